This design comes from an exercise in tuning for small area on the open sky130 flow, not from production work.
In this exercise RTL edits were held to simulation tests only and were not proved equivalent to the original.
Runs are listed by start time; runs that overlapped did not see each other's results, and the first one shown may already differ from the original design.
Some runs may be left out. An edit can pass the tests and still lose a function that they never use.
Power is estimated from default activity; no workload was simulated.

==> flow/design.v <==
`timescale 1ns / 1ps
module registro_param #(parameter N = 8)(
    input logic clk, reset, load,
    input logic [N-1 :0] D,
    output logic [N-1 :0] Q
    );
    always_ff@(posedge clk)
        if (reset)
            begin
                Q <= 'b0;
            end
        else if (load)
            Q <= D;   
        else 
            Q <= Q;   
endmodule
`timescale 1ns / 1ps
module S4_actividad3 #(parameter M = 8)(
	input logic [M-1:0] A,
	input logic [M-1:0] B,
	input logic [1:0] OpCode,
	output logic [M-1:0] Result,
	output logic [4:0] Flags
);
	logic N, Z, C, V, P;
	always_comb begin
		case(OpCode)
			2'b00: begin
			    {C, Result} = A - B;
				V = (Result[M-1] & ~A[M-1] & B[M-1]) | (~Result[M-1] & A[M-1] & ~B[M-1]);
			end
			2'b01: begin
			    {C, Result} = A + B;
				V = (Result[M-1] & ~A[M-1] & ~B[M-1]) | (~Result[M-1] & A[M-1] & B[M-1]);		
			end
			2'b10: begin
				Result = (A | B);
				C = 1'b0;
				V = 1'b0;
			end
			2'b11: begin
				Result = (A & B);
				C = 1'b0;
				V = 1'b0;
			end
		endcase
		N = Result[M-1];
		Z = (Result == '0);
		P = ^Result;
		Flags = {N, Z, C, V, P};
	end
endmodule
`timescale 1ns / 1ps
module alu_in_out_reg #(parameter N = 16)(
    input logic [N-1 : 0] data_in,
    input logic load_A, load_B, load_Op, clk, reset, updateRes,
    output logic [N-1 : 0] Result,
    output logic [4:0] Flags
    );
    logic [1:0] V_op;
    logic [N-1 : 0] V_a, V_b;
    logic [1:0] data_in_op;
    logic [N-1:0] Result_alu;
    logic [4:0] Flags_alu;
    assign  data_in_op = data_in[1:0];
    registro_param #(.N(N)) registro_a (.clk(clk), .reset(reset) , .load(load_A), .D(data_in),.Q(V_a));
    registro_param #(.N(N)) registro_b (.clk(clk), .reset(reset) , .load(load_B), .D(data_in),.Q(V_b));
    registro_param #(.N(2)) registro_op (.clk(clk), .reset(reset) , .load(load_Op), .D(data_in_op),.Q(V_op));
    S4_actividad3 #(.M(N)) alu (.A(V_a), .B(V_b), .OpCode(V_op), .Result(Result_alu), .Flags(Flags_alu));
    registro_param #(.N(N)) result_alu (.clk(clk), .reset(reset), .load(updateRes), .D(Result_alu),.Q(Result));  
    registro_param #(.N(5)) result_flags (.clk(clk), .reset(reset), .load(updateRes), .D(Flags_alu),.Q(Flags));
endmodule
`timescale 1ns / 1ps
module Debouncer_FSM #(
    parameter DELAY=15                  
    )
(
	input 	logic clk,                  
	input 	logic rst,                  
	input 	logic PB,                   
	output 	logic PB_pressed_status,    
	output  logic PB_pressed_pulse,     
	output  logic PB_released_pulse     
 );
	logic    PB_sync_aux, PB_sync;
 always_ff @(posedge clk) begin
     if (rst) begin
         PB_sync_aux <= 1'b0;
         PB_sync     <= 1'b0;
     end
     else begin
         PB_sync_aux <= PB;
         PB_sync     <= PB_sync_aux;
     end
 end
	localparam DELAY_WIDTH = $clog2(DELAY);
	logic [DELAY_WIDTH-1:0]    delay_timer; 
    enum logic[5:0] {PB_IDLE, PB_COUNT, PB_PRESSED, PB_STABLE, PB_RELEASED} state, next_state;
  always_ff @(posedge clk) begin
	if (rst) delay_timer <= 0;
	else if (state != next_state) delay_timer <= 0;  
	else delay_timer <= delay_timer + 1;
  end
    always_comb begin
        next_state          = PB_IDLE;
        PB_pressed_status   = 1'b0;
        PB_pressed_pulse    = 1'b0;
        PB_released_pulse   = 1'b0;
        case (state)
            PB_IDLE:        begin
                                if(PB_sync) begin    
                                    next_state= PB_COUNT;
                                end
                            end
            PB_COUNT:       begin
                                if ((PB_sync && (delay_timer >= DELAY-1))) begin
                                    next_state = PB_PRESSED;
                                end 
                                else if (PB_sync)
                                    next_state = PB_COUNT;
                            end
             PB_PRESSED:    begin
                                PB_pressed_pulse = 1'b1;
                                if (PB_sync)
                                    next_state = PB_STABLE;
                            end
             PB_STABLE:     begin
                                PB_pressed_status=1'b1;
                                next_state = PB_STABLE;
                                if (~PB_sync)
                                    next_state = PB_RELEASED;
                            end
              PB_RELEASED:  begin
                                PB_released_pulse = 1'b1;
                                next_state = PB_IDLE;
                            end    
         endcase
    end    
    always@(posedge clk) begin
        if(rst) 
            state <= PB_IDLE;
        else 
            state <= next_state;
    end
endmodule
`timescale 1ns / 1ps
module ReversePolishFSM(
    input logic Enter_pulse,reset,clock,Undo_pulse,
    output logic [2:0] Status,
    output logic LoadOpA,LoadOpB,LoadOpCode,
    output logic updateRes, ToDisplaySel
    );
    enum logic [7:0] {Entering_OpA, Load_OpA, Entering_OpB, Load_OpB, 
    Entering_OpCode, Load_OpCode, Show_Result } state, next_state;
    always_comb begin 
    next_state = Entering_OpA;
    Status = 3'b000;
    LoadOpA = 1'b0;
    LoadOpB = 1'b0;
    LoadOpCode = 1'b0;
    updateRes = 1'b0;
    ToDisplaySel = 1'b0;
        case (state)
            Entering_OpA:   begin
                                if (Enter_pulse) begin
                                    next_state = Load_OpA;
                                    end
                                else
                                    next_state = Entering_OpA;
                                Status = 3'd0;
                                LoadOpA = 1'b0;
                                LoadOpB = 1'b0;
                                LoadOpCode = 1'b0;
                                updateRes = 1'b0;
                                ToDisplaySel = 1'b0;
                            end
            Load_OpA:   begin
                            next_state = Entering_OpB;
                            Status = 3'd1;
                            LoadOpA = 1'b1;
                            LoadOpB = 1'b0;
                            LoadOpCode = 1'b0;
                            updateRes = 1'b0;
                            ToDisplaySel = 1'b0;
                        end
            Entering_OpB:   begin
                                if (Enter_pulse)
                                    next_state = Load_OpB;
                                else if (Undo_pulse)
                                    next_state = Entering_OpA;
                                else
                                    next_state = Entering_OpB;
                            Status = 3'd2;
                            LoadOpA = 1'b0;
                            LoadOpB = 1'b0;
                            LoadOpCode = 1'b0;
                            updateRes = 1'b0;
                            ToDisplaySel = 1'b0;
                        end
            Load_OpB:   begin
                            next_state = Entering_OpCode;
                            Status = 3'd3;
                            LoadOpA = 1'b0;
                            LoadOpB = 1'b1;
                            LoadOpCode = 1'b0;
                            updateRes = 1'b0;
                            ToDisplaySel = 1'b0;
                        end
            Entering_OpCode:   begin
                                if (Enter_pulse)
                                    next_state = Load_OpCode;
                                else if (Undo_pulse)
                                    next_state = Entering_OpB;
                                else
                                    next_state = Entering_OpCode;
                            Status = 3'd4;
                            LoadOpA = 1'b0;
                            LoadOpB = 1'b0;
                            LoadOpCode = 1'b0;
                            updateRes = 1'b0;
                            ToDisplaySel = 1'b0;
                        end
            Load_OpCode:   begin
                            next_state = Show_Result;
                            Status = 3'd5;
                            LoadOpA = 1'b0;
                            LoadOpB = 1'b0;
                            LoadOpCode = 1'b1;
                            updateRes = 1'b0;
                            ToDisplaySel = 1'b0;
                        end
            Show_Result:   begin
                                if (Enter_pulse)
                                    next_state = Entering_OpA;
                                else if (Undo_pulse)
                                    next_state = Entering_OpCode;
                                else
                                    next_state = Show_Result;
                            Status = 3'd6;
                            LoadOpA = 1'b0;
                            LoadOpB = 1'b0;
                            LoadOpCode = 1'b0;
                            updateRes = 1'b1;
                            ToDisplaySel = 1'b1;
                        end                        
        endcase
        end
    always_ff @(posedge clock) begin
        if(reset) 
            state <= Entering_OpA;
        else 
            state <= next_state;
    end
endmodule
`timescale 1ns / 1ps
module Display_selector(
    input logic [15:0] DataIn, Alu_result,
    input logic ToDisplaySel,
    output logic [15:0] ToDisplay
    );
    always_comb begin
        case(ToDisplaySel)
         1'b0:  ToDisplay = DataIn;
         1'b1:  ToDisplay = Alu_result;
         default ToDisplay = DataIn;      
        endcase
        end
endmodule
module unsigned_to_bcd
(
	input  logic 		clk, 	  
				reset,    
	input  logic 		trigger,  
	input  logic [31:0] 	in,       
	output logic  		idle,     
	output logic [31:0] 	bcd 	  
);
	localparam COUNTER_MAX = 32;
	enum logic [2:0] {S_IDLE, S_SHIFT, S_ADD3} state, state_next;
	logic [31:0] shift, shift_next;
	logic [31:0] bcd_next;
	logic [5:0] counter, counter_next;  
	always_comb begin
		{state_next, shift_next, bcd_next, counter_next} = {state, shift, bcd, counter};
		idle = 1'b0;  
		case (state)
		S_IDLE: begin
			counter_next = 'd1;
			shift_next = 'd0;
			idle = 1'b1;
			if (trigger) begin
				state_next = S_SHIFT;
			end
		end
		S_ADD3: begin
			if (shift[31:28] >= 5)
				shift_next[31:28] = shift[31:28] + 4'd3;
			if (shift[27:24] >= 5)
				shift_next[27:24] = shift[27:24] + 4'd3;
			if (shift[23:20] >= 5)
				shift_next[23:20] = shift[23:20] + 4'd3;
			if (shift[19:16] >= 5)
				shift_next[19:16] = shift[19:16] + 4'd3;
			if (shift[15:12] >= 5)
				shift_next[15:12] = shift[15:12] + 4'd3;
			if (shift[11:8] >= 5)
				shift_next[11:8] = shift[11:8] + 4'd3;
			if (shift[7:4] >= 5)
				shift_next[7:4] = shift[7:4] + 4'd3;
			if (shift[3:0] >= 5)
				shift_next[3:0] = shift[3:0] + 4'd3;
			state_next = S_SHIFT;
		end
		S_SHIFT: begin
			shift_next = {shift[30:0], in[COUNTER_MAX - counter_next]};
			if (counter == COUNTER_MAX) begin
				bcd_next = shift_next;
				state_next = S_IDLE;
			end else
				state_next = S_ADD3;
			counter_next = counter + 'd1;
		end
		default: begin
			state_next = S_IDLE;
		end
		endcase
	end
	always @(posedge clk) begin
		if(reset) begin
			{shift, bcd, counter} <= 'd0;
			state <= S_IDLE;
		end
		else
			{state, shift, bcd, counter} <= {state_next, shift_next, bcd_next, counter_next};
	end
endmodule
`timescale 1ns / 1ps
module contador_parameter #(parameter N = 3)(
    input logic clk,reset,
    output logic [N-1:0] count
    );
    always_ff @(posedge clk) 
    begin
        if(reset)
            count <= 'b0;
        else 
            count <= count + 1'b1;
    end
endmodule
`timescale 1ns / 1ps
module bcd_4bit(
    input logic [31:0] HEX,
    input logic [2:0] r_counter,
    output logic [3:0] digito_elegido
    );
    always_comb 
        begin
            case (r_counter)
                3'b000: digito_elegido = HEX[3:0];
                3'b001: digito_elegido = HEX[7:4];
                3'b010: digito_elegido = HEX[11:8];
                3'b011: digito_elegido = HEX[15:12];
                3'b100: digito_elegido = HEX[19:16];
                3'b101: digito_elegido = HEX[23:20];
                3'b110: digito_elegido = HEX[27:24];
                3'b111: digito_elegido = HEX[31:28];
                default: digito_elegido = 'b0;
            endcase
        end
endmodule
`timescale 1ns / 1ps
module BCD_to_sevenseg(
    input logic [3:0] BCD_in, 
    output logic [6:0] sevenSeg
    );
    always_comb begin
        case (BCD_in)
            4'd0:   sevenSeg = 7'b0000_001;  
            4'd1:   sevenSeg = 7'b1001_111;
            4'd2:   sevenSeg = 7'b0010_010;
            4'd3:   sevenSeg = 7'b0000_110;
            4'd4:   sevenSeg = 7'b1001_100;
            4'd5:   sevenSeg = 7'b0100_100;
            4'd6:   sevenSeg = 7'b0100_000;
            4'd7:   sevenSeg = 7'b0001_111;
            4'd8:   sevenSeg = 7'b0000_000;
            4'd9:   sevenSeg = 7'b0001_100;
            4'd10:  sevenSeg = 7'b0001_000;
            4'd11:  sevenSeg = 7'b1100_000;
            4'd12:  sevenSeg = 7'b0110_001;
            4'd13:  sevenSeg = 7'b1000_010;
            4'd14:  sevenSeg = 7'b0110_000;
            4'd15:  sevenSeg = 7'b0111_000;
            default sevenSeg = 'b0;
        endcase
    end 
endmodule 
`timescale 1ns / 1ps
module display_control(
    input logic [2:0] r_counter,
    output logic [7:0] Anodo
    );
    always_comb 
        begin
            case (r_counter)
                3'b000: Anodo = 8'b1111_1110;
                3'b001: Anodo = 8'b1111_1101;
                3'b010: Anodo = 8'b1111_1011;
                3'b011: Anodo = 8'b1111_0111;
                3'b100: Anodo = 8'b1110_1111;
                3'b101: Anodo = 8'b1101_1111;
                3'b110: Anodo = 8'b1011_1111;
                3'b111: Anodo = 8'b0111_1111;
                default: Anodo = 'b0;
            endcase
        end
endmodule
`timescale 1ns / 1ps
module S4_actividad1(
    input  logic        clock,
    input  logic        reset,
    input  logic [31:0] HEX_in,
    output logic [6:0]  segments,
    output logic [7:0]  anodes
    );
    logic [2:0]refresh_counter;
    logic [3:0] elegido;
    contador_parameter #(.N(3)) R_counter (.clk(clock), .reset(reset) , .count(refresh_counter));
    bcd_4bit bcd_selector (.HEX(HEX_in), .r_counter(refresh_counter), .digito_elegido(elegido));    
    BCD_to_sevenseg bcd_seg(.BCD_in(elegido), .sevenSeg(segments));
    display_control control_anodo (.r_counter(refresh_counter), .Anodo (anodes));
endmodule
`timescale 1ns / 1ps
module S8_actividad2 #(parameter N_DEBOUNCER = 10)(
    input logic clk,
    input logic resetN,
    input logic Enter,Undo, DisplayFormat,                
    input logic [15:0] DataIn,
    output logic [6:0] Segments,
    output logic [4:0] Flags,
    output logic [2:0] Status,
    output logic [7:0] Anodes 
    );
    logic reset;
    assign reset = ~resetN;
    logic EnterPulse;
    logic UndoPulse;
    logic LoadOpA,LoadOpB,LoadOpCode;
    logic updateRes, ToDisplaySel;
    logic [15:0] Alu_Result;
    logic [15:0] ToDisplay;
    Debouncer_FSM #(.DELAY(N_DEBOUNCER))debouncer_enterpulse (
        .clk(clk),
        .rst (reset),
        .PB(Enter),
        .PB_pressed_status(),
        .PB_pressed_pulse(EnterPulse),
        .PB_released_pulse()
        );
    Debouncer_FSM #(.DELAY(N_DEBOUNCER)) debouncer_undopulse (
        .clk(clk),
        .rst (reset),
        .PB(Undo),
        .PB_pressed_status(),
        .PB_pressed_pulse(UndoPulse),
        .PB_released_pulse()
        );
    ReversePolishFSM Maquina_estados (
        .Enter_pulse(EnterPulse),
	    .Undo_pulse (UndoPulse),
        .reset(reset),
        .clock(clk),
        .Status(Status),
        .LoadOpA(LoadOpA),
        .LoadOpB(LoadOpB),
        .LoadOpCode(LoadOpCode),
        .updateRes(updateRes),
        .ToDisplaySel(ToDisplaySel)
        );
    alu_in_out_reg #(.N(16)) Alu (
        .data_in(DataIn),
        .load_A(LoadOpA),
        .load_B(LoadOpB),
        .load_Op(LoadOpCode),
        .clk(clk),
        .reset(reset),
        .updateRes(updateRes),
        .Result(Alu_Result),
        .Flags(Flags)
        );
    Display_selector valor_a_display(
        .DataIn(DataIn),
        .Alu_result(Alu_Result),
        .ToDisplaySel(ToDisplaySel),
        .ToDisplay({ToDisplay})
        );     
    logic idle;
    logic [31:0] in_double_dabble;
    logic [31:0] bcd_out;
    assign in_double_dabble = {16'b0,ToDisplay};
    unsigned_to_bcd double_dabble (
        .clk(clk),
    	.reset(reset),
		.trigger(1'b1),
		.in(in_double_dabble),
		.idle(idle),
		.bcd(bcd_out)
	);
    logic [31:0] in_sevenSeg;
    always_comb begin 
        case (DisplayFormat)
            1'b0: in_sevenSeg = {16'b0,ToDisplay};
            1'b1: in_sevenSeg = {bcd_out};
        endcase
        end
    S4_actividad1 Hex_to_sevenSeg (
        .clock(clk),
        .reset(reset),
        .HEX_in(in_sevenSeg),
        .segments(Segments),
        .anodes(Anodes)
        );
endmodule
==> flow/run.sh <==
#!/bin/bash
# synth_recipe.tcl (not shown) runs the flow's synth.tcl, then flattens the netlist and writes it again
# the make line also repeats each setting of config.mk as NAME=value (left out here)
make -C /OpenROAD-flow-scripts/flow DESIGN_CONFIG=/design/flow/config.mk WORK_HOME=/design/flow/orfs CLKGATE_MAP_FILE= SYNTH_SCRIPT=/design/flow/synth_recipe.tcl finish
==> flow/config.mk <==
export PLATFORM = sky130hd
export DESIGN_NAME = S8_actividad2
export DESIGN_NICKNAME = S8_actividad2
export VERILOG_FILES = /design/flow/design.v
export SDC_FILE = /design/flow/constraint.sdc
export NUM_CORES = 4
export LEC_CHECK = 0
export CAP_MARGIN = 20
export CORE_MARGIN = 2
export CORE_UTILIZATION = 40
export PLACE_DENSITY = 0.6
export SLEW_MARGIN = 20
==> flow/constraint.sdc <==
create_clock -name core_clock -period 10.0 [get_ports {clk}]
set_input_delay 2.0000 -clock core_clock [delete_from_list [all_inputs] [get_ports {clk}]]
set_output_delay 2.0000 -clock core_clock [all_outputs]
set_load 0.01 [all_outputs]
==> impl_results.md, run 1 <==
* Status: finished clean
* Top cell types by occurrence after synthesis: sky130_fd_sc_hd__nand2_1 (200), sky130_fd_sc_hd__dfxtp_1 (158), sky130_fd_sc_hd__a21oi_1 (145), sky130_fd_sc_hd__inv_1 (100), sky130_fd_sc_hd__ha_1 (99)
* Maximum buffer depth of the clock tree at 2
* Timing-limited maximum frequency at 0.1320 GHz
* Leakage Power at 4.108 nW
* Cell at the slowest stage of the critical path: sky130_fd_sc_hd__clkdlybuf4s50_1
* Ranking of synthesized cells by area: sky130_fd_sc_hd__dfxtp_1 (30%), sky130_fd_sc_hd__ha_1 (12%), sky130_fd_sc_hd__nand2_1 (7.2%), sky130_fd_sc_hd__a21oi_1 (7.0%), sky130_fd_sc_hd__inv_1 (3.6%)
* Non-filler instance count after layout at around 1.7k
* Die outline area at 27,260 µm²
* Global-route wire length before repair at 44,580 µm
* Number of register bits inferred by synthesis at 158
* Count of antenna-violating nets left after detailed routing at 0
* Clock network fraction of total power at 0.428
* Critical path endpoint category: output pin
* TritonCTS clock tree: built
* Cell area after synthesis at about 10,000 µm²
* Count of max-cap constraint violations at 0
* Biggest cell delay along the critical path at 1.06 ns
* Clock Root Buffer: sky130_fd_sc_hd__clkbuf_16
* Largest net degree at the start of global routing at 64
* Dpl cell area at roughly 11,000 µm²
* Clk sinks at 158
* Antenna violations before repair at 0
* Worst EP required at 8.00 ns
* All-Layer GR Usage at 0.2067
* Net Sw Frac at 0.2759
* Final wirelength at 27,710 µm
* Maximum ir drop on the vdd rail at ~0.12 mV
* Pins Over Slew Limit at 0
* Share of synthesized cell area in full adder, half adder and majority cells at 0.1231
* Mux share of post-synthesis cell area at 0.05471
* Cell chain of the critical path: clkdlybuf4s50_1 > nand2_1 > o21ai_0 > a22o_1 > nor3_1 > a21oi_1 > inv_1 > ha_1 > or3b_1 > nand3_1 > clkdlybuf4s50_1
* Dominant synthesized flop cell: sky130_fd_sc_hd__dfxtp_1
* Biggest fanout along the worst timing path at 28
* Number of hold buffers added after cts at 0
* Setup TNS at 0 ns
* Gr ovfl total at 0
* Setup Crit Path Kind: primary input to output pin
* Internal power at 1.103 mW
* Final Hold Fails at 0
* Fraction of layout instances using a drive strength above 1 at 0.04930
* Area added between synthesis and finish at 11.58%
* Distinct cell type count of the synthesized netlist at between 70 and 80
* Wirelength per Cell at 16.41 µm
* Setup WS post-layout at 2.424 ns
* Fraction of synthesis flops using an asynchronous set or reset pin at 0
* Final min period at 7.576 ns
* Critical Path AT at about 5.6 ns
* Crit Reg-Reg Startpoint: Alu.registro_b.Q[1]
* Final HPWL DP at 19,960 µm
* Post-cts sizing count at 0
* Count of antenna diodes in the layout at 0
* Sequential share of the synthesized area at 0.3046
* Number of synthesized flops with an enable pin at 0
* Nets at about 1.5k
* Number of vias after detailed routing at ~9.3k
* Vias per inst at about 5.5
* Vert. Die Dim at around 170 µm
* Worst Max-Slew Pin Slew at roughly 0.93 ns
* Reported net switching power at 0.4203 mW
* Ratio of final minimum period to clock period at 0.7576
* Most used cell along the critical path: sky130_fd_sc_hd__clkdlybuf4s50_1
* Xor-xnor portion of the synthesized cell area at 0.03374
* Initial standard-cell utilization of the core at 0.4100
* RSZ-0062 raised after global routing: false
* Count of final setup violators at 0
* H-tree level count at 4
* Detailed router's first-iteration violation count at 628
* Tightest Hold Check Type: flip-flop to flip-flop
* Boundary pin count at 44
* Placed instance count at about 1.7k
* Hold_sp: debouncer_enterpulse.PB_sync_aux
* Num CTS Buffers at 17
* Buffers inserted during post-CTS setup optimization at 0
* Number of warning messages in the yosys log at 13
* Synthesized-area fraction occupied by and/or/nand/nor cells at 0.2059
* Cells after synthesis at 1,352
* Top cell type by total area after synthesis: sky130_fd_sc_hd__dfxtp_1
* Most common cell in the synthesized netlist: sky130_fd_sc_hd__nand2_1
* Post-synth top area share at 0.3046
* Filler cell count in the final layout at approximately 2.5k
* Placement-stage worst setup slack at ~2.5 ns
* Combinational family with the most area after synthesis: compound AO/OA/AOI/OAI gates
* Post-Syn Nets at 1,474
* CP Launch Type: primary input
* Count of cells along the worst register-to-register path at 14
* Die W at 165.1 µm
* Critical path launch point: DisplayFormat
* Core area at 25,330 µm²
* Logic pwr share at 0.144
* Worst hold path stage count at 1
* Final GP Congestion at roughly 0.86
* Vias in the first global route at 8,624
* Area fraction in compound gates after synthesis at 0.2088
* Final Instance Area at 11,590 µm²
* Number of rows in the core area at 58
* Count of buffers inserted at the top-level ports at 43
* Total power at 1.524 mW
* Clock-pin slew reported for the worst setup and hold paths after clock tree synthesis at about 0.06 ns
* Rel. slew slack at 0.3761
* Router iterations before antenna repair at 6
* Mean Syn Cell Area at a little under 8 µm²
* Clock latency at the later pin of the worst-skew pair at 0.43 ns
* Cell Pwr Density at 131.5 nW/µm²
* Total DRC errors in the routed layout at 0
* Final worst clock skew at 0.009326 ns
* Sequential share of power at 0.427
[flip-flops by register name, indices dropped and copies added, names as in the netlist, 2 cells and up]
| name | cells |
|---|---|
| Maquina_estados.state | 3 |
| double_dabble.counter | 6 |
| debouncer_undopulse.state | 3 |
| Alu.result_flags.Q | 5 |
| Alu.registro_a.Q | 16 |
| Alu.result_alu.Q | 15 |
| debouncer_enterpulse.state | 3 |
| Alu.registro_op.Q | 2 |
| double_dabble.bcd | 32 |
| debouncer_undopulse.delay_timer | 4 |
| debouncer_enterpulse.delay_timer | 4 |
| Anodes | 8 |
| Alu.registro_b.Q | 16 |
| double_dabble.shift | 32 |
| double_dabble.state | 2 |
| Hex_to_sevenSeg.R_counter.count | 3 |
[placed cells by master, fill, tap and decap left out, drive strengths merged, types with 32 or more instances in the layout]
| cell type | synthesis | routed |
|---|---|---|
| a21oi | 145 | 145 |
| clkdlybuf4s50 | 0 | 43 |
| dfxtp | 158 | 158 |
| ha | 99 | 99 |
| inv | 104 | 109 |
| mux2i | 32 | 32 |
| nand2 | 200 | 200 |
| nand2b | 32 | 32 |
| nand3 | 55 | 55 |
| nor2 | 85 | 85 |
| o21ai | 69 | 69 |
[stage by stage]
step / utilization / hold slack (ns)
4_1_cts: 0.4572 / 0.4487
3_3_place_gp: 0.4334 / 0.4200
5_1_grt: 0.4575 / 0.4678
3_5_place_dp: 0.4340 / 0.4223
2_1_floorplan: - / 0.4096
6_report: 0.4575 / 0.4493
[per-layer routing]
layer | part of all wire | vias up | track usage
met5 | 0 | - | 0
met4 | 0.031 | 0 | 0.08142
met3 | 0.047 | 48 | 0.02872
met2 | 0.46 | 229 | 0.3438
met1 | 0.46 | 4384 | 0.2709
li1 | - | 4683 | -
[worst paths after layout]
| kind | to | slack (ns) |
|---|---|---|
| worst min-delay path | debouncer_enterpulse.PB_sync | 0.45 |
| worst max register to register | Alu.result_flags.Q[0] | 5.63 |
| worst max-delay path | Segments[3] | 2.42 |
| worst min register to register | debouncer_enterpulse.PB_sync | 0.45 |
[critical path, delay by kind of cell]
| family | cells | cell delay (ns) |
|---|---|---|
| AND/OR/NAND/NOR | 4 | 0.61 |
| AO/OA/AOI/OAI | 3 | 0.77 |
| adder cells (fa/ha/maj) | 1 | 0.40 |
| buffers and inverters | 3 | 1.79 |
[power by group through the flow]
stage	combinational, mW	clock (mW)	sequential [mW]
finish	0.220	0.652	0.651
global route	0.241	0.696	0.653
CTS	0.219	0.664	0.651
detailed placement	0.218	0	0.665
global placement	0.216	0	0.665
floorplan	0.143	0	0.661
[cell families after synthesis]
group	count (synthesis)
multiplexers	46
buffers and inverters	183
AND/OR/NAND/NOR	467
flip-flops	158
adder cells (fa/ha/maj)	101
XOR/XNOR	40
AO/OA/AOI/OAI	357
[final cells by class]
class	count	area (µm²)	area share
clock buffers	18	429.2	0.03704
clock inverters	14	157.7	0.01361
inverters	105	395.4	0.03413
multi-input cells	1011	6515	0.5623
flip-flops and latches	158	3163	0.2730
well taps	330	412.9	0.03564
repair buffers	53	513.0	0.04428
==> run 2: changes to the inputs <==
==> flow/design.v (replaced) <==
module Debouncer_FSM (
    input  logic clk,
    input  logic rst,
    input  logic PB,
    output logic PB_pressed_pulse
);
    logic PB_sync_aux, PB_sync;
    logic [3:0] st;
    always_ff @(posedge clk) begin
        PB_sync_aux <= PB;
        PB_sync     <= PB_sync_aux;
    end
    always_ff @(posedge clk) begin
        if (rst)
            st <= 4'd14;
        else if (st[3:1] == 3'b111)
            st <= st + 4'd1;
        else if (st == 4'd13)
            st <= 4'd0;
        else if (st == 4'd12)
            st <= PB_sync ? 4'd12 : 4'd13;
        else
            st <= PB_sync ? st + 4'd1 : 4'd0;
    end
    assign PB_pressed_pulse = (st == 4'd11);
endmodule
module S8_actividad2 #(parameter N_DEBOUNCER = 10)(
    input  logic        clk,
    input  logic        resetN,
    input  logic        Enter, Undo, DisplayFormat,
    input  logic [15:0] DataIn,
    output logic [6:0]  Segments,
    output logic [4:0]  Flags,
    output logic [2:0]  Status,
    output logic [7:0]  Anodes
);
    logic reset;
    assign reset = ~resetN;
    logic EnterPulse, UndoPulse;
    Debouncer_FSM debouncer_enterpulse (.clk(clk), .rst(reset), .PB(Enter), .PB_pressed_pulse(EnterPulse));
    Debouncer_FSM debouncer_undopulse  (.clk(clk), .rst(reset), .PB(Undo),  .PB_pressed_pulse(UndoPulse));
    logic [2:0] state;
    always_ff @(posedge clk) begin
        if (reset)
            state <= 3'd0;
        else case (state)
            3'd0: if (EnterPulse) state <= 3'd1;
            3'd1: state <= 3'd2;
            3'd2: if (EnterPulse) state <= 3'd3; else if (UndoPulse) state <= 3'd0;
            3'd3: state <= 3'd4;
            3'd4: if (EnterPulse) state <= 3'd5; else if (UndoPulse) state <= 3'd2;
            3'd5: state <= 3'd6;
            3'd6: if (EnterPulse) state <= 3'd0; else if (UndoPulse) state <= 3'd4;
            default: state <= 3'd0;
        endcase
    end
    assign Status = state;
    logic show;
    assign show = (state == 3'd6);
    logic [15:0] opA, opB;
    logic [1:0]  opc;
    always_ff @(posedge clk) begin
        if (state == 3'd1) opA <= DataIn;
        if (state == 3'd3) opB <= DataIn;
        if (state == 3'd5) opc <= DataIn[1:0];
    end
    logic        sub, lg;
    logic [15:0] bx, sum, cout, alu;
    logic [16:0] cin;
    assign sub = (opc == 2'd0);
    assign lg  = opc[1];
    assign bx  = opB ^ {16{sub}};
    assign cin[0] = sub;
    always_comb begin
        for (int i = 0; i < 16; i++) begin
            logic ci;
            ci = lg ? ~opc[0] : cin[i];
            sum[i]   = opA[i] ^ bx[i] ^ ci;
            cout[i]  = (opA[i] & bx[i]) | (ci & (opA[i] | bx[i]));
            cin[i+1] = cout[i];
        end
    end
    assign alu = lg ? cout : sum;
    logic c15, c16;
    assign c15 = cin[15];
    assign c16 = cin[16];
    logic [15:0] res;
    logic        fC, fV, valid;
    always_ff @(posedge clk) begin
        if (show) res <= alu;
        if (reset) begin
            fC <= 1'b0;
            fV <= 1'b0;
            valid <= 1'b0;
        end else if (show) begin
            fC <= ~opc[1] & (c16 ^ sub);
            fV <= ~opc[1] & (c16 ^ c15);
            valid <= 1'b1;
        end
    end
    assign Flags = {valid & res[15], valid & ~(|res), fC, fV, valid & (^res)};
    logic [15:0] ToDisplay;
    assign ToDisplay = show ? (valid ? res : 16'd0) : DataIn;
    logic [5:0] ph;
    always_ff @(posedge clk) begin
        if (reset) ph <= 6'd0;
        else       ph <= ph + 6'd1;
    end
    logic [17:0] sh, sh_add;
    logic        bit_in;
    logic [18:0] bcd;
    logic        bvalid;
    assign bit_in = ph[5] & ToDisplay[~ph[4:1]];
    always_comb begin
        sh_add = sh;
        for (int d = 0; d < 4; d++)
            if (sh[4*d +: 4] >= 4'd5) sh_add[4*d +: 4] = sh[4*d +: 4] + 4'd3;
    end
    always_ff @(posedge clk) begin
        if (~ph[5] | ph[0]) sh <= {sh[16:0], bit_in};
        else                sh <= sh_add;
        if (ph == 6'd63) bcd <= {sh, bit_in};
        if (reset)           bvalid <= 1'b0;
        else if (ph == 6'd63) bvalid <= 1'b1;
    end
    logic [2:0] k;
    logic [3:0] hexd, decd, digit;
    assign k = ph[2:0];
    always_comb begin
        case (k[1:0])
            2'd0: hexd = ToDisplay[3:0];
            2'd1: hexd = ToDisplay[7:4];
            2'd2: hexd = ToDisplay[11:8];
            default: hexd = ToDisplay[15:12];
        endcase
        if (k[2]) hexd = 4'd0;
        case (k)
            3'd0: decd = bcd[3:0];
            3'd1: decd = bcd[7:4];
            3'd2: decd = bcd[11:8];
            3'd3: decd = bcd[15:12];
            3'd4: decd = {1'b0, bcd[18:16]};
            default: decd = 4'd0;
        endcase
        if (!bvalid) decd = 4'd0;
        digit = DisplayFormat ? decd : hexd;
        case (digit)
            4'd0:  Segments = 7'b0000001;
            4'd1:  Segments = 7'b1001111;
            4'd2:  Segments = 7'b0010010;
            4'd3:  Segments = 7'b0000110;
            4'd4:  Segments = 7'b1001100;
            4'd5:  Segments = 7'b0100100;
            4'd6:  Segments = 7'b0100000;
            4'd7:  Segments = 7'b0001111;
            4'd8:  Segments = 7'b0000000;
            4'd9:  Segments = 7'b0001100;
            4'd10: Segments = 7'b0001000;
            4'd11: Segments = 7'b1100000;
            4'd12: Segments = 7'b0110001;
            4'd13: Segments = 7'b1000010;
            4'd14: Segments = 7'b0110000;
            default: Segments = 7'b0111000;
        endcase
        Anodes = ~(8'd1 << k);
    end
endmodule
==> run 2 against run 1 <==
  * Highest routed layer unchanged
  * Fmax shrank 21%
  * First-iteration DRC count shrank 51%
  * Via count shrank 51%
  * Sequential cell count shrank 46
  * Largest power group is now registers
  * Die area shrank 35%
  * Hold slack lost 0.11 ns
  * Critical endpoint is now fV
  * Count of clock-buffer cells in the layout shrank 9
  * Clock power shrank 44%
  * Cell area shrank 34%
  * Critical path depth grew 39
  * Combinational power shrank about 10%
==> impl_results.md, run 2 <==
* Boundary pin count at 44 (unchanged)
* Mean Syn Cell Area at 10.76 µm² (+40%)
* Number of vias after detailed routing at 4,534 (-51%)
* Count of antenna diodes in the layout at 0 (unchanged)
* Pins Over Slew Limit at 0 (unchanged)
* Number of warning messages in the yosys log at 2 (-11)
* Post-Syn Nets at 686 (-53%)
* Dominant synthesized flop cell: sky130_fd_sc_hd__edfxtp_1
* Min-Delay Endpoint: debouncer_undopulse.PB_sync
* Clock Root Buffer: sky130_fd_sc_hd__clkbuf_16
* Xor-xnor portion of the synthesized cell area at 0.04367 (+0.009928)
* TritonCTS clock tree: built
* Core area at 16,350 µm² (-35%)
* Antenna violations before repair at 0 (unchanged)
* Maximum buffer depth of the clock tree at 2 (unchanged)
* Cell area after synthesis at 6619 µm² (-36%)
* Final HPWL DP at 10,040 µm (-50%)
* Synthesized-area fraction occupied by and/or/nand/nor cells at 0.1060 (-0.09988)
* Clock-pin slew reported for the worst setup and hold paths after clock tree synthesis at 0.07 ns (about the same)
* Num CTS Buffers at 9 (-8)
* All-Layer GR Usage at 0.1637 (-0.04302)
* Tightest Hold Check Type: flip-flop to flip-flop
* Final worst clock skew at 0.005563 ns (-0.003763 ns)
* Fraction of layout instances using a drive strength above 1 at 0.1214 (+0.07205)
* Wirelength per Cell at 16.24 µm (-0.99%)
* Worst Hold Margin at 0.3347 ns (-0.1146 ns)
* Setup Crit Path Kind: flip-flop to flip-flop
* Vert. Die Dim at 132.6 µm (-20%)
* Largest net degree at the start of global routing at 37 (-42%)
* Rel. slew slack at 0.3174 (-0.05872)
* Post-synth top area share at 0.3947 (+0.09009)
* Ranking of synthesized cells by area: sky130_fd_sc_hd__edfxtp_1 (39%), sky130_fd_sc_hd__dfxtp_1 (7.6%), sky130_fd_sc_hd__ha_1 (6.4%), sky130_fd_sc_hd__fa_1 (4.8%), sky130_fd_sc_hd__inv_1 (4.4%)
* Internal power at 0.8054 mW (-27%)
* Number of hold buffers added after cts at 0 (unchanged)
* Final GP Congestion at 0.8446 (-2.2%)
* Share of synthesized cell area in full adder, half adder and majority cells at 0.1127 (-0.01048)
* Number of register bits inferred by synthesis at 112 (-29%)
* Detailed router's first-iteration violation count at 306 (-51%)
* Top cell types by occurrence after synthesis: sky130_fd_sc_hd__edfxtp_1 (87), sky130_fd_sc_hd__inv_1 (78), sky130_fd_sc_hd__nand2_1 (52), sky130_fd_sc_hd__o21ai_0 (39), sky130_fd_sc_hd__ha_1 (34)
* Maximum ir drop on the vdd rail at 0.09178 mV (-21%)
* Status: finished clean
* Count of max-cap constraint violations at 0 (unchanged)
* Hold_sp: debouncer_undopulse.PB_sync_aux
* Global-route wire length before repair at 22,890 µm (-49%)
* CP Launch Type: flip-flop
* Most used cell along the critical path: sky130_fd_sc_hd__fa_2
* Fraction of synthesis flops using an asynchronous set or reset pin at 0 (unchanged)
* Count of final setup violators at 0 (unchanged)
* Worst hold path stage count at 0 (-1)
* Commonest non-fill, non-tap cell in the layout: sky130_fd_sc_hd__edfxtp_1
* Leakage Power at 2.944 nW (-28%)
* Reported net switching power at 0.3040 mW (-28%)
* Vias per inst at 5.206 (-5.9%)
* Count of antenna-violating nets left after detailed routing at 0 (unchanged)
* Worst EP required at 10.29 ns (+2.29 ns)
* Ratio of final minimum period to clock period at 0.9539 (+0.1963)
* Distinct cell type count of the synthesized netlist at 65 (-12%)
* Final wirelength at 14,150 µm (-49%)
* Vias in the first global route at 4,501 (-48%)
* Area fraction in compound gates after synthesis at 0.1357 (-0.07309)
* Timing-limited maximum frequency at 0.1048 GHz (-21%)
* Critical Path AT at 9.83 ns (+4.25 ns)
* Worst reg2reg path endpoint: fV
* Count of buffers inserted at the top-level ports at 43 (unchanged)
* Biggest fanout along the worst timing path at 3 (-89%)
* Net Sw Frac at 0.2740 (-0.001845)
* H-tree level count at 3 (-1)
* Combinational family with the most area after synthesis: compound AO/OA/AOI/OAI gates
* Final min period at 9.539 ns (+1.963 ns)
* Die outline area at 17,590 µm² (-35%)
* Clock network fraction of total power at 0.327 (-0.101)
* Logic pwr share at 0.178 (+0.034)
* Mux share of post-synthesis cell area at 0.06144 (+0.006731)
* Cell Pwr Density at 145.1 nW/µm² (+10%)
* Sequential share of the synthesized area at 0.4703 (+0.1657)
* Critical path endpoint category: flip-flop
* Commonest cells after routing, fill and taps aside: sky130_fd_sc_hd__edfxtp_1 (87), sky130_fd_sc_hd__inv_1 (72), sky130_fd_sc_hd__nand2_1 (52)
* Router iterations before antenna repair at 5 (-1)
* Max FFs per register at 19
* Total DRC errors in the routed layout at 0 (unchanged)
* Gr ovfl total at 0 (unchanged)
* Clk sinks at 112 (-29%)
* Die W at 132.6 µm (-20%)
* Register ranked first by flip-flop count: bcd
* Top cell type by total area after synthesis: sky130_fd_sc_hd__edfxtp_1
* R2r setup slk at 0.46 ns (-5.17 ns)
* Worst Max-Slew Pin Slew at 1.023 ns (+0.08801 ns)
* Number of rows in the core area at 47 (-19%)
* Area added between synthesis and finish at 15.50%
* Crit Reg-Reg Startpoint: opc[0]
* Cell at the slowest stage of the critical path: sky130_fd_sc_hd__edfxtp_1
* Cells after synthesis at 615 (-55%)
* Final Hold Fails at 0 (unchanged)
* Utilization after layout at 0.4676 (+0.01016)
* Count of cells along the worst register-to-register path at 50 (+36)
* Biggest cell delay along the critical path at 0.43 ns (-0.63 ns)
* Initial standard-cell utilization of the core at 0.4049 (-0.005122)
* Clock latency at the later pin of the worst-skew pair at 0.36 ns (-0.07 ns)
* Number of synthesized flops with an enable pin at 87 (+87)
* Most common cell in the synthesized netlist: sky130_fd_sc_hd__edfxtp_1
* Nets at 717 (-51%)
* Sequential share of power at 0.495 (+0.068)
-- run 2: cell count changes after synthesis, sizes merged, moves of 17 or more --
| cell | previous run | this run |
|---|---|---|
| a211oi | 25 | 3 |
| a21oi | 145 | 12 |
| clkbuf | 62 | 18 |
| dfxtp | 158 | 25 |
| edfxtp | 0 | 87 |
| ha | 99 | 34 |
| inv | 104 | 79 |
| nand2 | 200 | 52 |
| nand2b | 32 | 4 |
| nand3 | 55 | 19 |
| nor2 | 85 | 29 |
| nor3 | 29 | 12 |
| o21ai | 69 | 39 |
| o22ai | 25 | 2 |
-- run 2: timing repair --
item                       CTS  global route
setup endpoints to repair    0             4
gates resized for setup      0            49
setup buffers                0             4
-- run 2: through the flow --
stage	power (mW)	TNS [ns]	std cells	instance area [µm²]	worst slack (ns)
detailed placement	0.7540	0	851	7226	0.07036
global route	1.160	-0.03725	871	7645	-0.03725
finish	1.109	0	871	7645	0.4605
CTS	1.117	0	867	7522	0.07417
global placement	0.7405	0	851	7226	0.3805
floorplan	0.6905	0	615	6619	0.2283
-- run 2: final cells by class --
| class | count | area [µm²] |
|---|---|---|
| flip-flops and latches | 112 | 3113 |
| clock buffers | 9 | 225.2 |
| inverters | 80 | 301.5 |
| fillers | 1507 | 8703 |
| repair buffers | 54 | 513.0 |
| multi-input cells | 389 | 3146 |
| clock inverters | 7 | 71.32 |
| well taps | 220 | 275.3 |
-- run 2: cells by family (layout without fill, tap and decap cells) --
| kind of cell | after synthesis | after routing |
|---|---|---|
| and+or+nand+nor | 147 | 147 |
| AOI/OAI and AO/OA | 123 | 123 |
| buffers and inverters | 114 | 150 |
| DFF | 112 | 112 |
| adders and majority gates | 50 | 50 |
| muxes | 36 | 36 |
| xor gates and xnor gates | 33 | 33 |
-- run 2: critical path, delay by kind of cell (launching register included) --
family	cells	cell delay (ns)
buf+inv	13	0.81
mux	1	0.19
fa+ha+maj	16	6.27
flops	1	0.43
simple gates	3	0.48
xor+xnor	2	0.25
compound gates	15	1.05
-- run 2: per-layer routing --
metal / wire length, µm / part of all wire / GRT usage
met1: 6397 / 0.45 / 0.2084
met2: 7112 / 0.50 / 0.2855
met3: 480 / 0.034 / 0.03103
met4: 158 / 0.011 / 0.04421
met5: 0 / 0 / 0
-- run 2: worst max-delay path by stage --
stage,depth (start not counted),end,from
2_1_floorplan,51,fV,opc[1]
3_3_place_gp,50,fV,opc[1]
3_5_place_dp,50,fV,opc[1]
4_1_cts,50,fV,opc[1]
5_1_grt,50,fV,opc[0]
6_report,50,fV,opc[0]
-- run 2: power by group through the flow --
stage	registers [mW]	clock network (mW)	logic, mW
floorplan	0.544	0	0.146
global placement	0.556	0	0.184
detailed placement	0.559	0	0.195
CTS	0.549	0.372	0.196
global route	0.553	0.387	0.220
finish	0.549	0.363	0.197
==> run 3: changes to the inputs <==
==> flow/design.v (replaced) <==
module alu_in_out_reg (
    input  logic        clk, reset,
    input  logic [2:0]  state,
    input  logic [15:0] DataIn,
    output logic [4:0]  Flags,
    output logic [15:0] ToDisplay
);
    logic show;
    assign show = (state == 3'd6);
    logic [15:0] opA, opB;
    logic [1:0]  opc;
    always_ff @(posedge clk) begin
        if (state == 3'd1) opA <= DataIn;
        if (state == 3'd3) opB <= DataIn;
        if (state == 3'd5) opc <= DataIn[1:0];
    end
    logic        sub, lg;
    logic [15:0] bx, sum, lgc, alu;
    logic [16:0] c;
    assign sub = ~opc[1] & ~opc[0];
    assign lg  = opc[1];
    assign bx  = opB ^ {16{sub}};
    assign c[0] = sub;
    always_comb begin
        for (int i = 0; i < 16; i++) begin
            sum[i]   = opA[i] ^ bx[i] ^ c[i];
            c[i+1]   = (opA[i] & bx[i]) | (c[i] & (opA[i] | bx[i]));
            lgc[i]   = (opA[i] & opB[i]) | (~opc[0] & (opA[i] | opB[i]));
        end
    end
    assign alu = lg ? lgc : sum;
    logic c15, c16;
    assign c15 = c[15];
    assign c16 = c[16];
    logic [15:0] res;
    logic        fC, fV, valid;
    always_ff @(posedge clk) begin
        if (show) res <= alu;
        if (reset) begin
            fC <= 1'b0;
            fV <= 1'b0;
            valid <= 1'b0;
        end else if (show) begin
            fC <= ~opc[1] & (c16 ^ sub);
            fV <= ~opc[1] & (c16 ^ c15);
            valid <= 1'b1;
        end
    end
    assign Flags = {valid & res[15], valid & ~(|res), fC, fV, valid & (^res)};
    assign ToDisplay = show ? (valid ? res : 16'd0) : DataIn;
endmodule
module Debouncer_FSM (
    input  logic clk,
    input  logic rst,
    input  logic PB,
    output logic PB_pressed_pulse
);
    logic PB_sync_aux, PB_sync;
    logic [3:0] st, nx, adv;
    always_ff @(posedge clk) begin
        PB_sync_aux <= PB;
        PB_sync     <= PB_sync_aux;
    end
    localparam logic [3:0] R0 = 4'd1, R1 = 4'd2, I = 4'd4, P = 4'd12, S = 4'd8, RL = 4'd0;
    assign adv = {st[2:0], st[3] ^ st[2]};
    always_comb begin
        if (st == RL)                  nx = I;
        else if (st == R0 || st == R1) nx = adv;
        else if (st == S)              nx = PB_sync ? S : RL;
        else                           nx = PB_sync ? adv : I;
    end
    always_ff @(posedge clk) st <= rst ? R0 : nx;
    assign PB_pressed_pulse = (st == P);
endmodule
module ReversePolishFSM (
    input  logic clk, reset, Enter_pulse, Undo_pulse,
    output logic [2:0] state
);
    always_ff @(posedge clk) begin
        if (reset)
            state <= 3'd0;
        else case (state)
            3'd0: if (Enter_pulse) state <= 3'd1;
            3'd1: state <= 3'd2;
            3'd2: if (Enter_pulse) state <= 3'd3; else if (Undo_pulse) state <= 3'd0;
            3'd3: state <= 3'd4;
            3'd4: if (Enter_pulse) state <= 3'd5; else if (Undo_pulse) state <= 3'd2;
            3'd5: state <= 3'd6;
            3'd6: if (Enter_pulse) state <= 3'd0; else if (Undo_pulse) state <= 3'd4;
            default: state <= 3'd0;
        endcase
    end
endmodule
module unsigned_to_bcd (
    input  logic        clk, reset,
    input  logic [15:0] ToDisplay,
    output logic [5:0]  ph,
    output logic [18:0] bcd,
    output logic        bvalid
);
    always_ff @(posedge clk) begin
        if (reset) ph <= 6'd0;
        else       ph <= ph + 6'd1;
    end
    function automatic logic [3:0] add3(input logic [3:0] d);
        case (d)
            4'd5: add3 = 4'd8;
            4'd6: add3 = 4'd9;
            4'd7: add3 = 4'd10;
            4'd8: add3 = 4'd11;
            4'd9: add3 = 4'd12;
            default: add3 = d;
        endcase
    endfunction
    logic [17:0] sh, sh_add;
    logic        bit_in;
    assign bit_in = ph[5] & ToDisplay[~ph[4:1]];
    always_comb begin
        sh_add[17:16] = sh[17:16];
        for (int d = 0; d < 4; d++) sh_add[4*d +: 4] = add3(sh[4*d +: 4]);
    end
    always_ff @(posedge clk) begin
        if (~ph[5] | ph[0]) sh <= {sh[16:0], bit_in};
        else                sh <= sh_add;
        if (ph == 6'd63) bcd <= {sh, bit_in};
        if (reset)            bvalid <= 1'b0;
        else if (ph == 6'd63) bvalid <= 1'b1;
    end
endmodule
module S4_actividad1 (
    input  logic [2:0]  k,
    input  logic [15:0] ToDisplay,
    input  logic [18:0] bcd,
    input  logic        bvalid,
    input  logic        DisplayFormat,
    output logic [6:0]  Segments,
    output logic [7:0]  Anodes
);
    logic [3:0] hexd, decd, digit;
    always_comb begin
        case (k[1:0])
            2'd0: hexd = ToDisplay[3:0];
            2'd1: hexd = ToDisplay[7:4];
            2'd2: hexd = ToDisplay[11:8];
            default: hexd = ToDisplay[15:12];
        endcase
        if (k[2]) hexd = 4'd0;
        case (k)
            3'd0: decd = bcd[3:0];
            3'd1: decd = bcd[7:4];
            3'd2: decd = bcd[11:8];
            3'd3: decd = bcd[15:12];
            3'd4: decd = {1'b0, bcd[18:16]};
            default: decd = 4'd0;
        endcase
        if (!bvalid) decd = 4'd0;
        digit = DisplayFormat ? decd : hexd;
        case (digit)
            4'd0:  Segments = 7'b0000001;
            4'd1:  Segments = 7'b1001111;
            4'd2:  Segments = 7'b0010010;
            4'd3:  Segments = 7'b0000110;
            4'd4:  Segments = 7'b1001100;
            4'd5:  Segments = 7'b0100100;
            4'd6:  Segments = 7'b0100000;
            4'd7:  Segments = 7'b0001111;
            4'd8:  Segments = 7'b0000000;
            4'd9:  Segments = 7'b0001100;
            4'd10: Segments = 7'b0001000;
            4'd11: Segments = 7'b1100000;
            4'd12: Segments = 7'b0110001;
            4'd13: Segments = 7'b1000010;
            4'd14: Segments = 7'b0110000;
            default: Segments = 7'b0111000;
        endcase
        Anodes = ~(8'd1 << k);
    end
endmodule
module S8_actividad2 #(parameter N_DEBOUNCER = 10)(
    input  logic        clk,
    input  logic        resetN,
    input  logic        Enter, Undo, DisplayFormat,
    input  logic [15:0] DataIn,
    output logic [6:0]  Segments,
    output logic [4:0]  Flags,
    output logic [2:0]  Status,
    output logic [7:0]  Anodes
);
    logic reset;
    assign reset = ~resetN;
    logic EnterPulse, UndoPulse;
    Debouncer_FSM debouncer_enterpulse (.clk(clk), .rst(reset), .PB(Enter), .PB_pressed_pulse(EnterPulse));
    Debouncer_FSM debouncer_undopulse  (.clk(clk), .rst(reset), .PB(Undo),  .PB_pressed_pulse(UndoPulse));
    logic [2:0] state;
    ReversePolishFSM fsm (.clk(clk), .reset(reset), .Enter_pulse(EnterPulse), .Undo_pulse(UndoPulse), .state(state));
    assign Status = state;
    logic [15:0] ToDisplay;
    alu_in_out_reg alu (.clk(clk), .reset(reset), .state(state), .DataIn(DataIn), .Flags(Flags), .ToDisplay(ToDisplay));
    logic [5:0] ph;
    logic [18:0] bcd;
    logic bvalid;
    unsigned_to_bcd dd (.clk(clk), .reset(reset), .ToDisplay(ToDisplay), .ph(ph), .bcd(bcd), .bvalid(bvalid));
    S4_actividad1 disp (.k(ph[2:0]), .ToDisplay(ToDisplay), .bcd(bcd), .bvalid(bvalid), .DisplayFormat(DisplayFormat),
                        .Segments(Segments), .Anodes(Anodes));
endmodule
==> flow/flow/run.sh (new file) <==
#!/bin/bash
# Own layout flow: the standard ORFS flow (standard.sh) with
#  - an area-oriented ABC script and full-adder-only extraction in synthesis
#    (registers are mapped exactly as in the standard synthesis),
#  - minimum-size port buffers,
#  - a clock tree of small buffers without dummy loads.
# Each tool's output is kept in logs under this folder (orfs/logs) and in flow_make.log.
set -euo pipefail
W=$(pwd)
rm -rf "$W/scripts_mod"
cp -r "$FLOW_HOME/scripts" "$W/scripts_mod"
cp "$W/flow/abc_area.script" "$W/scripts_mod/abc_area.script"
sed -i 's/^  extract_fa {\*}\[dont_use_extract_fa_args\]$/  extract_fa -fa/' "$W/scripts_mod/synth.tcl"
grep -q '^  extract_fa -fa$' "$W/scripts_mod/synth.tcl"
. "$W/flow/knobs.sh"
bash "$W/standard.sh" SCRIPTS_DIR="$W/scripts_mod" ABC_AREA=1 \
  "BUFFER_PORTS_ARGS=$BUFFER_PORTS_ARGS" \
  "CTS_ARGS=$CTS_ARGS" \
  finish > "$W/flow_make.log" 2>&1
==> flow/flow/abc_area.script (new file) <==
strash
dch -f
map -a
strash
dch -f
map -a
strash
dch -f
amap
topo
==> flow/flow/knobs.sh (new file) <==
BUFFER_PORTS_ARGS="-buffer_cell sky130_fd_sc_hd__buf_1"
CTS_ARGS="-sink_clustering_enable -repair_clock_nets -dont_use_dummy_load -buf_list sky130_fd_sc_hd__clkbuf_8"
==> flow/standard.sh (new file) <==
#!/bin/bash
# synth_recipe.tcl (not shown) runs the flow's synth.tcl, then flattens the netlist and writes it again
# the make line also repeats each setting of config.mk as NAME=value (left out here)
make -C /OpenROAD-flow-scripts/flow DESIGN_CONFIG=/design/flow/config.mk WORK_HOME=/design/flow/orfs CLKGATE_MAP_FILE= SYNTH_SCRIPT=/design/flow/synth_recipe.tcl "${@:-finish}"
--- a/flow/config.mk
+++ b/flow/config.mk
@@ -7,6 +7,6 @@
 export LEC_CHECK = 0
 export CAP_MARGIN = 20
 export CORE_MARGIN = 2
-export CORE_UTILIZATION = 40
-export PLACE_DENSITY = 0.6
+export CORE_UTILIZATION = 65
+export PLACE_DENSITY = 0.75
 export SLEW_MARGIN = 20
removed: flow/run.sh
==> run 3 against run 2 <==
  * Still clean on timing, DRC and antenna
  * Utilization increased by 26 points
  * Combinational power shrank 68%
  * Area after synthesis decreased by 16%
  * Sequential power is 7.7% lower
  * Synthesized cell count is 8.0% lower
  * Routed wire length shrank 15%
  * Die area decreased by 47%
  * Sequential share of layout area is 11 points higher
  * First-iteration DRC count decreased by 7.2%
  * Critical endpoint is now alu.fV
  * Highest routed layer unchanged
==> impl_results.md, run 3 <==
* Final HPWL DP at 8763 µm (-13%)
* Count of buffers inserted at the top-level ports at 43 (unchanged)
* Detailed router's first-iteration violation count at 284 (-7.2%)
* Commonest cells after routing, fill and taps aside: sky130_fd_sc_hd__nor2_1 (100), sky130_fd_sc_hd__edfxtp_1 (87), sky130_fd_sc_hd__clkinv_1 (83)
* Leakage Power at 1.979 nW (-33%)
* Top cell types by occurrence after synthesis: sky130_fd_sc_hd__nor2_1 (100), sky130_fd_sc_hd__edfxtp_1 (87), sky130_fd_sc_hd__clkinv_1 (83), sky130_fd_sc_hd__nand2_1 (60), sky130_fd_sc_hd__a21oi_1 (53)
* Filler cell count in the final layout at 615 (-59%)
* Top cell type by total area after synthesis: sky130_fd_sc_hd__edfxtp_1
* Boundary pin count at 44 (unchanged)
* Router iterations before antenna repair at 5 (unchanged)
* CP Launch Type: flip-flop
* R2r setup slk at 1.10 ns (+0.64 ns)
* Cell Pwr Density at 130.5 nW/µm² (-10%)
* Gr ovfl total at 0 (unchanged)
* Setup Crit Path Kind: flip-flop to flip-flop
* Final GP Congestion at 0.8649 (+2.4%)
* Worst Hold Margin at 0.3391 ns (+0.004391 ns)
* Min-Delay Endpoint: debouncer_undopulse.PB_sync
* Final Hold Fails at 0 (unchanged)
* Status: finished clean
* Number of register bits inferred by synthesis at 112 (unchanged)
* Die outline area at 9284 µm² (-47%)
* Cell area after synthesis at 5544 µm² (-16%)
* Number of synthesized flops with an enable pin at 87 (unchanged)
* Critical Path AT at 9.20 ns (-0.63 ns)
* Critical path endpoint category: flip-flop
* Buffers inserted during post-CTS setup optimization at 0 (unchanged)
* Final wirelength at 12,060 µm (-15%)
* Tightest Hold Check Type: flip-flop to flip-flop
* Count of antenna diodes in the layout at 0 (unchanged)
* Number of warning messages in the yosys log at 5 (+3)
* Dominant synthesized flop cell: sky130_fd_sc_hd__edfxtp_1
* Vias in the first global route at 4,192 (-6.9%)
* Count of cells along the worst register-to-register path at 27 (-46%)
* Worst EP required at 10.29 ns (about the same)
* Post-cts sizing count at 0 (unchanged)
* Crit Reg-Reg Startpoint: alu.opc[1]
* Worst reg2reg path endpoint: alu.fV
* Ranking of synthesized cells by area: sky130_fd_sc_hd__edfxtp_1 (47%), sky130_fd_sc_hd__dfxtp_1 (9.0%), sky130_fd_sc_hd__nor2_1 (6.8%), sky130_fd_sc_hd__clkinv_1 (5.6%), sky130_fd_sc_hd__fa_1 (5.4%)
* Commonest non-fill, non-tap cell in the layout: sky130_fd_sc_hd__nor2_1
* Post-synth top area share at 0.4712 (+0.07652)
* Vias per inst at 6.153 (+18%)
* Setup TNS at 0 ns (unchanged)
* Number of hold buffers added after cts at 0 (unchanged)
* Area added between synthesis and finish at 7.989%
* Timing-limited maximum frequency at 0.1123 GHz (+7.2%)
* Number of rows in the core area at 33 (-30%)
* Num CTS Buffers at 9 (unchanged)
* Worst hold path stage count at 0 (unchanged)
* Nets at 658 (-8.2%)
* Global-route wire length before repair at 19,040 µm (-17%)
* Largest net degree at the start of global routing at 29 (-22%)
* Register ranked first by flip-flop count: dd.bcd
* Initial standard-cell utilization of the core at 0.6714 (+0.2665)
* Biggest cell delay along the critical path at 0.69 ns (+0.26 ns)
* Clock Root Buffer: sky130_fd_sc_hd__clkbuf_8
* Core area at 8258 µm² (-49%)
* Wirelength per Cell at 16.64 µm (+2.4%)
* Mean Syn Cell Area at 9.795 µm² (-9.0%)
* Maximum ir drop on the vdd rail at 0.09189 mV (+0.12%)
* Worst Max-Slew Pin Slew at 0.9699 ns (-0.05284 ns)
* Count of max-cap constraint violations at 0 (unchanged)
* Cells after synthesis at 566 (-8.0%)
* Pins Over Slew Limit at 0 (unchanged)
* Count of final setup violators at 0 (unchanged)
* Sequential share of the synthesized area at 0.5615 (+0.09118)
* Number of vias after detailed routing at 4,461 (-1.6%)
* Max FFs per register at 19 (unchanged)
* RSZ-0062 raised after global routing: false
* Rel. slew slack at 0.3513 (+0.03386)
* Count of antenna-violating nets left after detailed routing at 0 (unchanged)
* Most used cell along the critical path: sky130_fd_sc_hd__fa_1
* Final worst clock skew at 0.02617 ns (+0.02061 ns)
* Clock latency at the later pin of the worst-skew pair at 0.36 ns (about the same)
* H-tree level count at 3 (unchanged)
* TritonCTS clock tree: built
* Clock-pin slew reported for the worst setup and hold paths after clock tree synthesis at 0.11 ns (+0.04 ns)
* Fraction of synthesis flops using an asynchronous set or reset pin at 0 (unchanged)
* Ratio of final minimum period to clock period at 0.8901 (-0.06383)
* Final min period at 8.901 ns (-0.6383 ns)
* Antenna violations before repair at 0 (unchanged)
* Distinct cell type count of the synthesized netlist at 33 (-49%)
* All-Layer GR Usage at 0.2685 (+0.1049)
* Fraction of layout instances using a drive strength above 1 at 0.02258 (-0.09877)
* Maximum buffer depth of the clock tree at 2 (unchanged)
* Vert. Die Dim at 96.36 µm (-27%)
* Hold_sp: debouncer_undopulse.PB_sync_aux
* Biggest fanout along the worst timing path at 28 (+25)
* Most common cell in the synthesized netlist: sky130_fd_sc_hd__nor2_1
* Utilization after layout at 0.7250 (+0.2574)
* Post-Syn Nets at 602 (-12%)
* Total DRC errors in the routed layout at 0 (unchanged)
* Die W at 96.36 µm (-27%)
* Cell at the slowest stage of the critical path: sky130_fd_sc_hd__clkinv_1
* Clk sinks at 112 (unchanged)
run 3: cell type report:
type,count,area [µm²],area share
multi-input combinational,369,2116,0.3534
inverter,83,311.5,0.05204
clock buffer,9,123.9,0.02069
sequential,112,3113,0.5200
tap,105,131.4,0.02194
timing repair buffer,47,191.4,0.03197
run 3: critical path, delay by kind of cell, from the launching register on:
kind | cells | cell delay, ns
fa+ha+maj | 15 | 6.08
buf+inv | 6 | 1.24
compound gates | 3 | 0.46
flops | 1 | 0.37
simple gates | 3 | 0.68
run 3: worst max-delay path by stage:
stage	startpoint	to	slack, ns	cells after the start
floorplan	alu.opc[1]	alu.fV	1.82	26
global placement	alu.opc[1]	alu.fV	1.33	27
detailed placement	alu.opc[1]	alu.fV	1.04	27
CTS	alu.opc[1]	alu.fV	0.99	27
global route	alu.opc[1]	alu.fV	0.55	27
finish	alu.opc[1]	alu.fV	1.10	27
run 3: power breakdown:
part           leakage (nW)  internal (mW)  switching (mW)
clock network        0.0647         0.0813           0.130
logic                 0.860         0.0212          0.0410
registers              1.05          0.501         0.00598
run 3: logic make-up (layout without fill, tap and decap cells):
| logic type | Yosys count | in the layout | share of synthesized area |
|---|---|---|---|
| and+or+nand+nor | 192 | 192 | 0.1406 |
| AOI/OAI and AO/OA | 161 | 161 | 0.1833 |
| DFF | 112 | 112 | 0.5615 |
| buffers and inverters | 85 | 139 | 0.05890 |
| adders and majority gates | 15 | 15 | 0.05416 |
| xor gates and xnor gates | 1 | 1 | 0.001580 |
run 3: routing by layer:
metal | routed length, µm | GRT usage | vias to the layer above | part of all wire
met5 | 0 | 0 | - | 0
met4 | 163 | 0.08333 | 0 | 0.014
met3 | 678 | 0.04307 | 15 | 0.056
met2 | 6160 | 0.4809 | 158 | 0.51
met1 | 5060 | 0.3335 | 2150 | 0.42
li1 | - | - | 2138 | -
run 3: stage by stage:
step                      power [mW]  worst slack (ns)  instances  cell area, µm²
after floorplan               0.5577             1.818        566            5544
after global placement        0.5766             1.333        716            5863
after detailed placement      0.5788             1.042        716            5863
after CTS                     0.7823            0.9932        725            5987
after global routing          0.8072            0.5541        725            5987
final                         0.7810             1.099        725            5987
==> run 4: changes to the inputs <==
--- a/flow/config.mk
+++ b/flow/config.mk
@@ -7,6 +7,6 @@
 export LEC_CHECK = 0
 export CAP_MARGIN = 20
 export CORE_MARGIN = 2
-export CORE_UTILIZATION = 65
-export PLACE_DENSITY = 0.75
+export CORE_UTILIZATION = 40
+export PLACE_DENSITY = 0.6
 export SLEW_MARGIN = 20
==> run 4 against run 3 <==
  * Area after synthesis unchanged
  * Final cell count increased by 10%
  * Total power increased by 0.46%
  * Sequential share of layout area decreased by 0.81 points
  * Cell area increased by 1.6%
  * Still clean
  * Combinational power about the same
  * Sequential cell count unchanged
==> impl_results.md, run 4 <==
* Count of antenna diodes in the layout at 0 (unchanged)
* Vias in the first global route at 4,234 (+1.0%)
* Number of register bits inferred by synthesis at 112 (unchanged)
* Nets at 659 (+0.15%)
* Fraction of synthesis flops using an asynchronous set or reset pin at 0 (unchanged)
* Max FFs per register at 19 (unchanged)
* Cell Pwr Density at 129.0 nW/µm² (-1.1%)
* Min-Delay Endpoint: debouncer_undopulse.PB_sync
* Boundary pin count at 44 (unchanged)
* Count of buffers inserted at the top-level ports at 43 (unchanged)
* Die outline area at 14,820 µm² (+60%)
* Largest net degree at the start of global routing at 24 (-17%)
* Worst Max-Slew Pin Slew at 0.9344 ns (-0.03560 ns)
* Initial standard-cell utilization of the core at 0.4041 (-0.2673)
* Top cell type by total area after synthesis: sky130_fd_sc_hd__edfxtp_1
* Clock Root Buffer: sky130_fd_sc_hd__clkbuf_8
* Area added between synthesis and finish at 9.704%
* Placed instance count at 792 (+11%)
* Number of synthesized flops with an enable pin at 87 (unchanged)
* Global-route wire length before repair at 20,570 µm (+8.0%)
* Number of vias after detailed routing at 4,359 (-2.3%)
* Worst hold path stage count at 0 (unchanged)
* Cells after synthesis at 566 (unchanged)
* Biggest fanout along the worst timing path at 17 (-39%)
* Leakage Power at 1.984 nW (+0.25%)
* Total DRC errors in the routed layout at 0 (unchanged)
* Critical Path AT at 8.81 ns (-0.39 ns)
* Wirelength per Cell at 15.75 µm (-5.4%)
* Final wirelength at 12,610 µm (+4.5%)
* Rel. slew slack at 0.3692 (+0.01792)
* Final HPWL DP at 9109 µm (+4.0%)
* Final GP Congestion at 0.8578 (-0.82%)
* Router iterations before antenna repair at 5 (unchanged)
* Number of warning messages in the yosys log at 5 (unchanged)
* Critical path endpoint category: flip-flop
* Clock latency at the later pin of the worst-skew pair at 0.39 ns (+0.03 ns)
* Count of max-cap constraint violations at 0 (unchanged)
* Worst EP required at 10.30 ns (about the same)
* Clk sinks at 112 (unchanged)
* H-tree level count at 3 (unchanged)
* Buffers inserted during post-CTS setup optimization at 0 (unchanged)
* Register ranked first by flip-flop count: dd.bcd
* Clock-pin slew reported for the worst setup and hold paths after clock tree synthesis at 0.10 ns (about the same)
* Worst reg2reg path endpoint: alu.fV
* Maximum buffer depth of the clock tree at 2 (unchanged)
* Commonest cells after routing, fill and taps aside: sky130_fd_sc_hd__nor2_1 (100), sky130_fd_sc_hd__edfxtp_1 (87), sky130_fd_sc_hd__clkinv_1 (83)
* Pins Over Slew Limit at 0 (unchanged)
* Ratio of final minimum period to clock period at 0.8510 (-0.03915)
* Final Hold Fails at 0 (unchanged)
* RSZ-0062 raised after global routing: false
* Count of cells along the worst register-to-register path at 26 (-3.7%)
* Setup TNS at 0 ns (unchanged)
* Final min period at 8.510 ns (-0.3915 ns)
* Sequential share of the synthesized area at 0.5615 (unchanged)
* Fraction of layout instances using a drive strength above 1 at 0.02415 (+0.001574)
* Ranking of synthesized cells by area: sky130_fd_sc_hd__edfxtp_1 (47%), sky130_fd_sc_hd__dfxtp_1 (9.0%), sky130_fd_sc_hd__nor2_1 (6.8%), sky130_fd_sc_hd__clkinv_1 (5.6%), sky130_fd_sc_hd__fa_1 (5.4%)
* Vert. Die Dim at 121.7 µm (+26%)
* Most common cell in the synthesized netlist: sky130_fd_sc_hd__nor2_1
* CP Launch Type: flip-flop
* Top cell types by occurrence after synthesis: sky130_fd_sc_hd__nor2_1 (100), sky130_fd_sc_hd__edfxtp_1 (87), sky130_fd_sc_hd__clkinv_1 (83), sky130_fd_sc_hd__nand2_1 (60), sky130_fd_sc_hd__a21oi_1 (53)
* Number of rows in the core area at 43 (+30%)
* Distinct cell type count of the synthesized netlist at 33 (unchanged)
* Post-Syn Nets at 602 (unchanged)
* Core area at 13,720 µm² (+66%)
* Maximum ir drop on the vdd rail at 0.09395 mV (+2.2%)
* Setup Crit Path Kind: flip-flop to flip-flop
* Mean Syn Cell Area at 9.795 µm² (unchanged)
* Count of final setup violators at 0 (unchanged)
* Dominant synthesized flop cell: sky130_fd_sc_hd__edfxtp_1
* Hold_sp: debouncer_undopulse.PB_sync_aux
* Antenna violations before repair at 0 (unchanged)
* Die W at 121.7 µm (+26%)
* Tightest Hold Check Type: flip-flop to flip-flop
* Commonest non-fill, non-tap cell in the layout: sky130_fd_sc_hd__nor2_1
* Number of hold buffers added after cts at 0 (unchanged)
* R2r setup slk at 1.49 ns (+0.39 ns)
* Non-filler instance count after layout at 801 (+10%)
* Timing-limited maximum frequency at 0.1175 GHz (+4.6%)
* Count of antenna-violating nets left after detailed routing at 0 (unchanged)
* Vias per inst at 5.442 (-12%)
* Detailed router's first-iteration violation count at 356 (+25%)
* Num CTS Buffers at 9 (unchanged)
* Final worst clock skew at 0.04154 ns (+0.01537 ns)
* Crit Reg-Reg Startpoint: alu.opc[1]
* TritonCTS clock tree: built
* Post-synth top area share at 0.4712 (unchanged)
* Post-cts sizing count at 0 (unchanged)
* All-Layer GR Usage at 0.1797 (-0.08888)
* Status: finished clean
* Gr ovfl total at 0 (unchanged)
* Cell area after synthesis at 5544 µm² (unchanged)
-- run 4: logic make-up (layout without fill, tap and decap cells) --
| family | after synthesis | count (layout) | synth area share |
|---|---|---|---|
| AOI/OAI and AO/OA | 161 | 161 | 0.1833 |
| adders and majority gates | 15 | 15 | 0.05416 |
| and+or+nand+nor | 192 | 192 | 0.1406 |
| xor gates and xnor gates | 1 | 1 | 0.001580 |
| DFF | 112 | 112 | 0.5615 |
| buffers and inverters | 85 | 140 | 0.05890 |
-- run 4: critical path, stage by stage (launching register included) --
cell and delay, ns:
sky130_fd_sc_hd__edfxtp_1 0.69, sky130_fd_sc_hd__nor2_1 0.43, sky130_fd_sc_hd__clkinv_1 0.24, sky130_fd_sc_hd__nor2_1 0.13, sky130_fd_sc_hd__a21oi_1 0.07, sky130_fd_sc_hd__fa_1 0.46
sky130_fd_sc_hd__fa_1 0.41, sky130_fd_sc_hd__clkinv_1 0.07, sky130_fd_sc_hd__fa_1 0.18, sky130_fd_sc_hd__clkinv_1 0.09, sky130_fd_sc_hd__fa_1 0.44, sky130_fd_sc_hd__fa_1 0.44
sky130_fd_sc_hd__fa_1 0.43, sky130_fd_sc_hd__fa_1 0.44, sky130_fd_sc_hd__fa_1 0.44, sky130_fd_sc_hd__fa_1 0.42, sky130_fd_sc_hd__fa_1 0.42, sky130_fd_sc_hd__fa_1 0.42
sky130_fd_sc_hd__fa_1 0.43, sky130_fd_sc_hd__fa_1 0.40, sky130_fd_sc_hd__clkinv_1 0.07, sky130_fd_sc_hd__fa_1 0.19, sky130_fd_sc_hd__clkinv_1 0.11, sky130_fd_sc_hd__fa_1 0.45
sky130_fd_sc_hd__a221oi_1 0.35, sky130_fd_sc_hd__a21oi_1 0.09, sky130_fd_sc_hd__nor2_1 0.10
-- run 4: how the worst max path moves through the flow --
stage | from | to | slack [ns] | cells after the start
after floorplan | alu.opc[1] | alu.fV | 1.82 | 26
after global placement | alu.opc[1] | alu.fV | 1.64 | 26
after detailed placement | alu.opc[1] | alu.fV | 1.49 | 26
after CTS | alu.opc[1] | alu.fV | 1.41 | 26
after global routing | alu.opc[1] | alu.fV | 1.02 | 26
final | alu.opc[1] | alu.fV | 1.49 | 26
-- run 4: cell type report --
| type | count | area (µm²) |
|---|---|---|
| clock buffers | 9 | 123.9 |
| repair buffers | 48 | 198.9 |
| fillers | 1328 | 7637 |
| multi-input cells | 369 | 2110 |
| inverters | 83 | 311.5 |
| flip-flops and latches | 112 | 3113 |
| well taps | 180 | 225.2 |
-- run 4: report_power, final --
| group | switching [mW] | total, mW | internal [mW] |
|---|---|---|---|
| Combinational | 0.0413 | 0.0626 | 0.0212 |
| Clock | 0.134 | 0.215 | 0.0812 |
| Sequential | 0.00577 | 0.507 | 0.501 |
| Total | 0.181 | 0.785 | 0.604 |
-- run 4: metal layers --
layer | wire [µm] | track usage | vias up
met1 | 5581 | 0.2299 | 2062
li1 | - | - | 2150
met4 | 105 | 0.04885 | 0
met2 | 6206 | 0.3044 | 139
met5 | 0 | 0 | -
met3 | 719 | 0.04541 | 8
-- run 4: through the flow --
stage / hold slack [ns] / power (mW) / setup slack, ns / utilization / instance area (µm²)
after floorplan: 0.3096 / 0.5577 / 1.818 / - / 5544
after CTS: 0.3332 / 0.7950 / 1.415 / 0.4433 / 6082
after detailed placement: 0.3121 / 0.5795 / 1.489 / 0.4343 / 5958
after global routing: 0.3392 / 0.8193 / 1.021 / 0.4433 / 6082
after global placement: 0.3109 / 0.5774 / 1.642 / 0.4343 / 5958
final: 0.3321 / 0.7846 / 1.490 / 0.4433 / 6082
==> run 5: changes to the inputs <==
==> flow/flow/run.sh (replaced) <==
#!/bin/bash
# Own layout flow: the standard ORFS flow (standard.sh) with
#  - area-oriented ABC scripts and full-adder-only extraction in synthesis;
#    a few synthesis variants are tried and the smallest netlist is laid out
#    (registers are mapped exactly as in the standard synthesis, only the
#    combinational mapping differs between variants),
#  - minimum-size port buffers,
#  - a clock tree of clkbuf_8 buffers without dummy loads.
# Tool output: flow_*.log in this folder and orfs*/logs.
set -euo pipefail
W=$(pwd)
. "$W/flow/knobs.sh"

mkvariant() { # name noabc abc-script-file
  local d="$W/sd_$1"
  rm -rf "$d"; cp -r "$FLOW_HOME/scripts" "$d"
  cp "$W/flow/$3" "$d/abc_area.script"
  sed -i 's/^  extract_fa {\*}\[dont_use_extract_fa_args\]$/  extract_fa -fa/' "$d/synth.tcl"
  grep -q '^  extract_fa -fa$' "$d/synth.tcl"
  if [ "$2" = 1 ]; then
    sed -i 's/^  synth -top \$::env(DESIGN_NAME) -run fine: {\*}\$synth_full_args$/  synth -top $::env(DESIGN_NAME) -run fine: -noabc {*}$synth_full_args/' "$d/synth.tcl"
    grep -q -- '-run fine: -noabc' "$d/synth.tcl"
  fi
}

VARIANTS="a7:0:abc_a7.script a7n:1:abc_a7.script a4:0:abc_a4.script a4n:1:abc_a4.script a10:0:abc_a10.script a10n:1:abc_a10.script"
best=""; bestarea=""
for v in $VARIANTS; do
  IFS=: read -r name na scr <<< "$v"
  mkvariant "$name" "$na" "$scr"
done
pids=()
for v in $VARIANTS; do
  IFS=: read -r name na scr <<< "$v"
  bash "$W/standard.sh" WORK_HOME="$W/syn_$name" SCRIPTS_DIR="$W/sd_$name" ABC_AREA=1 synth > "$W/flow_synth_$name.log" 2>&1 &
  pids+=($!)
  while [ "$(jobs -rp | wc -l)" -ge 3 ]; do sleep 1; done
done
wait
for v in $VARIANTS; do
  IFS=: read -r name na scr <<< "$v"
  f="$W/syn_$name/reports/$FLOW_PLATFORM/S8_actividad2/base/synth_stat.txt"
  [ -f "$f" ] || continue
  a=$(grep "Chip area" "$f" | tail -1 | awk '{print $NF}')
  echo "variant $name area $a" | tee -a "$W/flow_variants.log"
  if [ -z "$bestarea" ] || awk "BEGIN{exit !($a < $bestarea)}"; then best=$name; bestarea=$a; fi
done
echo "chosen $best $bestarea" | tee -a "$W/flow_variants.log"
bash "$W/standard.sh" SCRIPTS_DIR="$W/sd_$best" ABC_AREA=1 \
  "BUFFER_PORTS_ARGS=$BUFFER_PORTS_ARGS" \
  "CTS_ARGS=$CTS_ARGS" \
  finish > "$W/flow_make.log" 2>&1
==> flow/flow/abc_a10.script (new file) <==
strash
dch -f
amap
topo
==> flow/flow/abc_a4.script (new file) <==
strash
dch -f
map -a
strash
dch -f
map -a
strash
dch -f
amap
strash
dch -f
map -a
strash
dch -f
amap
topo
==> flow/flow/abc_a7.script (new file) <==
strash
dch -f
map -a
strash
dch -f
map -a
strash
dch -f
amap
topo
--- a/flow/config.mk
+++ b/flow/config.mk
@@ -7,6 +7,6 @@
 export LEC_CHECK = 0
 export CAP_MARGIN = 20
 export CORE_MARGIN = 2
-export CORE_UTILIZATION = 40
-export PLACE_DENSITY = 0.6
+export CORE_UTILIZATION = 65
+export PLACE_DENSITY = 0.75
 export SLEW_MARGIN = 20
removed: flow/flow/abc_area.script
==> run 5 against run 4 <==
  * Total power down 0.12%
  * Hold slack better by 0.0061 ns
  * Setup slack worse by 0.70 ns
  * Highest routed layer unchanged
  * Clock skew down 0.011 ns
  * Critical endpoint is now alu.fV
  * Routed wire length down 2.0%
==> impl_results.md, run 5 <==
* Wirelength per Cell at 17.28 µm (+9.8%)
* Die W at 96.16 µm (-21%)
* Fraction of synthesis flops using an asynchronous set or reset pin at 0 (unchanged)
* Maximum ir drop on the vdd rail at 0.08649 mV (-7.9%)
* Maximum buffer depth of the clock tree at 2 (unchanged)
* Count of max-cap constraint violations at 0 (unchanged)
* Critical path endpoint category: flip-flop
* Logic pwr share at 0.078 (-0.002)
* H-tree level count at 3 (unchanged)
* Status: finished clean
* Critical Path AT at 9.48 ns (+0.67 ns)
* CP Launch Type: flip-flop
* Count of final setup violators at 0 (unchanged)
* Critical path launch point: alu.opc[1]
* Initial standard-cell utilization of the core at 0.6718 (+0.2677)
* Vias in the first global route at 4,196 (-0.90%)
* Worst hold path stage count at 0 (unchanged)
* Net Sw Frac at 0.2307 (+0.0002935)
* Max FFs per register at 19 (unchanged)
* Post-synth top area share at 0.4733 (+0.002029)
* Num CTS Buffers at 9 (unchanged)
* Register ranked first by flip-flop count: dd.bcd
* Router iterations before antenna repair at 6 (+1)
* Post-Syn Nets at 591 (-1.8%)
* Post-cts sizing count at 0 (unchanged)
* Global-route wire length before repair at 19,490 µm (-5.3%)
* Commonest non-fill, non-tap cell in the layout: sky130_fd_sc_hd__nor2_1
* Largest net degree at the start of global routing at 23 (-4.2%)
* Count of buffers inserted at the top-level ports at 43 (unchanged)
* Sequential share of the synthesized area at 0.5639 (+0.002418)
* Number of vias after detailed routing at 4,433 (+1.7%)
* Ratio of final minimum period to clock period at 0.9206 (+0.06958)
* Cell area after synthesis at 5520 µm² (-0.43%)
* Dominant synthesized flop cell: sky130_fd_sc_hd__edfxtp_1
* Setup Crit Path Kind: flip-flop to flip-flop
* Clock latency at the later pin of the worst-skew pair at 0.37 ns (-0.02 ns)
* Antenna violations before repair at 0 (unchanged)
* Distinct cell type count of the synthesized netlist at 40 (+21%)
* Filler cell count in the final layout at 631 (-52%)
* Utilization after layout at 0.7279 (+0.2846)
* Timing-limited maximum frequency at 0.1086 GHz (-7.6%)
* Worst Max-Slew Pin Slew at 0.9481 ns (+0.01374 ns)
* Mean Syn Cell Area at 9.964 µm² (+1.7%)
* Number of synthesized flops with an enable pin at 87 (unchanged)
* Final HPWL DP at 9058 µm (-0.56%)
* Biggest fanout along the worst timing path at 21 (+4)
* Ranking of synthesized cells by area: sky130_fd_sc_hd__edfxtp_1 (47%), sky130_fd_sc_hd__dfxtp_1 (9.1%), sky130_fd_sc_hd__a21oi_1 (7.2%), sky130_fd_sc_hd__nor2_1 (6.9%), sky130_fd_sc_hd__fa_1 (5.8%)
* Commonest cells after routing, fill and taps aside: sky130_fd_sc_hd__nor2_1 (101), sky130_fd_sc_hd__edfxtp_1 (87), sky130_fd_sc_hd__a21oi_1 (79)
* Final wirelength at 12,360 µm (-2.0%)
* Die outline area at 9246 µm² (-38%)
* Hold_sp: debouncer_enterpulse.PB_sync_aux
* Reported net switching power at 0.1808 mW (about the same)
* Total DRC errors in the routed layout at 0 (unchanged)
* TritonCTS clock tree: built
* Internal power at 0.6029 mW (-0.16%)
* Pins Over Slew Limit at 0 (unchanged)
* Rel. slew slack at 0.3599 (-0.009273)
* Count of antenna diodes in the layout at 0 (unchanged)
* Clk sinks at 112 (unchanged)
* Final min period at 9.206 ns (+0.6958 ns)
* Most common cell in the synthesized netlist: sky130_fd_sc_hd__nor2_1
* CP endpoint: alu.fV
* Tightest Hold Check Type: flip-flop to flip-flop
* Setup WS post-layout at 0.7945 ns (-0.6958 ns)
* Top cell type by total area after synthesis: sky130_fd_sc_hd__edfxtp_1
* Fraction of layout instances using a drive strength above 1 at 0.02787 (+0.003714)
* Final GP Congestion at 0.8966 (+4.5%)
* Leakage Power at 1.971 nW (-0.64%)
* Setup TNS at 0 ns (unchanged)
* Cell Pwr Density at 131.0 nW/µm² (+1.6%)
* Sequential share of power at 0.647 (about the same)
* Clock Root Buffer: sky130_fd_sc_hd__clkbuf_8
* Cells after synthesis at 554 (-2.1%)
* Detailed router's first-iteration violation count at 236 (-34%)
* Core area at 8217 µm² (-40%)
* Vias per inst at 6.200 (+14%)
* Buffers inserted during post-CTS setup optimization at 0 (unchanged)
* Crit Reg-Reg Startpoint: alu.opc[1]
* Area added between synthesis and finish at 8.341%
* Nets at 649 (-1.5%)
* Gr ovfl total at 0 (unchanged)
* Number of warning messages in the yosys log at 5 (unchanged)
* All-Layer GR Usage at 0.2805 (+0.1008)
* RSZ-0062 raised after global routing: false
* Worst EP required at 10.27 ns (-0.03 ns)
* Top cell types by occurrence after synthesis: sky130_fd_sc_hd__nor2_1 (102), sky130_fd_sc_hd__edfxtp_1 (87), sky130_fd_sc_hd__a21oi_1 (79), sky130_fd_sc_hd__clkinv_1 (59), sky130_fd_sc_hd__o21ai_0 (50)
* Count of antenna-violating nets left after detailed routing at 0 (unchanged)
* Number of rows in the core area at 33 (-23%)
* Number of register bits inferred by synthesis at 112 (unchanged)
* Boundary pin count at 44 (unchanged)
* Clock network fraction of total power at 0.275 (about the same)
* Clock-pin slew reported for the worst setup and hold paths after clock tree synthesis at 0.11 ns (about the same)
* Placement-stage worst setup slack at 0.7878 ns (-0.7009 ns)
* Worst reg2reg path endpoint: alu.fV
* Count of cells along the worst register-to-register path at 21 (-19%)
* Final worst clock skew at 0.03050 ns (-0.01104 ns)
* Vert. Die Dim at 96.16 µm (-21%)
* R2r setup slk at 0.79 ns (-0.70 ns)
* Final Hold Fails at 0 (unchanged)
* Number of hold buffers added after cts at 0 (unchanged)
-- run 5: changes by cell type in the layout (fill, tap and decap cells not counted), sizes merged, moves of 4 or more --
cell,previous run,this run
or3,0,4
nand3,5,9
o21ai,35,50
o22ai,15,9
a22oi,7,2
nor3,16,11
nand2,60,39
a211oi,6,11
a32oi,13,3
a21oi,53,79
clkinv,83,59
-- run 5: cells by family (layout without fill, tap and decap cells) --
| kind of cell | after synthesis | count (layout) | synth area share |
|---|---|---|---|
| and+or+nand+nor | 174 | 174 | 0.1299 |
| buffers and inverters | 61 | 117 | 0.04284 |
| AOI/OAI and AO/OA | 191 | 191 | 0.2054 |
| adders and majority gates | 16 | 16 | 0.05802 |
| DFF | 112 | 112 | 0.5639 |
-- run 5: layout make-up --
class	instances	area, µm²	share of cell area
clock buffers	9	123.9	0.02071
repair buffers	49	206.4	0.03452
well taps	105	131.4	0.02197
flip-flops and latches	112	3113	0.5205
multi-input cells	381	2185	0.3653
inverters	59	221.5	0.03703
-- run 5: worst min path at each step --
stage                                        end  slack (ns)
floorplan           debouncer_enterpulse.PB_sync        0.31
global placement    debouncer_enterpulse.PB_sync        0.31
detailed placement  debouncer_enterpulse.PB_sync        0.31
CTS                 debouncer_enterpulse.PB_sync        0.34
global route        debouncer_enterpulse.PB_sync        0.35
finish              debouncer_enterpulse.PB_sync        0.34
-- run 5: worst max-delay path: stages, from the launching register on --
cell	delay (ns)
sky130_fd_sc_hd__edfxtp_1	0.80
sky130_fd_sc_hd__nor2_2	0.14
sky130_fd_sc_hd__buf_4	0.24
sky130_fd_sc_hd__fa_1	0.43
sky130_fd_sc_hd__fa_1	0.47
sky130_fd_sc_hd__fa_1	0.47
sky130_fd_sc_hd__fa_1	0.46
sky130_fd_sc_hd__fa_1	0.48
sky130_fd_sc_hd__fa_1	0.47
sky130_fd_sc_hd__fa_1	0.47
sky130_fd_sc_hd__fa_1	0.46
sky130_fd_sc_hd__fa_1	0.48
sky130_fd_sc_hd__fa_1	0.47
sky130_fd_sc_hd__fa_1	0.47
sky130_fd_sc_hd__fa_1	0.46
sky130_fd_sc_hd__fa_1	0.46
sky130_fd_sc_hd__fa_1	0.46
sky130_fd_sc_hd__fa_1	0.50
sky130_fd_sc_hd__fa_1	0.50
sky130_fd_sc_hd__a211oi_1	0.27
sky130_fd_sc_hd__a21oi_1	0.07
sky130_fd_sc_hd__nor2_1	0.09
-- run 5: power groups by stage --
stage | sequential [mW] | clock [mW] | combinational, mW
after floorplan | 0.516 | 0 | 0.0402
after global placement | 0.517 | 0 | 0.0584
after detailed placement | 0.517 | 0 | 0.0602
after CTS | 0.507 | 0.217 | 0.0605
after global routing | 0.508 | 0.232 | 0.0684
final | 0.507 | 0.215 | 0.0615
-- run 5: stage by stage --
| step | power, mW | hold WS [ns] | instance area (µm²) | cells |
|---|---|---|---|---|
| 5_1_grt | 0.8087 | 0.3454 | 5981 | 715 |
| 2_1_floorplan | 0.5562 | 0.3096 | 5520 | 554 |
| 3_5_place_dp | 0.5776 | 0.3138 | 5857 | 706 |
| 6_report | 0.7837 | 0.3381 | 5981 | 715 |
| 4_1_cts | 0.7844 | 0.3411 | 5981 | 715 |
| 3_3_place_gp | 0.5755 | 0.3109 | 5857 | 706 |
-- run 5: layer usage --
metal	up-vias	routed length [µm]	track usage	part of all wire
met2	175	6352	0.5110	0.51
met3	22	883	0.04855	0.071
li1	2143	-	-	-
met5	-	0	0	0
met4	0	216	0.08690	0.017
met1	2093	4905	0.3374	0.40
==> run 6: changes to the inputs <==
--- a/flow/config.mk
+++ b/flow/config.mk
@@ -8,5 +8,6 @@
 export CAP_MARGIN = 20
 export CORE_MARGIN = 2
 export CORE_UTILIZATION = 65
+export GPL_TIMING_DRIVEN = 0
 export PLACE_DENSITY = 0.75
 export SLEW_MARGIN = 20
==> run 6 against run 5 <==
  * Clock skew increased by 0.0015 ns
  * Largest cell class unchanged
  * Critical path depth is 1 higher
  * Sequential share of layout area fell by 0.34 points
  * Total power is 0.55% lower
  * First-iteration DRC count grew 31%
  * Largest power group unchanged
  * Sequential cell count unchanged
  * Hold slack worse by 0.0019 ns
  * Count of clock-buffer cells in the layout unchanged
  * Critical path type unchanged
==> impl_results.md, run 6 <==
* Number of warning messages in the yosys log at 5 (unchanged)
* Largest net degree at the start of global routing at 36 (+57%)
* Biggest fanout along the worst timing path at 19 (-9.5%)
* Total DRC errors in the routed layout at 0 (unchanged)
* Num CTS Buffers at 9 (unchanged)
* Most used cell along the critical path: sky130_fd_sc_hd__fa_1
* Count of final setup violators at 0 (unchanged)
* CP Launch Type: flip-flop
* Commonest non-fill, non-tap cell in the layout: sky130_fd_sc_hd__nor2_1
* Boundary pin count at 44 (unchanged)
* Number of synthesized flops with an enable pin at 87 (unchanged)
* Utilization after layout at 0.7326 (+0.004720)
* Final GP Congestion at 0.8842 (-1.4%)
* Die outline area at 9246 µm² (unchanged)
* Clk sinks at 112 (unchanged)
* Dpl cell area at 5882 µm² (+0.43%)
* Count of buffer and inverter cells on the critical path at 1 (unchanged)
* Cell chain of the critical path: nor2_4 > buf_4 > fa_1 > fa_1 > fa_1 > fa_1 > fa_1 > fa_1 > fa_1 > fa_1 > fa_1 > fa_1 > fa_1 > fa_1 > fa_1 > fa_1 > fa_1 > fa_1 > nor2_1 > a211oi_1 > a21oi_1 > nor2_1
* Die W at 96.16 µm (unchanged)
* Area added between synthesis and finish at 9.043%
* Maximum buffer depth of the clock tree at 2 (unchanged)
* Tightest Hold Check Type: flip-flop to flip-flop
* Count of buffers inserted at the top-level ports at 43 (unchanged)
* H-tree level count at 3 (unchanged)
* Worst EP required at 10.26 ns (about the same)
* Top metal layer carrying routed signals: met4
* Number of rows in the core area at 33 (unchanged)
* Detailed router's first-iteration violation count at 309 (+31%)
* Clock latency at the later pin of the worst-skew pair at 0.37 ns (about the same)
* Count of antenna-violating nets left after detailed routing at 0 (unchanged)
* Critical Path AT at 9.64 ns (+0.16 ns)
* Antenna violations before repair at 0 (unchanged)
* RSZ-0062 raised after global routing: false
* Maximum ir drop on the vdd rail at 0.09848 mV (+14%)
* Sequential share of the synthesized area at 0.5639 (unchanged)
* Leakage Power at 1.986 nW (+0.78%)
* Fraction of layout instances using a drive strength above 1 at 0.03752 (+0.009652)
* Setup WS post-layout at 0.6232 ns (-0.1713 ns)
* Met3 routed WL at 745 µm (-16%)
* Core area at 8217 µm² (unchanged)
* Commonest cells after routing, fill and taps aside: sky130_fd_sc_hd__nor2_1 (98), sky130_fd_sc_hd__edfxtp_1 (87), sky130_fd_sc_hd__a21oi_1 (79)
* TritonCTS clock tree: built
* Biggest cell delay along the critical path at 0.87 ns (+0.07 ns)
* Count of max-cap constraint violations at 0 (unchanged)
* Final Hold Fails at 0 (unchanged)
* Critical path endpoint category: flip-flop
* Top cell type by total area after synthesis: sky130_fd_sc_hd__edfxtp_1
* Vias in the first global route at 4,119 (-1.8%)
* Cell at the slowest stage of the critical path: sky130_fd_sc_hd__edfxtp_1
* Timing-limited maximum frequency at 0.1066 GHz (-1.8%)
* Cell Pwr Density at 129.5 nW/µm² (-1.2%)
* Global-route wire length before repair at 19,090 µm (-2.0%)
* Fraction of synthesis flops using an asynchronous set or reset pin at 0 (unchanged)
* Number of vias after detailed routing at 4,410 (-0.52%)
* Final HPWL DP at 9056 µm (about the same)
* Final wirelength at 12,350 µm (about the same)
* Vias per inst at 6.142 (-0.93%)
* Top cell types by occurrence after synthesis: sky130_fd_sc_hd__nor2_1 (102), sky130_fd_sc_hd__edfxtp_1 (87), sky130_fd_sc_hd__a21oi_1 (79), sky130_fd_sc_hd__clkinv_1 (59), sky130_fd_sc_hd__o21ai_0 (50)
* DR WL met2 at 6373 µm (+0.33%)
* Count of antenna diodes in the layout at 0 (unchanged)
* Distinct cell type count of the synthesized netlist at 40 (unchanged)
* Sum of routed wire segments on met1 at 4993 µm (+1.8%)
* Post-Syn Nets at 591 (unchanged)
* Final Instance Area at 6020 µm² (+0.65%)
* Setup Crit Path Kind: flip-flop to flip-flop
* Placement-stage worst setup slack at 0.04124 ns (-0.7466 ns)
* Most common cell in the synthesized netlist: sky130_fd_sc_hd__nor2_1
* Cells after synthesis at 554 (unchanged)
* Family with the most delay on the worst path: adder cells
* Cell area after synthesis at 5520 µm² (unchanged)
* Vert. Die Dim at 96.16 µm (unchanged)
* Status: finished clean
* Ranking of synthesized cells by area: sky130_fd_sc_hd__edfxtp_1 (47%), sky130_fd_sc_hd__dfxtp_1 (9.1%), sky130_fd_sc_hd__a21oi_1 (7.2%), sky130_fd_sc_hd__nor2_1 (6.9%), sky130_fd_sc_hd__fa_1 (5.8%)
* Wirelength per Cell at 17.20 µm (-0.45%)
* Total power at 0.7794 mW (-0.55%)
* Gr ovfl total at 0 (unchanged)
* Ratio of final minimum period to clock period at 0.9377 (+0.01713)
* Clock Root Buffer: sky130_fd_sc_hd__clkbuf_8
* Setup TNS at 0 ns (unchanged)
* Mean Syn Cell Area at 9.964 µm² (unchanged)
* Worst Max-Slew Pin Slew at 0.9486 ns (+0.0004890 ns)
* Rel. slew slack at 0.3596 (about the same)
* Max FFs per register at 19 (unchanged)
* Clock-pin slew reported for the worst setup and hold paths after clock tree synthesis at 0.11 ns (about the same)
* Final worst clock skew at 0.03205 ns (+0.001549 ns)
* Pins Over Slew Limit at 0 (unchanged)
* Final min period at 9.377 ns (+0.1713 ns)
* Router iterations before antenna repair at 6 (unchanged)
* Register ranked first by flip-flop count: dd.bcd
* Nets at 652 (+0.46%)
* Number of register bits inferred by synthesis at 112 (unchanged)
* Dominant synthesized flop cell: sky130_fd_sc_hd__edfxtp_1
* Post-synth top area share at 0.4733 (unchanged)
* Initial standard-cell utilization of the core at 0.6718 (unchanged)
* All-Layer GR Usage at 0.2720 (-0.008488)
## run 6: cell count changes in the layout (fill, tap and decap cells not counted), sizes merged
cell  previous run  this run
nor2           102       103
buf             49        51
## run 6: per-stage QoR
stage / hold WS, ns / instances
final: 0.3362 / 718
after global routing: 0.3523 / 718
after CTS: 0.3384 / 716
after detailed placement: 0.3143 / 707
after global placement: 0.3114 / 702
after floorplan: 0.3096 / 554
## run 6: repair_timing
item | CTS | global route
gates resized for setup | 0 | 0
pin swaps | 1 | 1
cloned | 0 | 1
hold buffers | 0 | 0
setup endpoints to repair | 1 | 3
buffers inserted | 0 | 1
## run 6: cells by family after synthesis
| family | Yosys count | share of synthesized area |
|---|---|---|
| compound gates | 191 | 0.2054 |
| simple gates | 174 | 0.1299 |
| flops | 112 | 0.5639 |
| buf+inv | 61 | 0.04284 |
| fa+ha+maj | 16 | 0.05802 |
## run 6: final timing paths
check / from / endpoint / slack (ns) / cells past startpoint
max: alu.opc[1] / alu.fC / 0.62 / 22
min: debouncer_undopulse.PB_sync_aux / debouncer_undopulse.PB_sync / 0.34 / 0
max reg2reg: alu.opc[1] / alu.fC / 0.62 / 22
min reg2reg: debouncer_undopulse.PB_sync_aux / debouncer_undopulse.PB_sync / 0.34 / 0
## run 6: power by group
group | internal (mW) | switching [mW]
Sequential | 0.501 | 0.00576
Combinational | 0.0204 | 0.0419
Clock | 0.0813 | 0.129
## run 6: layer usage
layer | track usage | up-vias
li1 | - | 2160
met1 | 0.3367 | 2057
met2 | 0.4809 | 173
met3 | 0.03681 | 20
met4 | 0.1083 | 0
met5 | 0 | -
## run 6: layout make-up
cell class | count | area, µm²
multi-input combinational | 382 | 2197
inverter | 59 | 221.5
buffer | 2 | 15.01
tap | 105 | 131.4
clock buffer | 9 | 123.9
sequential | 112 | 3113
fill | 616 | 2197
timing repair buffer | 49 | 217.7
## run 6: worst reg2reg max path: cells and delay by family (launching register included)
| kind | cells | cell delay, ns |
|---|---|---|
| AND/OR/NAND/NOR | 3 | 0.28 |
| buffers and inverters | 1 | 0.23 |
| flip-flops | 1 | 0.87 |
| AO/OA/AOI/OAI | 2 | 0.21 |
| adder cells (fa/ha/maj) | 16 | 7.66 |
==> run 7: changes to the inputs <==
--- a/flow/config.mk
+++ b/flow/config.mk
@@ -5,9 +5,9 @@
 export SDC_FILE = /design/flow/constraint.sdc
 export NUM_CORES = 4
 export LEC_CHECK = 0
-export CAP_MARGIN = 20
+export CAP_MARGIN = 0
 export CORE_MARGIN = 2
 export CORE_UTILIZATION = 65
 export GPL_TIMING_DRIVEN = 0
 export PLACE_DENSITY = 0.75
-export SLEW_MARGIN = 20
+export SLEW_MARGIN = 0
==> run 7 against run 6 <==
  * Area after synthesis did not move
  * Critical path depth did not move
  * First-iteration DRC count fell by 6.8%
  * Setup slack got worse by 0.034 ns
  * Still clean
  * Global-route usage rose by 0.45 points
  * Cell area rose by 0.15%
  * Sequential cell count did not move
  * Fmax fell by 0.36%
  * Hold slack improved by 0.00092 ns
==> impl_results.md, run 7 <==
* Clock-pin slew reported for the worst setup and hold paths after clock tree synthesis at 0.11 ns (about the same)
* Detailed router's first-iteration violation count at 288 (-6.8%)
* Core area at 8217 µm² (unchanged)
* Vert. Die Dim at 96.16 µm (unchanged)
* Filler cell count in the final layout at 609 (-1.1%)
* Antenna violations before repair at 0 (unchanged)
* Fraction of layout instances using a drive strength above 1 at 0.03752 (unchanged)
* RSZ-0062 raised after global routing: false
* Timing-limited maximum frequency at 0.1063 GHz (-0.36%)
* Xor-xnor portion of the synthesized cell area at 0 (unchanged)
* Post-synth top area share at 0.4733 (unchanged)
* Register ranked first by flip-flop count: dd.bcd
* Number of rows in the core area at 33 (unchanged)
* Die outline area at 9246 µm² (unchanged)
* Top cell type by total area after synthesis: sky130_fd_sc_hd__edfxtp_1
* Area occupied by multi-input gates at 2191 µm² (-0.28%)
* Commonest non-fill, non-tap cell in the layout: sky130_fd_sc_hd__nor2_1
* Cells after synthesis at 554 (unchanged)
* Mean Syn Cell Area at 9.964 µm² (unchanged)
* Final Instance Area at 6028 µm² (+0.15%)
* Area added between synthesis and finish at 9.202%
* Max FFs per register at 19 (unchanged)
* Count of antenna diodes in the layout at 0 (unchanged)
* Synthesized-area fraction occupied by and/or/nand/nor cells at 0.1299 (unchanged)
* Count of antenna-violating nets left after detailed routing at 0 (unchanged)
* Non-filler instance count after layout at 718 (unchanged)
* Largest net degree at the start of global routing at 23 (-36%)
* Clk sinks at 112 (unchanged)
* Reported net switching power at 0.1800 mW (+1.9%)
* Distinct cell type count of the synthesized netlist at 40 (unchanged)
* Final GP Congestion at 0.8842 (unchanged)
* Placed instance count at 705 (-0.28%)
* Clock Root Buffer: sky130_fd_sc_hd__clkbuf_8
* Final worst clock skew at 0.03105 ns (-0.0009986 ns)
* TritonCTS clock tree: built
* Boundary pin count at 44 (unchanged)
* Clock network fraction of total power at 0.273 (+0.003)
* Leakage Power at 1.991 nW (+0.24%)
* Rel. slew slack at 0.3601 (+0.0004650)
* Number of vias after detailed routing at 4,394 (-0.36%)
* Net Sw Frac at 0.2299 (+0.003394)
* Sequential share of the synthesized area at 0.5639 (unchanged)
* All-Layer GR Usage at 0.2765 (+0.004544)
* Post-Syn Nets at 591 (unchanged)
* Global-route wire length before repair at 19,160 µm (+0.36%)
* Wirelength per Cell at 17.25 µm (+0.27%)
* Setup Crit Path Kind: flip-flop to flip-flop
* Nets at 652 (unchanged)
* Dpl cell area at 5869 µm² (-0.21%)
* Final wirelength at 12,390 µm (+0.27%)
* CP Launch Type: flip-flop
* Pins Over Slew Limit at 0 (unchanged)
* Count of max-cap constraint violations at 0 (unchanged)
* Cell area after synthesis at 5520 µm² (unchanged)
* Gr ovfl total at 0 (unchanged)
* Fraction of synthesis flops using an asynchronous set or reset pin at 0 (unchanged)
* Number of warning messages in the yosys log at 5 (unchanged)
* Vias in the first global route at 4,140 (+0.51%)
* Maximum ir drop on the vdd rail at 0.1289 mV (+31%)
* Worst Max-Slew Pin Slew at 0.9479 ns (-0.0006887 ns)
* Number of synthesized flops with an enable pin at 87 (unchanged)
* Sequential cell area in the final layout at 3113 µm² (unchanged)
* Sequential share of power at 0.647 (-0.003)
* Mux share of post-synthesis cell area at 0 (unchanged)
* Logic pwr share at 0.080 (about the same)
* Tightest Hold Check Type: flip-flop to flip-flop
* Most common cell in the synthesized netlist: sky130_fd_sc_hd__nor2_1
* Combinational family with the most area after synthesis: compound AO/OA/AOI/OAI gates
* Initial standard-cell utilization of the core at 0.6718 (unchanged)
* Cell Pwr Density at 129.9 nW/µm² (+0.30%)
* Critical Path AT at 9.68 ns (+0.04 ns)
* Commonest cells after routing, fill and taps aside: sky130_fd_sc_hd__nor2_1 (98), sky130_fd_sc_hd__edfxtp_1 (87), sky130_fd_sc_hd__a21oi_1 (79)
* Final min period at 9.411 ns (+0.03427 ns)
* Area fraction in compound gates after synthesis at 0.2053 (unchanged)
* Critical path endpoint category: flip-flop
* Total DRC errors in the routed layout at 0 (unchanged)
* Count of buffers inserted at the top-level ports at 43 (unchanged)
* Final HPWL DP at 9051 µm (about the same)
* Setup WS post-layout at 0.5889 ns (-0.03427 ns)
* Num CTS Buffers at 9 (unchanged)
* Status: finished clean
* Dominant synthesized flop cell: sky130_fd_sc_hd__edfxtp_1
* Final Hold Fails at 0 (unchanged)
* Count of final setup violators at 0 (unchanged)
* Internal power at 0.6028 mW (about the same)
* Router iterations before antenna repair at 5 (-1)
* Total power at 0.7828 mW (+0.44%)
* Clock latency at the later pin of the worst-skew pair at 0.37 ns (about the same)
* Worst EP required at 10.27 ns (about the same)
* Die W at 96.16 µm (unchanged)
* Maximum buffer depth of the clock tree at 2 (unchanged)
* Placement-stage worst setup slack at 0.1037 ns (+0.06242 ns)
* H-tree level count at 3 (unchanged)
* Number of register bits inferred by synthesis at 112 (unchanged)
* Vias per inst at 6.120 (-0.36%)
* Ratio of final minimum period to clock period at 0.9411 (+0.003427)
* Top cell types by occurrence after synthesis: sky130_fd_sc_hd__nor2_1 (102), sky130_fd_sc_hd__edfxtp_1 (87), sky130_fd_sc_hd__a21oi_1 (79), sky130_fd_sc_hd__clkinv_1 (59), sky130_fd_sc_hd__o21ai_0 (50)
* Biggest fanout along the worst timing path at 18 (-1)
* Ranking of synthesized cells by area: sky130_fd_sc_hd__edfxtp_1 (47%), sky130_fd_sc_hd__dfxtp_1 (9.1%), sky130_fd_sc_hd__a21oi_1 (7.2%), sky130_fd_sc_hd__nor2_1 (6.9%), sky130_fd_sc_hd__fa_1 (5.8%)
* Share of synthesized cell area in full adder, half adder and majority cells at 0.05802 (unchanged)
==> run 7: changes by cell type in the layout (fill, tap and decap cells not counted), sizes merged <==
cell	delta
buf	+1
nor2	-1
==> run 7: cells by family (layout without fill, tap and decap cells) <==
kind of cell	Yosys count	count (layout)
compound gates	191	191
fa+ha+maj	16	16
buf+inv	61	120
flops	112	112
simple gates	174	174
==> run 7: stage by stage <==
| stage | TNS [ns] | hold slack, ns | utilization |
|---|---|---|---|
| after floorplan | 0 | 0.3096 | - |
| after global placement | -3.090 | 0.3114 | 0.7075 |
| after detailed placement | 0 | 0.3143 | 0.7143 |
| after CTS | 0 | 0.3394 | 0.7294 |
| after global routing | 0 | 0.3526 | 0.7337 |
| final | 0 | 0.3371 | 0.7337 |
==> run 7: path summary, 6_finish.rpt <==
| check | depth (start not counted) | startpoint | slack, ns | endpoint |
|---|---|---|---|---|
| worst min register to register | 0 | debouncer_undopulse.PB_sync_aux | 0.34 | debouncer_undopulse.PB_sync |
| worst max register to register | 22 | alu.opc[1] | 0.59 | alu.fC |
| worst max-delay path | 22 | alu.opc[1] | 0.59 | alu.fC |
| worst min-delay path | 0 | debouncer_undopulse.PB_sync_aux | 0.34 | debouncer_undopulse.PB_sync |
==> run 7: metal layers <==
layer	vias to the layer above	GRT usage	wire [µm]
li1	2152	-	-
met5	-	0	0
met1	2071	0.3340	5040
met4	0	0.1012	231
met2	148	0.4925	6452
met3	23	0.05090	661
==> run 7: layout make-up <==
class	count	share of cell area
Buffer	2	0.002491
Inverter	59	0.03674
Sequential cell	112	0.5164
Multi-Input combinational cell	381	0.3634
Timing Repair Buffer	50	0.03861
Clock buffer	9	0.02055
Tap cell	105	0.02179
==> run 7: repair_timing <==
action / CTS / global route
buffers inserted: 0 / 4
setup endpoints to repair: 0 / 3
gates resized for setup: 0 / 1
hold buffers: 0 / 0
==> run 7: critical path, cell delays in order, from the launching register on <==
cell	delay [ns]
sky130_fd_sc_hd__edfxtp_1	0.87
sky130_fd_sc_hd__nor2_4	0.11
sky130_fd_sc_hd__nor2_1	0.14
sky130_fd_sc_hd__a21oi_1	0.07
sky130_fd_sc_hd__fa_1	0.46
sky130_fd_sc_hd__fa_1	0.49
sky130_fd_sc_hd__fa_1	0.50
sky130_fd_sc_hd__fa_1	0.46
sky130_fd_sc_hd__fa_1	0.49
sky130_fd_sc_hd__fa_1	0.48
sky130_fd_sc_hd__fa_1	0.47
sky130_fd_sc_hd__fa_1	0.47
sky130_fd_sc_hd__fa_1	0.47
sky130_fd_sc_hd__fa_1	0.47
sky130_fd_sc_hd__fa_1	0.46
sky130_fd_sc_hd__fa_1	0.46
sky130_fd_sc_hd__fa_1	0.48
sky130_fd_sc_hd__fa_1	0.48
sky130_fd_sc_hd__fa_1	0.53
sky130_fd_sc_hd__fa_1	0.51
sky130_fd_sc_hd__a211oi_1	0.26
sky130_fd_sc_hd__a21oi_1	0.07
sky130_fd_sc_hd__nor2_1	0.12
==> run 7: power groups by stage <==
stage | Clock (mW) | Combinational [mW] | Sequential [mW]
2_1_floorplan | 0 | 0.0402 | 0.516
3_3_place_gp | 0 | 0.0575 | 0.517
3_5_place_dp | 0 | 0.0604 | 0.517
4_1_cts | 0.213 | 0.0608 | 0.507
5_1_grt | 0.234 | 0.0690 | 0.508
6_report | 0.214 | 0.0623 | 0.507
==> run 8: changes to the inputs <==
--- a/flow/flow/run.sh
+++ b/flow/flow/run.sh
@@ -23,7 +23,7 @@
   fi
 }
 
-VARIANTS="a7:0:abc_a7.script a7n:1:abc_a7.script a4:0:abc_a4.script a4n:1:abc_a4.script a10:0:abc_a10.script a10n:1:abc_a10.script"
+VARIANTS="a7:0:abc_a7.script a4n:1:abc_a4.script a10:0:abc_a10.script d30:0:abc_d30.script d30n:1:abc_d30.script"
 best=""; bestarea=""
 for v in $VARIANTS; do
   IFS=: read -r name na scr <<< "$v"
==> flow/flow/abc_d30.script (new file) <==
strash
&get -n
&deepsyn -T 30
&put
dch -f
amap
strash
dch -f
map -a
strash
dch -f
amap
topo
--- a/flow/config.mk
+++ b/flow/config.mk
@@ -5,9 +5,8 @@
 export SDC_FILE = /design/flow/constraint.sdc
 export NUM_CORES = 4
 export LEC_CHECK = 0
-export CAP_MARGIN = 0
+export CAP_MARGIN = 20
 export CORE_MARGIN = 2
 export CORE_UTILIZATION = 65
-export GPL_TIMING_DRIVEN = 0
 export PLACE_DENSITY = 0.75
-export SLEW_MARGIN = 0
+export SLEW_MARGIN = 20
==> run 8 against run 7 <==
  * Still clean
  * Global-route usage shrank 0.063 points
  * Final cell count down 3.2%
  * Register-to-register slack gained 0.31 ns
  * Critical path type unchanged
  * Largest cell class unchanged
==> impl_results.md, run 8 <==
* Biggest cell delay along the critical path at 0.51 ns (-0.36 ns)
* Nets at 629 (-3.5%)
* Final GP Congestion at 0.9351 (+5.8%)
* Mux share of post-synthesis cell area at 0 (unchanged)
* Count of cells along the worst register-to-register path at 21 (-4.5%)
* Leakage Power at 1.939 nW (-2.6%)
* Maximum ir drop on the vdd rail at 0.1032 mV (-20%)
* RSZ-0062 raised after global routing: false
* Count of antenna-violating nets left after detailed routing at 0 (unchanged)
* Rel. slew slack at 0.4122 (+0.05216)
* Global-route wire length before repair at 18,890 µm (-1.4%)
* Count of buffers inserted at the top-level ports at 43 (unchanged)
* Fraction of layout instances using a drive strength above 1 at 0.02881 (-0.008707)
* Hold_sp: debouncer_enterpulse.PB_sync_aux
* Vias in the first global route at 3,896 (-5.9%)
* Fraction of synthesis flops using an asynchronous set or reset pin at 0 (unchanged)
* Total DRC errors in the routed layout at 0 (unchanged)
* Worst Hold Margin at 0.3462 ns (+0.009056 ns)
* Crit Reg-Reg Startpoint: alu.opc[1]
* Die W at 95.26 µm (-0.94%)
* H-tree level count at 3 (unchanged)
* Final wirelength at 11,690 µm (-5.6%)
* Wirelength per Cell at 16.83 µm (-2.5%)
* Combinational family with the most area after synthesis: compound AO/OA/AOI/OAI gates
* Mean Syn Cell Area at 10.12 µm² (+1.5%)
* Cell at the slowest stage of the critical path: sky130_fd_sc_hd__fa_1
* Synthesized-area fraction occupied by and/or/nand/nor cells at 0.1463 (+0.01645)
* Critical path launch point: alu.opc[1]
* CP Launch Type: flip-flop
* Register ranked first by flip-flop count: dd.bcd
* Ranking of synthesized cells by area: sky130_fd_sc_hd__edfxtp_1 (48%), sky130_fd_sc_hd__dfxtp_1 (9.2%), sky130_fd_sc_hd__nor2_1 (6.7%), sky130_fd_sc_hd__a21oi_1 (6.0%), sky130_fd_sc_hd__fa_1 (5.9%)
* Post-synth top area share at 0.4827 (+0.009408)
* Max FFs per register at 19 (unchanged)
* Pins Over Slew Limit at 0 (unchanged)
* Distinct cell type count of the synthesized netlist at 37 (-7.5%)
* All-Layer GR Usage at 0.2759 (-0.0006306)
* Clock latency at the later pin of the worst-skew pair at 0.38 ns (about the same)
* Boundary pin count at 44 (unchanged)
* Status: finished clean
* Post-Syn Nets at 572 (-3.2%)
* Count of max-cap constraint violations at 0 (unchanged)
* Number of warning messages in the yosys log at 5 (unchanged)
* Final worst clock skew at 0.03592 ns (+0.004871 ns)
* Timing-limited maximum frequency at 0.1099 GHz (+3.4%)
* Number of hold buffers added after cts at 0 (unchanged)
* Detailed router's first-iteration violation count at 257 (-11%)
* Buffers inserted during post-CTS setup optimization at 0 (unchanged)
* Area fraction in compound gates after synthesis at 0.1768 (-0.02851)
* Setup Crit Path Kind: flip-flop to flip-flop
* Gr ovfl total at 0 (unchanged)
* Ratio of final minimum period to clock period at 0.9102 (-0.03092)
* Sequential share of the synthesized area at 0.5751 (+0.01121)
* Setup TNS at 0 ns (unchanged)
* Number of synthesized flops with an enable pin at 87 (unchanged)
* Most common cell in the synthesized netlist: sky130_fd_sc_hd__nor2_1
* Critical path endpoint category: flip-flop
* Die outline area at 9074 µm² (-1.9%)
* Number of register bits inferred by synthesis at 112 (unchanged)
* Worst Max-Slew Pin Slew at 0.8788 ns (-0.06906 ns)
* TritonCTS clock tree: built
* Core area at 8134 µm² (-1.0%)
* Final Hold Fails at 0 (unchanged)
* Cell Pwr Density at 133.0 nW/µm² (+2.4%)
* Commonest non-fill, non-tap cell in the layout: sky130_fd_sc_hd__nor2_1
* Cell area after synthesis at 5413 µm² (-1.9%)
* Number of rows in the core area at 33 (unchanged)
* Count of antenna diodes in the layout at 0 (unchanged)
* Xor-xnor portion of the synthesized cell area at 0.001618 (+0.001618)
* Worst reg2reg path endpoint: alu.fV
* Top cell type by total area after synthesis: sky130_fd_sc_hd__edfxtp_1
* Share of synthesized cell area in full adder, half adder and majority cells at 0.05918 (+0.001153)
* Final min period at 9.102 ns (-0.3092 ns)
* CP endpoint: alu.fV
* Biggest fanout along the worst timing path at 18 (unchanged)
* Vert. Die Dim at 95.26 µm (-0.94%)
* Number of vias after detailed routing at 4,212 (-4.1%)
* Count of final setup violators at 0 (unchanged)
* R2r setup slk at 0.90 ns (+0.31 ns)
* Area added between synthesis and finish at 8.460%
* Most used cell along the critical path: sky130_fd_sc_hd__fa_1
* Vias per inst at 6.060 (-0.97%)
* Cell chain of the critical path: buf_4 > nor2_2 > a21oi_1 > fa_1 > fa_1 > fa_1 > fa_1 > fa_1 > fa_1 > fa_1 > fa_1 > fa_1 > fa_1 > fa_1 > fa_1 > fa_1 > fa_1 > fa_1 > fa_1 > o21ai_0 > o22ai_1
* Num CTS Buffers at 9 (unchanged)
* Maximum buffer depth of the clock tree at 2 (unchanged)
* Antenna violations before repair at 0 (unchanged)
* Tightest Hold Check Type: flip-flop to flip-flop
* Largest net degree at the start of global routing at 35 (+52%)
* Router iterations before antenna repair at 6 (+1)
* Cells after synthesis at 535 (-3.4%)
* Clock Root Buffer: sky130_fd_sc_hd__clkbuf_8
* Worst EP required at 10.25 ns (-0.02 ns)
* Post-cts sizing count at 0 (unchanged)
* Clock-pin slew reported for the worst setup and hold paths after clock tree synthesis at 0.11 ns (about the same)
* Commonest cells after routing, fill and taps aside: sky130_fd_sc_hd__nor2_1 (95), sky130_fd_sc_hd__edfxtp_1 (87), sky130_fd_sc_hd__a21oi_1 (65)
* Final HPWL DP at 8366 µm (-7.6%)
* Initial standard-cell utilization of the core at 0.6654 (-0.006408)
* Top cell types by occurrence after synthesis: sky130_fd_sc_hd__nor2_1 (96), sky130_fd_sc_hd__edfxtp_1 (87), sky130_fd_sc_hd__a21oi_1 (65), sky130_fd_sc_hd__clkinv_1 (55), sky130_fd_sc_hd__o21ai_0 (41)
* Critical Path AT at 9.35 ns (-0.33 ns)
* Clk sinks at 112 (unchanged)
* Dominant synthesized flop cell: sky130_fd_sc_hd__edfxtp_1
## run 8: changes by cell type after synthesis, sizes merged, moves of 4 or more
cell | before | now
a21oi | 79 | 65
o221ai | 4 | 0
nor2 | 102 | 96
or2 | 1 | 5
o21ai | 50 | 41
a222oi | 4 | 0
nor3 | 11 | 29
o22ai | 9 | 14
clkinv | 59 | 55
## run 8: logic make-up (layout without fill, tap and decap cells)
group,after synthesis,after routing
buffers and inverters,57,112
AO/OA/AOI/OAI,162,162
AND/OR/NAND/NOR,187,187
adder cells (fa/ha/maj),16,16
XOR/XNOR,1,1
flip-flops,112,112
## run 8: where the power goes
group | switching, mW | leakage [nW] | internal [mW]
clock network | 0.131 | 0.0647 | 0.0812
registers | 0.00593 | 1.05 | 0.501
logic | 0.0408 | 0.822 | 0.0211
## run 8: stage by stage
step                instances  utilization  instance area [µm²]  setup slack (ns)  power [mW]
floorplan                 535            -                 5413            0.3116      0.5567
CTS                       695       0.7217                 5871            0.8420      0.7858
global route              695       0.7217                 5871            0.5395      0.8063
finish                    695       0.7217                 5871            0.8981      0.7809
detailed placement        686       0.7065                 5747            0.9173      0.5781
global placement          686       0.7065                 5747             1.088      0.5760
## run 8: worst min-delay path by stage
| stage | to | slack [ns] | depth (start not counted) |
|---|---|---|---|
| global placement | debouncer_enterpulse.PB_sync | 0.31 | 0 |
| CTS | debouncer_enterpulse.PB_sync | 0.35 | 0 |
| finish | debouncer_enterpulse.PB_sync | 0.35 | 0 |
| detailed placement | debouncer_undopulse.PB_sync | 0.31 | 0 |
| global route | debouncer_undopulse.PB_sync | 0.36 | 0 |
| floorplan | debouncer_enterpulse.PB_sync | 0.31 | 0 |
## run 8: cell type report
| cell class | instances | area (µm²) |
|---|---|---|
| sequential | 112 | 3113 |
| fill | 610 | 2263 |
| multi-input combinational | 366 | 2097 |
| inverter | 55 | 206.4 |
| timing repair buffer | 48 | 198.9 |
| tap | 105 | 131.4 |
| clock buffer | 9 | 123.9 |
## run 8: metal layers
metal | vias to the layer above | track usage | part of all wire
met3 | 15 | 0.05692 | 0.067
met2 | 146 | 0.4689 | 0.51
met4 | 0 | 0.08333 | 0.014
met5 | - | 0 | 0
met1 | 1990 | 0.3591 | 0.41
li1 | 2061 | - | -
## run 8: critical path: cells and delay by family (launching register included)
| kind | cells | cell delay, ns |
|---|---|---|
| fa+ha+maj | 16 | 7.63 |
| simple gates | 1 | 0.30 |
| buf+inv | 1 | 0.21 |
| compound gates | 3 | 0.47 |
| flops | 1 | 0.36 |
==> run 9: changes to the inputs <==
--- a/flow/design.v
+++ b/flow/design.v
@@ -6,13 +6,13 @@
     output logic [15:0] ToDisplay
 );
     logic show;
-    assign show = (state == 3'd6);
+    assign show = state[2] & state[1];    
     logic [15:0] opA, opB;
     logic [1:0]  opc;
     always_ff @(posedge clk) begin
         if (state == 3'd1) opA <= DataIn;
         if (state == 3'd3) opB <= DataIn;
-        if (state == 3'd5) opc <= DataIn[1:0];
+        if (state[2] & state[0]) opc <= DataIn[1:0];    
     end
     logic        sub, lg;
     logic [15:0] bx, sum, lgc, alu;
@@ -103,14 +103,12 @@
         else       ph <= ph + 6'd1;
     end
     function automatic logic [3:0] add3(input logic [3:0] d);
-        case (d)
-            4'd5: add3 = 4'd8;
-            4'd6: add3 = 4'd9;
-            4'd7: add3 = 4'd10;
-            4'd8: add3 = 4'd11;
-            4'd9: add3 = 4'd12;
-            default: add3 = d;
-        endcase
+        logic g;
+        g = d[3] | (d[2] & (d[1] | d[0]));
+        add3[3] = g;
+        add3[2] = (d[2] & ~d[1] & ~d[0]) | (d[3] & d[0]);
+        add3[1] = (~g & d[1]) | (d[2] & d[1] & d[0]) | (d[3] & ~d[0]);
+        add3[0] = d[0] ^ g;
     endfunction
     logic [17:0] sh, sh_add;
     logic        bit_in;
==> run 9 against run 8 <==
  * Total power shrank 1.3%
  * Count of clock-buffer cells in the layout stayed put
  * Setup slack lost 0.41 ns
  * Die area down 1.5%
  * Sequential share of layout area decreased by 1.9 points
  * Hold slack worse by 0.0075 ns
  * Clock skew shrank 0.012 ns
  * Synthesized cell count grew 5.0%
  * Register-to-register slack worse by 0.41 ns
  * Cell area is 1.6% lower
  * Via count is 2.5% higher
  * Largest cell class unchanged
==> impl_results.md, run 9 <==
* Leakage Power at 1.945 nW (+0.28%)
* Family with the most delay on the worst path: adder cells
* Final GP Congestion at 0.9088 (-2.8%)
* Final wirelength at 11,870 µm (+1.5%)
* Met1 usage at 0.3541 (-0.005002)
* Worst EP required at 10.27 ns (+0.02 ns)
* Mean Syn Cell Area at 9.480 µm² (-6.3%)
* Clock latency at the later pin of the worst-skew pair at 0.37 ns (about the same)
* Boundary pin count at 44 (unchanged)
* Clock Root Buffer: sky130_fd_sc_hd__clkbuf_8
* Clock-pin slew reported for the worst setup and hold paths after clock tree synthesis at 0.10 ns (about the same)
* Final HPWL DP at 8725 µm (+4.3%)
* Num CTS Buffers at 9 (unchanged)
* Gr ovfl total at 0 (unchanged)
* Most used cell along the critical path: sky130_fd_sc_hd__fa_1
* Cell chain of the critical path: nor2_2 > a21oi_1 > fa_1 > fa_1 > fa_1 > fa_1 > fa_1 > fa_1 > fa_1 > fa_1 > fa_1 > fa_1 > fa_1 > fa_1 > fa_1 > fa_1 > fa_1 > fa_1 > clkinv_1 > nor2_1 > o32ai_1
* Largest net degree at the start of global routing at 23 (-34%)
* Count of buffers inserted at the top-level ports at 43 (unchanged)
* Biggest cell delay along the critical path at 0.70 ns (+0.19 ns)
* Pins Over Slew Limit at 0 (unchanged)
* Critical path endpoint category: flip-flop
* RSZ-0062 raised after global routing: false
* Die W at 94.54 µm (-0.76%)
* Post-cts sizing count at 0 (unchanged)
* H-tree level count at 3 (unchanged)
* Clk sinks at 112 (unchanged)
* Ratio of final minimum period to clock period at 0.9510 (+0.04081)
* Tightest Hold Check Type: flip-flop to flip-flop
* Post-Syn Nets at 599 (+4.7%)
* Biggest fanout along the worst timing path at 18 (unchanged)
* Global routing's busiest layer: met2
* Status: finished clean
* Maximum ir drop on the vdd rail at 0.09660 mV (-6.4%)
* Top cell type by total area after synthesis: sky130_fd_sc_hd__edfxtp_1
* Initial standard-cell utilization of the core at 0.6583 (-0.007118)
* Setup Crit Path Kind: flip-flop to flip-flop
* Area added between synthesis and finish at 8.478% (about the same)
* Antenna violations before repair at 0 (unchanged)
* Register ranked first by flip-flop count: dd.bcd
* Buffers inserted during post-CTS setup optimization at 0 (unchanged)
* Nets at 656 (+4.3%)
* Post-synth top area share at 0.4002 (-0.08248)
* Cell Pwr Density at 133.4 nW/µm² (+0.26%)
* Timing-limited maximum frequency at 0.1052 GHz (-4.3%)
* Count of antenna-violating nets left after detailed routing at 0 (unchanged)
* Number of register bits inferred by synthesis at 112 (unchanged)
* Commonest non-fill, non-tap cell in the layout: sky130_fd_sc_hd__nor2_1
* Rel. slew slack at 0.5172 (+0.1049)
* Met2 capacity usage during global routing at 0.4804 (+0.01146)
* Count of final setup violators at 0 (unchanged)
* Wirelength per Cell at 16.45 µm (-2.3%)
* Ranking of synthesized cells by area: sky130_fd_sc_hd__edfxtp_1 (40%), sky130_fd_sc_hd__dfxtp_1 (15%), sky130_fd_sc_hd__o21ai_0 (7.3%), sky130_fd_sc_hd__nor2_1 (7.3%), sky130_fd_sc_hd__fa_1 (6.0%)
* CP Launch Type: flip-flop
* Fraction of layout instances using a drive strength above 1 at 0.02755 (-0.001261)
* Final min period at 9.510 ns (+0.4081 ns)
* Hold_sp: debouncer_undopulse.PB_sync_aux
* Vias in the first global route at 4,205 (+7.9%)
* Critical Path AT at 9.78 ns (+0.43 ns)
* Count of max-cap constraint violations at 0 (unchanged)
* Dominant synthesized flop cell: sky130_fd_sc_hd__edfxtp_1
* Dpl cell area at 5655 µm² (-1.6%)
* Number of synthesized flops with an enable pin at 71 (-18%)
* Detailed router's first-iteration violation count at 273 (+6.2%)
* Worst Hold Margin at 0.3387 ns (-0.007515 ns)
* Vert. Die Dim at 94.54 µm (-0.76%)
* Cell area after synthesis at 5328 µm² (-1.6%)
* Crit Reg-Reg Startpoint: alu.opc[1]
* Count of antenna diodes in the layout at 0 (unchanged)
* Count of buffer and inverter cells on the critical path at 1 (unchanged)
* Final worst clock skew at 0.02412 ns (-0.01179 ns)
* Critical path launch point: alu.opc[1]
* Number of vias after detailed routing at 4,316 (+2.5%)
* Final Instance Area at 5779 µm² (-1.6%)
* Maximum buffer depth of the clock tree at 2 (unchanged)
* Commonest cells after routing, fill and taps aside: sky130_fd_sc_hd__nor2_1 (103), sky130_fd_sc_hd__o21ai_0 (78), sky130_fd_sc_hd__edfxtp_1 (71)
* Number of hold buffers added after cts at 0 (unchanged)
* Global-route wire length before repair at 19,300 µm (+2.2%)
* Vias per inst at 5.978 (-1.4%)
* Most common cell in the synthesized netlist: sky130_fd_sc_hd__nor2_1
* TritonCTS clock tree: built
* R2r setup slk at 0.49 ns (-0.41 ns)
* Router iterations before antenna repair at 5 (-1)
* All-Layer GR Usage at 0.2846 (+0.008743)
* Final Hold Fails at 0 (unchanged)
* Sequential share of the synthesized area at 0.5543 (-0.02088)
* Filler cell count in the final layout at 642 (+5.2%)
* Total DRC errors in the routed layout at 0 (unchanged)
* Number of rows in the core area at 33 (unchanged)
* Distinct cell type count of the synthesized netlist at 33 (-11%)
* Global-route met3 utilization at 0.05587 (-0.001051)
* Die outline area at 8937 µm² (-1.5%)
* Number of warning messages in the yosys log at 5 (unchanged)
* Worst Max-Slew Pin Slew at 0.7203 ns (-0.1585 ns)
* Setup TNS at 0 ns (unchanged)
* Core area at 8093 µm² (-0.51%)
* Top cell types by occurrence after synthesis: sky130_fd_sc_hd__nor2_1 (104), sky130_fd_sc_hd__o21ai_0 (78), sky130_fd_sc_hd__edfxtp_1 (71), sky130_fd_sc_hd__clkinv_1 (63), sky130_fd_sc_hd__a21oi_1 (54)
* Cell at the slowest stage of the critical path: sky130_fd_sc_hd__edfxtp_1
* Cells after synthesis at 562 (+5.0%)
* Fraction of synthesis flops using an asynchronous set or reset pin at 0 (unchanged)
* Max FFs per register at 19 (unchanged)
-- run 9: area by class of cell --
cell class	count	area (µm²)	area share
Timing Repair Buffer	48	198.9	0.03442
Sequential cell	112	2953	0.5109
Inverter	63	236.5	0.04092
Multi-Input combinational cell	385	2136	0.3696
Clock buffer	9	123.9	0.02143
Tap cell	105	131.4	0.02273
-- run 9: worst paths after layout --
kind | endpoint | cells after the start
max | alu.fC | 21
min | debouncer_undopulse.PB_sync | 0
min reg2reg | debouncer_undopulse.PB_sync | 0
max reg2reg | alu.fC | 21
-- run 9: cell families after synthesis --
kind of cell,after synthesis,share of synthesized area
flip-flops,112,0.5543
AND/OR/NAND/NOR,194,0.1484
AO/OA/AOI/OAI,175,0.1900
buffers and inverters,65,0.04721
adder cells (fa/ha/maj),16,0.06012
-- run 9: per-layer routing --
metal	vias to the layer above	part of all wire	wire [µm]
met2	136	0.50	5895
li1	2101	-	-
met3	30	0.057	680
met4	0	0.029	347
met5	-	0	0
met1	2049	0.42	4951
-- run 9: report_power, final --
part / internal [mW] / switching (mW) / total [mW]
Clock: 0.0813 / 0.130 / 0.212
Sequential: 0.492 / 0.00665 / 0.499
Combinational: 0.0207 / 0.0397 / 0.0604
Total: 0.594 / 0.177 / 0.771
-- run 9: stage by stage --
stage	instances	setup WS, ns	util	total power, mW
after detailed placement	713	0.4968	0.6988	0.5685
after global placement	713	0.7402	0.6988	0.5666
after CTS	722	0.4407	0.7141	0.7729
after global routing	722	0.1160	0.7141	0.7965
after floorplan	562	0.3393	-	0.5473
final	722	0.4900	0.7141	0.7708
-- run 9: worst register-to-register path, stage by stage (launching register included) --
cell	delay, ns
sky130_fd_sc_hd__edfxtp_1	0.70
sky130_fd_sc_hd__nor2_2	0.54
sky130_fd_sc_hd__a21oi_1	0.18
sky130_fd_sc_hd__fa_1	0.48
sky130_fd_sc_hd__fa_1	0.47
sky130_fd_sc_hd__fa_1	0.46
sky130_fd_sc_hd__fa_1	0.48
sky130_fd_sc_hd__fa_1	0.47
sky130_fd_sc_hd__fa_1	0.46
sky130_fd_sc_hd__fa_1	0.47
sky130_fd_sc_hd__fa_1	0.47
sky130_fd_sc_hd__fa_1	0.47
sky130_fd_sc_hd__fa_1	0.46
sky130_fd_sc_hd__fa_1	0.46
sky130_fd_sc_hd__fa_1	0.50
sky130_fd_sc_hd__fa_1	0.47
sky130_fd_sc_hd__fa_1	0.46
sky130_fd_sc_hd__fa_1	0.50
sky130_fd_sc_hd__fa_1	0.49
sky130_fd_sc_hd__clkinv_1	0.09
sky130_fd_sc_hd__nor2_1	0.04
sky130_fd_sc_hd__o32ai_1	0.29
==> run 10: changes to the inputs <==
--- a/flow/flow/run.sh
+++ b/flow/flow/run.sh
@@ -23,7 +23,7 @@
   fi
 }
 
-VARIANTS="a7:0:abc_a7.script a4n:1:abc_a4.script a10:0:abc_a10.script d30:0:abc_d30.script d30n:1:abc_d30.script"
+VARIANTS="a7:0:abc_a7.script a4n:1:abc_a4.script d30:0:abc_d30.script d30n:1:abc_d30.script d30m:1:abc_d30m.script d30m0:0:abc_d30m.script"
 best=""; bestarea=""
 for v in $VARIANTS; do
   IFS=: read -r name na scr <<< "$v"
==> flow/flow/abc_d30m.script (new file) <==
strash
&get -n
&deepsyn -T 30
&put
dch -f
map -a
strash
dch -f
map -a
topo
==> run 10 against run 9 <==
  * Total power shrank 0.17%
  * Critical path depth grew 1
  * Non-clock buffer count grew 1
  * Combinational power shrank 2%
  * Largest cell class unchanged
  * Largest power group unchanged
==> impl_results.md, run 10 <==
* Status: finished clean
* Utilization after layout at 0.7362 (+0.02209)
* Wirelength per Cell at 16.85 µm (+2.4%)
* Commonest non-fill, non-tap cell in the layout: sky130_fd_sc_hd__o21ai_0
* Largest net degree at the start of global routing at 22 (-4.3%)
* Cells after synthesis at 521 (-7.3%)
* Clock latency at the later pin of the worst-skew pair at 0.39 ns (+0.02 ns)
* Critical path endpoint category: flip-flop
* Buffers inserted during post-CTS setup optimization at 0 (unchanged)
* Final wirelength at 11,440 µm (-3.7%)
* CP Launch Type: flip-flop
* Boundary pin count at 44 (unchanged)
* Ranking of synthesized cells by area: sky130_fd_sc_hd__edfxtp_1 (40%), sky130_fd_sc_hd__dfxtp_1 (16%), sky130_fd_sc_hd__o21ai_0 (6.9%), sky130_fd_sc_hd__fa_1 (6.1%), sky130_fd_sc_hd__nand2_1 (4.3%)
* Clock network fraction of total power at 0.275 (about the same)
* Mean Syn Cell Area at 10.16 µm² (+7.2%)
* Setup WS post-layout at 0.9926 ns (+0.5026 ns)
* Most common cell in the synthesized netlist: sky130_fd_sc_hd__o21ai_0
* Top cell types by occurrence after synthesis: sky130_fd_sc_hd__o21ai_0 (73), sky130_fd_sc_hd__edfxtp_1 (71), sky130_fd_sc_hd__nand2_1 (61), sky130_fd_sc_hd__clkinv_1 (54), sky130_fd_sc_hd__nor2_1 (53)
* Cell Pwr Density at 133.9 nW/µm² (+0.37%)
* Setup TNS at 0 ns (unchanged)
* Global routing's busiest layer: met2
* Post-cts sizing count at 0 (unchanged)
* Distinct cell type count of the synthesized netlist at 29 (-12%)
* H-tree level count at 3 (unchanged)
* Net Sw Frac at 0.2287 (-0.0004798)
* Final min period at 9.007 ns (-0.5026 ns)
* Count of buffers inserted at the top-level ports at 43 (unchanged)
* Final HPWL DP at 8287 µm (-5.0%)
* Count of cells along the worst register-to-register path at 22 (+4.8%)
* Logic pwr share at 0.077 (about the same)
* Number of hold buffers added after cts at 0 (unchanged)
* Core area at 7807 µm² (-3.5%)
* Leakage Power at 1.923 nW (-1.1%)
* Met2 capacity usage during global routing at 0.4732 (-0.007143)
* Critical path launch point: alu.opc[1]
* TritonCTS clock tree: built
* Clk sinks at 112 (unchanged)
* Antenna violations before repair at 0 (unchanged)
* Nets at 616 (-6.1%)
* Reported net switching power at 0.1760 mW (-0.38%)
* Number of synthesized flops with an enable pin at 71 (unchanged)
* Pins Over Slew Limit at 0 (unchanged)
* Post-synth top area share at 0.4028 (+0.002649)
* Clock-pin slew reported for the worst setup and hold paths after clock tree synthesis at 0.11 ns (about the same)
* Commonest cells after routing, fill and taps aside: sky130_fd_sc_hd__o21ai_0 (73), sky130_fd_sc_hd__edfxtp_1 (71), sky130_fd_sc_hd__nand2_1 (61)
* Setup Crit Path Kind: flip-flop to flip-flop
* Count of max-cap constraint violations at 0 (unchanged)
* Worst Max-Slew Pin Slew at 0.9368 ns (+0.2164 ns)
* Fraction of layout instances using a drive strength above 1 at 0.03293 (+0.005376)
* Crit Reg-Reg Startpoint: alu.opc[1]
* Critical Path AT at 9.28 ns (-0.50 ns)
* Dominant synthesized flop cell: sky130_fd_sc_hd__edfxtp_1
* Die outline area at 8880 µm² (-0.63%)
* Worst Hold Margin at 0.3392 ns (+0.0004870 ns)
* CP endpoint: alu.fC
* All-Layer GR Usage at 0.2717 (-0.01288)
* Top cell type by total area after synthesis: sky130_fd_sc_hd__edfxtp_1
* Num CTS Buffers at 9 (unchanged)
* Sequential share of power at 0.648 (about the same)
* Tightest Hold Check Type: flip-flop to flip-flop
* Ratio of final minimum period to clock period at 0.9007 (-0.05026)
* Filler cell count in the final layout at 581 (-9.5%)
* Max FFs per register at 19 (unchanged)
* Maximum ir drop on the vdd rail at 0.1288 mV (+33%)
* Count of antenna diodes in the layout at 0 (unchanged)
* Global-route met3 utilization at 0.05939 (+0.003524)
* Number of register bits inferred by synthesis at 112 (unchanged)
* Vert. Die Dim at 94.24 µm (-0.32%)
* Router iterations before antenna repair at 5 (unchanged)
* Final GP Congestion at 0.9088 (unchanged)
* Vias per inst at 6.032 (+0.91%)
* Area added between synthesis and finish at 8.605%
* Initial standard-cell utilization of the core at 0.6779 (+0.01957)
* Met1 usage at 0.3395 (-0.01461)
* Final Hold Fails at 0 (unchanged)
* Internal power at 0.5935 mW (-0.11%)
* Vias in the first global route at 3,949 (-6.1%)
* Worst EP required at 10.27 ns (about the same)
* Biggest fanout along the worst timing path at 18 (unchanged)
* Count of antenna-violating nets left after detailed routing at 0 (unchanged)
* Global-route wire length before repair at 18,350 µm (-4.9%)
* Die W at 94.24 µm (-0.32%)
* Detailed router's first-iteration violation count at 255 (-6.6%)
* Rel. slew slack at 0.3732 (-0.1440)
* Maximum buffer depth of the clock tree at 2 (unchanged)
* Final worst clock skew at 0.03878 ns (+0.01466 ns)
* Post-Syn Nets at 558 (-6.8%)
* Fraction of synthesis flops using an asynchronous set or reset pin at 0 (unchanged)
* Worst reg2reg path endpoint: alu.fC
* Register ranked first by flip-flop count: dd.bcd
* Placement-stage worst setup slack at 0.9561 ns (+0.4592 ns)
* Clock Root Buffer: sky130_fd_sc_hd__clkbuf_8
* Sequential share of the synthesized area at 0.5579 (+0.003669)
* Total DRC errors in the routed layout at 0 (unchanged)
* Count of final setup violators at 0 (unchanged)
* RSZ-0062 raised after global routing: false
* Gr ovfl total at 0 (unchanged)
* Number of warning messages in the yosys log at 5 (unchanged)
* Number of rows in the core area at 32 (-3.0%)
* Number of vias after detailed routing at 4,096 (-5.1%)
* R2r setup slk at 0.99 ns (+0.50 ns)
* Timing-limited maximum frequency at 0.1110 GHz (+5.6%)
* Cell area after synthesis at 5293 µm² (-0.66%)
==> run 10: changes by cell type after synthesis, sizes merged, moves of 5 or more <==
cell    previous run  this run
a211oi            12         3
a21oi             54        38
a221oi             1         6
a22oi              3        17
clkinv            63        54
nand2             52        61
nand3              8        16
nor2             104        53
nor3              20        15
o21ai             78        73
xnor2              0         8
xor2               0        22
==> run 10: power by group through the flow <==
stage | sequential, mW | clock (mW) | combinational (mW)
after detailed placement | 0.509 | 0 | 0.0582
after global routing | 0.499 | 0.228 | 0.0661
after floorplan | 0.507 | 0 | 0.0389
after global placement | 0.509 | 0 | 0.0566
final | 0.499 | 0.212 | 0.0590
after CTS | 0.499 | 0.214 | 0.0584
==> run 10: metrics by stage <==
step                      total power [mW]  cells  cell area (µm²)
after floorplan                     0.5463    521             5293
after global placement              0.5652    670             5624
after detailed placement            0.5672    670             5624
after CTS                           0.7704    679             5748
after global routing                0.7934    679             5748
final                               0.7695    679             5748
==> run 10: how the worst min path moves through the flow <==
stage | startpoint | slack, ns | to | cells after the start
after floorplan | debouncer_enterpulse.PB_sync_aux | 0.31 | debouncer_enterpulse.PB_sync | 0
after global placement | debouncer_enterpulse.PB_sync_aux | 0.31 | debouncer_enterpulse.PB_sync | 0
after global routing | debouncer_enterpulse.PB_sync_aux | 0.35 | debouncer_enterpulse.PB_sync | 0
final | debouncer_enterpulse.PB_sync_aux | 0.34 | debouncer_enterpulse.PB_sync | 0
after CTS | debouncer_enterpulse.PB_sync_aux | 0.34 | debouncer_enterpulse.PB_sync | 0
after detailed placement | debouncer_enterpulse.PB_sync_aux | 0.31 | debouncer_enterpulse.PB_sync | 0
==> run 10: logic make-up (layout without fill, tap and decap cells) <==
logic type,count (synthesis),after routing,synth area share
AO/OA/AOI/OAI,158,158,0.1759
XOR/XNOR,30,30,0.04965
adder cells (fa/ha/maj),16,16,0.06052
buffers and inverters,56,112,0.04113
flip-flops,112,112,0.5579
AND/OR/NAND/NOR,149,149,0.1149
==> run 10: critical path, cell delays in order (launching register included) <==
cell and delay (ns):
sky130_fd_sc_hd__edfxtp_1 0.33, sky130_fd_sc_hd__buf_4 0.24, sky130_fd_sc_hd__nor2_2 0.08, sky130_fd_sc_hd__buf_4 0.23, sky130_fd_sc_hd__fa_1 0.46, sky130_fd_sc_hd__fa_1 0.49
sky130_fd_sc_hd__fa_1 0.48, sky130_fd_sc_hd__fa_1 0.46, sky130_fd_sc_hd__fa_1 0.48, sky130_fd_sc_hd__fa_1 0.48, sky130_fd_sc_hd__fa_1 0.47, sky130_fd_sc_hd__fa_1 0.46
sky130_fd_sc_hd__fa_1 0.47, sky130_fd_sc_hd__fa_1 0.46, sky130_fd_sc_hd__fa_1 0.46, sky130_fd_sc_hd__fa_1 0.47, sky130_fd_sc_hd__fa_1 0.47, sky130_fd_sc_hd__fa_1 0.49
sky130_fd_sc_hd__fa_1 0.51, sky130_fd_sc_hd__fa_1 0.49, sky130_fd_sc_hd__nor2_1 0.15, sky130_fd_sc_hd__nor2_1 0.08, sky130_fd_sc_hd__a32o_1 0.20
==> run 10: final cells by class <==
| class | count | area [µm²] | share of cell area |
|---|---|---|---|
| multi-input cells | 353 | 2135 | 0.3714 |
| inverters | 54 | 202.7 | 0.03526 |
| flip-flops and latches | 112 | 2953 | 0.5137 |
| clock buffers | 9 | 123.9 | 0.02155 |
| repair buffers | 49 | 206.4 | 0.03592 |
| well taps | 102 | 127.6 | 0.02220 |
==> run 10: per-layer routing <==
| metal | up-vias | routed length [µm] | part of all wire |
|---|---|---|---|
| met4 | 0 | 159 | 0.014 |
| met2 | 130 | 5866 | 0.51 |
| met5 | - | 0 | 0 |
| met3 | 19 | 604 | 0.053 |
| li1 | 1974 | - | - |
| met1 | 1973 | 4809 | 0.42 |
==> run 11: changes to the inputs <==
--- a/flow/design.v
+++ b/flow/design.v
@@ -20,8 +20,8 @@
     assign sub = ~opc[1] & ~opc[0];
     assign lg  = opc[1];
     assign bx  = opB ^ {16{sub}};
-    assign c[0] = sub;
-    always_comb begin
+    always_comb begin
+        c[0] = sub;
         for (int i = 0; i < 16; i++) begin
             sum[i]   = opA[i] ^ bx[i] ^ c[i];
             c[i+1]   = (opA[i] & bx[i]) | (c[i] & (opA[i] | bx[i]));
--- a/flow/flow/run.sh
+++ b/flow/flow/run.sh
@@ -23,7 +23,7 @@
   fi
 }
 
-VARIANTS="a7:0:abc_a7.script a4n:1:abc_a4.script d30:0:abc_d30.script d30n:1:abc_d30.script d30m:1:abc_d30m.script d30m0:0:abc_d30m.script"
+VARIANTS="a7:0:abc_a7.script a4n:1:abc_a4.script d30n:1:abc_d30.script d30m:1:abc_d30m.script d30m0:0:abc_d30m.script ds2:1:abc_ds2.script"
 best=""; bestarea=""
 for v in $VARIANTS; do
   IFS=: read -r name na scr <<< "$v"
==> flow/flow/abc_ds2.script (new file) <==
strash
&get -n
&deepsyn -T 30 -S 2
&put
dch -f
map -a
strash
dch -f
map -a
topo
==> run 11 against run 10 <==
  * Still clean on timing, DRC and antenna
  * Count of clock-buffer cells in the layout unchanged
  * Critical path depth is 1 lower
  * Non-clock buffer count down 2
  * Via count fell by 1.8%
  * Hold slack better by 0.0075 ns
  * Register-to-register slack lost 0.20 ns
  * First-iteration DRC count up 3.9%
  * Final cell count shrank 0.59%
  * Sequential cell count stayed put
  * Clock power hardly changed
  * Largest cell class unchanged
==> impl_results.md, run 11 <==
* Detailed router's first-iteration violation count at 265 (+3.9%)
* Setup WS post-layout at 0.7943 ns (-0.1983 ns)
* Pins Over Slew Limit at 0 (unchanged)
* Top cell types by occurrence after synthesis: sky130_fd_sc_hd__nand2_1 (74), sky130_fd_sc_hd__edfxtp_1 (71), sky130_fd_sc_hd__o21ai_0 (60), sky130_fd_sc_hd__nor2_1 (59), sky130_fd_sc_hd__clkinv_1 (43)
* Number of warning messages in the yosys log at 5 (unchanged)
* Maximum buffer depth of the clock tree at 2 (unchanged)
* Number of rows in the core area at 32 (unchanged)
* Most used cell along the critical path: sky130_fd_sc_hd__fa_1
* Final worst clock skew at 0.02188 ns (-0.01690 ns)
* Most common cell in the synthesized netlist: sky130_fd_sc_hd__nand2_1
* Core area at 7807 µm² (unchanged)
* Global-route wire length before repair at 18,680 µm (+1.8%)
* Boundary pin count at 44 (unchanged)
* Count of antenna diodes in the layout at 0 (unchanged)
* Number of vias after detailed routing at 4,022 (-1.8%)
* Worst Max-Slew Pin Slew at 0.9442 ns (+0.007464 ns)
* Vias in the first global route at 4,011 (+1.6%)
* Gr ovfl total at 0 (unchanged)
* Wirelength per Cell at 16.86 µm (about the same)
* Count of cells along the worst register-to-register path at 21 (-4.5%)
* Dominant synthesized flop cell: sky130_fd_sc_hd__edfxtp_1
* Top metal layer carrying routed signals: met4
* Biggest cell delay along the critical path at 0.72 ns (+0.21 ns)
* Largest net degree at the start of global routing at 24 (+9.1%)
* Cell Pwr Density at 135.0 nW/µm² (+0.81%)
* Sequential share of the synthesized area at 0.5606 (+0.002650)
* DR WL met2 at 6045 µm (+3.1%)
* R2r setup slk at 0.79 ns (-0.20 ns)
* Utilization after layout at 0.7311 (-0.005128)
* Initial standard-cell utilization of the core at 0.6747 (-0.003205)
* Fraction of synthesis flops using an asynchronous set or reset pin at 0 (unchanged)
* Worst EP required at 10.25 ns (-0.02 ns)
* Post-cts sizing count at 0 (unchanged)
* Buffers inserted during post-CTS setup optimization at 0 (unchanged)
* RSZ-0062 raised after global routing: false
* Final GP Congestion at 0.9687 (+6.6%)
* Setup TNS at 0 ns (unchanged)
* Timing-limited maximum frequency at 0.1086 GHz (-2.2%)
* Met3 routed WL at 562 µm (-7.0%)
* Top cell type by total area after synthesis: sky130_fd_sc_hd__edfxtp_1
* CP endpoint: alu.fC
* Total DRC errors in the routed layout at 0 (unchanged)
* Ranking of synthesized cells by area: sky130_fd_sc_hd__edfxtp_1 (40%), sky130_fd_sc_hd__dfxtp_1 (16%), sky130_fd_sc_hd__fa_1 (6.1%), sky130_fd_sc_hd__o21ai_0 (5.7%), sky130_fd_sc_hd__nand2_1 (5.3%)
* Placement-stage worst setup slack at 0.7065 ns (-0.2496 ns)
* Critical path launch point: alu.opc[1]
* Router iterations before antenna repair at 5 (unchanged)
* Register ranked first by flip-flop count: dd.bcd
* Die W at 94.02 µm (-0.23%)
* Max FFs per register at 19 (unchanged)
* H-tree level count at 3 (unchanged)
* Distinct cell type count of the synthesized netlist at 29 (unchanged)
* Fraction of layout instances using a drive strength above 1 at 0.03316 (+0.0002299)
* Rel. slew slack at 0.3682 (-0.004994)
* Count of max-cap constraint violations at 0 (unchanged)
* Status: finished clean
* Vert. Die Dim at 94.02 µm (-0.23%)
* Biggest fanout along the worst timing path at 18 (unchanged)
* Final HPWL DP at 8213 µm (-0.89%)
* CP Launch Type: flip-flop
* Number of register bits inferred by synthesis at 112 (unchanged)
* Die outline area at 8840 µm² (-0.46%)
* Leakage Power at 1.942 nW (+1.0%)
* Critical path endpoint category: flip-flop
* Count of buffers inserted at the top-level ports at 43 (unchanged)
* Vias per inst at 5.959 (-1.2%)
* Tightest Hold Check Type: flip-flop to flip-flop
* Final Hold Fails at 0 (unchanged)
* Clk sinks at 112 (unchanged)
* Dpl cell area at 5584 µm² (-0.71%)
* Critical Path AT at 9.45 ns (+0.17 ns)
* Num CTS Buffers at 9 (unchanged)
* Area added between synthesis and finish at 8.361%
* Clock latency at the later pin of the worst-skew pair at 0.38 ns (about the same)
* Maximum ir drop on the vdd rail at 0.09901 mV (-23%)
* TritonCTS clock tree: built
* Sum of routed wire segments on met1 at 4537 µm (-5.7%)
* Antenna violations before repair at 0 (unchanged)
* Final Instance Area at 5708 µm² (-0.70%)
* Filler cell count in the final layout at 591 (+1.7%)
* Clock Root Buffer: sky130_fd_sc_hd__clkbuf_8
* Number of synthesized flops with an enable pin at 71 (unchanged)
* Final min period at 9.206 ns (+0.1983 ns)
* Cell at the slowest stage of the critical path: sky130_fd_sc_hd__edfxtp_1
* Count of final setup violators at 0 (unchanged)
* Cell chain of the critical path: nor2_2 > buf_4 > fa_1 > fa_1 > fa_1 > fa_1 > fa_1 > fa_1 > fa_1 > fa_1 > fa_1 > fa_1 > fa_1 > fa_1 > fa_1 > fa_1 > fa_1 > fa_1 > nor2_1 > nor2_1 > a32o_1
* Worst reg2reg path endpoint: alu.fC
* Sequential cell area in the final layout at 2953 µm² (unchanged)
* Ratio of final minimum period to clock period at 0.9206 (+0.01983)
* Cell area after synthesis at 5268 µm² (-0.47%)
* Commonest non-fill, non-tap cell in the layout: sky130_fd_sc_hd__nand2_1
* Nets at 612 (-0.65%)
* All-Layer GR Usage at 0.2778 (+0.006041)
* Final wirelength at 11,380 µm (-0.54%)
* Setup Crit Path Kind: flip-flop to flip-flop
* Number of hold buffers added after cts at 0 (unchanged)
* Crit Reg-Reg Startpoint: alu.opc[1]
* Mean Syn Cell Area at 10.15 µm² (about the same)
* Area occupied by multi-input gates at 2151 µm² (+0.76%)
* Commonest cells after routing, fill and taps aside: sky130_fd_sc_hd__nand2_1 (74), sky130_fd_sc_hd__edfxtp_1 (71), sky130_fd_sc_hd__o21ai_0 (60)
* Post-Syn Nets at 556 (-0.36%)
* Count of antenna-violating nets left after detailed routing at 0 (unchanged)
* Clock-pin slew reported for the worst setup and hold paths after clock tree synthesis at 0.11 ns (about the same)
* Post-synth top area share at 0.4048 (+0.001914)
* Cells after synthesis at 519 (-0.38%)
run 11: cell count changes after synthesis, sizes merged, moves of 4 or more:
cell / before / now
nand2: 61 / 74
o21ai: 73 / 60
clkinv: 54 / 43
nand3: 16 / 25
nor2: 53 / 59
a22oi: 17 / 12
a221oi: 6 / 2
a31oi: 1 / 5
o221ai: 4 / 0
run 11: metrics by stage:
step / cells / power, mW / hold slack (ns)
floorplan: 519 / 0.5486 / 0.3096
global placement: 666 / 0.5679 / 0.3121
detailed placement: 666 / 0.5701 / 0.3135
CTS: 675 / 0.7728 / 0.3483
global route: 675 / 0.7975 / 0.3520
finish: 675 / 0.7703 / 0.3467
run 11: cell type report:
type / count / area share
repair buffers: 47 / 0.03354
clock buffers: 9 / 0.02170
well taps: 102 / 0.02236
flip-flops and latches: 112 / 0.5173
multi-input cells: 362 / 0.3768
inverters: 43 / 0.02828
run 11: worst max-delay path: cells and delay by family, from the launching register on:
kind,cells,cell delay [ns]
adders and majority gates,16,7.62
AOI/OAI and AO/OA,1,0.19
buffers and inverters,1,0.26
DFF,1,0.72
and+or+nand+nor,3,0.32
run 11: power breakdown:
part | internal [mW] | switching (mW) | total, mW
sequential | 0.492 | 0.00644 | 0.499
clock | 0.0812 | 0.128 | 0.210
combinational | 0.0211 | 0.0410 | 0.0621
total | 0.595 | 0.176 | 0.770
run 11: kinds of logic (layout without fill, tap and decap cells):
logic type	Yosys count	in the layout	share of synthesized area
fa+ha+maj	16	16	0.06081
xor+xnor	33	33	0.05487
flops	112	112	0.5606
compound gates	139	139	0.1556
simple gates	174	174	0.1347
buf+inv	45	99	0.03349
run 11: worst min-delay path by stage:
| stage | cells after the start | slack, ns | endpoint | start |
|---|---|---|---|---|
| floorplan | 0 | 0.31 | debouncer_enterpulse.PB_sync | debouncer_enterpulse.PB_sync_aux |
| global placement | 0 | 0.31 | debouncer_undopulse.PB_sync | debouncer_undopulse.PB_sync_aux |
| detailed placement | 0 | 0.31 | debouncer_enterpulse.PB_sync | debouncer_enterpulse.PB_sync_aux |
| CTS | 0 | 0.35 | debouncer_undopulse.PB_sync | debouncer_undopulse.PB_sync_aux |
| global route | 0 | 0.35 | debouncer_undopulse.PB_sync | debouncer_undopulse.PB_sync_aux |
| finish | 0 | 0.35 | debouncer_enterpulse.PB_sync | debouncer_enterpulse.PB_sync_aux |
run 11: metal layers:
metal | global-route usage | vias up
li1 | - | 1949
met2 | 0.5095 | 103
met4 | 0.1002 | 0
met3 | 0.04896 | 21
met1 | 0.3251 | 1949
met5 | 0 | -
==> run 12: changes to the inputs <==
--- a/flow/config.mk
+++ b/flow/config.mk
@@ -5,8 +5,8 @@
 export SDC_FILE = /design/flow/constraint.sdc
 export NUM_CORES = 4
 export LEC_CHECK = 0
-export CAP_MARGIN = 20
+export CAP_MARGIN = 0
 export CORE_MARGIN = 2
 export CORE_UTILIZATION = 65
 export PLACE_DENSITY = 0.75
-export SLEW_MARGIN = 20
+export SLEW_MARGIN = 0
==> run 12 against run 11 <==
  * Area after synthesis did not move
  * Routed wire length stayed put
  * Register-to-register slack hardly changed
  * Total power is the same
  * Critical endpoint unchanged
  * Largest power group unchanged
  * Cell area unchanged
  * Via count stayed put
  * Clock power about the same
  * Setup slack unchanged
  * Sequential cell count did not move
==> impl_results.md, run 12 <==
* Clock-pin slew reported for the worst setup and hold paths after clock tree synthesis at 0.11 ns (about the same)
* Number of register bits inferred by synthesis at 112 (unchanged)
* Clock latency at the later pin of the worst-skew pair at 0.38 ns (about the same)
* Buffers inserted during post-CTS setup optimization at 0 (unchanged)
* Detailed router's first-iteration violation count at 265 (unchanged)
* RSZ-0062 raised after global routing: false
* Nets at 612 (unchanged)
* Cell Pwr Density at 135.0 nW/µm² (unchanged)
* Total DRC errors in the routed layout at 0 (unchanged)
* Vias in the first global route at 4,011 (unchanged)
* Maximum buffer depth of the clock tree at 2 (unchanged)
* Vert. Die Dim at 94.02 µm (unchanged)
* Commonest non-fill, non-tap cell in the layout: sky130_fd_sc_hd__nand2_1
* Total power at 0.7703 mW (unchanged)
* Internal power at 0.5946 mW (unchanged)
* Setup TNS at 0 ns (unchanged)
* Worst Max-Slew Pin Slew at 0.9442 ns (unchanged)
* Max FFs per register at 19 (unchanged)
* Maximum ir drop on the vdd rail at 0.09901 mV (unchanged)
* Fraction of synthesis flops using an asynchronous set or reset pin at 0 (unchanged)
* Wirelength per Cell at 16.86 µm (unchanged)
* Die outline area at 8840 µm² (unchanged)
* Count of final setup violators at 0 (unchanged)
* Antenna violations before repair at 0 (unchanged)
* Distinct cell type count of the synthesized netlist at 29 (unchanged)
* Top cell type by total area after synthesis: sky130_fd_sc_hd__edfxtp_1
* Clk sinks at 112 (unchanged)
* Count of antenna-violating nets left after detailed routing at 0 (unchanged)
* Number of hold buffers added after cts at 0 (unchanged)
* Sequential share of power at 0.647 (about the same)
* Ratio of final minimum period to clock period at 0.9206 (unchanged)
* Cell area after synthesis at 5268 µm² (unchanged)
* Most common cell in the synthesized netlist: sky130_fd_sc_hd__nand2_1
* Initial standard-cell utilization of the core at 0.6747 (unchanged)
* Sequential share of the synthesized area at 0.5606 (unchanged)
* Leakage Power at 1.942 nW (unchanged)
* Cells after synthesis at 519 (unchanged)
* CP Launch Type: flip-flop
* R2r setup slk at 0.79 ns (about the same)
* Post-Syn Nets at 556 (unchanged)
* Crit Reg-Reg Startpoint: alu.opc[1]
* Final Hold Fails at 0 (unchanged)
* Post-synth top area share at 0.4048 (unchanged)
* Number of warning messages in the yosys log at 5 (unchanged)
* Clock Root Buffer: sky130_fd_sc_hd__clkbuf_8
* Die W at 94.02 µm (unchanged)
* Worst Hold Margin at 0.3467 ns (unchanged)
* Tightest Hold Check Type: flip-flop to flip-flop
* Commonest cells after routing, fill and taps aside: sky130_fd_sc_hd__nand2_1 (74), sky130_fd_sc_hd__edfxtp_1 (71), sky130_fd_sc_hd__o21ai_0 (60)
* Count of buffers inserted at the top-level ports at 43 (unchanged)
* Biggest fanout along the worst timing path at 18 (unchanged)
* Register ranked first by flip-flop count: dd.bcd
* Ranking of synthesized cells by area: sky130_fd_sc_hd__edfxtp_1 (40%), sky130_fd_sc_hd__dfxtp_1 (16%), sky130_fd_sc_hd__fa_1 (6.1%), sky130_fd_sc_hd__o21ai_0 (5.7%), sky130_fd_sc_hd__nand2_1 (5.3%)
* TritonCTS clock tree: built
* All-Layer GR Usage at 0.2778 (unchanged)
* Timing-limited maximum frequency at 0.1086 GHz (unchanged)
* Dominant synthesized flop cell: sky130_fd_sc_hd__edfxtp_1
* Status: finished clean
* Number of rows in the core area at 32 (unchanged)
* Area added between synthesis and finish at 8.361% (unchanged)
* Number of vias after detailed routing at 4,022 (unchanged)
* Count of max-cap constraint violations at 0 (unchanged)
* Final wirelength at 11,380 µm (unchanged)
* Reported net switching power at 0.1757 mW (unchanged)
* H-tree level count at 3 (unchanged)
* Clock network fraction of total power at 0.272 (about the same)
* Worst EP required at 10.25 ns (about the same)
* Critical path launch point: alu.opc[1]
* Number of synthesized flops with an enable pin at 71 (unchanged)
* Critical path endpoint category: flip-flop
* CP endpoint: alu.fC
* Final worst clock skew at 0.02188 ns (unchanged)
* Setup Crit Path Kind: flip-flop to flip-flop
* Placed instance count at 666 (unchanged)
* Vias per inst at 5.959 (unchanged)
* Post-cts sizing count at 0 (unchanged)
* Count of cells along the worst register-to-register path at 21 (unchanged)
* Mean Syn Cell Area at 10.15 µm² (unchanged)
* Top cell types by occurrence after synthesis: sky130_fd_sc_hd__nand2_1 (74), sky130_fd_sc_hd__edfxtp_1 (71), sky130_fd_sc_hd__o21ai_0 (60), sky130_fd_sc_hd__nor2_1 (59), sky130_fd_sc_hd__clkinv_1 (43)
* Final GP Congestion at 0.9687 (unchanged)
* Largest net degree at the start of global routing at 24 (unchanged)
* Boundary pin count at 44 (unchanged)
* Count of antenna diodes in the layout at 0 (unchanged)
* Pins Over Slew Limit at 0 (unchanged)
* Gr ovfl total at 0 (unchanged)
* Fraction of layout instances using a drive strength above 1 at 0.03316 (unchanged)
* Non-filler instance count after layout at 675 (unchanged)
* Critical Path AT at 9.45 ns (about the same)
* Net Sw Frac at 0.2281 (unchanged)
* Router iterations before antenna repair at 5 (unchanged)
* Final min period at 9.206 ns (unchanged)
* Core area at 7807 µm² (unchanged)
* Rel. slew slack at 0.3682 (unchanged)
* Global-route wire length before repair at 18,680 µm (unchanged)
* Final HPWL DP at 8213 µm (unchanged)
* Num CTS Buffers at 9 (unchanged)
* Worst reg2reg path endpoint: alu.fC
* Logic pwr share at 0.081 (about the same)
run 12: cell counts after synthesis:
No cell type changed its count.
run 12: metrics by stage:
step                cell area (µm²)  setup slack (ns)    util
floorplan                      5268            0.3800       -
global placement               5584            0.9703  0.7152
detailed placement             5584            0.7065  0.7152
CTS                            5708            0.6861  0.7311
global route                   5708            0.4120  0.7311
finish                         5708            0.7943  0.7311
run 12: how the worst min path moves through the flow:
stage	start	to	cells past startpoint
floorplan	debouncer_enterpulse.PB_sync_aux	debouncer_enterpulse.PB_sync	0
global placement	debouncer_undopulse.PB_sync_aux	debouncer_undopulse.PB_sync	0
detailed placement	debouncer_enterpulse.PB_sync_aux	debouncer_enterpulse.PB_sync	0
CTS	debouncer_undopulse.PB_sync_aux	debouncer_undopulse.PB_sync	0
global route	debouncer_undopulse.PB_sync_aux	debouncer_undopulse.PB_sync	0
finish	debouncer_enterpulse.PB_sync_aux	debouncer_enterpulse.PB_sync	0
run 12: worst max-delay path: stages, from the launching register on:
cell	delay, ns
sky130_fd_sc_hd__edfxtp_1	0.72
sky130_fd_sc_hd__nor2_2	0.12
sky130_fd_sc_hd__buf_4	0.26
sky130_fd_sc_hd__fa_1	0.46
sky130_fd_sc_hd__fa_1	0.47
sky130_fd_sc_hd__fa_1	0.48
sky130_fd_sc_hd__fa_1	0.47
sky130_fd_sc_hd__fa_1	0.49
sky130_fd_sc_hd__fa_1	0.47
sky130_fd_sc_hd__fa_1	0.46
sky130_fd_sc_hd__fa_1	0.46
sky130_fd_sc_hd__fa_1	0.47
sky130_fd_sc_hd__fa_1	0.48
sky130_fd_sc_hd__fa_1	0.48
sky130_fd_sc_hd__fa_1	0.46
sky130_fd_sc_hd__fa_1	0.49
sky130_fd_sc_hd__fa_1	0.47
sky130_fd_sc_hd__fa_1	0.50
sky130_fd_sc_hd__fa_1	0.51
sky130_fd_sc_hd__nor2_1	0.13
sky130_fd_sc_hd__nor2_1	0.07
sky130_fd_sc_hd__a32o_1	0.19
run 12: cell families after synthesis:
| group | count (synthesis) | synth area share |
|---|---|---|
| AO/OA/AOI/OAI | 139 | 0.1556 |
| AND/OR/NAND/NOR | 174 | 0.1347 |
| flip-flops | 112 | 0.5606 |
| XOR/XNOR | 33 | 0.05487 |
| buffers and inverters | 45 | 0.03349 |
| adder cells (fa/ha/maj) | 16 | 0.06081 |
run 12: power by group through the flow:
stage | sequential (mW) | clock (mW) | combinational (mW)
2_1_floorplan | 0.507 | 0 | 0.0411
3_3_place_gp | 0.509 | 0 | 0.0591
3_5_place_dp | 0.509 | 0 | 0.0610
4_1_cts | 0.499 | 0.213 | 0.0615
5_1_grt | 0.500 | 0.228 | 0.0701
6_report | 0.499 | 0.210 | 0.0621
run 12: final cells by class:
class / instances / area, µm²
Fill cell: 591 / 2100
Inverter: 43 / 161.4
Clock buffer: 9 / 123.9
Tap cell: 102 / 127.6
Timing Repair Buffer: 47 / 191.4
Multi-Input combinational cell: 362 / 2151
Sequential cell: 112 / 2953
run 12: layer usage:
metal	vias to the layer above	GRT usage	wire (µm)
met3	21	0.04896	562
met4	0	0.1002	231
li1	1949	-	-
met5	-	0	0
met2	103	0.5095	6045
met1	1949	0.3251	4537
==> run 13: changes to the inputs <==
==> flow/config.mk (replaced) <==
export PLATFORM = sky130hd
export DESIGN_NAME = S8_actividad2
export DESIGN_NICKNAME = S8_actividad2
export VERILOG_FILES = /design/flow/design.v
export SDC_FILE = /design/flow/constraint.sdc
export NUM_CORES = 4
export LEC_CHECK = 0
export CAP_MARGIN = 20
export CORE_MARGIN = 2
export CORE_UTILIZATION = 80
export PLACE_DENSITY = 0.88
export SLEW_MARGIN = 20
==> run 13 against run 12 <==
  * Still clean
  * Setup slack worse by 0.029 ns
  * Count of clock-buffer cells in the layout stayed put
  * Clock power barely moved
  * Area after synthesis did not move
  * Final cell count down 3.7%
  * Sequential power barely moved
  * Non-clock buffer count stayed put
  * Clock skew increased by 0.015 ns
  * Fmax is 0.31% lower
  * Largest cell class unchanged
  * Largest power group unchanged
==> impl_results.md, run 13 <==
* Count of buffers inserted at the top-level ports at 43 (unchanged)
* Cell depth of the worst setup path at 21 (unchanged)
* Ranking of synthesized cells by area: sky130_fd_sc_hd__edfxtp_1 (40%), sky130_fd_sc_hd__dfxtp_1 (16%), sky130_fd_sc_hd__fa_1 (6.1%), sky130_fd_sc_hd__o21ai_0 (5.7%), sky130_fd_sc_hd__nand2_1 (5.3%)
* Worst Max-Slew Pin Slew at 1.037 ns (+0.09310 ns)
* Final HPWL DP at 8974 µm (+9.3%)
* Final min period at 9.234 ns (+0.02859 ns)
* Worst hold path stage count at 0 (unchanged)
* Count of max-cap constraint violations at 0 (unchanged)
* Core area at 6350 µm² (-19%)
* Tightest Hold Check Type: flip-flop to flip-flop
* Post-cts sizing count at 0 (unchanged)
* Biggest cell delay along the critical path at 0.77 ns (+0.05 ns)
* Timing-limited maximum frequency at 0.1083 GHz (-0.31%)
* Vias in the first global route at 4,179 (+4.2%)
* Ratio of final minimum period to clock period at 0.9234 (+0.002859)
* Clock-pin slew reported for the worst setup and hold paths after clock tree synthesis at 0.11 ns (about the same)
* Cell at the slowest stage of the critical path: sky130_fd_sc_hd__edfxtp_1
* Distinct cell type count of the synthesized netlist at 29 (unchanged)
* Share of synthesized cell area in full adder, half adder and majority cells at 0.06081 (unchanged)
* Vert. Die Dim at 85.15 µm (-9.4%)
* Top cell types by occurrence after synthesis: sky130_fd_sc_hd__nand2_1 (74), sky130_fd_sc_hd__edfxtp_1 (71), sky130_fd_sc_hd__o21ai_0 (60), sky130_fd_sc_hd__nor2_1 (59), sky130_fd_sc_hd__clkinv_1 (43)
* Area added between synthesis and finish at 7.767%
* Total DRC errors in the routed layout at 0 (unchanged)
* Top cell type by total area after synthesis: sky130_fd_sc_hd__edfxtp_1
* Buffers inserted during post-CTS setup optimization at 0 (unchanged)
* Router iterations before antenna repair at 5 (unchanged)
* Mean Syn Cell Area at 10.15 µm² (unchanged)
* Boundary pin count at 44 (unchanged)
* Critical Path AT at 9.48 ns (+0.03 ns)
* Final Hold Fails at 0 (unchanged)
* Fraction of layout instances using a drive strength above 1 at 0.03316 (unchanged)
* Maximum buffer depth of the clock tree at 2 (unchanged)
* Leakage Power at 1.942 nW (unchanged)
* Maximum ir drop on the vdd rail at 0.1544 mV (+56%)
* Max FFs per register at 19 (unchanged)
* Post-synth top area share at 0.4048 (unchanged)
* Final Instance Area at 5677 µm² (-0.55%)
* Register ranked first by flip-flop count: dd.bcd
* All-Layer GR Usage at 0.3601 (+0.08229)
* Count of buffer and inverter cells on the critical path at 1 (unchanged)
* Most used cell along the critical path: sky130_fd_sc_hd__fa_1
* Dominant synthesized flop cell: sky130_fd_sc_hd__edfxtp_1
* H-tree level count at 3 (unchanged)
* Wirelength per Cell at 19.16 µm (+14%)
* Number of warning messages in the yosys log at 5 (unchanged)
* Rel. slew slack at 0.3059 (-0.06230)
* Die W at 85.15 µm (-9.4%)
* Vias per inst at 6.625 (+11%)
* Number of hold buffers added after cts at 0 (unchanged)
* Setup Crit Path Kind: flip-flop to flip-flop
* Largest net degree at the start of global routing at 24 (unchanged)
* Setup TNS at 0 ns (unchanged)
* Xor-xnor portion of the synthesized cell area at 0.05487 (unchanged)
* Global-route wire length before repair at 20,090 µm (+7.5%)
* Count of final setup violators at 0 (unchanged)
* Antenna violations before repair at 0 (unchanged)
* Most common cell in the synthesized netlist: sky130_fd_sc_hd__nand2_1
* Nets at 612 (unchanged)
* Family with the most delay on the worst path: adder cells
* Fraction of synthesis flops using an asynchronous set or reset pin at 0 (unchanged)
* Mux share of post-synthesis cell area at 0 (unchanged)
* Gr ovfl total at 0 (unchanged)
* Clock latency at the later pin of the worst-skew pair at 0.38 ns (about the same)
* CP Launch Type: flip-flop
* Number of synthesized flops with an enable pin at 71 (unchanged)
* Clk sinks at 112 (unchanged)
* TritonCTS clock tree: built
* Worst EP required at 10.24 ns (about the same)
* Critical path endpoint category: flip-flop
* Clock Root Buffer: sky130_fd_sc_hd__clkbuf_8
* Biggest fanout along the worst timing path at 18 (unchanged)
* Count of antenna diodes in the layout at 0 (unchanged)
* Non-filler instance count after layout at 650 (-3.7%)
* Die outline area at 7250 µm² (-18%)
* Sequential share of the synthesized area at 0.5606 (unchanged)
* Pins Over Slew Limit at 0 (unchanged)
* RSZ-0062 raised after global routing: false
* Commonest cells after routing, fill and taps aside: sky130_fd_sc_hd__nand2_1 (74), sky130_fd_sc_hd__edfxtp_1 (71), sky130_fd_sc_hd__o21ai_0 (60)
* Number of register bits inferred by synthesis at 112 (unchanged)
* Final GP Congestion at 0.9198 (-5.0%)
* Final worst clock skew at 0.03683 ns (+0.01494 ns)
* Cells after synthesis at 519 (unchanged)
* Num CTS Buffers at 9 (unchanged)
* Initial standard-cell utilization of the core at 0.8296 (+0.1549)
* Combinational family with the most area after synthesis: compound AO/OA/AOI/OAI gates
* Detailed router's first-iteration violation count at 493 (+86%)
* Count of cells along the worst register-to-register path at 21 (unchanged)
* Dpl cell area at 5553 µm² (-0.56%)
* Commonest non-fill, non-tap cell in the layout: sky130_fd_sc_hd__nand2_1
* Cell Pwr Density at 136.4 nW/µm² (+1.1%)
* Post-Syn Nets at 556 (unchanged)
* Count of antenna-violating nets left after detailed routing at 0 (unchanged)
* Final wirelength at 12,450 µm (+9.5%)
* Placed instance count at 641 (-3.8%)
* Cell chain of the critical path: nor2_2 > buf_4 > fa_1 > fa_1 > fa_1 > fa_1 > fa_1 > fa_1 > fa_1 > fa_1 > fa_1 > fa_1 > fa_1 > fa_1 > fa_1 > fa_1 > fa_1 > fa_1 > nor2_1 > nor2_1 > a32o_1
* Status: finished clean
* Synthesized-area fraction occupied by and/or/nand/nor cells at 0.1347 (unchanged)
* Number of vias after detailed routing at 4,306 (+7.1%)
* Area fraction in compound gates after synthesis at 0.1556 (unchanged)
* Number of rows in the core area at 29 (-9.4%)
* Cell area after synthesis at 5268 µm² (unchanged)
## run 13: cell counts in the layout (fill, tap and decap cells not counted)
No cell type changed its count.
## run 13: cells by family after synthesis
logic type | count (synthesis)
buf+inv | 45
fa+ha+maj | 16
xor+xnor | 33
compound gates | 139
flops | 112
simple gates | 174
## run 13: layer usage
layer	track usage	routed length, µm	vias up	part of all wire
met1	0.4442	4442	2023	0.36
li1	-	-	1951	-
met3	0.06907	1200	51	0.096
met5	0	0	-	0
met2	0.6392	6472	281	0.52
met4	0.1227	338	0	0.027
## run 13: per-stage QoR
step | hold slack [ns] | setup WS [ns] | utilization | power (mW)
after floorplan | 0.3096 | 0.3800 | - | 0.5486
after detailed placement | 0.3192 | 0.7948 | 0.8745 | 0.5720
after CTS | 0.3459 | 0.7844 | 0.8940 | 0.7725
final | 0.3434 | 0.7657 | 0.8940 | 0.7745
after global routing | 0.3560 | 0.4225 | 0.8940 | 0.7954
after global placement | 0.3145 | 1.006 | 0.8745 | 0.5674
## run 13: cell type report
type                    count  area, µm²
well taps                  77      96.34
inverters                  43      161.4
multi-input cells         362       2151
fillers                   286      673.1
flip-flops and latches    112       2953
repair buffers             47      191.4
clock buffers               9      123.9
## run 13: path summary, 6_finish.rpt
path                                                 startpoint                           to  slack (ns)
worst min-delay path            debouncer_undopulse.PB_sync_aux  debouncer_undopulse.PB_sync        0.34
worst max register to register                       alu.opc[1]                       alu.fV        0.77
worst min register to register  debouncer_undopulse.PB_sync_aux  debouncer_undopulse.PB_sync        0.34
worst max-delay path                                 alu.opc[1]                       alu.fV        0.77
## run 13: where the power goes
group	total, mW	leakage (nW)	internal, mW	switching, mW
combinational	0.0645	0.905	0.0211	0.0433
sequential	0.499	0.973	0.492	0.00710
clock	0.211	0.0647	0.0812	0.129
==> run 14: changes to the inputs <==
--- a/flow/flow/run.sh
+++ b/flow/flow/run.sh
@@ -3,7 +3,8 @@
 #  - area-oriented ABC scripts and full-adder-only extraction in synthesis;
 #    a few synthesis variants are tried and the smallest netlist is laid out
 #    (registers are mapped exactly as in the standard synthesis, only the
-#    combinational mapping differs between variants),
+#    combinational mapping differs between variants); the chosen netlist
+#    is handed to the rest of the flow as it is,
 #  - minimum-size port buffers,
 #  - a clock tree of clkbuf_8 buffers without dummy loads.
 # Tool output: flow_*.log in this folder and orfs*/logs.
@@ -23,7 +24,7 @@
   fi
 }
 
-VARIANTS="a7:0:abc_a7.script a4n:1:abc_a4.script d30n:1:abc_d30.script d30m:1:abc_d30m.script d30m0:0:abc_d30m.script ds2:1:abc_ds2.script"
+VARIANTS="a7:0:abc_a7.script a4n:1:abc_a4.script d30n:1:abc_d30.script d30m:1:abc_d30m.script ds2:1:abc_ds2.script g2:1:abc_g2.script f3:1:abc_f3.script"
 best=""; bestarea=""
 for v in $VARIANTS; do
   IFS=: read -r name na scr <<< "$v"
@@ -46,7 +47,9 @@
   if [ -z "$bestarea" ] || awk "BEGIN{exit !($a < $bestarea)}"; then best=$name; bestarea=$a; fi
 done
 echo "chosen $best $bestarea" | tee -a "$W/flow_variants.log"
-bash "$W/standard.sh" SCRIPTS_DIR="$W/sd_$best" ABC_AREA=1 \
+# Lay out exactly the netlist that was measured (some ABC scripts are time-limited).
+cp "$W/syn_$best/results/$FLOW_PLATFORM/S8_actividad2/base/1_2_yosys.v" "$W/chosen_netlist.v"
+bash "$W/standard.sh" SCRIPTS_DIR="$W/sd_$best" ABC_AREA=1 SYNTH_NETLIST_FILES="$W/chosen_netlist.v" \
   "BUFFER_PORTS_ARGS=$BUFFER_PORTS_ARGS" \
   "CTS_ARGS=$CTS_ARGS" \
   finish > "$W/flow_make.log" 2>&1
==> flow/flow/abc_f3.script (new file) <==
strash
&get -n
&deepsyn -T 60 -S 2
&put
dch -f
map -a
strash
dch -f
map -a
topo
==> flow/flow/abc_g2.script (new file) <==
strash
&get -n
&deepsyn -T 30 -S 2
&dch -f
&nf -a -R 1000
&put
topo
--- a/flow/config.mk
+++ b/flow/config.mk
@@ -7,6 +7,6 @@
 export LEC_CHECK = 0
 export CAP_MARGIN = 20
 export CORE_MARGIN = 2
-export CORE_UTILIZATION = 80
-export PLACE_DENSITY = 0.88
+export CORE_UTILIZATION = 65
+export PLACE_DENSITY = 0.75
 export SLEW_MARGIN = 20
removed: flow/flow/abc_a10.script
==> run 14 against run 13 <==
  * Global-route usage down 9.3 points
  * Area after synthesis down 0.21%
  * Fmax up 2.3%
  * Sequential share of layout area down 0.21 points
  * Count of clock-buffer cells in the layout unchanged
  * Non-clock buffer count up 1
  * Register-to-register slack better by 0.21 ns
  * Critical endpoint unchanged
==> impl_results.md, run 14 <==
* Router iterations before antenna repair at 5 (unchanged)
* Final wirelength at 10,870 µm (-13%)
* Worst EP required at 10.24 ns (about the same)
* Placed instance count at 583 (-9.0%)
* Commonest non-fill, non-tap cell in the layout: sky130_fd_sc_hd__edfxtp_1
* Clock network fraction of total power at 0.277 (+0.005)
* Buffers inserted during post-CTS setup optimization at 0 (unchanged)
* Vert. Die Dim at 93.93 µm (+10%)
* Final Hold Fails at 0 (unchanged)
* Die outline area at 8822 µm² (+22%)
* Final GP Congestion at 0.9239 (+0.45%)
* Cell Pwr Density at 135.1 nW/µm² (-1.0%)
* Non-filler instance count after layout at 592 (-8.9%)
* Setup TNS at 0 ns (unchanged)
* Hold_sp: debouncer_enterpulse.PB_sync_aux
* Tightest Hold Check Type: flip-flop to flip-flop
* Net Sw Frac at 0.2266 (-0.005564)
* RSZ-0062 raised after global routing: false
* Register ranked first by flip-flop count: dd.bcd
* Area added between synthesis and finish at 8.427%
* R2r setup slk at 0.98 ns (+0.21 ns)
* Logic pwr share at 0.073 (-0.010)
* Count of buffer and inverter cells on the critical path at 2 (+1)
* Crit Reg-Reg Startpoint: alu.opc[1]
* Critical Path AT at 9.26 ns (-0.22 ns)
* Final HPWL DP at 7768 µm (-13%)
* Filler cell count in the final layout at 556 (+94%)
* Number of hold buffers added after cts at 0 (unchanged)
* Maximum ir drop on the vdd rail at 0.1118 mV (-28%)
* Clk sinks at 112 (unchanged)
* Sequential share of power at 0.650 (+0.005)
* Count of cells along the worst register-to-register path at 21 (unchanged)
* Initial standard-cell utilization of the core at 0.6767 (-0.1528)
* Pins Over Slew Limit at 0 (unchanged)
* Mean Syn Cell Area at 12.08 µm² (+19%)
* Worst reg2reg path endpoint: alu.fV
* Vias per inst at 6.150 (-7.2%)
* Ratio of final minimum period to clock period at 0.9025 (-0.02098)
* Most used cell along the critical path: sky130_fd_sc_hd__fa_1
* Status: finished clean
* Placement-stage worst setup slack at 0.9524 ns (+0.1576 ns)
* All-Layer GR Usage at 0.2669 (-0.09315)
* Worst hold path stage count at 0 (unchanged)
* Cell area after synthesis at 5256 µm² (-0.21%)
* Biggest fanout along the worst timing path at 19 (+1)
* Global-route wire length before repair at 18,060 µm (-10%)
* Post-Syn Nets at 472 (-15%)
* Area occupied by multi-input gates at 2232 µm² (+3.8%)
* Detailed router's first-iteration violation count at 231 (-53%)
* Reported net switching power at 0.1745 mW (-3.0%)
* Worst Max-Slew Pin Slew at 0.8516 ns (-0.1857 ns)
* Final Instance Area at 5699 µm² (+0.40%)
* Biggest cell delay along the critical path at 0.51 ns (-0.26 ns)
* Rel. slew slack at 0.4323 (+0.1264)
* Boundary pin count at 44 (unchanged)
* Timing-limited maximum frequency at 0.1108 GHz (+2.3%)
* Cells after synthesis at 435 (-16%)
* Vias in the first global route at 3,640 (-13%)
* Leakage Power at 1.952 nW (+0.51%)
* H-tree level count at 3 (unchanged)
* Clock latency at the later pin of the worst-skew pair at 0.38 ns (about the same)
* Nets at 529 (-14%)
* Count of antenna-violating nets left after detailed routing at 0 (unchanged)
* Count of final setup violators at 0 (unchanged)
* Commonest cells after routing, fill and taps aside: sky130_fd_sc_hd__edfxtp_1 (71), sky130_fd_sc_hd__buf_1 (43), sky130_fd_sc_hd__dfxtp_1 (41)
* Count of buffers inserted at the top-level ports at 43 (unchanged)
* Gr ovfl total at 0 (unchanged)
* Number of vias after detailed routing at 3,641 (-15%)
* Sequential cell area in the final layout at 2953 µm² (unchanged)
* Post-cts sizing count at 0 (unchanged)
* Critical path endpoint category: flip-flop
* Total power at 0.7697 mW (-0.62%)
* Setup Crit Path Kind: flip-flop to flip-flop
* Core area at 7767 µm² (+22%)
* Wirelength per Cell at 18.36 µm (-4.2%)
* Setup WS post-layout at 0.9754 ns (+0.2098 ns)
* Antenna violations before repair at 0 (unchanged)
* Family with the most delay on the worst path: adder cells
* Cell chain of the critical path: buf_4 > nor2_2 > buf_4 > fa_1 > fa_1 > fa_1 > fa_1 > fa_1 > fa_1 > fa_1 > fa_1 > fa_1 > fa_1 > fa_1 > fa_1 > fa_1 > fa_1 > fa_1 > fa_1 > xor2_1 > a32o_1
* Total DRC errors in the routed layout at 0 (unchanged)
* Final min period at 9.025 ns (-0.2098 ns)
* TritonCTS clock tree: built
* Worst Hold Margin at 0.3496 ns (+0.006141 ns)
* Min-Delay Endpoint: debouncer_enterpulse.PB_sync
* Final worst clock skew at 0.04165 ns (+0.004822 ns)
* Internal power at 0.5953 mW (+0.10%)
* Count of max-cap constraint violations at 0 (unchanged)
* Dpl cell area at 5575 µm² (+0.41%)
* Clock-pin slew reported for the worst setup and hold paths after clock tree synthesis at 0.12 ns (about the same)
* Die W at 93.93 µm (+10%)
* Number of warning messages in the yosys log at 0 (-5)
* CP Launch Type: flip-flop
* Max FFs per register at 19 (unchanged)
* Fraction of layout instances using a drive strength above 1 at 0.03265 (-0.0005058)
* Maximum buffer depth of the clock tree at 2 (unchanged)
* Count of antenna diodes in the layout at 0 (unchanged)
* Largest net degree at the start of global routing at 23 (-4.2%)
* Clock Root Buffer: sky130_fd_sc_hd__clkbuf_8
* Num CTS Buffers at 9 (unchanged)
* Utilization after layout at 0.7337 (-0.1603)
* Number of rows in the core area at 32 (+10%)
* Cell at the slowest stage of the critical path: sky130_fd_sc_hd__fa_1
[run 14: how the worst max path moves through the flow]
stage                           from      to  cells after the start
after floorplan           alu.opc[1]  alu.fV                     20
after global placement    alu.opc[1]  alu.fV                     21
after CTS                 alu.opc[1]  alu.fV                     21
final                     alu.opc[1]  alu.fV                     21
after global routing      alu.opc[1]  alu.fV                     21
after detailed placement  alu.opc[1]  alu.fV                     21
[run 14: area by class of cell]
class / count / area share
timing repair buffer: 48 / 0.03491
inverter: 17 / 0.01120
clock buffer: 9 / 0.02173
multi-input combinational: 304 / 0.3917
sequential: 112 / 0.5181
tap: 102 / 0.02239
[run 14: power by group through the flow]
stage,clock network (mW),registers [mW],logic (mW)
2_1_floorplan,0,0.508,0.0373
3_3_place_gp,0,0.510,0.0548
3_5_place_dp,0,0.510,0.0560
4_1_cts,0.216,0.500,0.0563
5_1_grt,0.230,0.501,0.0637
6_report,0.213,0.500,0.0562
[run 14: layer usage]
metal  part of all wire  GRT usage  routed length (µm)
met1               0.43     0.3518                4716
met2               0.50     0.4494                5402
met3              0.049    0.04575                 537
met4              0.020    0.09300                 212
met5                  0          0                   0

[re-timing with driven ports]
Ports are ideal in the flow. The routed layouts listed here were re-timed in OpenROAD.
Step 1 sets driving cells, clkbuf_16 on the clock port and buf_2 on the other inputs (assumed; they add their load-dependent delay and slew).
Step 2 also shifts input and output timing later by t, the mid clock arrival at the registers, as if the neighbouring blocks saw the same clock.
a / b / c = no drivers / after step 1 / after step 2; a / b = the first two.
run	t (ns)	setup WS [ns]	clock arrival spread, ns
run 1	0.468	2.424 / 2.401 / 2.401	0.010 / 0.009
run 2	0.392	0.461 / 0.461 / 0.461	0.006 / 0.006
run 3	0.381	1.099 / 1.099 / 1.099	0.027 / 0.027
run 4	0.407	1.490 / 1.490 / 1.490	0.046 / 0.045
run 5	0.391	0.794 / 0.794 / 0.794	0.036 / 0.035
run 6	0.387	0.623 / 0.623 / 0.623	0.033 / 0.033
run 7	0.389	0.589 / 0.589 / 0.589	0.031 / 0.032
run 8	0.396	0.898 / 0.898 / 0.898	0.038 / 0.038
run 9	0.390	0.490 / 0.490 / 0.490	0.027 / 0.026
run 10	0.398	0.993 / 0.993 / 0.993	0.038 / 0.039
run 11	0.392	0.794 / 0.794 / 0.794	0.035 / 0.035
run 12	0.392	0.794 / 0.794 / 0.794	0.035 / 0.035
run 13	0.392	0.766 / 0.766 / 0.766	0.038 / 0.038
run 14	0.396	0.975 / 0.975 / 0.975	0.042 / 0.042
After both steps every run listed still meets setup and hold. For run 1, which loses most, drivers alone change the setup slack by -0.023 ns; drivers and shift together by -0.023 ns.
